What follows belongs to an exercise in optimizing a design on an open flow for small area; a production flow would make more cautious choices.
RTL that was checked went through simulation tests only; none was proved equivalent to the original.
Order is by start time. A run may have started before the one above it ended, and the first run may already hold edits.
Some runs may be left out. An edit can pass the tests and still lose a function that they never use.
No functional check of the RTL was part of run 12.
No driver is modelled on the clock port, so clocking that relies on it looks cheaper here than on a real chip.
No activity file was given, so power comes from the tool's default toggle rates.

==> flow/design.v <==
`timescale 1ns / 1ps
module debouncer(
    input raw,
    input clk,
    input reset,
    output reg clean
    );
	parameter N = 12;  
	reg [N:0] count;
	always @(posedge clk or posedge reset) 
	begin
		if (reset)
		begin
			count <= 0;
			clean <= 0;
		end
		else
		begin
		count <= (raw != clean)? (count + 1) : 0;
		clean <= (count[N] == 1) ? raw : clean;
		end
	end
endmodule
`timescale 1ns / 1ps
module debounce_buttons( 
	 input b0, b1, b2, b3,
    input clk,
    input reset,
	 output reg [3:0] bp
    );
	wire cleanb0;  
   wire cleanb1;  
	wire cleanb2;
	wire cleanb3;
	debouncer deb0(b0, clk, reset, cleanb0);  
	debouncer deb1(b1, clk, reset, cleanb1);
	debouncer deb2(b2, clk, reset, cleanb2);
	debouncer deb3(b3, clk, reset, cleanb3);
	always@(cleanb0 or cleanb1 or cleanb2 or cleanb3)
		bp = {cleanb0, cleanb1, cleanb2, cleanb3};
endmodule
`timescale 1ns / 1ps
module validate_btns(
	input [3:0] display_bits,
	input [3:0] bp,
	output reg game_over
);
	always@(bp, display_bits)
		begin
			if (bp != 4'b0000)
				begin
					game_over = (bp == display_bits) ? 0 : 1;
				end
			else
				game_over = 0;
		end
endmodule
`timescale 1ns / 1ps
module sound(
input clk_50M, reset, clk_1Hz,
input playing,
output reg pwm_out
);
reg [16:0] count;
reg tone_out;
always @(posedge clk_50M or posedge reset)
	if (reset)
	begin
		count <= 0;
		tone_out <= 0;
		pwm_out <= 0;
	end
	else
	begin 
		count <= count + 1;
		tone_out <= count[16];
		pwm_out <= tone_out && playing;
	end
endmodule
`timescale 1ns / 1ps
module display4digit(
    input win, lose, doneNormal, input [3:0] display_bits,
    input clk_50M, reset,
    output reg an3, an2, an1, an0,
    output reg [6:0] seven_seg
    );
	reg [18:0] counter;
	reg [1:0] toptwo;
	reg [3:0] digitselect;
	wire [27:0] A1 = 28'b1000111_1000000_0010010_0000110;  
	wire [27:0] A2 = 28'b0010000_1000000_1000000_0100001 ;  
	 always @(posedge clk_50M or posedge reset)
		if (reset)
		begin
			counter <= 0;
			toptwo <= 0;
			digitselect <= 0;
		end
		else
		begin
			counter <= counter + 1;	
			toptwo <= counter[18:17];
			digitselect <= ~ (  toptwo == 2'b00 ? 4'b0001   
													: toptwo == 2'b01 ? 4'b0010
													: toptwo == 2'b10 ? 4'b0100
																: 4'b1000 );
		end
	     always@(*)
		  begin
  	         if((win == 1) | (lose == 1))
				   begin
						if(win == 1)
							begin
							an3 = (digitselect == ~4'b1000 ? 0 : 1);
							an2 = (digitselect == ~4'b0100 ? 0 : 1);
							an1 = (digitselect == ~4'b0010 ? 0 : 1);	
							an0 = (digitselect == ~4'b0001 ? 0 : 1);
							seven_seg =   (toptwo == 2'b00 ? A2[6:0]
															: toptwo == 2'b01 ? A2[13:7]
															: toptwo == 2'b10 ? A2[20:14]
																					: A2[27:21] );
							end
						else
							begin								
							an3 = (digitselect == ~4'b1000 ? 0 : 1);
							an2 = (digitselect == ~4'b0100 ? 0 : 1);
							an1 = (digitselect == ~4'b0010 ? 0 : 1);	
							an0 = (digitselect == ~4'b0001 ? 0 : 1);	
							seven_seg   =   (toptwo == 2'b00 ? A1[6:0]
															: toptwo == 2'b01 ? A1[13:7]
															: toptwo == 2'b10 ? A1[20:14]
																					: A1[27:21] );
							end
					end
				else if(doneNormal == 0)
					begin
						an3 = (display_bits == 4'b1000 ? 0 : 1);
						an2 = (display_bits == 4'b0100 ? 0 : 1);
						an1 = (display_bits == 4'b0010 ? 0 : 1);	
						an0 = (display_bits == 4'b0001 ? 0 : 1);
						seven_seg = 7'b100_0000;
					end
				else
					begin	
					an3 = 1;
					an2 = 1;
					an1 = 1;
					an0 = 1;
					seven_seg = 7'b000_0000;
					end	
		end 
endmodule
`timescale 1ns / 1ps
module simon_fsm(
	 input reset,
    input clk_50M,
	 input b0, b1, b2, b3,
    output [6:0] seven_seg,
    output an0,
	 output an1,
	 output an2,
	 output an3,
	 output pwm_out,
	 output reg led, win, lose
);
reg clk_1Hz;  
reg [24:0] counter_50M;
parameter COUNT_50M = 16383;  
always @(posedge clk_50M or posedge reset)
begin
	if (reset)
		begin
			counter_50M <= 0;
			clk_1Hz <= 1'b0;
		end
	else
		if (counter_50M == COUNT_50M)
			begin
				counter_50M <= 0;
				clk_1Hz <= !clk_1Hz;
			end
		else
			counter_50M <= counter_50M + 1;
end
reg doneNormal;
wire [3:0] bp;
reg [3:0] display_bits;  
wire game_over;
debounce_buttons mydebounce_buttons(b0, b1, b2, b3, clk_50M, reset, bp);
validate_btns my_validate_btns(display_bits, bp, game_over);
reg playing;
sound my_sound(clk_50M, reset, clk_1Hz, playing, pwm_out);
display4digit myDisplay(win, lose, doneNormal, display_bits, clk_50M, reset, an3, an2, an1, an0,seven_seg);
reg [4:0] state_reg;
reg [4:0] next_state;
parameter reset_state        = 4'b0000;
parameter win_state          = 4'b0001;
parameter lose_state         = 4'b0010;
parameter show_first_pattern_state1 = 5'b0011;
parameter read_first_pattern_state1 = 5'b0100;
parameter show_first_pattern_state2 = 5'b00101;
parameter show_second_pattern_state1 = 5'b00110;
parameter read_first_pattern_state2 = 5'b00111;
parameter read_second_pattern_state1 = 5'b01000;
parameter show_first_pattern_state3 = 5'b01001;
parameter show_second_pattern_state2 = 5'b01010;
parameter show_third_pattern_state1 = 5'b01011;
parameter read_first_pattern_state3 = 5'b01100;
parameter read_second_pattern_state2 = 5'b01101;
parameter read_third_pattern_state1 = 5'b01110;
wire tick_1Hz = (counter_50M == COUNT_50M) && !clk_1Hz;
always @(posedge clk_50M or posedge reset)
begin
	if (reset)
		state_reg <= reset_state;
	else if (tick_1Hz)
		state_reg <= next_state;
end
always @(*)
begin
	playing = 0;
	case (state_reg)
		reset_state:
			begin
				doneNormal = 1;
				next_state = show_first_pattern_state1;
				led = 0;
				win = 0;
				lose = 0;
				playing = 0;
				display_bits = 4'b0000;
			end
		show_first_pattern_state1:
			begin
				win = 0;
				lose = 0;
				led = 0;
				display_bits = 4'b1000;
				doneNormal = 0;
				next_state = read_first_pattern_state1;
			end
		read_first_pattern_state1:
			begin
				led = 1;
				doneNormal = 1;
				lose = 0;
				win = 0;
				display_bits = 4'b1000;
				if (game_over == 0)
					if (bp == display_bits)  
						begin
							next_state = show_first_pattern_state2;
							playing = 1;
						end
					else  
						if (bp == 4'b0000)  
							next_state = read_first_pattern_state1;
						else  
							next_state = lose_state;
				else
					next_state = lose_state;
			end
		show_first_pattern_state2:
			begin
				win = 0;
				lose = 0;
				led = 0;
				doneNormal = 0;
				display_bits = 4'b1000;
				next_state = show_second_pattern_state1;
			end
		show_second_pattern_state1:
			begin
				win = 0;
				lose = 0;
				led = 0;
				doneNormal = 0;
				display_bits = 4'b0100;
				next_state = read_first_pattern_state2;
			end
		read_first_pattern_state2:
			begin
				led = 1;
				doneNormal = 1;
				lose = 0;
				win = 0;
				display_bits = 4'b1000;
				if (game_over == 0)
					if (bp == display_bits)  
						begin
							next_state = read_second_pattern_state1;
							playing = 1;
						end
					else  
						if (bp == 4'b0000)  
							next_state = read_first_pattern_state2;
						else  
							next_state = lose_state;
				else
					next_state = lose_state;
			end
		read_second_pattern_state1:
			begin
				led = 1;
				doneNormal = 1;
				lose = 0;
				win = 0;
				display_bits = 4'b0100;
				if (game_over == 0)
					if (bp == display_bits)  
						begin
							next_state = show_first_pattern_state3;
							playing = 1;
						end
					else  
						if (bp == 4'b0000)  
							next_state = read_second_pattern_state1;
						else  
							next_state = lose_state;
				else
					next_state = lose_state;
			end
		show_first_pattern_state3:
			begin
				win = 0;
				lose = 0;
				led = 0;
				doneNormal = 0;
				display_bits = 4'b1000;
				next_state = show_second_pattern_state2;
			end
		show_second_pattern_state2:
			begin
				win = 0;
				lose = 0;
				led = 0;
				doneNormal = 0;
				display_bits = 4'b0100;
				next_state = show_third_pattern_state1;
			end
		show_third_pattern_state1:
			begin
				win = 0;
				lose = 0;
				led = 0;
				doneNormal = 0;
				display_bits = 4'b0001;
				next_state = read_first_pattern_state3;
			end
		read_first_pattern_state3:
			begin
				led = 1;
				doneNormal = 1;
				lose = 0;
				win = 0;
				display_bits = 4'b1000;
				if (game_over == 0)
					if (bp == display_bits)  
						begin
							next_state = read_second_pattern_state2;
							playing = 1;
						end
					else  
						if (bp == 4'b0000)  
							next_state = read_first_pattern_state3;
						else  
							next_state = lose_state;
				else
					next_state = lose_state;
			end
		read_second_pattern_state2:
			begin
				led = 1;
				doneNormal = 1;
				lose = 0;
				win = 0;
				display_bits = 4'b0100;
				if (game_over == 0)
					if (bp == display_bits)  
						begin
							next_state = read_third_pattern_state1;
							playing = 1;
						end
					else  
						if (bp == 4'b0000)  
							next_state = read_second_pattern_state2;
						else  
							next_state = lose_state;
				else
					next_state = lose_state;
			end
		read_third_pattern_state1:
			begin
				led = 1;
				doneNormal = 1;
				lose = 0;
				win = 0;
				display_bits = 4'b0001;
				if (game_over == 0)
					if (bp == display_bits)  
						begin
							next_state = win_state;
							playing = 1;
						end
					else  
						if (bp == 4'b0000)  
							next_state = read_third_pattern_state1;
						else  
							next_state = lose_state;
				else
					next_state = lose_state;
			end
		win_state:
			begin		
				win = 1;
				lose = 0;
				led = 0;
				doneNormal = 1;
				display_bits = 4'b0000;
				next_state = win_state;
			end
		lose_state:
			begin
				lose = 1;
				win = 0;
				led = 0;
				doneNormal = 1;
				display_bits = 4'b0000;
				next_state = lose_state;
			end
		default:
			begin
				doneNormal = 1;
				display_bits = 4'b0000;
				next_state = lose_state;
				lose = 0;
				win = 0;
				led = 0;
			end
	endcase
end
endmodule
==> flow/run.sh <==
#!/bin/bash
# synth_recipe.tcl (not shown) runs the flow's synth.tcl, then flattens the netlist and writes it again
# the make line also repeats each setting of config.mk as NAME=value (left out here)
make -C /OpenROAD-flow-scripts/flow DESIGN_CONFIG=/design/flow/config.mk WORK_HOME=/design/flow/orfs CLKGATE_MAP_FILE= SYNTH_SCRIPT=/design/flow/synth_recipe.tcl finish
==> flow/config.mk <==
export PLATFORM = sky130hd
export DESIGN_NAME = simon_fsm
export DESIGN_NICKNAME = simon_fsm
export VERILOG_FILES = /design/flow/design.v
export SDC_FILE = /design/flow/constraint.sdc
export NUM_CORES = 4
export LEC_CHECK = 0
export CAP_MARGIN = 20
export CORE_MARGIN = 2
export CORE_UTILIZATION = 40
export PLACE_DENSITY = 0.6
export SLEW_MARGIN = 20
==> flow/constraint.sdc <==
create_clock -name core_clock -period 10.0 [get_ports {clk_50M}]
set_input_delay 2.0000 -clock core_clock [delete_from_list [all_inputs] [get_ports {clk_50M}]]
set_output_delay 2.0000 -clock core_clock [all_outputs]
set_load 0.01 [all_outputs]
==> run notes, run 1 <==
instance count of the mapped netlist=623; number of buffers inserted during clock tree synthesis=17; quantity of gates resized following cts=0; Final period util=47.9%; register bank with the most flops=counter_50M; Die ar.=16800 um^2; Clock Sinks=130; CTS H-Tree Depth=4; CTS max path bufs=2; RSZ-0062 raised after global routing=no; EDFF count, synth=0; nets=659; minimum clock period=4.79 ns; sequential area share after synthesis=51.4%; Setup TNS Final=0 ns; Synth Cell Area=6320 um^2; max cap viols=0; result of the run=finished clean; Hold Path Depth=0; worst setup path category=flop to output pin; Critical Path, Cell by Cell=inv_1, nor2_1, nand2_1, inv_1, a22o_1, clkdlybuf4s50_1; Reg-to-Reg End=state_reg[3]; max-slew headroom at the worst pin=around a third; clock latency on the worst-skew pair=0.42 ns; pin count of the biggest net entering global routing=81; hold crit path type=flop to flop; Largest regs=counter_50M: 25 flops, myDisplay.counter: 19 flops, my_sound.count: 17 flops; share of async-settable or async-resettable flops after synthesis=100%; floorplan core area=15300 um^2; Worst setup EP type=output pin; average wire per standard cell=13.7 um; initial core utilization=41.3%; clk slew on worst S/H paths=0.05 ns; leading cell type in the layout, fill and taps excluded=sky130_fd_sc_hd__dfrtp_1; fraction of layout instances using a drive strength above 1=between 5 and 6%; YS warnings=6; number of optimization iterations in the first detailed-route pass=4; final-layout fill cell count=1443; Worst Max-Slew Pin Slew=slightly below 1 ns; final std cell area, no fill=7260 um^2; pwr/cell area=170 nW/um^2; Synth cell types=61; Hold Path Origin=my_sound.count[16]; cell type with the highest occurrence count on the critical path=sky130_fd_sc_hd__inv_1; Worst Path Max Fanout=30; number of hold-repair buffers added at the cts stage=0; count of input and output buffers=19; DIE WIDTH=130 um; worst path arrival time=2.79 ns; maximum single-stage delay on the critical path=0.90 ns; R2R cell count=5; number of buffers inserted by post-CTS setup repair=0; required time of the worst setup path=8.00 ns; drt drc=0; die height=130 um; post-route clock skew=0.00965 ns; synthesized net count=642; Placement Cell Area=6690 um^2; most used cells in the layout excluding fill and tap cells=sky130_fd_sc_hd__dfrtp_1, sky130_fd_sc_hd__nor2_1, sky130_fd_sc_hd__xnor2_1, sky130_fd_sc_hd__xor2_1, sky130_fd_sc_hd__nand2_1; antenna diode instance count=0; hold endpoint=my_sound.tone_out; crit start category=flop; number of nets with antenna violations after detailed routing=0; count of pins over their slew limit=0; slack of the worst reg-to-reg path=approximately 7.9 ns; via count=4403; drt total wl=approximately 12 mm; Slowest cell on crit path=sky130_fd_sc_hd__dfrtp_1; Final Setup Violations=0; flip-flop count of the largest register, all copies and words added=25; final global-route overflow total=0; top-level I/O count=21; flip-flop and latch count after synthesis=130; Overall Global Routing Usage=15.7%; RePlAce Congestion=0.863; final hold violations=0; final HPWL from detailed placement=8.06 mm; CTS tree=built; first-pass GRT wire length=20.9 mm; layout-stage area growth over the synthesis result=14.7%; DR iter-0 viols=275; Main synth FF type=sky130_fd_sc_hd__dfrtp_1; Design Power=1230 uW; count of standard-cell rows=45; worst vdd ir=119 uV; initial antenna violation count=0; highest attainable clock frequency=approximately 0.21 GHz; average via count per standard cell=roughly 5.1; Leakage=0.00320 uW; Syn Area/Cell=10.2 um^2; source of the worst register-to-register timing path=state_reg[1]; Root Buffer Master=sky130_fd_sc_hd__clkbuf_16; via count of the first global-routing pass=between 4000 and 5000
[metrics by stage]
stage	util (%)	hold slack, ns	setup slack (ns)	instances
5_1_grt	47.4	0.413	4.93	862
6_report	47.4	0.399	5.21	862
2_1_floorplan	-	0.373	4.53	623
3_3_place_gp	43.7	0.388	5.79	832
3_5_place_dp	43.7	0.387	5.70	832
4_1_cts	47.4	0.400	5.23	862
[cell type report]
| type | instances | area [um^2] | share of cell area, % |
|---|---|---|---|
| Clock inverter | 6 | 80.1 | 1.10 |
| Multi-Input combinational cell | 451 | 2900 | 40.0 |
| Tap cell | 211 | 264 | 3.64 |
| Clock buffer | 24 | 482 | 6.64 |
| Timing Repair Buffer | 20 | 198 | 2.72 |
| Sequential cell | 130 | 3250 | 44.8 |
| Inverter | 20 | 80.1 | 1.10 |
[worst max path at each step]
stage	from	cells after the start	slack (ns)	endpoint
after floorplan	reset	1	4.53	clk_1Hz
after global placement	state_reg[1]	6	5.79	seven_seg[4]
after detailed placement	state_reg[1]	6	5.70	seven_seg[4]
after CTS	state_reg[1]	6	5.23	seven_seg[4]
after global routing	state_reg[1]	6	4.93	seven_seg[4]
final	state_reg[1]	6	5.21	seven_seg[4]
[per-layer routing]
layer	vias to the layer above	track usage, %	part of all wire, %
met5	-	0	0
met4	0	6.39	1.5
met3	16	4.35	4.2
met2	69	25.8	49
met1	2142	19.7	46
li1	2176	-	-
[power by group]
| group | internal (uW) | switching (uW) | leakage [uW] |
|---|---|---|---|
| sequential | 545 | 26.0 | 0.00174 |
| clock | 382 | 212 | 0.000280 |
| combinational | 27.3 | 41.4 | 0.00118 |
[cells in the mapped netlist (all sizes together) (2+ instances only)]
master | number | area (um^2)
xnor2 | 56 | 490
nand2 | 39 | 146
nor2b | 15 | 93.8
and2 | 7 | 43.8
o311a | 2 | 20.0
dfrtp | 130 | 3250
mux2 | 3 | 33.8
o21ai | 24 | 120
nor4 | 7 | 58.8
and3 | 18 | 113
o211ai | 4 | 30.0
or3 | 11 | 68.8
a21oi | 19 | 95.1
xor2 | 42 | 368
a31oi | 4 | 25.0
mux2i | 2 | 20.0
nor3 | 10 | 66.3
ha | 13 | 163
nand4 | 22 | 153
nor2 | 80 | 300
o22ai | 2 | 12.5
buf | 6 | 37.5
inv | 20 | 75.1
clkbuf | 16 | 60.1
nand3 | 39 | 200
and4 | 7 | 65.1
[logic make-up (layout without fill, tap and decap cells)]
group | Yosys count | in the layout | share of synthesized area [%]
other | 1 | 1 | 0.0593
DFF | 130 | 130 | 51.4
buffers and inverters | 42 | 70 | 2.73
and+or+nand+nor | 264 | 264 | 21.9
adders and majority gates | 14 | 14 | 2.73
AOI/OAI and AO/OA | 69 | 69 | 6.75
muxes | 5 | 5 | 0.851
xor gates and xnor gates | 98 | 98 | 13.6
[worst max-delay path, delay by kind of cell, from the launching register on]
kind	cells	cell delay, ns
buffers and inverters	3	0.96
DFF	1	0.90
AOI/OAI and AO/OA	1	0.14
and+or+nand+nor	2	0.37
==> run 2: changes to the inputs <==
==> flow/design.v (replaced) <==
module debouncer(
    input raw,
    input clk,
    input reset,
    output reg clean
    );
	reg [11:0] p;
	reg f;
	wire differ = raw ^ clean;
	wire z = ~|p[10:0];
	wire last = p[11] & z;
	wire fb = p[11] ^ p[0] ^ p[1] ^ p[7] ^ z;
	always @(posedge clk or posedge reset)
		if (reset) begin
			p <= 12'd0;
			f <= 1'b0;
			clean <= 1'b0;
		end else begin
			p <= differ ? {p[10:0], fb} : 12'd0;
			f <= differ & (f ^ last);
			clean <= clean ^ (differ & f);
		end
endmodule
module debounce_buttons(
	input b0, b1, b2, b3,
	input clk,
	input reset,
	output [3:0] bp
	);
	debouncer deb0(b0, clk, reset, bp[3]);
	debouncer deb1(b1, clk, reset, bp[2]);
	debouncer deb2(b2, clk, reset, bp[1]);
	debouncer deb3(b3, clk, reset, bp[0]);
endmodule
module validate_btns(
	input [1:0] d,
	input [3:0] bp,
	output correct,
	output none
);
	assign none = (bp == 4'b0000);
	assign correct = (d == 2'd0) ? (bp == 4'b1000) :
	                 (d == 2'd1) ? (bp == 4'b0100) : (bp == 4'b0001);
endmodule
module sound(
	input clk_50M, reset,
	input tone,      
	input playing,
	output reg pwm_out
);
	always @(posedge clk_50M or posedge reset)
		if (reset)
			pwm_out <= 1'b0;
		else
			pwm_out <= tone & playing;
endmodule
module display4digit(
	input win, lose, show, input [1:0] d, input [1:0] toptwo,
	input clk_50M,
	output an3, an2, an1, an0,
	output [6:0] seven_seg
	);
	reg [1:0] sel;
	always @(posedge clk_50M)
		sel <= toptwo;
	wire [27:0] A1 = 28'b1000111_1000000_0010010_0000110;  
	wire [27:0] A2 = 28'b0010000_1000000_1000000_0100001;  
	wire [27:0] A = win ? A2 : A1;
	wire wl = win | lose;
	assign an3 = wl ? ~(sel == 2'd3) : ~(show & (d == 2'd0));
	assign an2 = wl ? ~(sel == 2'd2) : ~(show & (d == 2'd1));
	assign an1 = wl ? ~(sel == 2'd1) : 1'b1;
	assign an0 = wl ? ~(sel == 2'd0) : ~(show & (d == 2'd2));
	assign seven_seg = wl ? A[toptwo*7 +: 7] : {show, 6'b000000};
endmodule
module simon_fsm(
	input reset,
	input clk_50M,
	input b0, b1, b2, b3,
	output [6:0] seven_seg,
	output an0,
	output an1,
	output an2,
	output an3,
	output pwm_out,
	output reg led, win, lose
);
reg [13:0] p;
reg [4:0] hi;
wire z = ~|p[12:0];
wire wrap = z & ~p[13];           
wire fb = p[13] ^ p[0] ^ p[2] ^ p[4] ^ z;
always @(posedge clk_50M or posedge reset)
	if (reset) begin
		p <= 14'd0;
		hi <= 5'b11111;
	end else begin
		p <= {p[12:0], fb};
		if (wrap)
			hi <= hi + 5'd1;
	end
wire tick_1Hz = z & p[13] & ~hi[0];
wire [3:0] bp;
debounce_buttons mydebounce_buttons(b0, b1, b2, b3, clk_50M, reset, bp);
localparam R0 = 4'd0, S11 = 4'd1, R11 = 4'd2, S21 = 4'd3, S22 = 4'd4,
           R21 = 4'd5, R22 = 4'd6, S31 = 4'd7, S32 = 4'd8, S33 = 4'd9,
           R31 = 4'd10, R32 = 4'd11, R33 = 4'd12, W = 4'd13, L = 4'd15;
reg [3:0] state;
reg show, rd;
reg [1:0] d;      
wire correct, none;
always @(*) begin
	show = 0; rd = 0; d = 2'd0; win = 0; lose = 0;
	case (state)
		S11, S21, S31: show = 1;
		S22, S32: begin show = 1; d = 2'd1; end
		S33: begin show = 1; d = 2'd2; end
		R11, R21, R31: rd = 1;
		R22, R32: begin rd = 1; d = 2'd1; end
		R33: begin rd = 1; d = 2'd2; end
		W: win = 1;
		L: lose = 1;
		default: ;
	endcase
	led = rd;
end
validate_btns my_validate_btns(d, bp, correct, none);
always @(posedge clk_50M or posedge reset)
	if (reset)
		state <= R0;
	else if (tick_1Hz) begin
		if (rd) begin
			if (correct)
				state <= state + 4'd1;
			else if (!none)
				state <= L;
		end else if (!win && !lose)
			state <= state + 4'd1;
	end
sound my_sound(clk_50M, reset, hi[2], rd & correct, pwm_out);
display4digit myDisplay(win, lose, show, d, hi[4:3], clk_50M,
	an3, an2, an1, an0, seven_seg);
endmodule
==> run notes, run 2 <==
result of the run=finished clean (unchanged); drt drc=0 (unchanged); number of hold-repair buffers added at the cts stage=0 (unchanged); number of optimization iterations in the first detailed-route pass=4 (unchanged); count of standard-cell rows=33 (was 45); highest attainable clock frequency=0.224 GHz (was 0.209 GHz); Commonest cells post-synth=sky130_fd_sc_hd__dfrtp_1, sky130_fd_sc_hd__and2_1, sky130_fd_sc_hd__xnor2_1, sky130_fd_sc_hd__nor2_1, sky130_fd_sc_hd__xor2_1 (was sky130_fd_sc_hd__dfrtp_1, sky130_fd_sc_hd__nor2_1, sky130_fd_sc_hd__xnor2_1, sky130_fd_sc_hd__xor2_1, sky130_fd_sc_hd__nand2_1); Final Setup Violations=0 (unchanged); Overall Global Routing Usage=13.0% (was 15.7%); flip-flop and latch count after synthesis=82 (was 130); Critical Path, Cell by Cell=inv_1, ha_1, o21ai_0, o21ai_1, nor3_1, a31oi_1, clkdlybuf4s50_1 (was inv_1, nor2_1, nand2_1, inv_1, a22o_1, clkdlybuf4s50_1); RSZ-0062 raised after global routing=no (unchanged); clk slew on worst S/H paths=0.08 ns (was 0.05 ns); category of cells accounting for the largest share of critical-path delay=buffers and inverters (unchanged); average via count per standard cell=4.85 (was 5.11); buffers plus inverters on the worst setup path=2 (was 3); worst hold-check slack=0.387 ns (was 0.399 ns); Reg-to-Reg End=state[1] (was state_reg[3]); worst path arrival time=2.46 ns (was 2.79 ns); leading area contributor after synthesis=sky130_fd_sc_hd__dfrtp_1 (unchanged); post-layout utilization of the core=48.1% (was 47.4%); antenna diode instance count=0 (unchanged); minimum clock period=4.46 ns (was 4.79 ns); Synth cell types=48 (was 61); EDFF count, synth=0 (unchanged); pwr/cell area=177 nW/um^2 (was 170 nW/um^2); cell types with the largest area share after synthesis=sky130_fd_sc_hd__dfrtp_1, sky130_fd_sc_hd__and2_1, sky130_fd_sc_hd__xnor2_1 (was sky130_fd_sc_hd__dfrtp_1, sky130_fd_sc_hd__xnor2_1, sky130_fd_sc_hd__xor2_1); max-slew headroom at the worst pin=53.5% (was 33.3%); number of buffers inserted by post-CTS setup repair=0 (unchanged); RePlAce Congestion=0.842 (was 0.863); max cap viols=0 (unchanged); DIE WIDTH=97.0 um (was 130 um); sequential area share after synthesis=59.2% (was 51.4%); Synth Cell Area=3460 um^2 (was 6320 um^2); pin count of the biggest net entering global routing=81 (unchanged); count of input and output buffers=19 (unchanged); number of nets with antenna violations after detailed routing=0 (unchanged); clock latency on the worst-skew pair=0.34 ns (was 0.42 ns); floorplan core area=8300 um^2 (was 15300 um^2); final global-route overflow total=0 (unchanged); die height=97.0 um (was 130 um); CTS H-Tree Depth=3 (was 4); YS warnings=4 (was 6); most used cells in the layout excluding fill and tap cells=sky130_fd_sc_hd__dfrtp_1, sky130_fd_sc_hd__and2_1, sky130_fd_sc_hd__xnor2_1, sky130_fd_sc_hd__clkdlybuf4s50_1, sky130_fd_sc_hd__nor2_1 (was sky130_fd_sc_hd__dfrtp_1, sky130_fd_sc_hd__nor2_1, sky130_fd_sc_hd__xnor2_1, sky130_fd_sc_hd__xor2_1, sky130_fd_sc_hd__nand2_1); nets=324 (was 659); hold crit path type=flop to flop (unchanged); slack of the worst reg-to-reg path=7.89 ns (was 7.88 ns); average wire per standard cell=13.0 um (was 13.7 um); instance count of the mapped netlist=289 (was 623); Design Power=709 uW (was 1230 uW); Slowest cell on crit path=sky130_fd_sc_hd__clkdlybuf4s50_1 (was sky130_fd_sc_hd__dfrtp_1); share of async-settable or async-resettable flops after synthesis=97.6% (was 100%); initial core utilization=41.7% (was 41.3%); Leakage=0.00182 uW (was 0.00320 uW); Clock Sinks=82 (was 130); flip-flop count of the largest register, all copies and words added=14 (was 25); first-pass GRT wire length=9.81 mm (was 20.9 mm); worst vdd ir=96.1 uV (was 119 uV); capture point of the worst path=an0 (was seven_seg[4]); maximum single-stage delay on the critical path=0.51 ns (was 0.90 ns); Worst Path Max Fanout=5 (was 30); quantity of gates resized following cts=0 (unchanged); Root Buffer Master=sky130_fd_sc_hd__clkbuf_8 (was sky130_fd_sc_hd__clkbuf_16); Worst setup EP type=output pin (unchanged); DR iter-0 viols=64 (was 275); final hold violations=0 (unchanged); Worst Setup SP=state[0] (was state_reg[1]); CTS max path bufs=2 (unchanged); CTS tree=built (unchanged); top-area cell type share of the netlist area=54.2% (was 51.4%); required time of the worst setup path=8.00 ns (about the same); cell with the most instances after synthesis=sky130_fd_sc_hd__dfrtp_1 (unchanged); number of cells on the critical path=7 (was 6); count of pins over their slew limit=0 (unchanged); Setup TNS Final=0 ns (unchanged); Die ar.=9420 um^2 (was 16800 um^2); via count=2047 (was 4403); R2R cell count=7 (was 5); final HPWL from detailed placement=3.68 mm (was 8.06 mm); leading cell type in the layout, fill and taps excluded=sky130_fd_sc_hd__dfrtp_1 (unchanged); top-level I/O count=21 (unchanged); register bank with the most flops=p (was counter_50M); Hold Path Origin=p[8] (was my_sound.count[16]); worst setup path category=flop to output pin (unchanged); drt total wl=5.47 mm (was 11.8 mm); post-route clock skew=0.00639 ns (was 0.00965 ns); synthesized net count=301 (was 642); Main synth FF type=sky130_fd_sc_hd__dfrtp_1 (unchanged); source of the worst register-to-register timing path=state[0] (was state_reg[1]); number of buffers inserted during clock tree synthesis=9 (was 17); via count of the first global-routing pass=2044 (was 4529); layout-stage area growth over the synthesis result=15.4% (was 14.7%); Syn Area/Cell=12.0 um^2 (was 10.2 um^2); initial antenna violation count=0 (unchanged); Worst Max-Slew Pin Slew=0.697 ns (was 0.994 ns); crit start category=flop (unchanged); Final period util=44.6% (was 47.9%); fraction of layout instances using a drive strength above 1=12.3% (was 5.99%)
[run 2: changes by cell type after synthesis, sizes merged, moves of 17 or more]
cell	change
and2	+47
and3	-17
dfrtp	-55
nand2	-32
nand3	-33
nor2	-64
o21ai	-20
xnor2	-36
xor2	-31
[run 2: power breakdown]
| group | total (uW) | internal [uW] | switching, uW |
|---|---|---|---|
| logic | 73.5 | 39.6 | 33.9 |
| clock network | 279 | 167 | 111 |
| registers | 357 | 345 | 11.3 |
| total | 709 | 552 | 157 |
[run 2: worst min-delay path by stage]
stage	end	slack, ns	depth (start not counted)
floorplan	p[6]	0.35	0
global placement	p[11]	0.36	0
detailed placement	p[11]	0.37	0
CTS	p[9]	0.39	0
global route	p[9]	0.39	0
finish	p[9]	0.39	0
[run 2: per-stage QoR]
step	cell area (um^2)	std cells	setup WS [ns]
after floorplan	3460	289	5.96
after detailed placement	3760	406	5.96
after global placement	3760	406	6.03
after global routing	3990	422	5.36
final	3990	422	5.54
after CTS	3990	422	5.55
[run 2: cells by family after synthesis]
kind of cell | share of synthesized area, %
mux | 2.60
compound gates | 4.45
flops | 59.2
fa+ha+maj | 2.17
buf+inv | 1.66
simple gates | 22.0
xor+xnor | 7.84
other cells | 0.108
[run 2: area by class of cell]
type	count	area, um^2
inverters	6	22.5
clock inverters	4	98.8
flip-flops and latches	82	2050
clock buffers	12	135
fillers	751	4310
repair buffers	20	201
multi-input cells	193	1360
well taps	105	131
[run 2: layer usage]
layer / wire length, um / up-vias / track usage, %
met4: 70 / 0 / 4.88
met3: 252 / 9 / 4.48
met5: 0 / - / 0
met1: 2820 / 979 / 18.7
met2: 2320 / 38 / 18.2
li1: - / 1021 / -
==> run 3: changes to the inputs <==
--- a/flow/config.mk
+++ b/flow/config.mk
@@ -9,4 +9,7 @@
 export CORE_MARGIN = 2
 export CORE_UTILIZATION = 40
+export CTS_BUF_LIST = sky130_fd_sc_hd__clkbuf_16
+export CTS_CLUSTER_DIAMETER = 500
+export CTS_CLUSTER_SIZE = 100
 export PLACE_DENSITY = 0.6
 export SLEW_MARGIN = 20
==> run notes, run 3 <==
xor/xnor share of the synthesized area=7.84% (unchanged); leading area contributor after synthesis=sky130_fd_sc_hd__dfrtp_1 (unchanged); number of nets with antenna violations after detailed routing=0 (unchanged); Leakage=0.00188 uW (was 0.00182 uW); proportion of synthesized area in mux cells=2.60% (unchanged); worst path arrival time=2.43 ns (was 2.46 ns); share of the synthesized area in compound gates (AO/OA/AOI/OAI)=4.45% (unchanged); count of input and output buffers=19 (unchanged); most used cells in the layout excluding fill and tap cells=sky130_fd_sc_hd__dfrtp_1, sky130_fd_sc_hd__and2_1, sky130_fd_sc_hd__xnor2_1, sky130_fd_sc_hd__clkdlybuf4s50_1, sky130_fd_sc_hd__nor2_1 (unchanged); clk slew on worst S/H paths=0.06 ns (was 0.08 ns); buffers plus inverters on the worst setup path=2 (unchanged); Slowest cell on crit path=sky130_fd_sc_hd__clkdlybuf4s50_1 (unchanged); Synth cell types=48 (unchanged); required time of the worst setup path=8.00 ns (about the same); Final period util=44.3% (was 44.6%); maximum single-stage delay on the critical path=0.51 ns (about the same); Overall Global Routing Usage=13.0% (about the same); pin count of the biggest net entering global routing=81 (unchanged); count of pins over their slew limit=0 (unchanged); final HPWL from detailed placement=3.68 mm (unchanged); register bank with the most flops=p (unchanged); max-slew headroom at the worst pin=54.1% (was 53.5%); DR iter-0 viols=55 (was 64); Hold Path Depth=0 (unchanged); final global-route overflow total=0 (unchanged); crit start category=flop (unchanged); initial core utilization=41.7% (unchanged); Clock Sinks=82 (unchanged); result of the run=finished clean (unchanged); Worst Path Max Fanout=5 (unchanged); RePlAce Congestion=0.842 (unchanged); dominant combinational cell family by area after synthesis=simple AND/OR/NAND/NOR gates (unchanged); number of buffers inserted during clock tree synthesis=9 (unchanged); RSZ-0062 raised after global routing=no (unchanged); Root Buffer Master=sky130_fd_sc_hd__clkbuf_16 (was sky130_fd_sc_hd__clkbuf_8); leading cell type in the layout, fill and taps excluded=sky130_fd_sc_hd__dfrtp_1 (unchanged); post-route clock skew=0.00606 ns (was 0.00639 ns); Commonest cells post-synth=sky130_fd_sc_hd__dfrtp_1, sky130_fd_sc_hd__and2_1, sky130_fd_sc_hd__xnor2_1, sky130_fd_sc_hd__nor2_1, sky130_fd_sc_hd__xor2_1 (unchanged); fraction of layout instances using a drive strength above 1=12.3% (unchanged); via count of the first global-routing pass=2053 (was 2044); Main synth FF type=sky130_fd_sc_hd__dfrtp_1 (unchanged); R2R cell count=7 (unchanged); Design Power=795 uW (was 709 uW); Syn Area/Cell=12.0 um^2 (unchanged); EDFF count, synth=0 (unchanged); via count=2079 (was 2047); max cap viols=0 (unchanged); top-area cell type share of the netlist area=54.2% (unchanged); final hold violations=0 (unchanged); CTS max path bufs=2 (unchanged); Critical Path, Cell by Cell=inv_1, ha_1, o21ai_0, o21ai_1, nor3_1, a31oi_1, clkdlybuf4s50_1 (unchanged); share of synthesized cell area in full adder, half adder and majority cells=2.17% (unchanged); drt total wl=5.51 mm (was 5.47 mm); CTS tree=built (unchanged); pwr/cell area=194 nW/um^2 (was 177 nW/um^2); worst setup path category=flop to output pin (unchanged); Synth Cell Area=3460 um^2 (unchanged); flip-flop and latch count after synthesis=82 (unchanged); number of buffers inserted by post-CTS setup repair=0 (unchanged); initial antenna violation count=0 (unchanged); Die ar.=9420 um^2 (unchanged); minimum clock period=4.43 ns (was 4.46 ns); hold crit path type=flop to flop (unchanged); synthesized net count=301 (unchanged); YS warnings=4 (unchanged); drt drc=0 (unchanged); first-pass GRT wire length=9.85 mm (was 9.81 mm); DIE WIDTH=97.0 um (unchanged); flip-flop count of the largest register, all copies and words added=14 (unchanged); highest attainable clock frequency=0.226 GHz (was 0.224 GHz); CTS H-Tree Depth=3 (unchanged); quantity of gates resized following cts=0 (unchanged); Worst Max-Slew Pin Slew=0.689 ns (was 0.697 ns); cell types with the largest area share after synthesis=sky130_fd_sc_hd__dfrtp_1, sky130_fd_sc_hd__and2_1, sky130_fd_sc_hd__xnor2_1 (unchanged); Placed Cells=406 (unchanged); top-level I/O count=21 (unchanged); worst hold-check slack=0.380 ns (was 0.387 ns); category of cells accounting for the largest share of critical-path delay=buffers and inverters (unchanged); post-layout utilization of the core=49.3% (was 48.1%); clock latency on the worst-skew pair=0.33 ns (was 0.34 ns); worst vdd ir=106 uV (was 96.1 uV); average via count per standard cell=4.93 (was 4.85); number of cells on the critical path=7 (unchanged); nets=324 (unchanged); antenna diode instance count=0 (unchanged); die height=97.0 um (unchanged); share of async-settable or async-resettable flops after synthesis=97.6% (unchanged); Final Setup Violations=0 (unchanged); number of hold-repair buffers added at the cts stage=0 (unchanged); number of standard cells in the layout, taps in and fillers out=422 (unchanged); Setup TNS Final=0 ns (unchanged); average wire per standard cell=13.0 um (about the same); sequential area share after synthesis=59.2% (unchanged); layout-stage area growth over the synthesis result=18.3% (was 15.4%); floorplan core area=8300 um^2 (unchanged); instance count of the mapped netlist=289 (unchanged); number of optimization iterations in the first detailed-route pass=4 (unchanged); count of standard-cell rows=33 (unchanged); Worst setup EP type=output pin (unchanged); simple-gate area share of the yosys netlist=22.0% (unchanged); cell with the most instances after synthesis=sky130_fd_sc_hd__dfrtp_1 (unchanged)
[run 3: kinds of logic (layout without fill, tap and decap cells)]
family          count (synthesis)  in the layout
simple gates                  126            126
flops                          82             82
xor+xnor                       31             31
compound gates                 22             22
buf+inv                        14             42
mux                             7              7
fa+ha+maj                       6              6
other cells                     1              1
[run 3: layer usage]
metal / vias up / wire [um] / global-route usage (%)
li1: 1023 / - / -
met1: 1005 / 2820 / 18.8
met2: 40 / 2340 / 18.3
met3: 11 / 243 / 3.61
met4: 0 / 107 / 5.85
met5: - / 0 / 0
[run 3: layout make-up]
class	instances	area (um^2)
clock buffers	9	225
clock inverters	7	110
fillers	742	4200
flip-flops and latches	82	2050
multi-input cells	193	1360
repair buffers	20	201
inverters	6	22.5
well taps	105	131
[run 3: worst paths after layout]
check,from,endpoint,slack (ns)
hold / removal,p[11],p[12],0.38
setup reg to reg,state[0],state[1],7.90
max in group asynchronous,reset,p[4],7.35
min in group asynchronous,reset,mydebounce_buttons.deb2.p[4],2.18
setup / recovery,state[0],an0,5.57
hold reg to reg,p[11],p[12],0.38
[run 3: where the power goes]
group          internal (uW)  switching [uW]
sequential               346            11.3
clock                    242             122
combinational           39.6            33.8
[run 3: through the flow]
| stage | cell area [um^2] | setup WS [ns] |
|---|---|---|
| after floorplan | 3460 | 5.96 |
| after global placement | 3760 | 6.03 |
| after detailed placement | 3760 | 5.96 |
| after CTS | 4090 | 5.58 |
| after global routing | 4100 | 5.40 |
| final | 4100 | 5.57 |
==> run 4: changes to the inputs <==
==> flow/flow/run.sh (new file) <==
#!/bin/bash
# Standard ORFS layout, with minimum-size port buffers and a clock tree
# without dummy loads.
set -euo pipefail
export BUFFER_PORTS_ARGS="-buffer_cell sky130_fd_sc_hd__buf_1"
export CTS_ARGS="-sink_clustering_enable -repair_clock_nets -dont_use_dummy_load -buf_list sky130_fd_sc_hd__clkbuf_8"
bash standard.sh > standard.log 2>&1
==> flow/standard.sh (new file) <==
#!/bin/bash
# synth_recipe.tcl (not shown) runs the flow's synth.tcl, then flattens the netlist and writes it again
# the make line also repeats each setting of config.mk as NAME=value (left out here)
make -C /OpenROAD-flow-scripts/flow DESIGN_CONFIG=/design/flow/config.mk WORK_HOME=/design/flow/orfs CLKGATE_MAP_FILE= SYNTH_SCRIPT=/design/flow/synth_recipe.tcl "${@:-finish}"
--- a/flow/config.mk
+++ b/flow/config.mk
@@ -9,7 +9,4 @@
 export CORE_MARGIN = 2
 export CORE_UTILIZATION = 40
-export CTS_BUF_LIST = sky130_fd_sc_hd__clkbuf_16
-export CTS_CLUSTER_DIAMETER = 500
-export CTS_CLUSTER_SIZE = 100
 export PLACE_DENSITY = 0.6
 export SLEW_MARGIN = 20
removed: flow/run.sh
==> run notes, run 4 <==
Die ar.=9420 um^2 (unchanged); antenna diode instance count=0 (unchanged); nets=324 (unchanged); hold crit path type=flop to flop (unchanged); required time of the worst setup path=8.00 ns (about the same); drt drc=0 (unchanged); final global-route overflow total=0 (unchanged); pwr/cell area=161 nW/um^2 (was 194 nW/um^2); CTS tree=built (unchanged); first-pass GRT wire length=9.67 mm (was 9.85 mm); result of the run=finished clean (unchanged); CTS H-Tree Depth=3 (unchanged); source of the worst register-to-register timing path=state[1] (was state[0]); count of input and output buffers=19 (unchanged); fraction of layout instances using a drive strength above 1=11.3% (was 12.3%); number of buffers inserted during clock tree synthesis=9 (unchanged); slack of the worst reg-to-reg path=7.85 ns (was 7.90 ns); worst vdd ir=88.4 uV (was 106 uV); post-route clock skew=0.0248 ns (was 0.00606 ns); Final Setup Violations=0 (unchanged); initial core utilization=41.7% (unchanged); number of optimization iterations in the first detailed-route pass=4 (unchanged); number of buffers inserted by post-CTS setup repair=0 (unchanged); Hold Path Origin=p[9] (was p[11]); top-level I/O count=21 (unchanged); Synth Cell Area=3460 um^2 (unchanged); floorplan core area=8300 um^2 (unchanged); RSZ-0062 raised after global routing=no (unchanged); Final period util=40.6% (was 44.3%); max-slew headroom at the worst pin=34.9% (was 54.1%); Overall Global Routing Usage=12.7% (was 13.0%); Root Buffer Master=sky130_fd_sc_hd__clkbuf_8 (was sky130_fd_sc_hd__clkbuf_16); top-area cell type share of the netlist area=54.2% (unchanged); Leakage=0.00172 uW (was 0.00188 uW); flip-flop and latch count after synthesis=82 (unchanged); Worst setup EP type=output pin (unchanged); Synth cell types=48 (unchanged); dpl ws=6.33 ns (was 5.96 ns); leading area contributor after synthesis=sky130_fd_sc_hd__dfrtp_1 (unchanged); pin count of the biggest net entering global routing=81 (unchanged); worst setup margin=5.94 ns (was 5.57 ns); instance count of the mapped netlist=289 (unchanged); Clock Sinks=82 (unchanged); die height=97.0 um (unchanged); layout-stage area growth over the synthesis result=8.64% (was 18.3%); clk slew on worst S/H paths=0.08 ns (was 0.06 ns); number of hold-repair buffers added at the cts stage=0 (unchanged); final HPWL from detailed placement=3.77 mm (was 3.68 mm); YS warnings=4 (unchanged); EDFF count, synth=0 (unchanged); average via count per standard cell=4.94 (was 4.93); worst hold-check slack=0.392 ns (was 0.380 ns); worst path arrival time=2.06 ns (was 2.43 ns); sequential area share after synthesis=59.2% (unchanged); R2R cell count=7 (unchanged); max cap viols=0 (unchanged); hold endpoint=p[10] (was p[12]); Reg-to-Reg End=state[3] (was state[1]); Worst Path Max Fanout=5 (unchanged); cell with the most instances after synthesis=sky130_fd_sc_hd__dfrtp_1 (unchanged); via count of the first global-routing pass=2070 (was 2053); final-layout fill cell count=758 (was 742); cell types with the largest area share after synthesis=sky130_fd_sc_hd__dfrtp_1, sky130_fd_sc_hd__and2_1, sky130_fd_sc_hd__xnor2_1 (unchanged); Setup TNS Final=0 ns (unchanged); initial antenna violation count=0 (unchanged); register bank with the most flops=p (unchanged); Hold Path Depth=0 (unchanged); average wire per standard cell=13.2 um (was 13.0 um); RePlAce Congestion=0.830 (was 0.842); most used cells in the layout excluding fill and tap cells=sky130_fd_sc_hd__dfrtp_1, sky130_fd_sc_hd__and2_1, sky130_fd_sc_hd__xnor2_1, sky130_fd_sc_hd__buf_1, sky130_fd_sc_hd__nor2_1 (was sky130_fd_sc_hd__dfrtp_1, sky130_fd_sc_hd__and2_1, sky130_fd_sc_hd__xnor2_1, sky130_fd_sc_hd__clkdlybuf4s50_1, sky130_fd_sc_hd__nor2_1); number of nets with antenna violations after detailed routing=0 (unchanged); via count=2049 (was 2079); count of standard-cell rows=33 (unchanged); Main synth FF type=sky130_fd_sc_hd__dfrtp_1 (unchanged); leading cell type in the layout, fill and taps excluded=sky130_fd_sc_hd__dfrtp_1 (unchanged); quantity of gates resized following cts=0 (unchanged); final hold violations=0 (unchanged); crit start category=flop (unchanged); drt total wl=5.49 mm (was 5.51 mm); DIE WIDTH=97.0 um (unchanged); synthesized net count=301 (unchanged); Commonest cells post-synth=sky130_fd_sc_hd__dfrtp_1, sky130_fd_sc_hd__and2_1, sky130_fd_sc_hd__xnor2_1, sky130_fd_sc_hd__nor2_1, sky130_fd_sc_hd__xor2_1 (unchanged); CTS max path bufs=2 (unchanged); highest attainable clock frequency=0.247 GHz (was 0.226 GHz); flip-flop count of the largest register, all copies and words added=14 (unchanged); DR iter-0 viols=98 (was 55); clock latency on the worst-skew pair=0.34 ns (was 0.33 ns); share of async-settable or async-resettable flops after synthesis=97.6% (unchanged); Worst Max-Slew Pin Slew=0.976 ns (was 0.689 ns); count of pins over their slew limit=0 (unchanged); worst setup path category=flop to output pin (unchanged); minimum clock period=4.06 ns (was 4.43 ns); Syn Area/Cell=12.0 um^2 (unchanged)
==> run 4: changes by cell type in the layout (fill, tap and decap cells not counted), sizes merged <==
cell and delta:
bufinv -3, clkdlybuf4s50 -19, buf +19, inv -4
==> run 4: worst max-delay path, stage by stage (launching register included) <==
cell                      delay [ns]
sky130_fd_sc_hd__dfrtp_1        0.43
sky130_fd_sc_hd__inv_1          0.13
sky130_fd_sc_hd__ha_1           0.37
sky130_fd_sc_hd__o21ai_0        0.16
sky130_fd_sc_hd__o21ai_1        0.12
sky130_fd_sc_hd__nor3_1         0.22
sky130_fd_sc_hd__a31oi_1        0.12
sky130_fd_sc_hd__buf_1          0.16
==> run 4: stage by stage <==
step / total power, uW / instances / utilization [%] / area, um^2
5_1_grt: 641 / 415 / 45.3 / 3760
4_1_cts: 618 / 415 / 45.3 / 3760
6_report: 606 / 415 / 45.3 / 3760
2_1_floorplan: 424 / 289 / - / 3460
3_5_place_dp: 436 / 406 / 43.8 / 3640
3_3_place_gp: 436 / 406 / 43.8 / 3640
==> run 4: power by group <==
part | switching (uW) | internal [uW] | total, uW | leakage, uW
Combinational | 33.7 | 38.2 | 71.9 | 0.000577
Clock | 96.2 | 80.4 | 177 | 0.0000647
Sequential | 11.4 | 346 | 357 | 0.00107
Total | 141 | 464 | 606 | 0.00172
==> run 4: worst max path at each step <==
stage                     startpoint        end  slack [ns]  cells past startpoint
after floorplan                reset  async pin        5.96                      1
after global routing        state[0]        an0        5.69                      7
after detailed placement    state[0]        an0        6.33                      7
after CTS                   state[0]        an0        5.94                      7
after global placement      state[0]        an0        6.38                      7
final                       state[0]        an0        5.94                      7
==> run 4: layout make-up <==
class	instances	area [um^2]	area share (%)
Timing Repair Buffer	20	78.8	2.10
Sequential cell	82	2050	54.5
Inverter	6	22.5	0.599
Multi-Input combinational cell	193	1360	36.1
Clock buffer	9	124	3.29
Tap cell	105	131	3.49
==> run 4: layer usage <==
metal / GRT usage (%) / vias to the layer above / part of all wire (%)
met3: 4.77 / 2 / 4.3
met4: 4.01 / 0 / 0.56
li1: - / 1013 / -
met1: 18.4 / 997 / 52
met5: 0 / - / 0
met2: 17.8 / 37 / 44
==> run 4: cells by family after synthesis <==
family,share of synthesized area (%)
buffers and inverters,1.66
adder cells (fa/ha/maj),2.17
flip-flops,59.2
AND/OR/NAND/NOR,22.0
XOR/XNOR,7.84
multiplexers,2.60
other,0.108
AO/OA/AOI/OAI,4.45
==> run 5: changes to the inputs <==
==> flow/flow/run.sh (replaced) <==
#!/bin/bash
# Standard ORFS layout, with minimum-size port buffers and a clock tree
# without dummy loads.
set -euo pipefail
export BUFFER_PORTS_ARGS="-buffer_cell sky130_fd_sc_hd__buf_1"
export CTS_ARGS="-sink_clustering_enable -repair_clock_nets -dont_use_dummy_load -buf_list {sky130_fd_sc_hd__clkbuf_2 sky130_fd_sc_hd__clkbuf_4 sky130_fd_sc_hd__clkbuf_8}"
bash standard.sh > standard.log 2>&1
==> run notes, run 5 <==
max cap viols=0 (unchanged); YS warnings=4 (unchanged); initial core utilization=41.7% (unchanged); Worst Path Max Fanout=5 (unchanged); most used cells in the layout excluding fill and tap cells=sky130_fd_sc_hd__dfrtp_1, sky130_fd_sc_hd__and2_1, sky130_fd_sc_hd__xnor2_1, sky130_fd_sc_hd__buf_1, sky130_fd_sc_hd__nor2_1 (unchanged); required time of the worst setup path=8.00 ns (about the same); DR iter-0 viols=98 (unchanged); average wire per standard cell=13.2 um (unchanged); number of buffers inserted during clock tree synthesis=9 (unchanged); number of optimization iterations in the first detailed-route pass=4 (unchanged); worst vdd ir=88.4 uV (unchanged); Synth Cell Area=3460 um^2 (unchanged); highest attainable clock frequency=0.247 GHz (unchanged); max-slew headroom at the worst pin=34.9% (unchanged); result of the run=finished clean (unchanged); pin count of the biggest net entering global routing=81 (unchanged); EDFF count, synth=0 (unchanged); count of input and output buffers=19 (unchanged); crit start category=flop (unchanged); buffers plus inverters on the worst setup path=2 (unchanged); cell with the most instances after synthesis=sky130_fd_sc_hd__dfrtp_1 (unchanged); hold crit path type=flop to flop (unchanged); Leakage=0.00172 uW (unchanged); register bank with the most flops=p (unchanged); first-pass GRT wire length=9.67 mm (unchanged); Synth cell types=48 (unchanged); Final Setup Violations=0 (unchanged); clk slew on worst S/H paths=0.08 ns (about the same); nets=324 (unchanged); CTS H-Tree Depth=3 (unchanged); instance count of the mapped netlist=289 (unchanged); drt total wl=5.49 mm (unchanged); minimum clock period=4.06 ns (unchanged); top-area cell type share of the netlist area=54.2% (unchanged); final HPWL from detailed placement=3.77 mm (unchanged); share of the synthesized area in compound gates (AO/OA/AOI/OAI)=4.45% (unchanged); Die ar.=9420 um^2 (unchanged); Main synth FF type=sky130_fd_sc_hd__dfrtp_1 (unchanged); quantity of gates resized following cts=0 (unchanged); Setup TNS Final=0 ns (unchanged); antenna diode instance count=0 (unchanged); Syn Area/Cell=12.0 um^2 (unchanged); post-route clock skew=0.0248 ns (unchanged); category of cells accounting for the largest share of critical-path delay=flip-flops (unchanged); CTS max path bufs=2 (unchanged); via count of the first global-routing pass=2070 (unchanged); CTS tree=built (unchanged); leading cell type in the layout, fill and taps excluded=sky130_fd_sc_hd__dfrtp_1 (unchanged); Commonest cells post-synth=sky130_fd_sc_hd__dfrtp_1, sky130_fd_sc_hd__and2_1, sky130_fd_sc_hd__xnor2_1, sky130_fd_sc_hd__nor2_1, sky130_fd_sc_hd__xor2_1 (unchanged); drt drc=0 (unchanged); share of synthesized cell area in full adder, half adder and majority cells=2.17% (unchanged); pwr/cell area=161 nW/um^2 (unchanged); Slowest cell on crit path=sky130_fd_sc_hd__dfrtp_1 (unchanged); DIE WIDTH=97.0 um (unchanged); dpl ws=6.33 ns (unchanged); number of nets with antenna violations after detailed routing=0 (unchanged); proportion of synthesized area in mux cells=2.60% (unchanged); worst setup margin=5.94 ns (unchanged); simple-gate area share of the yosys netlist=22.0% (unchanged); flip-flop count of the largest register, all copies and words added=14 (unchanged); number of hold-repair buffers added at the cts stage=0 (unchanged); flip-flop and latch count after synthesis=82 (unchanged); clock latency on the worst-skew pair=0.34 ns (about the same); die height=97.0 um (unchanged); worst path arrival time=2.06 ns (about the same); layout-stage area growth over the synthesis result=8.64% (unchanged); via count=2049 (unchanged); worst setup path category=flop to output pin (unchanged); count of pins over their slew limit=0 (unchanged); sequential area share after synthesis=59.2% (unchanged); leading area contributor after synthesis=sky130_fd_sc_hd__dfrtp_1 (unchanged); Worst Max-Slew Pin Slew=0.976 ns (unchanged); Overall Global Routing Usage=12.7% (unchanged); share of async-settable or async-resettable flops after synthesis=97.6% (unchanged); fraction of layout instances using a drive strength above 1=11.3% (unchanged); count of standard-cell rows=33 (unchanged); floorplan core area=8300 um^2 (unchanged); maximum single-stage delay on the critical path=0.43 ns (about the same); RSZ-0062 raised after global routing=no (unchanged); Worst setup EP type=output pin (unchanged); final global-route overflow total=0 (unchanged); RePlAce Congestion=0.830 (unchanged); Final period util=40.6% (unchanged); Clock Sinks=82 (unchanged); Critical Path, Cell by Cell=inv_1, ha_1, o21ai_0, o21ai_1, nor3_1, a31oi_1, buf_1 (unchanged); number of buffers inserted by post-CTS setup repair=0 (unchanged); Root Buffer Master=sky130_fd_sc_hd__clkbuf_8 (unchanged); average via count per standard cell=4.94 (unchanged); xor/xnor share of the synthesized area=7.84% (unchanged); initial antenna violation count=0 (unchanged); synthesized net count=301 (unchanged); cell types with the largest area share after synthesis=sky130_fd_sc_hd__dfrtp_1, sky130_fd_sc_hd__and2_1, sky130_fd_sc_hd__xnor2_1 (unchanged); top-level I/O count=21 (unchanged); final hold violations=0 (unchanged); dominant combinational cell family by area after synthesis=simple AND/OR/NAND/NOR gates (unchanged)
## run 5: cell counts after synthesis
No cell type changed its count.
## run 5: layer usage
layer | part of all wire (%) | global-route usage [%]
met1 | 52 | 18.4
met2 | 44 | 17.8
met3 | 4.3 | 4.77
met4 | 0.56 | 4.01
met5 | 0 | 0
## run 5: layout make-up
cell class,count,area (um^2)
clock buffers,9,124
well taps,105,131
multi-input cells,193,1360
flip-flops and latches,82,2050
inverters,6,22.5
repair buffers,20,78.8
fillers,758,4540
## run 5: kinds of logic (layout without fill, tap and decap cells)
logic type	Yosys count	in the layout
flops	82	82
compound gates	22	22
fa+ha+maj	6	6
mux	7	7
buf+inv	14	35
simple gates	126	126
other cells	1	1
xor+xnor	31	31
## run 5: stage by stage
stage               hold WS [ns]  instances  total power, uW  util [%]  instance area (um^2)
floorplan                  0.354        289              424         -                  3460
global placement           0.361        406              436      43.8                  3640
detailed placement         0.373        406              436      43.8                  3640
CTS                        0.392        415              618      45.3                  3760
global route               0.395        415              641      45.3                  3760
finish                     0.392        415              606      45.3                  3760
## run 5: power by group
group	leakage (uW)	switching [uW]	internal [uW]	total [uW]
clock	0.0000647	96.2	80.4	177
sequential	0.00107	11.4	346	357
combinational	0.000577	33.7	38.2	71.9
## run 5: final timing paths
path | startpoint | endpoint | slack, ns | cells past startpoint
worst min-delay path | p[9] | p[10] | 0.39 | 0
worst max register to register | state[1] | state[3] | 7.85 | 7
max in group asynchronous | reset | mydebounce_buttons.deb1.p[1] | 7.42 | 3
worst min register to register | p[9] | p[10] | 0.39 | 0
worst max-delay path | state[0] | an0 | 5.94 | 7
min in group asynchronous | reset | mydebounce_buttons.deb2.p[1] | 1.92 | 3
## run 5: worst reg2reg max path, stage by stage, from the launching register on
cell and delay [ns]:
sky130_fd_sc_hd__dfrtp_1 0.45, sky130_fd_sc_hd__inv_1 0.10, sky130_fd_sc_hd__ha_1 0.24, sky130_fd_sc_hd__mux2_2 0.32, sky130_fd_sc_hd__a2111oi_0 0.40, sky130_fd_sc_hd__nand3b_1 0.20
sky130_fd_sc_hd__o2bb2ai_2 0.18, sky130_fd_sc_hd__a2bb2oi_1 0.10
==> run 6: changes to the inputs <==
--- a/flow/design.v
+++ b/flow/design.v
@@ -5,19 +5,21 @@
     output reg clean
     );
-	reg [11:0] p;
+	reg [11:0] q;
 	reg f;
+	wire [11:0] p = q ^ 12'haaa;
 	wire differ = raw ^ clean;
 	wire z = ~|p[10:0];
 	wire last = p[11] & z;
-	wire fb = p[11] ^ p[0] ^ p[1] ^ p[7] ^ z;
+	wire y = p[0] ^ p[1] ^ p[7];
+	wire fb = p[11] ^ (y | z);    
 	always @(posedge clk or posedge reset)
 		if (reset) begin
-			p <= 12'd0;
+			q <= 12'haaa;
 			f <= 1'b0;
 			clean <= 1'b0;
 		end else begin
-			p <= differ ? {p[10:0], fb} : 12'd0;
+			q <= (differ ? {p[10:0], fb} : 12'd0) ^ 12'haaa;
 			f <= differ & (f ^ last);
-			clean <= clean ^ (differ & f);
+			clean <= f ? raw : clean;
 		end
 endmodule
==> flow/flow/run.sh (replaced) <==
#!/bin/bash
# Own layout flow: the standard ORFS flow, with three changes:
#  1. after the standard synthesis, the combinational logic between the
#     (unchanged) registers is re-mapped by Yosys/ABC with an area-oriented
#     script (flow/reopt.sh); registers keep their cells and names;
#  2. ports are buffered with minimum-size buffers;
#  3. the clock tree is built without dummy loads.
# Each tool's output goes to a log file of its own in this folder.
set -euo pipefail
export BUFFER_PORTS_ARGS="-buffer_cell sky130_fd_sc_hd__buf_1"
export CTS_ARGS="-sink_clustering_enable -repair_clock_nets -dont_use_dummy_load -buf_list sky130_fd_sc_hd__clkbuf_8"
R=$PWD/orfs/results/$FLOW_PLATFORM/simon_fsm/base
bash standard.sh $R/1_2_yosys.v > synth.log 2>&1
cp $R/1_2_yosys.v std_synth.v
bash flow/reopt.sh std_synth.v reopt.v > reopt.log 2>&1
cp reopt.v $R/1_2_yosys.v
bash standard.sh > standard.log 2>&1
==> flow/flow/reopt.sh (new file) <==
#!/bin/bash
# reopt.sh IN.v OUT.v: re-map the combinational cells of a mapped netlist
# for area.  Flip-flops (and tie cells) are kept as they are, with their
# instance names and the names of the nets on their outputs.
set -euo pipefail
LIB=$FLOW_HOME/platforms/sky130hd/lib/sky130_fd_sc_hd__tt_025C_1v80.lib
DU=""
for c in $(sed -n '/DONT_USE_CELLS +=/,/^#/p' $FLOW_HOME/platforms/sky130hd/config.mk | grep -o "sky130_fd_sc_hd__[a-z0-9_]*"); do
  DU="$DU -dont_use $c"
done
cat > reopt.ys <<EOY
read_liberty -ignore_miss_func $LIB
blackbox sky130_fd_sc_hd__df* sky130_fd_sc_hd__conb_1
read_verilog $1
hierarchy -top $FLOW_TOP
flatten
rename -hide w:_*
opt -purge
abc -script +strash;&get,-n;&deepsyn,-T,30;&put;dch;amap;topo -liberty $LIB $DU
opt_clean -purge
hilomap -singleton -hicell sky130_fd_sc_hd__conb_1 HI -locell sky130_fd_sc_hd__conb_1 LO
splitnets
opt_clean -purge
tee -o reopt_stat.txt stat -liberty $LIB
write_verilog -noattr -nohex -nodec $2
EOY
yosys -c /dev/null >/dev/null 2>&1 || true
yosys reopt.ys
==> run notes, run 6 <==
Die ar.=8380 um^2 (was 9420 um^2); initial antenna violation count=0 (unchanged); Syn Area/Cell=10.7 um^2 (was 12.0 um^2); max cap viols=0 (unchanged); buffers plus inverters on the worst setup path=2 (unchanged); RSZ-0062 raised after global routing=no (unchanged); pin count of the biggest net entering global routing=81 (unchanged); die height=91.5 um (was 97.0 um); maximum single-stage delay on the critical path=0.42 ns (was 0.43 ns); Final Setup Violations=0 (unchanged); count of pins over their slew limit=0 (unchanged); floorplan core area=7330 um^2 (was 8300 um^2); fraction of layout instances using a drive strength above 1=12.9% (was 11.3%); clk slew on worst S/H paths=0.07 ns (was 0.08 ns); CTS H-Tree Depth=3 (unchanged); via count=2007 (was 2049); Synth Cell Area=3070 um^2 (was 3460 um^2); required time of the worst setup path=8.00 ns (about the same); Root Buffer Master=sky130_fd_sc_hd__clkbuf_8 (unchanged); CTS max path bufs=2 (unchanged); leading cell type in the layout, fill and taps excluded=sky130_fd_sc_hd__nor2_1 (was sky130_fd_sc_hd__dfrtp_1); antenna diode instance count=0 (unchanged); number of standard cells in the layout, taps in and fillers out=416 (was 415); dpl ws=6.15 ns (was 6.33 ns); max-slew headroom at the worst pin=46.4% (was 34.9%); Placement Cell Area=3270 um^2 (was 3640 um^2); drt total wl=4.83 mm (was 5.49 mm); Worst setup EP type=output pin (unchanged); Setup TNS Final=0 ns (unchanged); minimum clock period=4.23 ns (was 4.06 ns); first-pass GRT wire length=8.63 mm (was 9.67 mm); DR iter-0 viols=83 (was 98); Worst Max-Slew Pin Slew=0.804 ns (was 0.976 ns); number of buffers inserted during clock tree synthesis=9 (unchanged); initial core utilization=41.8% (was 41.7%); crit start category=flop (unchanged); instance count of the mapped netlist=287 (was 289); Final period util=42.3% (was 40.6%); final std cell area, no fill=3410 um^2 (was 3760 um^2); final global-route overflow total=0 (unchanged); result of the run=finished clean (unchanged); average wire per standard cell=11.6 um (was 13.2 um); average via count per standard cell=4.82 (was 4.94); R2R cell count=12 (was 7); nets=325 (was 324); source of the worst register-to-register timing path=state[2] (was state[1]); number of optimization iterations in the first detailed-route pass=4 (unchanged); Critical Path, Cell by Cell=clkinv_1, nor2b_1, nand2_1, nor2_1, a2111o_1, nor2_1, nor2_1, a21o_1, buf_1 (was inv_1, ha_1, o21ai_0, o21ai_1, nor3_1, a31oi_1, buf_1); most used cells in the layout excluding fill and tap cells=sky130_fd_sc_hd__nor2_1, sky130_fd_sc_hd__dfrtp_1, sky130_fd_sc_hd__nand2_1, sky130_fd_sc_hd__dfstp_2, sky130_fd_sc_hd__clkinv_1 (was sky130_fd_sc_hd__dfrtp_1, sky130_fd_sc_hd__and2_1, sky130_fd_sc_hd__xnor2_1, sky130_fd_sc_hd__buf_1, sky130_fd_sc_hd__nor2_1); number of hold-repair buffers added at the cts stage=0 (unchanged); worst vdd ir=80.7 uV (was 88.4 uV); highest attainable clock frequency=0.237 GHz (was 0.247 GHz); CTS tree=built (unchanged); Overall Global Routing Usage=13.1% (was 12.7%); Clock Sinks=82 (unchanged); Worst Setup SP=state[2] (was state[0]); worst setup path category=flop to output pin (unchanged); Hold Path Depth=0 (unchanged); post-route clock skew=0.0144 ns (was 0.0248 ns); Leakage=0.00142 uW (was 0.00172 uW); cell type with the highest occurrence count on the critical path=sky130_fd_sc_hd__nor2_1; Worst Path Max Fanout=8 (was 5); clock latency on the worst-skew pair=0.34 ns (about the same); synthesized net count=293 (was 301); Design Power=612 uW (was 606 uW); number of cells on the critical path=9 (was 7); Reg-to-Reg End=state[3] (unchanged); number of nets with antenna violations after detailed routing=0 (unchanged); count of input and output buffers=19 (unchanged); RePlAce Congestion=0.780 (was 0.830); Placed Cells=406 (unchanged); capture point of the worst path=seven_seg[0] (was an0); worst path arrival time=2.23 ns (was 2.06 ns); count of standard-cell rows=31 (was 33); hold crit path type=flop to flop (unchanged); Slowest cell on crit path=sky130_fd_sc_hd__dfrtp_1 (unchanged); pwr/cell area=179 nW/um^2 (was 161 nW/um^2); category of cells accounting for the largest share of critical-path delay=simple AND/OR/NAND/NOR gates (was flip-flops); drt drc=0 (unchanged); via count of the first global-routing pass=1896 (was 2070); register bank with the most flops=p (unchanged); slack of the worst reg-to-reg path=7.82 ns (was 7.85 ns); number of buffers inserted by post-CTS setup repair=0 (unchanged); flip-flop count of the largest register, all copies and words added=14 (unchanged); YS warnings=4 (unchanged); final HPWL from detailed placement=3.35 mm (was 3.77 mm); top-level I/O count=21 (unchanged); layout-stage area growth over the synthesis result=11.3% (was 8.64%); worst setup margin=5.77 ns (was 5.94 ns); DIE WIDTH=91.5 um (was 97.0 um); quantity of gates resized following cts=0 (unchanged); final hold violations=0 (unchanged)
## run 6: layer usage
layer,global-route usage [%],part of all wire [%],vias up
met2,18.6,44,37
met4,4.17,1.6,0
met5,0,0,-
li1,-,-,1028
met1,18.4,50,934
met3,5.06,4.7,8
## run 6: final cells by class
cell class | count | area, um^2
inverters | 28 | 105
repair buffers | 21 | 98.8
fillers | 687 | 3920
well taps | 99 | 124
multi-input cells | 177 | 882
clock buffers | 9 | 124
flip-flops and latches | 82 | 2080
## run 6: where the power goes
group | internal, uW | leakage (uW) | switching [uW] | total (uW)
registers | 355 | 0.000980 | 11.4 | 366
clock network | 80.4 | 0.0000647 | 96.2 | 177
logic | 25.4 | 0.000380 | 44.0 | 69.4
total | 460 | 0.00142 | 152 | 612
## run 6: worst min path at each step
stage                                   endpoint                          from  slack, ns
finish                                     p[12]                         p[11]       0.38
global route        mydebounce_buttons.deb1.q[3]  mydebounce_buttons.deb1.q[2]       0.38
CTS                                        p[12]                         p[11]       0.38
detailed placement                          p[6]                          p[5]       0.37
global placement                            p[6]                          p[5]       0.36
floorplan                                   p[8]                          p[7]       0.35
## run 6: metrics by stage
step / util, % / hold WS, ns
2_1_floorplan: - / 0.354
3_3_place_gp: 44.6 / 0.365
3_5_place_dp: 44.6 / 0.367
4_1_cts: 46.3 / 0.382
5_1_grt: 46.5 / 0.384
6_report: 46.5 / 0.380
## run 6: worst reg2reg max path: stages (launching register included)
cell	delay (ns)
sky130_fd_sc_hd__dfrtp_1	0.42
sky130_fd_sc_hd__clkinv_1	0.16
sky130_fd_sc_hd__o21ai_0	0.25
sky130_fd_sc_hd__nor2_1	0.09
sky130_fd_sc_hd__a211oi_1	0.36
sky130_fd_sc_hd__nand2_1	0.14
sky130_fd_sc_hd__nand2_1	0.10
sky130_fd_sc_hd__nor2_1	0.06
sky130_fd_sc_hd__clkinv_1	0.05
sky130_fd_sc_hd__nor2_1	0.04
sky130_fd_sc_hd__clkinv_1	0.06
sky130_fd_sc_hd__nor2_1	0.04
sky130_fd_sc_hd__or3_1	0.30
==> run 7: changes to the inputs <==
--- a/flow/flow/reopt.sh
+++ b/flow/flow/reopt.sh
@@ -25,4 +25,3 @@
 write_verilog -noattr -nohex -nodec $2
 EOY
-yosys -c /dev/null >/dev/null 2>&1 || true
 yosys reopt.ys
==> run notes, run 7 <==
Die ar.=8380 um^2 (unchanged); via count=2007 (unchanged); R2R cell count=12 (unchanged); Synth Cell Area=3070 um^2 (unchanged); RSZ-0062 raised after global routing=no (unchanged); Setup TNS Final=0 ns (unchanged); number of hold-repair buffers added at the cts stage=0 (unchanged); Syn Area/Cell=10.7 um^2 (unchanged); top-level I/O count=21 (unchanged); Slowest cell on crit path=sky130_fd_sc_hd__dfrtp_1 (unchanged); floorplan core area=7330 um^2 (unchanged); capture point of the worst path=seven_seg[0] (unchanged); total area of sequential cells=2080 um^2 (unchanged); final-layout fill cell count=687 (unchanged); Clock Sinks=82 (unchanged); number of cells on the critical path=9 (unchanged); most used cells in the layout excluding fill and tap cells=sky130_fd_sc_hd__nor2_1, sky130_fd_sc_hd__dfrtp_1, sky130_fd_sc_hd__nand2_1, sky130_fd_sc_hd__dfstp_2, sky130_fd_sc_hd__clkinv_1 (unchanged); drt drc=0 (unchanged); number of optimization iterations in the first detailed-route pass=4 (unchanged); wire length on met2=2.11 mm (unchanged); via count of the first global-routing pass=1896 (unchanged); maximum single-stage delay on the critical path=0.42 ns (about the same); max-slew headroom at the worst pin=46.4% (unchanged); cell type with the highest occurrence count on the critical path=sky130_fd_sc_hd__nor2_1 (unchanged); hold crit path type=flop to flop (unchanged); antenna diode instance count=0 (unchanged); DIE WIDTH=91.5 um (unchanged); category of cells accounting for the largest share of critical-path delay=simple AND/OR/NAND/NOR gates (unchanged); Worst setup EP type=output pin (unchanged); Final Setup Violations=0 (unchanged); worst setup path category=flop to output pin (unchanged); CTS H-Tree Depth=3 (unchanged); first-pass GRT wire length=8.63 mm (unchanged); clk slew on worst S/H paths=0.07 ns (about the same); final HPWL from detailed placement=3.35 mm (unchanged); slack of the worst reg-to-reg path=7.82 ns (about the same); pwr/cell area=179 nW/um^2 (unchanged); Reg-to-Reg End=state[3] (unchanged); pin count of the biggest net entering global routing=81 (unchanged); instance count of the mapped netlist=287 (unchanged); drt total wl=4.83 mm (unchanged); met1 wire length=2.41 mm (unchanged); fraction of layout instances using a drive strength above 1=12.9% (unchanged); leading cell type in the layout, fill and taps excluded=sky130_fd_sc_hd__nor2_1 (unchanged); final global-route overflow total=0 (unchanged); DR iter-0 viols=83 (unchanged); number of buffers inserted during clock tree synthesis=9 (unchanged); highest attainable clock frequency=0.237 GHz (unchanged); average wire per standard cell=11.6 um (unchanged); Root Buffer Master=sky130_fd_sc_hd__clkbuf_8 (unchanged); worst path arrival time=2.23 ns (about the same); met3 WL=228 um (unchanged); result of the run=finished clean (unchanged); minimum clock period=4.23 ns (unchanged); required time of the worst setup path=8.00 ns (about the same); Final period util=42.3% (unchanged); count of standard-cell rows=31 (unchanged); RePlAce Congestion=0.780 (unchanged); Worst Path Max Fanout=8 (unchanged); buffers plus inverters on the worst setup path=2 (unchanged); area taken by multi-input logic gates=882 um^2 (unchanged); clock latency on the worst-skew pair=0.34 ns (about the same); count of input and output buffers=19 (unchanged); synthesized net count=293 (unchanged); Worst Max-Slew Pin Slew=0.804 ns (unchanged); die height=91.5 um (unchanged); quantity of gates resized following cts=0 (unchanged); crit start category=flop (unchanged); worst vdd ir=80.7 uV (unchanged); Top Metal Used=met4 (unchanged); max cap viols=0 (unchanged); Leakage=0.00142 uW (unchanged); number of nets with antenna violations after detailed routing=0 (unchanged); Placed Cells=406 (unchanged); count of pins over their slew limit=0 (unchanged); Design Power=612 uW (unchanged); initial core utilization=41.8% (unchanged); register bank with the most flops=p (unchanged); nets=325 (unchanged); source of the worst register-to-register timing path=state[2] (unchanged); YS warnings=4 (unchanged); Worst Setup SP=state[2] (unchanged); number of standard cells in the layout, taps in and fillers out=416 (unchanged); average via count per standard cell=4.82 (unchanged); layout-stage area growth over the synthesis result=11.3% (unchanged); post-route clock skew=0.0144 ns (unchanged); Overall Global Routing Usage=13.1% (unchanged); CTS tree=built (unchanged); number of buffers inserted by post-CTS setup repair=0 (unchanged); flip-flop count of the largest register, all copies and words added=14 (unchanged); final hold violations=0 (unchanged); initial antenna violation count=0 (unchanged); Critical Path, Cell by Cell=clkinv_1, nor2b_1, nand2_1, nor2_1, a2111o_1, nor2_1, nor2_1, a21o_1, buf_1 (unchanged); CTS max path bufs=2 (unchanged)
run 7: worst min path at each step:
stage,cells past startpoint,end,start
after CTS,0,p[12],p[11]
after floorplan,0,p[8],p[7]
after global routing,1,mydebounce_buttons.deb1.q[3],mydebounce_buttons.deb1.q[2]
final,0,p[12],p[11]
after global placement,0,p[6],p[5]
after detailed placement,0,p[6],p[5]
run 7: per-stage QoR:
| stage | setup slack, ns | area, um^2 | hold WS [ns] | utilization, % |
|---|---|---|---|---|
| final | 5.77 | 3410 | 0.380 | 46.5 |
| after global routing | 5.49 | 3410 | 0.384 | 46.5 |
| after CTS | 5.76 | 3390 | 0.382 | 46.3 |
| after detailed placement | 6.15 | 3270 | 0.367 | 44.6 |
| after global placement | 6.24 | 3270 | 0.365 | 44.6 |
| after floorplan | 6.20 | 3070 | 0.354 | - |
run 7: area by class of cell:
type	count	share of cell area (%)
flip-flops and latches	82	60.9
repair buffers	21	2.90
multi-input cells	177	25.9
well taps	99	3.63
inverters	28	3.08
clock buffers	9	3.63
run 7: power by group:
part,leakage (uW),internal [uW],switching [uW]
combinational,0.000380,25.4,44.0
sequential,0.000980,355,11.4
clock,0.0000647,80.4,96.2
run 7: metal layers:
layer  track usage (%)  up-vias
met5                 0        -
met4              4.17        0
met3              5.06        8
met2              18.6       37
met1              18.4      934
li1                  -     1028
==> run 8: changes to the inputs <==
--- a/flow/flow/run.sh
+++ b/flow/flow/run.sh
@@ -9,5 +9,5 @@
 set -euo pipefail
 export BUFFER_PORTS_ARGS="-buffer_cell sky130_fd_sc_hd__buf_1"
-export CTS_ARGS="-sink_clustering_enable -repair_clock_nets -dont_use_dummy_load -buf_list sky130_fd_sc_hd__clkbuf_8"
+export CTS_ARGS="-sink_clustering_enable -repair_clock_nets -dont_use_dummy_load -buf_list sky130_fd_sc_hd__clkbuf_16"
 R=$PWD/orfs/results/$FLOW_PLATFORM/simon_fsm/base
 bash standard.sh $R/1_2_yosys.v > synth.log 2>&1
==> run notes, run 8 <==
YS warnings=4 (unchanged); required time of the worst setup path=8.00 ns (about the same); drt drc=0 (unchanged); floorplan core area=7330 um^2 (unchanged); buffers plus inverters on the worst setup path=2 (unchanged); count of standard-cell rows=31 (unchanged); synthesized net count=293 (unchanged); Root Buffer Master=sky130_fd_sc_hd__clkbuf_16 (was sky130_fd_sc_hd__clkbuf_8); pin count of the biggest net entering global routing=81 (unchanged); crit start category=flop (unchanged); Leakage=0.00147 uW (was 0.00142 uW); minimum clock period=4.23 ns (about the same); fraction of layout instances using a drive strength above 1=12.9% (unchanged); most used cells in the layout excluding fill and tap cells=sky130_fd_sc_hd__nor2_1, sky130_fd_sc_hd__dfrtp_1, sky130_fd_sc_hd__nand2_1, sky130_fd_sc_hd__dfstp_2, sky130_fd_sc_hd__clkinv_1 (unchanged); drt total wl=4.89 mm (was 4.83 mm); initial core utilization=41.8% (unchanged); final HPWL from detailed placement=3.35 mm (unchanged); first-pass GRT wire length=8.71 mm (was 8.63 mm); Critical Path, Cell by Cell=clkinv_1, nor2b_1, nand2_1, nor2_1, a2111o_1, nor2_1, nor2_1, a21o_1, buf_1 (unchanged); dpl ws=6.15 ns (unchanged); initial antenna violation count=0 (unchanged); number of buffers inserted during clock tree synthesis=9 (unchanged); maximum single-stage delay on the critical path=0.42 ns (about the same); clk slew on worst S/H paths=0.06 ns (was 0.07 ns); count of input and output buffers=19 (unchanged); Hold Path Origin=p[8] (was p[11]); number of optimization iterations in the first detailed-route pass=4 (unchanged); clock latency on the worst-skew pair=0.32 ns (was 0.34 ns); Overall Global Routing Usage=13.2% (was 13.1%); DIE WIDTH=91.5 um (unchanged); max cap viols=0 (unchanged); RSZ-0062 raised after global routing=no (unchanged); Placed Cells=406 (unchanged); antenna diode instance count=0 (unchanged); via count of the first global-routing pass=1907 (was 1896); Final Setup Violations=0 (unchanged); final hold violations=0 (unchanged); layout-stage area growth over the synthesis result=14.9% (was 11.3%); Clock Sinks=82 (unchanged); average via count per standard cell=4.86 (was 4.82); Worst Max-Slew Pin Slew=0.804 ns (about the same); Synth Cell Area=3070 um^2 (unchanged); number of hold-repair buffers added at the cts stage=0 (unchanged); final global-route overflow total=0 (unchanged); pwr/cell area=199 nW/um^2 (was 179 nW/um^2); max-slew headroom at the worst pin=46.4% (about the same); average wire per standard cell=11.8 um (was 11.6 um); worst path arrival time=2.23 ns (about the same); nets=325 (unchanged); slack of the worst reg-to-reg path=7.77 ns (was 7.82 ns); DR iter-0 viols=87 (was 83); Final period util=42.3% (about the same); source of the worst register-to-register timing path=state[2] (unchanged); Worst setup EP type=output pin (unchanged); result of the run=finished clean (unchanged); Die ar.=8380 um^2 (unchanged); leading cell type in the layout, fill and taps excluded=sky130_fd_sc_hd__nor2_1 (unchanged); Worst Setup SP=state[2] (unchanged); via count=2023 (was 2007); category of cells accounting for the largest share of critical-path delay=simple AND/OR/NAND/NOR gates (unchanged); hold crit path type=flop to flop (unchanged); cell type with the highest occurrence count on the critical path=sky130_fd_sc_hd__nor2_1 (unchanged); final-layout fill cell count=673 (was 687); worst vdd ir=101 uV (was 80.7 uV); Syn Area/Cell=10.7 um^2 (unchanged); post-route clock skew=0.0101 ns (was 0.0144 ns); register bank with the most flops=p (unchanged); flip-flop count of the largest register, all copies and words added=14 (unchanged); die height=91.5 um (unchanged); instance count of the mapped netlist=287 (unchanged); highest attainable clock frequency=0.236 GHz (was 0.237 GHz); Worst Path Max Fanout=8 (unchanged); post-layout utilization of the core=48.0% (was 46.5%); count of pins over their slew limit=0 (unchanged); Slowest cell on crit path=sky130_fd_sc_hd__dfrtp_1 (unchanged); Setup TNS Final=0 ns (unchanged); RePlAce Congestion=0.780 (unchanged); number of buffers inserted by post-CTS setup repair=0 (unchanged); CTS H-Tree Depth=3 (unchanged); worst setup margin=5.77 ns (about the same); quantity of gates resized following cts=0 (unchanged); top-level I/O count=21 (unchanged); number of standard cells in the layout, taps in and fillers out=416 (unchanged); number of nets with antenna violations after detailed routing=0 (unchanged); worst setup path category=flop to output pin (unchanged); CTS max path bufs=2 (unchanged); CTS tree=built (unchanged)
-- run 8: path summary, 6_finish.rpt --
| check | end | cells past startpoint |
|---|---|---|
| max | seven_seg[0] | 9 |
| min | p[9] | 0 |
| max reg2reg | state[3] | 12 |
| min reg2reg | p[9] | 0 |
| max in group asynchronous | mydebounce_buttons.deb0.q[7] | 4 |
| min in group asynchronous | p[10] | 3 |
-- run 8: power breakdown --
part           leakage (uW)  total (uW)  internal [uW]  switching, uW
sequential         0.000980         367            355           11.4
clock              0.000111         264            158            106
combinational      0.000383        69.7           25.7           44.0
-- run 8: metal layers --
layer | global-route usage, % | wire, um
met1 | 18.7 | 2370
met2 | 19.0 | 2190
met3 | 4.81 | 244
met4 | 4.17 | 78
met5 | 0 | 0
-- run 8: metrics by stage --
| stage | area, um^2 | hold WS, ns | power [uW] |
|---|---|---|---|
| floorplan | 3070 | 0.354 | 426 |
| global placement | 3270 | 0.365 | 441 |
| detailed placement | 3270 | 0.367 | 442 |
| CTS | 3490 | 0.381 | 711 |
| global route | 3520 | 0.389 | 741 |
| finish | 3520 | 0.379 | 700 |
-- run 8: area by class of cell --
class	instances	area, um^2	share of cell area (%)
repair buffers	21	106	3.02
multi-input cells	177	882	25.1
clock buffers	9	225	6.40
inverters	28	105	2.99
flip-flops and latches	82	2080	59.0
well taps	99	124	3.52
==> run 9: changes to the inputs <==
--- a/flow/flow/run.sh
+++ b/flow/flow/run.sh
@@ -9,5 +9,5 @@
 set -euo pipefail
 export BUFFER_PORTS_ARGS="-buffer_cell sky130_fd_sc_hd__buf_1"
-export CTS_ARGS="-sink_clustering_enable -repair_clock_nets -dont_use_dummy_load -buf_list sky130_fd_sc_hd__clkbuf_16"
+export CTS_ARGS="-sink_clustering_enable -repair_clock_nets -dont_use_dummy_load -sink_clustering_size 10 -sink_clustering_max_diameter 40 -buf_list sky130_fd_sc_hd__clkbuf_4"
 R=$PWD/orfs/results/$FLOW_PLATFORM/simon_fsm/base
 bash standard.sh $R/1_2_yosys.v > synth.log 2>&1
==> run notes, run 9 <==
flip-flop count of the largest register, all copies and words added=14 (unchanged); max-slew headroom at the worst pin=45.4% (was 46.4%); number of optimization iterations in the first detailed-route pass=4 (unchanged); clk slew on worst S/H paths=0.10 ns (was 0.06 ns); drt drc=0 (unchanged); Die ar.=8380 um^2 (unchanged); cell type with the highest occurrence count on the critical path=sky130_fd_sc_hd__nor2_1 (unchanged); Clock Sinks=82 (unchanged); pwr/cell area=169 nW/um^2 (was 199 nW/um^2); minimum clock period=4.30 ns (was 4.23 ns); Worst setup EP type=output pin (unchanged); number of buffers inserted by post-CTS setup repair=0 (unchanged); Overall Global Routing Usage=13.1% (was 13.2%); floorplan core area=7330 um^2 (unchanged); instance count of the mapped netlist=287 (unchanged); Synth Cell Area=3070 um^2 (unchanged); switching component of the power=145 uW (was 161 uW); area taken by multi-input logic gates=882 um^2 (unchanged); number of nets with antenna violations after detailed routing=0 (unchanged); maximum single-stage delay on the critical path=0.43 ns (was 0.42 ns); post-route clock skew=0.0246 ns (was 0.0101 ns); fraction of layout instances using a drive strength above 1=12.9% (unchanged); final-layout fill cell count=689 (was 673); category of cells accounting for the largest share of critical-path delay=simple AND/OR/NAND/NOR gates (unchanged); count of input and output buffers=19 (unchanged); CTS H-Tree Depth=3 (unchanged); Clock power frac=23.2% (was 37.7%); Hold Path Depth=0 (unchanged); Critical Path, Cell by Cell=clkinv_1, nor2b_1, nand2_1, nor2_1, a2111o_1, nor2_1, nor2_1, a21o_1, buf_1 (unchanged); drt total wl=4.81 mm (was 4.89 mm); most used cells in the layout excluding fill and tap cells=sky130_fd_sc_hd__nor2_1, sky130_fd_sc_hd__dfrtp_1, sky130_fd_sc_hd__nand2_1, sky130_fd_sc_hd__dfstp_2, sky130_fd_sc_hd__clkinv_1 (unchanged); layout-stage area growth over the synthesis result=9.47% (was 14.9%); worst hold-check slack=0.378 ns (was 0.379 ns); YS warnings=4 (unchanged); Reg-to-Reg End=state[3] (unchanged); RePlAce Congestion=0.780 (unchanged); antenna diode instance count=0 (unchanged); source of the worst register-to-register timing path=state[2] (unchanged); Slowest cell on crit path=sky130_fd_sc_hd__dfrtp_1 (unchanged); Setup TNS Final=0 ns (unchanged); Final Setup Violations=0 (unchanged); number of buffers inserted during clock tree synthesis=9 (unchanged); quantity of gates resized following cts=0 (unchanged); required time of the worst setup path=8.00 ns (about the same); power share of the sequential group=64.5% (was 52.4%); worst vdd ir=75.7 uV (was 101 uV); count of pins over their slew limit=0 (unchanged); average via count per standard cell=4.81 (was 4.86); worst setup path category=flop to output pin (unchanged); final global-route overflow total=0 (unchanged); crit start category=flop (unchanged); Root Buffer Master=sky130_fd_sc_hd__clkbuf_4 (was sky130_fd_sc_hd__clkbuf_16); nets=325 (unchanged); R2R cell count=12 (unchanged); max cap viols=0 (unchanged); CTS max path bufs=2 (unchanged); CTS tree=built (unchanged); Syn Area/Cell=10.7 um^2 (unchanged); Final period util=43.0% (was 42.3%); via count=2003 (was 2023); hold crit path type=flop to flop (unchanged); total area of sequential cells=2080 um^2 (unchanged); average wire per standard cell=11.6 um (was 11.8 um); clock latency on the worst-skew pair=0.40 ns (was 0.32 ns); leading cell type in the layout, fill and taps excluded=sky130_fd_sc_hd__nor2_1 (unchanged); initial core utilization=41.8% (unchanged); final hold violations=0 (unchanged); via count of the first global-routing pass=1897 (was 1907); part of the total power dissipated in combinational logic=12.3% (was 10.0%); result of the run=finished clean (unchanged); Leakage=0.00140 uW (was 0.00147 uW); slack of the worst reg-to-reg path=7.82 ns (was 7.77 ns); initial antenna violation count=0 (unchanged); first-pass GRT wire length=8.63 mm (was 8.71 mm); number of hold-repair buffers added at the cts stage=0 (unchanged); DR iter-0 viols=78 (was 87); synthesized net count=293 (unchanged); count of standard-cell rows=31 (unchanged); final HPWL from detailed placement=3.35 mm (unchanged); highest attainable clock frequency=0.233 GHz (was 0.236 GHz); pin count of the biggest net entering global routing=81 (unchanged); Hold Path Origin=p[11] (was p[8]); register bank with the most flops=p (unchanged); buffers plus inverters on the worst setup path=2 (unchanged); sw frac=25.6% (was 23.0%); hold endpoint=p[12] (was p[9]); die height=91.5 um (unchanged); Worst Max-Slew Pin Slew=0.819 ns (was 0.804 ns); worst path arrival time=2.30 ns (was 2.23 ns); Worst Path Max Fanout=8 (unchanged); internal power of the cells=422 uW (was 539 uW); RSZ-0062 raised after global routing=no (unchanged); top-level I/O count=21 (unchanged); DIE WIDTH=91.5 um (unchanged)
-- run 9: power groups by stage --
stage	Combinational, uW	Sequential [uW]	Clock, uW
floorplan	56.8	369	0
global placement	68.8	372	0
detailed placement	69.9	372	0
CTS	69.9	366	143
global route	80.8	370	156
finish	69.4	366	132
-- run 9: worst max-delay path by stage --
stage,from,end,slack (ns),depth (start not counted)
floorplan,state[2],seven_seg[0],6.20,8
global placement,state[2],seven_seg[0],6.24,9
detailed placement,state[2],seven_seg[0],6.15,9
CTS,state[2],seven_seg[0],5.67,9
global route,state[2],seven_seg[0],5.39,9
finish,state[2],seven_seg[0],5.70,9
-- run 9: final cells by class --
cell class	count	share of cell area (%)
clock buffer	9	2.01
inverter	28	3.13
multi-input combinational	177	26.3
sequential	82	61.9
tap	99	3.69
timing repair buffer	21	2.95
-- run 9: metal layers --
layer	routed length, um	track usage, %	vias to the layer above	share of wire, %
met4	85	5.30	0	1.8
met5	0	0	-	0
met3	205	4.32	8	4.3
met1	2390	18.4	928	50
met2	2120	18.7	33	44
li1	-	-	1034	-
-- run 9: per-stage QoR --
step	instance area (um^2)	instances	util (%)	power, uW	setup slack [ns]
3_5_place_dp	3270	406	44.6	442	6.15
2_1_floorplan	3070	287	-	426	6.20
6_report	3360	416	45.8	567	5.70
4_1_cts	3340	415	45.5	579	5.67
3_3_place_gp	3270	406	44.6	441	6.24
5_1_grt	3360	416	45.8	606	5.39
==> run 10: changes to the inputs <==
--- a/flow/flow/run.sh
+++ b/flow/flow/run.sh
@@ -9,5 +9,5 @@
 set -euo pipefail
 export BUFFER_PORTS_ARGS="-buffer_cell sky130_fd_sc_hd__buf_1"
-export CTS_ARGS="-sink_clustering_enable -repair_clock_nets -dont_use_dummy_load -sink_clustering_size 10 -sink_clustering_max_diameter 40 -buf_list sky130_fd_sc_hd__clkbuf_4"
+export CTS_ARGS="-sink_clustering_enable -repair_clock_nets -dont_use_dummy_load -sink_clustering_size 16 -sink_clustering_max_diameter 60 -buf_list sky130_fd_sc_hd__clkbuf_4"
 R=$PWD/orfs/results/$FLOW_PLATFORM/simon_fsm/base
 bash standard.sh $R/1_2_yosys.v > synth.log 2>&1
==> run notes, run 10 <==
floorplan core area=7330 um^2 (unchanged); leading cell type in the layout, fill and taps excluded=sky130_fd_sc_hd__nor2_1 (unchanged); switching component of the power=145 uW (unchanged); pin count of the biggest net entering global routing=81 (unchanged); sw frac=25.6% (unchanged); Synth Cell Area=3070 um^2 (unchanged); busiest grt layer=met2 (unchanged); Leakage=0.00140 uW (unchanged); fraction of layout instances using a drive strength above 1=12.9% (unchanged); Placed Cells=406 (unchanged); met2 track utilization from global routing=18.7% (unchanged); drt drc=0 (unchanged); number of hold-repair buffers added at the cts stage=0 (unchanged); global routing usage on met1=18.4% (unchanged); number of buffers inserted during clock tree synthesis=9 (unchanged); Syn Area/Cell=10.7 um^2 (unchanged); register bank with the most flops=p (unchanged); initial antenna violation count=0 (unchanged); CTS tree=built (unchanged); instance count of the mapped netlist=287 (unchanged); count of standard-cell rows=31 (unchanged); Worst Max-Slew Pin Slew=0.819 ns (unchanged); final global-route overflow total=0 (unchanged); final hold violations=0 (unchanged); result of the run=finished clean (unchanged); initial core utilization=41.8% (unchanged); clk slew on worst S/H paths=0.10 ns (about the same); minimum clock period=4.30 ns (unchanged); synthesized net count=293 (unchanged); part of the total power dissipated in combinational logic=12.3% (about the same); Root Buffer Master=sky130_fd_sc_hd__clkbuf_4 (unchanged); required time of the worst setup path=8.00 ns (about the same); clock latency on the worst-skew pair=0.40 ns (about the same); crit start category=flop (unchanged); pwr/cell area=169 nW/um^2 (unchanged); first-pass GRT wire length=8.63 mm (unchanged); number of buffers inserted by post-CTS setup repair=0 (unchanged); Final period util=43.0% (unchanged); drt total wl=4.81 mm (unchanged); Worst setup EP type=output pin (unchanged); Worst Path Max Fanout=8 (unchanged); global routing usage on met3=4.32% (unchanged); RSZ-0062 raised after global routing=no (unchanged); DIE WIDTH=91.5 um (unchanged); CTS H-Tree Depth=3 (unchanged); worst setup path category=flop to output pin (unchanged); Final Setup Violations=0 (unchanged); count of pins over their slew limit=0 (unchanged); quantity of gates resized following cts=0 (unchanged); final HPWL from detailed placement=3.35 mm (unchanged); Overall Global Routing Usage=13.1% (unchanged); antenna diode instance count=0 (unchanged); max cap viols=0 (unchanged); power share of the sequential group=64.5% (about the same); highest attainable clock frequency=0.233 GHz (unchanged); top-level I/O count=21 (unchanged); layout-stage area growth over the synthesis result=9.47% (unchanged); Placement Cell Area=3270 um^2 (unchanged); flip-flop count of the largest register, all copies and words added=14 (unchanged); max-slew headroom at the worst pin=45.4% (unchanged); via count of the first global-routing pass=1897 (unchanged); Clock power frac=23.2% (about the same); RePlAce Congestion=0.780 (unchanged); YS warnings=4 (unchanged); count of input and output buffers=19 (unchanged); Die ar.=8380 um^2 (unchanged); post-route clock skew=0.0246 ns (unchanged); DR iter-0 viols=78 (unchanged); die height=91.5 um (unchanged); Clock Sinks=82 (unchanged); nets=325 (unchanged); average via count per standard cell=4.81 (unchanged); worst vdd ir=75.7 uV (unchanged); average wire per standard cell=11.6 um (unchanged); Setup TNS Final=0 ns (unchanged); CTS max path bufs=2 (unchanged); worst path arrival time=2.30 ns (about the same); hold crit path type=flop to flop (unchanged); most used cells in the layout excluding fill and tap cells=sky130_fd_sc_hd__nor2_1, sky130_fd_sc_hd__dfrtp_1, sky130_fd_sc_hd__nand2_1, sky130_fd_sc_hd__dfstp_2, sky130_fd_sc_hd__clkinv_1 (unchanged); via count=2003 (unchanged); number of standard cells in the layout, taps in and fillers out=416 (unchanged); final std cell area, no fill=3360 um^2 (unchanged); number of optimization iterations in the first detailed-route pass=4 (unchanged); internal power of the cells=422 uW (unchanged); number of nets with antenna violations after detailed routing=0 (unchanged)
## run 10: cell type report
class	instances	area, um^2
well taps	99	124
multi-input cells	177	882
repair buffers	21	98.8
fillers	689	3980
flip-flops and latches	82	2080
inverters	28	105
clock buffers	9	67.6
## run 10: worst paths after layout
check	from	to	slack, ns	cells past startpoint
min in group asynchronous	reset	p[10]	1.65	3
max	state[2]	seven_seg[0]	5.70	9
min reg2reg	p[11]	p[12]	0.38	0
min	p[11]	p[12]	0.38	0
max in group asynchronous	reset	mydebounce_buttons.deb0.q[7]	7.69	4
max reg2reg	state[2]	state[3]	7.82	12
## run 10: power groups by stage
stage,registers [uW],clock network [uW],logic [uW]
2_1_floorplan,369,0,56.8
3_3_place_gp,372,0,68.8
3_5_place_dp,372,0,69.9
4_1_cts,366,143,69.9
5_1_grt,370,156,80.8
6_report,366,132,69.4
## run 10: metrics by stage
step,util (%),setup WS [ns],hold slack (ns),power (uW)
floorplan,-,6.20,0.354,426
global placement,44.6,6.24,0.365,441
detailed placement,44.6,6.15,0.367,442
CTS,45.5,5.67,0.381,579
global route,45.8,5.39,0.377,606
finish,45.8,5.70,0.378,567
## run 10: critical path, stage by stage, from the launching register on
cell,delay [ns]
sky130_fd_sc_hd__dfrtp_1,0.43
sky130_fd_sc_hd__clkinv_1,0.16
sky130_fd_sc_hd__nor2b_1,0.22
sky130_fd_sc_hd__nand2_1,0.22
sky130_fd_sc_hd__nor2_1,0.23
sky130_fd_sc_hd__a2111o_1,0.22
sky130_fd_sc_hd__nor2_1,0.05
sky130_fd_sc_hd__nor2_1,0.11
sky130_fd_sc_hd__a21o_1,0.13
sky130_fd_sc_hd__buf_1,0.14
## run 10: layer usage
metal  wire length [um]  part of all wire, %
met5                  0                    0
met4                 85                  1.8
met2               2120                   44
met1               2390                   50
met3                205                  4.3
==> run 11: changes to the inputs <==
--- a/flow/flow/run.sh
+++ b/flow/flow/run.sh
@@ -9,5 +9,5 @@
 set -euo pipefail
 export BUFFER_PORTS_ARGS="-buffer_cell sky130_fd_sc_hd__buf_1"
-export CTS_ARGS="-sink_clustering_enable -repair_clock_nets -dont_use_dummy_load -sink_clustering_size 16 -sink_clustering_max_diameter 60 -buf_list sky130_fd_sc_hd__clkbuf_4"
+export CTS_ARGS="-sink_clustering_enable -repair_clock_nets -dont_use_dummy_load -sink_clustering_size 8 -sink_clustering_max_diameter 30 -buf_list sky130_fd_sc_hd__clkbuf_4"
 R=$PWD/orfs/results/$FLOW_PLATFORM/simon_fsm/base
 bash standard.sh $R/1_2_yosys.v > synth.log 2>&1
--- a/flow/config.mk
+++ b/flow/config.mk
@@ -6,7 +6,7 @@
 export NUM_CORES = 4
 export LEC_CHECK = 0
-export CAP_MARGIN = 20
+export CAP_MARGIN = 0
 export CORE_MARGIN = 2
 export CORE_UTILIZATION = 40
 export PLACE_DENSITY = 0.6
-export SLEW_MARGIN = 20
+export SLEW_MARGIN = 0
==> run notes, run 11 <==
quantity of gates resized following cts=0 (unchanged); clock latency on the worst-skew pair=0.40 ns (about the same); max-slew headroom at the worst pin=36.6% (was 45.4%); Synth Cell Area=3070 um^2 (unchanged); worst setup margin=5.71 ns (was 5.70 ns); R2R cell count=12 (unchanged); CTS tree=built (unchanged); average via count per standard cell=4.82 (was 4.81); Syn Area/Cell=10.7 um^2 (unchanged); minimum clock period=4.29 ns (was 4.30 ns); leading cell type in the layout, fill and taps excluded=sky130_fd_sc_hd__nor2_1 (unchanged); pin count of the biggest net entering global routing=81 (unchanged); worst path arrival time=2.29 ns (was 2.30 ns); CTS H-Tree Depth=3 (unchanged); initial core utilization=41.8% (unchanged); initial antenna violation count=0 (unchanged); Worst setup EP type=output pin (unchanged); Worst Max-Slew Pin Slew=0.951 ns (was 0.819 ns); final global-route overflow total=0 (unchanged); CTS max path bufs=2 (unchanged); first-pass GRT wire length=8.63 mm (unchanged); final-layout fill cell count=691 (was 689); clk slew on worst S/H paths=0.10 ns (about the same); max cap viols=0 (unchanged); number of nets with antenna violations after detailed routing=0 (unchanged); crit start category=flop (unchanged); worst vdd ir=75.2 uV (was 75.7 uV); nets=324 (was 325); Final period util=42.9% (was 43.0%); count of standard-cell rows=31 (unchanged); source of the worst register-to-register timing path=state[2] (unchanged); Placed Cells=406 (unchanged); Die ar.=8380 um^2 (unchanged); slack of the worst reg-to-reg path=7.82 ns (about the same); Hold Path Depth=0 (unchanged); instance count of the mapped netlist=287 (unchanged); RePlAce Congestion=0.780 (unchanged); count of pins over their slew limit=0 (unchanged); Final Setup Violations=0 (unchanged); highest attainable clock frequency=0.233 GHz (about the same); drt drc=0 (unchanged); Hold Path Origin=p[11] (unchanged); post-route clock skew=0.0247 ns (was 0.0246 ns); register bank with the most flops=p (unchanged); number of standard cells in the layout, taps in and fillers out=415 (was 416); total area of sequential cells=2080 um^2 (unchanged); die height=91.5 um (unchanged); fraction of layout instances using a drive strength above 1=12.7% (was 12.9%); worst setup path category=flop to output pin (unchanged); layout-stage area growth over the synthesis result=8.82% (was 9.47%); count of input and output buffers=19 (unchanged); via count=2000 (was 2003); YS warnings=4 (unchanged); pwr/cell area=170 nW/um^2 (was 169 nW/um^2); via count of the first global-routing pass=1897 (unchanged); number of buffers inserted by post-CTS setup repair=0 (unchanged); synthesized net count=293 (unchanged); Worst Path Max Fanout=8 (unchanged); number of buffers inserted during clock tree synthesis=9 (unchanged); result of the run=finished clean (unchanged); hold crit path type=flop to flop (unchanged); dpl ws=6.15 ns (unchanged); floorplan core area=7330 um^2 (unchanged); number of optimization iterations in the first detailed-route pass=4 (unchanged); Reg-to-Reg End=state[3] (unchanged); RSZ-0062 raised after global routing=no (unchanged); Leakage=0.00139 uW (was 0.00140 uW); most used cells in the layout excluding fill and tap cells=sky130_fd_sc_hd__nor2_1, sky130_fd_sc_hd__dfrtp_1, sky130_fd_sc_hd__nand2_1, sky130_fd_sc_hd__dfstp_2, sky130_fd_sc_hd__clkinv_1 (unchanged); DR iter-0 viols=86 (was 78); Overall Global Routing Usage=13.1% (unchanged); final HPWL from detailed placement=3.35 mm (unchanged); antenna diode instance count=0 (unchanged); Root Buffer Master=sky130_fd_sc_hd__clkbuf_4 (unchanged); Setup TNS Final=0 ns (unchanged); area taken by multi-input logic gates=882 um^2 (unchanged); DIE WIDTH=91.5 um (unchanged); hold endpoint=p[12] (unchanged); drt total wl=4.80 mm (was 4.81 mm); required time of the worst setup path=8.00 ns (about the same); number of hold-repair buffers added at the cts stage=0 (unchanged); top-level I/O count=21 (unchanged); Clock Sinks=82 (unchanged); flip-flop count of the largest register, all copies and words added=14 (unchanged); final hold violations=0 (unchanged); average wire per standard cell=11.6 um (about the same)
run 11: cell types whose count changed in the layout (fill, tap and decap cells not counted):
cell	delta
sky130_fd_sc_hd__buf_12	-1
run 11: critical path, cell delays in order, from the launching register on:
cell and delay, ns:
sky130_fd_sc_hd__dfrtp_1 0.44, sky130_fd_sc_hd__clkinv_1 0.16, sky130_fd_sc_hd__nor2b_1 0.22, sky130_fd_sc_hd__nand2_1 0.21, sky130_fd_sc_hd__nor2_1 0.23, sky130_fd_sc_hd__a2111o_1 0.22, sky130_fd_sc_hd__nor2_1 0.05, sky130_fd_sc_hd__nor2_1 0.11
sky130_fd_sc_hd__a21o_1 0.13, sky130_fd_sc_hd__buf_1 0.14
run 11: through the flow:
stage,hold WS (ns),util (%),instance area (um^2),power (uW)
after floorplan,0.354,-,3070,426
after global placement,0.365,44.6,3270,441
after detailed placement,0.367,44.6,3270,442
after CTS,0.381,45.5,3340,579
after global routing,0.377,45.5,3340,605
final,0.378,45.5,3340,566
run 11: layout make-up:
| type | instances | share of cell area, % |
|---|---|---|
| well taps | 99 | 3.71 |
| multi-input cells | 177 | 26.4 |
| flip-flops and latches | 82 | 62.3 |
| repair buffers | 20 | 2.36 |
| clock buffers | 9 | 2.03 |
| inverters | 28 | 3.15 |
run 11: how the worst max path moves through the flow:
stage | from | end | slack, ns | depth (start not counted)
3_5_place_dp | state[2] | seven_seg[0] | 6.15 | 9
5_1_grt | state[2] | seven_seg[0] | 5.39 | 9
3_3_place_gp | state[2] | seven_seg[0] | 6.24 | 9
4_1_cts | state[2] | seven_seg[0] | 5.67 | 9
2_1_floorplan | state[2] | seven_seg[0] | 6.20 | 8
6_report | state[2] | seven_seg[0] | 5.71 | 9
run 11: routing by layer:
metal	vias up	track usage, %	wire (um)
met5	-	0	0
met4	0	5.30	85
met3	8	4.32	200
met2	31	18.7	2130
met1	929	18.4	2390
li1	1032	-	-
run 11: report_power, final:
part | internal [uW] | total (uW) | leakage, uW | switching (uW)
registers | 354 | 366 | 0.000980 | 11.4
clock network | 42.0 | 131 | 0.0000414 | 89.5
logic | 24.6 | 68.4 | 0.000370 | 43.8
==> run 12: changes to the inputs <==
--- a/flow/design.v
+++ b/flow/design.v
@@ -92,5 +92,7 @@
 wire z = ~|p[12:0];
 wire wrap = z & ~p[13];           
-wire fb = p[13] ^ p[0] ^ p[2] ^ p[4] ^ z;
+wire y = p[0] ^ p[2] ^ p[4];
+wire fb = p[13] ^ (y | z);        
+wire [4:0] carry = {carry[3:0] & hi[3:0], wrap};
 always @(posedge clk_50M or posedge reset)
 	if (reset) begin
@@ -99,29 +101,33 @@
 	end else begin
 		p <= {p[12:0], fb};
-		if (wrap)
-			hi <= hi + 5'd1;
+		hi <= hi ^ carry;
 	end
 wire tick_1Hz = z & p[13] & ~hi[0];
 wire [3:0] bp;
 debounce_buttons mydebounce_buttons(b0, b1, b2, b3, clk_50M, reset, bp);
-localparam R0 = 4'd0, S11 = 4'd1, R11 = 4'd2, S21 = 4'd3, S22 = 4'd4,
-           R21 = 4'd5, R22 = 4'd6, S31 = 4'd7, S32 = 4'd8, S33 = 4'd9,
-           R31 = 4'd10, R32 = 4'd11, R33 = 4'd12, W = 4'd13, L = 4'd15;
 reg [3:0] state;
+reg [3:0] adv;
 reg show, rd;
 reg [1:0] d;      
 wire correct, none;
 always @(*) begin
-	show = 0; rd = 0; d = 2'd0; win = 0; lose = 0;
+	show = 0; rd = 0; d = 2'd0; win = 0; lose = 0; adv = 4'd0;
 	case (state)
-		S11, S21, S31: show = 1;
-		S22, S32: begin show = 1; d = 2'd1; end
-		S33: begin show = 1; d = 2'd2; end
-		R11, R21, R31: rd = 1;
-		R22, R32: begin rd = 1; d = 2'd1; end
-		R33: begin rd = 1; d = 2'd2; end
-		W: win = 1;
-		L: lose = 1;
-		default: ;
+		4'd8: begin adv = 4'd11; end
+		4'd11: begin show = 1; adv = 4'd2; end
+		4'd2: begin rd = 1; adv = 4'd12; end
+		4'd12: begin show = 1; adv = 4'd14; end
+		4'd14: begin show = 1; d = 2'd1; adv = 4'd6; end
+		4'd6: begin rd = 1; adv = 4'd7; end
+		4'd7: begin rd = 1; d = 2'd1; adv = 4'd4; end
+		4'd4: begin show = 1; adv = 4'd10; end
+		4'd10: begin show = 1; d = 2'd1; adv = 4'd9; end
+		4'd9: begin show = 1; d = 2'd2; adv = 4'd1; end
+		4'd1: begin rd = 1; adv = 4'd3; end
+		4'd3: begin rd = 1; d = 2'd1; adv = 4'd0; end
+		4'd0: begin rd = 1; d = 2'd2; adv = 4'd15; end
+		4'd15: begin win = 1; adv = 4'd15; end
+		4'd13: begin lose = 1; adv = 4'd13; end
+		default: begin lose = 1; adv = 4'd13; end
 	endcase
 	led = rd;
@@ -130,13 +136,10 @@
 always @(posedge clk_50M or posedge reset)
 	if (reset)
-		state <= R0;
+		state <= 4'd8;
 	else if (tick_1Hz) begin
-		if (rd) begin
-			if (correct)
-				state <= state + 4'd1;
-			else if (!none)
-				state <= L;
-		end else if (!win && !lose)
-			state <= state + 4'd1;
+		if (!rd || correct)
+			state <= adv;
+		else if (!none)
+			state <= 4'd13;
 	end
 sound my_sound(clk_50M, reset, hi[2], rd & correct, pwm_out);
==> run notes, run 12 <==
worst vdd ir=51.9 uV (was 75.2 uV); number of nets with antenna violations after detailed routing=0 (unchanged); Placement Cell Area=3380 um^2 (was 3270 um^2); Hold Path Depth=0 (unchanged); synthesized net count=316 (was 293); Worst Max-Slew Pin Slew=0.951 ns (about the same); worst setup margin=5.86 ns (was 5.71 ns); drt drc=0 (unchanged); crit start category=flop (unchanged); Final period util=41.4% (was 42.9%); most used cells in the layout excluding fill and tap cells=sky130_fd_sc_hd__nor2_1, sky130_fd_sc_hd__dfrtp_1, sky130_fd_sc_hd__clkinv_1, sky130_fd_sc_hd__dfstp_2 (was sky130_fd_sc_hd__nor2_1, sky130_fd_sc_hd__dfrtp_1, sky130_fd_sc_hd__nand2_1, sky130_fd_sc_hd__dfstp_2, sky130_fd_sc_hd__clkinv_1); Critical Path, Cell by Cell=clkinv_1, nor2_1, clkinv_1, nor3_1, clkinv_1, nor3_1, or2_0, buf_1 (was clkinv_1, nor2b_1, nand2_1, nor2_1, a2111o_1, nor2_1, nor2_1, a21o_1, buf_1); number of standard cells in the layout, taps in and fillers out=441 (was 415); final std cell area, no fill=3450 um^2 (was 3340 um^2); Clock Sinks=82 (unchanged); Worst setup EP type=output pin (unchanged); CTS max path bufs=2 (unchanged); max-slew headroom at the worst pin=36.6% (about the same); slack of the worst reg-to-reg path=7.98 ns (was 7.82 ns); antenna diode instance count=0 (unchanged); top-level I/O count=21 (unchanged); count of pins over their slew limit=0 (unchanged); final HPWL from detailed placement=3.51 mm (was 3.35 mm); quantity of gates resized following cts=0 (unchanged); via count of the first global-routing pass=2062 (was 1897); initial antenna violation count=0 (unchanged); Overall Global Routing Usage=13.2% (was 13.1%); first-pass GRT wire length=9.06 mm (was 8.63 mm); DIE WIDTH=93.1 um (was 91.5 um); average via count per standard cell=4.83 (was 4.82); final-layout fill cell count=754 (was 691); result of the run=finished clean (unchanged); Slowest cell on crit path=sky130_fd_sc_hd__dfrtp_1 (unchanged); pin count of the biggest net entering global routing=81 (unchanged); instance count of the mapped netlist=310 (was 287); Final Setup Violations=0 (unchanged); average wire per standard cell=11.4 um (was 11.6 um); pwr/cell area=178 nW/um^2 (was 170 nW/um^2); Syn Area/Cell=10.3 um^2 (was 10.7 um^2); count of standard-cell rows=32 (was 31); register bank with the most flops=p (unchanged); floorplan core area=7730 um^2 (was 7330 um^2); YS warnings=4 (unchanged); RSZ-0062 raised after global routing=no (unchanged); final hold violations=0 (unchanged); maximum single-stage delay on the critical path=0.44 ns (about the same); worst setup path category=flop to output pin (unchanged); die height=93.1 um (was 91.5 um); via count=2128 (was 2000); minimum clock period=4.14 ns (was 4.29 ns); number of hold-repair buffers added at the cts stage=0 (unchanged); flip-flop count of the largest register, all copies and words added=14 (unchanged); worst path arrival time=2.14 ns (was 2.29 ns); fraction of layout instances using a drive strength above 1=12.1% (was 12.7%); highest attainable clock frequency=0.242 GHz (was 0.233 GHz); count of input and output buffers=19 (unchanged); clk slew on worst S/H paths=0.10 ns (about the same); Leakage=0.00142 uW (was 0.00139 uW); CTS tree=built (unchanged); DR iter-0 viols=66 (was 86); nets=347 (was 324); R2R cell count=8 (was 12); required time of the worst setup path=8.00 ns (about the same); CTS H-Tree Depth=3 (unchanged); number of optimization iterations in the first detailed-route pass=4 (unchanged); cell type with the highest occurrence count on the critical path=sky130_fd_sc_hd__clkinv_1 (was sky130_fd_sc_hd__nor2_1); Placed Cells=432 (was 406); dpl ws=6.28 ns (was 6.15 ns); layout-stage area growth over the synthesis result=8.62% (was 8.82%); initial core utilization=41.1% (was 41.8%); Worst Path Max Fanout=6 (was 8); final global-route overflow total=0 (unchanged); number of buffers inserted during clock tree synthesis=9 (unchanged); post-route clock skew=0.0357 ns (was 0.0247 ns); number of buffers inserted by post-CTS setup repair=0 (unchanged); clock latency on the worst-skew pair=0.40 ns (about the same); hold crit path type=flop to flop (unchanged); worst hold-check slack=0.384 ns (was 0.378 ns); leading cell type in the layout, fill and taps excluded=sky130_fd_sc_hd__nor2_1 (unchanged); Setup TNS Final=0 ns (unchanged); Synth Cell Area=3180 um^2 (was 3070 um^2); Die ar.=8670 um^2 (was 8380 um^2); drt total wl=5.04 mm (was 4.80 mm); Root Buffer Master=sky130_fd_sc_hd__clkbuf_4 (unchanged); max cap viols=0 (unchanged); RePlAce Congestion=0.902 (was 0.780)
## run 12: layout make-up
| class | instances | area (um^2) | area share, % |
|---|---|---|---|
| clock buffer | 9 | 67.6 | 1.96 |
| inverter | 46 | 173 | 5.00 |
| multi-input combinational | 182 | 926 | 26.8 |
| sequential | 82 | 2080 | 60.2 |
| tap | 102 | 128 | 3.70 |
| timing repair buffer | 20 | 78.8 | 2.28 |
## run 12: per-layer routing
layer	up-vias	global-route usage, %	share of wire, %
met5	-	0	0
met4	0	6.74	1.8
met3	9	3.30	3.4
met2	31	20.2	44
met1	1005	17.5	50
li1	1083	-	-
## run 12: worst paths after layout
check	startpoint	end
max in group asynchronous	reset	p[5]
worst min register to register	p[5]	p[6]
min in group asynchronous	reset	mydebounce_buttons.deb3.q[8]
worst min-delay path	p[5]	p[6]
worst max register to register	state[1]	state[0]
worst max-delay path	state[0]	seven_seg[0]
## run 12: metrics by stage
stage / util [%] / total power [uW]
CTS: 44.7 / 625
detailed placement: 43.8 / 490
global route: 44.7 / 656
global placement: 43.8 / 489
floorplan: - / 465
finish: 44.7 / 614
## run 12: power by group
part | switching (uW) | internal [uW] | total (uW)
Combinational | 59.8 | 36.3 | 96.1
Sequential | 20.0 | 366 | 386
Clock | 89.8 | 42.0 | 132
## run 12: critical path, delay by kind of cell, from the launching register on
kind | cells | cell delay [ns]
AND/OR/NAND/NOR | 4 | 0.75
buffers and inverters | 4 | 0.56
flip-flops | 1 | 0.44
==> run 13: changes to the inputs <==
--- a/flow/design.v
+++ b/flow/design.v
@@ -59,11 +59,8 @@
 module display4digit(
 	input win, lose, show, input [1:0] d, input [1:0] toptwo,
-	input clk_50M,
+	input [1:0] sel,
 	output an3, an2, an1, an0,
 	output [6:0] seven_seg
 	);
-	reg [1:0] sel;
-	always @(posedge clk_50M)
-		sel <= toptwo;
 	wire [27:0] A1 = 28'b1000111_1000000_0010010_0000110;  
 	wire [27:0] A2 = 28'b0010000_1000000_1000000_0100001;  
@@ -90,9 +87,9 @@
 reg [13:0] p;
 reg [4:0] hi;
-wire z = ~|p[12:0];
+wire w = ~|p[12:1];
+wire z = w & ~p[0];               
 wire wrap = z & ~p[13];           
-wire y = p[0] ^ p[2] ^ p[4];
-wire fb = p[13] ^ (y | z);        
-wire [4:0] carry = {carry[3:0] & hi[3:0], wrap};
+wire idx1 = w & p[0] & ~p[13];    
+wire fb = p[13] ^ p[0] ^ p[2] ^ p[4] ^ z;
 always @(posedge clk_50M or posedge reset)
 	if (reset) begin
@@ -101,33 +98,29 @@
 	end else begin
 		p <= {p[12:0], fb};
-		hi <= hi ^ carry;
+		if (wrap)
+			hi <= hi + 5'd1;
 	end
 wire tick_1Hz = z & p[13] & ~hi[0];
 wire [3:0] bp;
 debounce_buttons mydebounce_buttons(b0, b1, b2, b3, clk_50M, reset, bp);
+localparam R0 = 4'd0, S11 = 4'd1, R11 = 4'd2, S21 = 4'd3, S22 = 4'd4,
+           R21 = 4'd5, R22 = 4'd6, S31 = 4'd7, S32 = 4'd8, S33 = 4'd9,
+           R31 = 4'd10, R32 = 4'd11, R33 = 4'd12, W = 4'd13, L = 4'd15;
 reg [3:0] state;
-reg [3:0] adv;
 reg show, rd;
 reg [1:0] d;      
 wire correct, none;
 always @(*) begin
-	show = 0; rd = 0; d = 2'd0; win = 0; lose = 0; adv = 4'd0;
+	show = 0; rd = 0; d = 2'd0; win = 0; lose = 0;
 	case (state)
-		4'd8: begin adv = 4'd11; end
-		4'd11: begin show = 1; adv = 4'd2; end
-		4'd2: begin rd = 1; adv = 4'd12; end
-		4'd12: begin show = 1; adv = 4'd14; end
-		4'd14: begin show = 1; d = 2'd1; adv = 4'd6; end
-		4'd6: begin rd = 1; adv = 4'd7; end
-		4'd7: begin rd = 1; d = 2'd1; adv = 4'd4; end
-		4'd4: begin show = 1; adv = 4'd10; end
-		4'd10: begin show = 1; d = 2'd1; adv = 4'd9; end
-		4'd9: begin show = 1; d = 2'd2; adv = 4'd1; end
-		4'd1: begin rd = 1; adv = 4'd3; end
-		4'd3: begin rd = 1; d = 2'd1; adv = 4'd0; end
-		4'd0: begin rd = 1; d = 2'd2; adv = 4'd15; end
-		4'd15: begin win = 1; adv = 4'd15; end
-		4'd13: begin lose = 1; adv = 4'd13; end
-		default: begin lose = 1; adv = 4'd13; end
+		S11, S21, S31: show = 1;
+		S22, S32: begin show = 1; d = 2'd1; end
+		S33: begin show = 1; d = 2'd2; end
+		R11, R21, R31: rd = 1;
+		R22, R32: begin rd = 1; d = 2'd1; end
+		R33: begin rd = 1; d = 2'd2; end
+		W: win = 1;
+		L: lose = 1;
+		default: ;
 	endcase
 	led = rd;
@@ -136,13 +129,18 @@
 always @(posedge clk_50M or posedge reset)
 	if (reset)
-		state <= 4'd8;
+		state <= R0;
 	else if (tick_1Hz) begin
-		if (!rd || correct)
-			state <= adv;
-		else if (!none)
-			state <= 4'd13;
+		if (rd) begin
+			if (correct)
+				state <= state + 4'd1;
+			else if (!none)
+				state <= L;
+		end else if (!win && !lose)
+			state <= state + 4'd1;
 	end
 sound my_sound(clk_50M, reset, hi[2], rd & correct, pwm_out);
-display4digit myDisplay(win, lose, show, d, hi[4:3], clk_50M,
+wire sel_b = idx1 & ~|hi[2:0];
+wire [1:0] sel = hi[4:3] - {1'b0, sel_b};
+display4digit myDisplay(win, lose, show, d, hi[4:3], sel,
 	an3, an2, an1, an0, seven_seg);
 endmodule
==> run notes, run 13 <==
number of nets with antenna violations after detailed routing=0 (unchanged); Setup TNS Final=0 ns (unchanged); number of optimization iterations in the first detailed-route pass=4 (unchanged); number of buffers inserted by post-CTS setup repair=0 (unchanged); Hold Path Origin=p[6] (was p[5]); YS warnings=3 (was 4); Worst Max-Slew Pin Slew=0.962 ns (was 0.951 ns); Worst Setup SP=p[11] (was state[0]); final hold violations=0 (unchanged); via count=2060 (was 2128); Root Buffer Master=sky130_fd_sc_hd__clkbuf_4 (unchanged); fraction of layout instances using a drive strength above 1=12.3% (was 12.1%); pin count of the biggest net entering global routing=81 (unchanged); final global-route overflow total=0 (unchanged); post-layout utilization of the core=44.1% (was 44.7%); worst path arrival time=2.37 ns (was 2.14 ns); Worst setup EP type=output pin (unchanged); Final Setup Violations=0 (unchanged); Clock Sinks=80 (was 82); initial antenna violation count=0 (unchanged); worst vdd ir=43.1 uV (was 51.9 uV); RePlAce Congestion=0.741 (was 0.902); Placed Cells=419 (was 432); hold crit path type=flop to flop (unchanged); antenna diode instance count=0 (unchanged); via count of the first global-routing pass=1997 (was 2062); initial core utilization=40.5% (was 41.1%); Critical Path, Cell by Cell=nor4_1, nand4_1, nor4_1, nor2_1, a21oi_1, nor2_1, a22oi_1, o21ai_0, buf_1 (was clkinv_1, nor2_1, clkinv_1, nor3_1, clkinv_1, nor3_1, or2_0, buf_1); number of standard cells in the layout, taps in and fillers out=428 (was 441); CTS H-Tree Depth=3 (unchanged); Die ar.=8420 um^2 (was 8670 um^2); maximum single-stage delay on the critical path=0.40 ns (was 0.44 ns); layout-stage area growth over the synthesis result=8.89% (was 8.62%); DR iter-0 viols=67 (was 66); leading cell type in the layout, fill and taps excluded=sky130_fd_sc_hd__nor2_1 (unchanged); count of input and output buffers=19 (unchanged); post-route clock skew=0.0316 ns (was 0.0357 ns); pwr/cell area=179 nW/um^2 (was 178 nW/um^2); quantity of gates resized following cts=0 (unchanged); count of pins over their slew limit=0 (unchanged); die height=91.8 um (was 93.1 um); synthesized net count=303 (was 316); final-layout fill cell count=746 (was 754); highest attainable clock frequency=0.229 GHz (was 0.242 GHz); CTS max path bufs=2 (unchanged); average via count per standard cell=4.81 (was 4.83); clk slew on worst S/H paths=0.12 ns (was 0.10 ns); DIE WIDTH=91.8 um (was 93.1 um); Synth Cell Area=3080 um^2 (was 3180 um^2); minimum clock period=4.37 ns (was 4.14 ns); average wire per standard cell=11.7 um (was 11.4 um); first-pass GRT wire length=8.95 mm (was 9.06 mm); nets=334 (was 347); CTS tree=built (unchanged); flip-flop count of the largest register, all copies and words added=14 (unchanged); most used cells in the layout excluding fill and tap cells=sky130_fd_sc_hd__nor2_1, sky130_fd_sc_hd__dfrtp_1, sky130_fd_sc_hd__clkinv_1, sky130_fd_sc_hd__dfstp_2, sky130_fd_sc_hd__buf_1 (was sky130_fd_sc_hd__nor2_1, sky130_fd_sc_hd__dfrtp_1, sky130_fd_sc_hd__clkinv_1, sky130_fd_sc_hd__dfstp_2); Final period util=43.7% (was 41.4%); RSZ-0062 raised after global routing=no (unchanged); number of buffers inserted during clock tree synthesis=9 (unchanged); drt drc=0 (unchanged); count of standard-cell rows=32 (unchanged); Syn Area/Cell=10.4 um^2 (was 10.3 um^2); crit start category=flop (unchanged); Leakage=0.00137 uW (was 0.00142 uW); final HPWL from detailed placement=3.42 mm (was 3.51 mm); required time of the worst setup path=8.00 ns (about the same); Slowest cell on crit path=sky130_fd_sc_hd__dfrtp_1 (unchanged); max cap viols=0 (unchanged); floorplan core area=7610 um^2 (was 7730 um^2); source of the worst register-to-register timing path=state[1] (unchanged); top-level I/O count=21 (unchanged); register bank with the most flops=p (unchanged); max-slew headroom at the worst pin=35.9% (was 36.6%); instance count of the mapped netlist=297 (was 310); clock latency on the worst-skew pair=0.41 ns (was 0.40 ns); number of hold-repair buffers added at the cts stage=0 (unchanged); Overall Global Routing Usage=13.3% (was 13.2%); worst setup path category=flop to output pin (unchanged); drt total wl=5.00 mm (was 5.04 mm); result of the run=finished clean (unchanged); Worst Path Max Fanout=3 (was 6)
==> run 13: cell type report <==
type,count,area (um^2),share of cell area [%]
Sequential cell,80,2040,60.7
Multi-Input combinational cell,183,916,27.3
Inverter,34,128,3.80
Tap cell,102,128,3.80
Timing Repair Buffer,20,78.8,2.35
Clock buffer,9,67.6,2.01
==> run 13: power by group <==
part / switching (uW) / internal (uW)
Clock: 91.1 / 42.0
Combinational: 56.1 / 35.1
Sequential: 18.2 / 357
==> run 13: per-stage QoR <==
stage	hold slack, ns	worst slack [ns]	total power, uW	instance area [um^2]
after floorplan	0.354	6.23	450	3080
after global placement	0.356	6.14	471	3290
after detailed placement	0.364	6.10	474	3290
after CTS	0.368	5.62	609	3360
after global routing	0.386	5.28	640	3360
final	0.362	5.63	599	3360
==> run 13: routing by layer <==
metal  track usage [%]  up-vias  part of all wire (%)
met1              18.9      967                    52
met4              7.09        0                   2.4
li1                  -     1047                     -
met2              19.7       37                    43
met3              2.30        9                   3.0
met5                 0        -                     0
==> run 13: worst max-delay path, delay by kind of cell (launching register included) <==
kind / cells / cell delay, ns
AOI/OAI and AO/OA: 3 / 0.50
buffers and inverters: 1 / 0.14
DFF: 1 / 0.40
and+or+nand+nor: 5 / 0.92
==> run 13: path summary, 6_finish.rpt <==
kind,endpoint,slack [ns],depth (start not counted)
setup / recovery,an0,5.63,9
hold / removal,p[7],0.36,0
setup reg to reg,state[1],7.53,13
hold reg to reg,p[7],0.36,0
max in group asynchronous,mydebounce_buttons.deb0.q[2],7.50,3
min in group asynchronous,p[4],1.84,3
==> run 14: changes to the inputs <==
--- a/flow/flow/run.sh
+++ b/flow/flow/run.sh
@@ -10,4 +10,5 @@
 export BUFFER_PORTS_ARGS="-buffer_cell sky130_fd_sc_hd__buf_1"
 export CTS_ARGS="-sink_clustering_enable -repair_clock_nets -dont_use_dummy_load -sink_clustering_size 8 -sink_clustering_max_diameter 30 -buf_list sky130_fd_sc_hd__clkbuf_4"
+export POST_CTS_TCL=$PWD/flow/post_cts.tcl
 R=$PWD/orfs/results/$FLOW_PLATFORM/simon_fsm/base
 bash standard.sh $R/1_2_yosys.v > synth.log 2>&1
==> flow/flow/post_cts.tcl (new file) <==
# Clock leaf buffers driving many flip-flops get a stronger cell, so that the
# flip-flop clock pins keep their slew well under the limit after routing.
set changed 0
foreach inst [[ord::get_db_block] getInsts] {
  if { [[$inst getMaster] getName] != "sky130_fd_sc_hd__clkbuf_4" } { continue }
  set out [$inst findITerm X]
  set net [$out getNet]
  if { $net == "NULL" } { continue }
  set n [expr { [llength [$net getITerms]] - 1 }]
  if { $n >= 12 } {
    replace_cell [$inst getName] sky130_fd_sc_hd__clkbuf_8
    incr changed
  }
}
puts "post_cts: $changed clock buffers upsized"
if { $changed > 0 } {
  detailed_placement
  check_placement -verbose
  estimate_parasitics -placement
}
==> flow/flow/reopt.sh (replaced) <==
#!/bin/bash
# reopt.sh IN.v OUT.v: re-map the combinational cells of a mapped netlist
# for area.  Flip-flops (and tie cells) are kept as they are, with their
# instance names and the names of the nets on their outputs.  ABC's deepsyn
# is run with a few random seeds; the smallest result is kept.
set -euo pipefail
LIB=$FLOW_HOME/platforms/sky130hd/lib/sky130_fd_sc_hd__tt_025C_1v80.lib
DU=""
for c in $(sed -n '/DONT_USE_CELLS +=/,/^#/p' $FLOW_HOME/platforms/sky130hd/config.mk | grep -o "sky130_fd_sc_hd__[a-z0-9_]*"); do
  DU="$DU -dont_use $c"
done
for S in 0 1 2 3; do
cat > reopt_$S.ys <<EOY
read_liberty -ignore_miss_func $LIB
blackbox sky130_fd_sc_hd__df* sky130_fd_sc_hd__conb_1
read_verilog $1
hierarchy -top $FLOW_TOP
flatten
rename -hide w:_*
opt -purge
abc -script +strash;&get,-n;&deepsyn,-T,30,-S,$S;&put;dch;amap;topo -liberty $LIB $DU
opt_clean -purge
hilomap -singleton -hicell sky130_fd_sc_hd__conb_1 HI -locell sky130_fd_sc_hd__conb_1 LO
splitnets
opt_clean -purge
tee -o reopt_stat_$S.txt stat -liberty $LIB
write_verilog -noattr -nohex -nodec reopt_$S.v
EOY
yosys reopt_$S.ys > reopt_$S.log 2>&1 &
done
wait
best=$(for S in 0 1 2 3; do echo "$(grep 'Chip area' reopt_stat_$S.txt | awk '{print $NF}') $S"; done | sort -n | head -n 1 | awk '{print $2}')
echo "areas:"; grep 'Chip area' reopt_stat_*.txt; echo "kept seed $best"
cp reopt_$best.v $2
==> run notes, run 14 <==
die height=91.4 um (was 91.8 um); internal power of the cells=414 uW (was 434 uW); Worst Setup SP=p[12] (was p[11]); synthesized net count=306 (was 303); final hold violations=0 (unchanged); nets=337 (was 334); pwr/cell area=168 nW/um^2 (was 179 nW/um^2); Clock power frac=25.5% (was 22.2%); most used cells in the layout excluding fill and tap cells=sky130_fd_sc_hd__nor2_1, sky130_fd_sc_hd__dfrtp_1, sky130_fd_sc_hd__nand2_1, sky130_fd_sc_hd__dfstp_2, sky130_fd_sc_hd__clkinv_1 (was sky130_fd_sc_hd__nor2_1, sky130_fd_sc_hd__dfrtp_1, sky130_fd_sc_hd__clkinv_1, sky130_fd_sc_hd__dfstp_2, sky130_fd_sc_hd__buf_1); clock latency on the worst-skew pair=0.41 ns (about the same); antenna diode instance count=0 (unchanged); source of the worst register-to-register timing path=state[1] (unchanged); average wire per standard cell=11.7 um (about the same); floorplan core area=7330 um^2 (was 7610 um^2); via count of the first global-routing pass=2007 (was 1997); maximum single-stage delay on the critical path=0.40 ns (about the same); category of cells accounting for the largest share of critical-path delay=simple AND/OR/NAND/NOR gates (unchanged); result of the run=finished clean (unchanged); final HPWL from detailed placement=3.55 mm (was 3.42 mm); register bank with the most flops=p (unchanged); hold crit path type=flop to flop (unchanged); number of nets with antenna violations after detailed routing=0 (unchanged); count of standard-cell rows=31 (was 32); layout-stage area growth over the synthesis result=9.25% (was 8.89%); global routing usage on met3=2.82% (was 2.30%); DR iter-0 viols=72 (was 67); global routing usage on met1=17.6% (was 18.9%); via count=2078 (was 2060); top-level I/O count=21 (unchanged); buffers plus inverters on the worst setup path=1 (unchanged); number of optimization iterations in the first detailed-route pass=4 (unchanged); initial antenna violation count=0 (unchanged); required time of the worst setup path=8.00 ns (about the same); CTS tree=built (unchanged); max-slew headroom at the worst pin=36.8% (was 35.9%); Synth Cell Area=3060 um^2 (was 3080 um^2); cell type with the highest occurrence count on the critical path=sky130_fd_sc_hd__nor4_1; count of pins over their slew limit=0 (unchanged); sw frac=26.2% (was 27.6%); clk slew on worst S/H paths=0.10 ns (was 0.12 ns); switching component of the power=147 uW (was 165 uW); Final period util=43.4% (was 43.7%); RSZ-0062 raised after global routing=no (unchanged); post-route clock skew=0.0267 ns (was 0.0316 ns); leading cell type in the layout, fill and taps excluded=sky130_fd_sc_hd__nor2_1 (unchanged); Clock Sinks=80 (unchanged); Placed Cells=419 (unchanged); busiest grt layer=met2 (unchanged); DIE WIDTH=91.4 um (was 91.8 um); initial core utilization=41.7% (was 40.5%); Worst Max-Slew Pin Slew=0.947 ns (was 0.962 ns); met2 track utilization from global routing=20.2% (was 19.7%); Worst Path Max Fanout=4 (was 3); part of the total power dissipated in combinational logic=11.6% (was 15.2%); Hold Path Origin=p[2] (was p[6]); Syn Area/Cell=10.2 um^2 (was 10.4 um^2); worst path arrival time=2.34 ns (was 2.37 ns); drt drc=0 (unchanged); max cap viols=0 (unchanged); flip-flop count of the largest register, all copies and words added=14 (unchanged); Leakage=0.00139 uW (was 0.00137 uW); instance count of the mapped netlist=300 (was 297); drt total wl=4.99 mm (was 5.00 mm); highest attainable clock frequency=0.230 GHz (was 0.229 GHz); fraction of layout instances using a drive strength above 1=12.2% (was 12.3%); Overall Global Routing Usage=13.2% (was 13.3%); Final Setup Violations=0 (unchanged); Worst setup EP type=output pin (unchanged); first-pass GRT wire length=8.80 mm (was 8.95 mm); RePlAce Congestion=0.825 (was 0.741); minimum clock period=4.34 ns (was 4.37 ns); worst vdd ir=50.5 uV (was 43.1 uV); count of input and output buffers=19 (unchanged); number of standard cells in the layout, taps in and fillers out=428 (unchanged); crit start category=flop (unchanged); final global-route overflow total=0 (unchanged); power share of the sequential group=63.0% (was 62.6%); Die ar.=8350 um^2 (was 8420 um^2); YS warnings=3 (unchanged); average via count per standard cell=4.86 (was 4.81); Critical Path, Cell by Cell=nor4_1, nand4_1, nor4_1, nor2_1, a21oi_1, or2_0, o22a_1, buf_1 (was nor4_1, nand4_1, nor4_1, nor2_1, a21oi_1, nor2_1, a22oi_1, o21ai_0, buf_1); Setup TNS Final=0 ns (unchanged); Slowest cell on crit path=sky130_fd_sc_hd__dfrtp_1 (unchanged); pin count of the biggest net entering global routing=81 (unchanged); worst setup path category=flop to output pin (unchanged)
==> run 14: cell type report <==
cell class / count / area, um^2
Fill cell: 692 / 3990
Sequential cell: 80 / 2040
Multi-Input combinational cell: 194 / 920
Tap cell: 99 / 124
Inverter: 26 / 97.6
Clock buffer: 9 / 80.1
Timing Repair Buffer: 20 / 78.8
==> run 14: metal layers <==
| layer | wire, um | vias to the layer above |
|---|---|---|
| met5 | 0 | - |
| met4 | 112 | 0 |
| met3 | 164 | 10 |
| met2 | 2130 | 31 |
| met1 | 2590 | 972 |
| li1 | - | 1065 |
==> run 14: path summary, 6_finish.rpt <==
check                                           endpoint  slack (ns)  cells after the start
hold reg to reg                                     p[3]        0.37                      0
setup / recovery                                     an2        5.66                      8
min in group asynchronous                           p[1]        1.86                      3
hold / removal                                      p[3]        0.37                      0
max in group asynchronous  mydebounce_buttons.deb3.q[10]        7.52                      3
setup reg to reg                                state[2]        7.80                     11
==> run 14: power groups by stage <==
stage / Sequential (uW) / Combinational, uW / Clock, uW
after floorplan: 356 / 52.3 / 0
after detailed placement: 358 / 66.4 / 0
final: 353 / 64.8 / 143
after global routing: 356 / 76.4 / 158
after global placement: 359 / 64.5 / 0
==> run 14: per-stage QoR <==
step	util (%)	total power [uW]	cell area (um^2)	hold WS (ns)	setup WS [ns]
after floorplan	-	408	3060	0.354	6.39
after global placement	44.4	423	3260	0.362	6.14
after detailed placement	44.4	425	3260	0.366	6.09
after global routing	45.5	590	3340	0.399	5.43
final	45.5	561	3340	0.367	5.66
==> run 15: changes to the inputs <==
--- a/flow/flow/run.sh
+++ b/flow/flow/run.sh
@@ -5,5 +5,7 @@
 #     script (flow/reopt.sh); registers keep their cells and names;
 #  2. ports are buffered with minimum-size buffers;
-#  3. the clock tree is built without dummy loads.
+#  3. the clock tree is built from clkbuf_4 cells without dummy loads, and
+#     leaf buffers with 12 or more flip-flops are then upsized
+#     (flow/post_cts.tcl).
 # Each tool's output goes to a log file of its own in this folder.
 set -euo pipefail
==> flow/flow/reopt.sh (replaced) <==
#!/bin/bash
# reopt.sh IN.v OUT.v: re-map the combinational cells of a mapped netlist
# for area.  Flip-flops (and tie cells) are kept as they are, with their
# instance names and the names of the nets on their outputs.  ABC's deepsyn
# is run with eight random seeds (four at a time); the smallest result is
# kept.
set -euo pipefail
LIB=$FLOW_HOME/platforms/sky130hd/lib/sky130_fd_sc_hd__tt_025C_1v80.lib
DU=""
for c in $(sed -n '/DONT_USE_CELLS +=/,/^#/p' $FLOW_HOME/platforms/sky130hd/config.mk | grep -o "sky130_fd_sc_hd__[a-z0-9_]*"); do
  DU="$DU -dont_use $c"
done
for S in 0 1 2 3 4 5 6 7; do
cat > reopt_$S.ys <<EOY
read_liberty -ignore_miss_func $LIB
blackbox sky130_fd_sc_hd__df* sky130_fd_sc_hd__conb_1
read_verilog $1
hierarchy -top $FLOW_TOP
flatten
rename -hide w:_*
opt -purge
abc -script +strash;&get,-n;&deepsyn,-T,30,-S,$S;&put;dch;amap,-m,-F,4,-A,10;topo -liberty $LIB $DU
opt_clean -purge
hilomap -singleton -hicell sky130_fd_sc_hd__conb_1 HI -locell sky130_fd_sc_hd__conb_1 LO
splitnets
opt_clean -purge
tee -o reopt_stat_$S.txt stat -liberty $LIB
write_verilog -noattr -nohex -nodec reopt_$S.v
EOY
yosys reopt_$S.ys > reopt_$S.log 2>&1 &
if [ $S = 3 ]; then wait; fi
done
wait
best=$(for S in 0 1 2 3 4 5 6 7; do echo "$(grep 'Chip area' reopt_stat_$S.txt | awk '{print $NF}') $S"; done | sort -n | head -n 1 | awk '{print $2}')
echo "areas:"; grep 'Chip area' reopt_stat_*.txt; echo "kept seed $best"
cp reopt_$best.v $2
==> run notes, run 15 <==
result of the run=finished clean (unchanged); pin count of the biggest net entering global routing=81 (unchanged); initial antenna violation count=0 (unchanged); antenna diode instance count=0 (unchanged); max-slew headroom at the worst pin=36.5% (was 36.8%); maximum single-stage delay on the critical path=0.41 ns (was 0.40 ns); drt total wl=5.29 mm (was 4.99 mm); clk slew on worst S/H paths=0.11 ns (was 0.10 ns); post-layout utilization of the core=45.6% (was 45.5%); YS warnings=3 (unchanged); Worst Path Max Fanout=4 (unchanged); most used cells in the layout excluding fill and tap cells=sky130_fd_sc_hd__nor2_1, sky130_fd_sc_hd__dfrtp_1, sky130_fd_sc_hd__nand2_1, sky130_fd_sc_hd__dfstp_2, sky130_fd_sc_hd__clkinv_1 (unchanged); required time of the worst setup path=8.00 ns (about the same); final HPWL from detailed placement=3.67 mm (was 3.55 mm); Overall Global Routing Usage=14.3% (was 13.2%); Slowest cell on crit path=sky130_fd_sc_hd__dfrtp_1 (unchanged); cell type with the highest occurrence count on the critical path=sky130_fd_sc_hd__nor4_1 (unchanged); average via count per standard cell=4.93 (was 4.86); final-layout fill cell count=734 (was 692); average wire per standard cell=12.5 um (was 11.7 um); layout-stage area growth over the synthesis result=9.29% (was 9.25%); instance count of the mapped netlist=294 (was 300); hold crit path type=flop to flop (unchanged); worst path arrival time=2.29 ns (was 2.34 ns); number of standard cells in the layout, taps in and fillers out=422 (was 428); floorplan core area=7290 um^2 (was 7330 um^2); Clock Sinks=80 (unchanged); Setup TNS Final=0 ns (unchanged); Worst Setup SP=p[2] (was p[12]); Design Power=534 uW (was 561 uW); Worst setup EP type=output pin (unchanged); count of pins over their slew limit=0 (unchanged); register bank with the most flops=p (unchanged); DR iter-0 viols=131 (was 72); via count=2081 (was 2078); Worst Max-Slew Pin Slew=0.952 ns (was 0.947 ns); via count of the first global-routing pass=2032 (was 2007); leading cell type in the layout, fill and taps excluded=sky130_fd_sc_hd__nor2_1 (unchanged); die height=91.2 um (was 91.4 um); hold endpoint=mydebounce_buttons.deb0.q[7] (was p[3]); count of standard-cell rows=31 (unchanged); clock latency on the worst-skew pair=0.42 ns (was 0.41 ns); Reg-to-Reg End=state[2] (unchanged); Final Setup Violations=0 (unchanged); drt drc=0 (unchanged); RSZ-0062 raised after global routing=no (unchanged); slack of the worst reg-to-reg path=7.37 ns (was 7.80 ns); CTS tree=built (unchanged); fraction of layout instances using a drive strength above 1=12.4% (was 12.2%); Hold Path Depth=1 (was 0); final global-route overflow total=0 (unchanged); post-route clock skew=0.0301 ns (was 0.0267 ns); final hold violations=0 (unchanged); Syn Area/Cell=10.4 um^2 (was 10.2 um^2); source of the worst register-to-register timing path=state[1] (unchanged); number of optimization iterations in the first detailed-route pass=4 (unchanged); Critical Path, Cell by Cell=nor4_1, nand4_1, nor4_1, nor2_1, a21oi_1, or2_0, o22a_1, buf_1 (unchanged); synthesized net count=300 (was 306); minimum clock period=4.29 ns (was 4.34 ns); nets=331 (was 337); pwr/cell area=161 nW/um^2 (was 168 nW/um^2); Die ar.=8320 um^2 (was 8350 um^2); max cap viols=0 (unchanged); Leakage=0.00138 uW (was 0.00139 uW); worst setup path category=flop to output pin (unchanged); first-pass GRT wire length=9.36 mm (was 8.80 mm); R2R cell count=13 (was 11); initial core utilization=41.7% (about the same); number of nets with antenna violations after detailed routing=0 (unchanged); flip-flop count of the largest register, all copies and words added=14 (unchanged); Hold Path Origin=mydebounce_buttons.deb0.q[6] (was p[2]); worst vdd ir=58.6 uV (was 50.5 uV); top-level I/O count=21 (unchanged); Final period util=42.9% (was 43.4%); crit start category=flop (unchanged); RePlAce Congestion=0.839 (was 0.825); worst hold-check slack=0.366 ns (was 0.367 ns); highest attainable clock frequency=0.233 GHz (was 0.230 GHz); Placed Cells=413 (was 419); DIE WIDTH=91.2 um (was 91.4 um); count of input and output buffers=19 (unchanged); Synth Cell Area=3040 um^2 (was 3060 um^2)
## run 15: routing by layer
metal | track usage (%) | vias to the layer above | wire length, um
met3 | 3.98 | 7 | 150
met2 | 20.1 | 25 | 2310
met5 | 0 | - | 0
li1 | - | 1054 | -
met1 | 20.2 | 995 | 2750
met4 | 7.20 | 0 | 77
## run 15: critical path: cells and delay by family (launching register included)
kind            cells  cell delay [ns]
compound gates      2             0.34
buf+inv             1             0.15
flops               1             0.41
simple gates        5             0.99
## run 15: worst max path at each step
stage	endpoint	slack, ns
2_1_floorplan	seven_seg[0]	6.32
3_3_place_gp	an2	6.13
3_5_place_dp	seven_seg[1]	6.15
5_1_grt	seven_seg[1]	5.42
6_report	an0	5.71
## run 15: power by group
group / internal (uW) / switching, uW / total, uW
Clock: 50.4 / 94.3 / 145
Combinational: 13.9 / 31.2 / 45.1
Sequential: 337 / 6.95 / 344
Total: 402 / 132 / 534
## run 15: layout make-up
cell class,count,area [um^2],share of cell area [%]
inverter,25,93.8,2.82
multi-input combinational,189,911,27.4
timing repair buffer,20,78.8,2.37
tap,99,124,3.72
clock buffer,9,80.1,2.41
sequential,80,2040,61.3
## run 15: per-stage QoR
step | cell area [um^2] | worst slack (ns)
floorplan | 3040 | 6.32
global placement | 3250 | 6.13
detailed placement | 3250 | 6.15
global route | 3330 | 5.42
finish | 3330 | 5.71
==> run 16: changes to the inputs <==
--- a/flow/flow/run.sh
+++ b/flow/flow/run.sh
@@ -11,5 +11,5 @@
 set -euo pipefail
 export BUFFER_PORTS_ARGS="-buffer_cell sky130_fd_sc_hd__buf_1"
-export CTS_ARGS="-sink_clustering_enable -repair_clock_nets -dont_use_dummy_load -sink_clustering_size 8 -sink_clustering_max_diameter 30 -buf_list sky130_fd_sc_hd__clkbuf_4"
+export CTS_ARGS="-sink_clustering_enable -repair_clock_nets -dont_use_dummy_load -sink_clustering_levels 1 -sink_clustering_size 25 -sink_clustering_max_diameter 200 -buf_list sky130_fd_sc_hd__clkbuf_8"
 export POST_CTS_TCL=$PWD/flow/post_cts.tcl
 R=$PWD/orfs/results/$FLOW_PLATFORM/simon_fsm/base
==> run notes, run 16 <==
Die ar.=8320 um^2 (unchanged); required time of the worst setup path=8.00 ns (about the same); final global-route overflow total=0 (unchanged); nets=331 (unchanged); instance count of the mapped netlist=294 (unchanged); die height=91.2 um (unchanged); hold crit path type=flop to flop (unchanged); layout-stage area growth over the synthesis result=10.7% (was 9.29%); YS warnings=3 (unchanged); initial core utilization=41.7% (unchanged); number of optimization iterations in the first detailed-route pass=4 (unchanged); top-level I/O count=21 (unchanged); synthesized net count=300 (unchanged); final HPWL from detailed placement=3.67 mm (unchanged); sw frac=23.7% (was 24.8%); met2 track utilization from global routing=20.7% (was 20.1%); Slowest cell on crit path=sky130_fd_sc_hd__dfrtp_1 (unchanged); number of nets with antenna violations after detailed routing=0 (unchanged); RePlAce Congestion=0.839 (unchanged); source of the worst register-to-register timing path=state[1] (unchanged); Worst Path Max Fanout=4 (unchanged); R2R cell count=13 (unchanged); DR iter-0 viols=119 (was 131); global routing usage on met3=4.23% (was 3.98%); DIE WIDTH=91.2 um (unchanged); cell type with the highest occurrence count on the critical path=sky130_fd_sc_hd__nor4_1 (unchanged); Reg-to-Reg End=state[2] (unchanged); final std cell area, no fill=3370 um^2 (was 3330 um^2); maximum single-stage delay on the critical path=0.41 ns (about the same); Worst setup EP type=output pin (unchanged); via count of the first global-routing pass=2054 (was 2032); floorplan core area=7290 um^2 (unchanged); Overall Global Routing Usage=14.3% (unchanged); crit start category=flop (unchanged); Final period util=42.5% (was 42.9%); average wire per standard cell=12.6 um (was 12.5 um); Leakage=0.00140 uW (was 0.00138 uW); final hold violations=0 (unchanged); busiest grt layer=met2 (was met1); global routing usage on met1=20.0% (was 20.2%); worst path arrival time=2.25 ns (was 2.29 ns); post-route clock skew=0.0221 ns (was 0.0301 ns); Critical Path, Cell by Cell=nor4_1, nand4_1, nor4_1, nor2_1, a21oi_1, or2_0, o22a_1, buf_1 (unchanged); pin count of the biggest net entering global routing=81 (unchanged); fraction of layout instances using a drive strength above 1=12.4% (unchanged); hold endpoint=p[12] (was mydebounce_buttons.deb0.q[7]); switching component of the power=134 uW (was 132 uW); register bank with the most flops=p (unchanged); drt drc=0 (unchanged); Hold Path Origin=p[11] (was mydebounce_buttons.deb0.q[6]); first-pass GRT wire length=9.43 mm (was 9.36 mm); drt total wl=5.30 mm (was 5.29 mm); flip-flop count of the largest register, all copies and words added=14 (unchanged); clock latency on the worst-skew pair=0.35 ns (was 0.42 ns); max cap viols=0 (unchanged); clk slew on worst S/H paths=0.09 ns (was 0.11 ns); Clock power frac=31.1% (was 27.1%); result of the run=finished clean (unchanged); antenna diode instance count=0 (unchanged); CTS tree=built (unchanged); internal power of the cells=432 uW (was 402 uW); part of the total power dissipated in combinational logic=8.0% (was 8.4%); Worst Max-Slew Pin Slew=0.951 ns (was 0.952 ns); worst setup path category=flop to output pin (unchanged); leading cell type in the layout, fill and taps excluded=sky130_fd_sc_hd__nor2_1 (unchanged); pwr/cell area=168 nW/um^2 (was 161 nW/um^2); Final Setup Violations=0 (unchanged); slack of the worst reg-to-reg path=7.37 ns (about the same); final-layout fill cell count=721 (was 734); most used cells in the layout excluding fill and tap cells=sky130_fd_sc_hd__nor2_1, sky130_fd_sc_hd__dfrtp_1, sky130_fd_sc_hd__nand2_1, sky130_fd_sc_hd__dfstp_2, sky130_fd_sc_hd__clkinv_1 (unchanged); average via count per standard cell=4.96 (was 4.93); worst vdd ir=60.6 uV (was 58.6 uV); power share of the sequential group=60.9% (was 64.5%); Placement Cell Area=3250 um^2 (unchanged); RSZ-0062 raised after global routing=no (unchanged); count of pins over their slew limit=0 (unchanged); Hold Path Depth=0 (was 1); Clock Sinks=80 (unchanged); via count=2093 (was 2081); count of input and output buffers=19 (unchanged); highest attainable clock frequency=0.235 GHz (was 0.233 GHz); Synth Cell Area=3040 um^2 (unchanged); Setup TNS Final=0 ns (unchanged); initial antenna violation count=0 (unchanged); minimum clock period=4.25 ns (was 4.29 ns); max-slew headroom at the worst pin=36.6% (was 36.5%); count of standard-cell rows=31 (unchanged); Syn Area/Cell=10.4 um^2 (unchanged)
## run 16: critical path: cells and delay by family, from the launching register on
| kind | cells | cell delay (ns) |
|---|---|---|
| buffers and inverters | 1 | 0.15 |
| AO/OA/AOI/OAI | 2 | 0.34 |
| flip-flops | 1 | 0.41 |
| AND/OR/NAND/NOR | 5 | 1.00 |
## run 16: layout make-up
cell class	instances	area (um^2)	area share, %
clock buffer	9	124	3.68
inverter	25	93.8	2.78
multi-input combinational	189	911	27.0
sequential	80	2040	60.5
tap	99	124	3.68
timing repair buffer	20	78.8	2.34
## run 16: worst max path at each step
| stage | slack, ns | startpoint | end | cells past startpoint |
|---|---|---|---|---|
| floorplan | 6.32 | state[2] | seven_seg[0] | 5 |
| global placement | 6.13 | p[2] | an2 | 7 |
| detailed placement | 6.15 | state[2] | seven_seg[1] | 7 |
| global route | 5.52 | state[2] | seven_seg[1] | 7 |
| finish | 5.75 | p[2] | an0 | 8 |
## run 16: power by group through the flow
stage / combinational [uW] / clock (uW) / sequential [uW]
floorplan: 35.7 / 0 / 348
global placement: 45.4 / 0 / 350
detailed placement: 46.1 / 0 / 350
global route: 53.3 / 198 / 346
finish: 45.2 / 176 / 345
## run 16: metrics by stage
step / hold WS [ns] / cells / power [uW] / worst slack [ns] / utilization, %
6_report: 0.371 / 422 / 566 / 5.75 / 46.2
5_1_grt: 0.375 / 422 / 598 / 5.52 / 46.2
3_5_place_dp: 0.362 / 413 / 396 / 6.15 / 44.5
3_3_place_gp: 0.362 / 413 / 396 / 6.13 / 44.5
2_1_floorplan: 0.354 / 294 / 384 / 6.32 / -
## run 16: routing by layer
layer	part of all wire (%)	vias to the layer above	wire, um
li1	-	1049	-
met1	51	1002	2680
met2	45	35	2380
met3	2.9	7	155
met4	1.6	0	83
met5	0	-	0
==> run 17: changes to the inputs <==
--- a/flow/flow/run.sh
+++ b/flow/flow/run.sh
@@ -11,5 +11,5 @@
 set -euo pipefail
 export BUFFER_PORTS_ARGS="-buffer_cell sky130_fd_sc_hd__buf_1"
-export CTS_ARGS="-sink_clustering_enable -repair_clock_nets -dont_use_dummy_load -sink_clustering_levels 1 -sink_clustering_size 25 -sink_clustering_max_diameter 200 -buf_list sky130_fd_sc_hd__clkbuf_8"
+export CTS_ARGS="-repair_clock_nets -dont_use_dummy_load -buf_list sky130_fd_sc_hd__clkbuf_8"
 export POST_CTS_TCL=$PWD/flow/post_cts.tcl
 R=$PWD/orfs/results/$FLOW_PLATFORM/simon_fsm/base
==> run notes, run 17 <==
instance count of the mapped netlist=294 (unchanged); highest attainable clock frequency=0.235 GHz (unchanged); number of nets with antenna violations after detailed routing=0 (unchanged); fraction of layout instances using a drive strength above 1=12.4% (unchanged); via count of the first global-routing pass=2054 (unchanged); Worst Setup SP=p[2] (unchanged); worst path arrival time=2.25 ns (about the same); area taken by multi-input logic gates=911 um^2 (unchanged); number of cells on the critical path=8 (unchanged); Reg-to-Reg End=state[2] (unchanged); CTS tree=built (unchanged); slack of the worst reg-to-reg path=7.37 ns (about the same); source of the worst register-to-register timing path=state[1] (unchanged); YS warnings=3 (unchanged); antenna diode instance count=0 (unchanged); switching component of the power=134 uW (unchanged); hold crit path type=flop to flop (unchanged); max-slew headroom at the worst pin=36.6% (unchanged); flip-flop count of the largest register, all copies and words added=14 (unchanged); cell type with the highest occurrence count on the critical path=sky130_fd_sc_hd__nor4_1 (unchanged); R2R cell count=13 (unchanged); result of the run=finished clean (unchanged); most used cells in the layout excluding fill and tap cells=sky130_fd_sc_hd__nor2_1, sky130_fd_sc_hd__dfrtp_1, sky130_fd_sc_hd__nand2_1, sky130_fd_sc_hd__dfstp_2, sky130_fd_sc_hd__clkinv_1 (unchanged); power share of the sequential group=60.9% (about the same); Die ar.=8320 um^2 (unchanged); count of standard-cell rows=31 (unchanged); via count=2093 (unchanged); floorplan core area=7290 um^2 (unchanged); Top Metal Used=met4 (unchanged); initial antenna violation count=0 (unchanged); worst setup path category=flop to output pin (unchanged); RSZ-0062 raised after global routing=no (unchanged); required time of the worst setup path=8.00 ns (about the same); average via count per standard cell=4.96 (unchanged); top-level I/O count=21 (unchanged); Placed Cells=413 (unchanged); Worst setup EP type=output pin (unchanged); part of the total power dissipated in combinational logic=8.0% (about the same); number of optimization iterations in the first detailed-route pass=4 (unchanged); layout-stage area growth over the synthesis result=10.7% (unchanged); minimum clock period=4.25 ns (unchanged); met3 WL=155 um (unchanged); number of standard cells in the layout, taps in and fillers out=422 (unchanged); final hold violations=0 (unchanged); pwr/cell area=168 nW/um^2 (unchanged); Leakage=0.00140 uW (unchanged); drt drc=0 (unchanged); maximum single-stage delay on the critical path=0.41 ns (about the same); internal power of the cells=432 uW (unchanged); die height=91.2 um (unchanged); Clock power frac=31.1% (about the same); drt total wl=5.30 mm (unchanged); final HPWL from detailed placement=3.67 mm (unchanged); Slowest cell on crit path=sky130_fd_sc_hd__dfrtp_1 (unchanged); capture point of the worst path=an0 (unchanged); register bank with the most flops=p (unchanged); Worst Path Max Fanout=4 (unchanged); Setup TNS Final=0 ns (unchanged); count of pins over their slew limit=0 (unchanged); first-pass GRT wire length=9.43 mm (unchanged); Overall Global Routing Usage=14.3% (unchanged); Clock Sinks=80 (unchanged); sw frac=23.7% (unchanged); wire length on met2=2.38 mm (unchanged); met1 wire length=2.68 mm (unchanged); worst hold-check slack=0.371 ns (unchanged); final global-route overflow total=0 (unchanged); leading cell type in the layout, fill and taps excluded=sky130_fd_sc_hd__nor2_1 (unchanged); initial core utilization=41.7% (unchanged); clock latency on the worst-skew pair=0.35 ns (about the same); Final period util=42.5% (unchanged); RePlAce Congestion=0.839 (unchanged); buffers plus inverters on the worst setup path=1 (unchanged); Design Power=566 uW (unchanged); category of cells accounting for the largest share of critical-path delay=simple AND/OR/NAND/NOR gates (unchanged); clk slew on worst S/H paths=0.09 ns (about the same); average wire per standard cell=12.6 um (unchanged); nets=331 (unchanged); worst vdd ir=60.6 uV (unchanged); final-layout fill cell count=721 (unchanged); synthesized net count=300 (unchanged); count of input and output buffers=19 (unchanged); DIE WIDTH=91.2 um (unchanged); Syn Area/Cell=10.4 um^2 (unchanged); Worst Max-Slew Pin Slew=0.951 ns (unchanged); total area of sequential cells=2040 um^2 (unchanged); post-route clock skew=0.0221 ns (unchanged); pin count of the biggest net entering global routing=81 (unchanged); crit start category=flop (unchanged); Critical Path, Cell by Cell=nor4_1, nand4_1, nor4_1, nor2_1, a21oi_1, or2_0, o22a_1, buf_1 (unchanged); Final Setup Violations=0 (unchanged); Synth Cell Area=3040 um^2 (unchanged); DR iter-0 viols=119 (unchanged); max cap viols=0 (unchanged)
## run 17: layout make-up
type	count	share of cell area, %
Inverter	25	2.78
Clock buffer	9	3.68
Timing Repair Buffer	20	2.34
Sequential cell	80	60.5
Multi-Input combinational cell	189	27.0
Tap cell	99	3.68
## run 17: per-stage QoR
stage / util, % / cell area (um^2) / setup slack [ns]
finish: 46.2 / 3370 / 5.75
global route: 46.2 / 3370 / 5.52
detailed placement: 44.5 / 3250 / 6.15
global placement: 44.5 / 3250 / 6.13
floorplan: - / 3040 / 6.32
## run 17: power by group through the flow
stage / combinational [uW] / clock, uW / sequential (uW)
final: 45.2 / 176 / 345
after detailed placement: 46.1 / 0 / 350
after global placement: 45.4 / 0 / 350
after floorplan: 35.7 / 0 / 348
after global routing: 53.3 / 198 / 346
## run 17: how the worst min path moves through the flow
stage / start / endpoint / slack [ns] / depth (start not counted)
floorplan: p[12] / p[13] / 0.35 / 0
global placement: p[9] / p[10] / 0.36 / 0
detailed placement: p[12] / p[13] / 0.36 / 0
global route: p[11] / p[12] / 0.37 / 0
finish: p[11] / p[12] / 0.37 / 0
## run 17: worst reg2reg max path, delay by kind of cell (launching register included)
family / cells / cell delay (ns)
buffers and inverters: 3 / 0.54
AND/OR/NAND/NOR: 5 / 0.99
flip-flops: 1 / 0.47
AO/OA/AOI/OAI: 5 / 0.52
## run 17: per-layer routing
metal / global-route usage (%) / vias up
met4: 6.06 / 0
met5: 0 / -
met2: 20.7 / 35
met3: 4.23 / 7
met1: 20.0 / 1002
li1: - / 1049
==> run 18: changes to the inputs <==
--- a/flow/design.v
+++ b/flow/design.v
@@ -11,5 +11,5 @@
 	wire z = ~|p[10:0];
 	wire last = p[11] & z;
-	wire y = p[0] ^ p[1] ^ p[7];
+	wire y = p[1] ^ p[2] ^ p[8];
 	wire fb = p[11] ^ (y | z);    
 	always @(posedge clk or posedge reset)
@@ -91,5 +91,5 @@
 wire wrap = z & ~p[13];           
 wire idx1 = w & p[0] & ~p[13];    
-wire fb = p[13] ^ p[0] ^ p[2] ^ p[4] ^ z;
+wire fb = p[13] ^ p[1] ^ p[2] ^ p[7] ^ z;
 always @(posedge clk_50M or posedge reset)
 	if (reset) begin
--- a/flow/flow/run.sh
+++ b/flow/flow/run.sh
@@ -11,5 +11,5 @@
 set -euo pipefail
 export BUFFER_PORTS_ARGS="-buffer_cell sky130_fd_sc_hd__buf_1"
-export CTS_ARGS="-repair_clock_nets -dont_use_dummy_load -buf_list sky130_fd_sc_hd__clkbuf_8"
+export CTS_ARGS="-sink_clustering_enable -repair_clock_nets -dont_use_dummy_load -sink_clustering_size 8 -sink_clustering_max_diameter 30 -buf_list sky130_fd_sc_hd__clkbuf_4"
 export POST_CTS_TCL=$PWD/flow/post_cts.tcl
 R=$PWD/orfs/results/$FLOW_PLATFORM/simon_fsm/base
==> run notes, run 18 <==
count of standard-cell rows=31 (unchanged); layout-stage area growth over the synthesis result=9.30% (was 10.7%); Syn Area/Cell=10.4 um^2 (about the same); clk slew on worst S/H paths=0.09 ns (about the same); cell type with the highest occurrence count on the critical path=sky130_fd_sc_hd__nor4_1 (unchanged); final global-route overflow total=0 (unchanged); maximum single-stage delay on the critical path=0.42 ns (was 0.41 ns); register bank with the most flops=p (unchanged); Setup TNS Final=0 ns (unchanged); Overall Global Routing Usage=14.6% (was 14.3%); fraction of layout instances using a drive strength above 1=12.5% (was 12.4%); buffers plus inverters on the worst setup path=2 (was 1); Clock Sinks=80 (unchanged); drt drc=0 (unchanged); hold crit path type=flop to flop (unchanged); slack of the worst reg-to-reg path=7.69 ns (was 7.37 ns); most used cells in the layout excluding fill and tap cells=sky130_fd_sc_hd__nor2_1, sky130_fd_sc_hd__dfrtp_1, sky130_fd_sc_hd__nand2_1, sky130_fd_sc_hd__dfstp_2, sky130_fd_sc_hd__clkinv_1 (unchanged); RePlAce Congestion=0.819 (was 0.839); worst path arrival time=2.53 ns (was 2.25 ns); source of the worst register-to-register timing path=state[2] (was state[1]); crit start category=flop (unchanged); Design Power=583 uW (was 566 uW); Hold Path Depth=0 (unchanged); YS warnings=3 (unchanged); number of optimization iterations in the first detailed-route pass=4 (unchanged); instance count of the mapped netlist=291 (was 294); highest attainable clock frequency=0.221 GHz (was 0.235 GHz); via count=2037 (was 2093); via count of the first global-routing pass=2006 (was 2054); hold endpoint=p[5] (was p[12]); max-slew headroom at the worst pin=36.3% (was 36.6%); DR iter-0 viols=107 (was 119); worst vdd ir=45.6 uV (was 60.6 uV); worst setup margin=5.47 ns (was 5.75 ns); worst hold-check slack=0.384 ns (was 0.371 ns); initial core utilization=41.7% (about the same); number of nets with antenna violations after detailed routing=0 (unchanged); Reg-to-Reg End=state[2] (unchanged); minimum clock period=4.53 ns (was 4.25 ns); first-pass GRT wire length=9.48 mm (was 9.43 mm); Worst setup EP type=output pin (unchanged); drt total wl=5.24 mm (was 5.30 mm); Critical Path, Cell by Cell=nor4_1, nand4_1, nor4_1, o21ai_0, nand3_1, clkinv_1, or4_1, buf_1 (was nor4_1, nand4_1, nor4_1, nor2_1, a21oi_1, or2_0, o22a_1, buf_1); Slowest cell on crit path=sky130_fd_sc_hd__dfrtp_1 (unchanged); floorplan core area=7290 um^2 (unchanged); max cap viols=0 (unchanged); count of pins over their slew limit=0 (unchanged); dpl ws=5.91 ns (was 6.15 ns); worst setup path category=flop to output pin (unchanged); leading cell type in the layout, fill and taps excluded=sky130_fd_sc_hd__nor2_1 (unchanged); clock latency on the worst-skew pair=0.41 ns (was 0.35 ns); Final period util=45.3% (was 42.5%); R2R cell count=12 (was 13); Die ar.=8310 um^2 (was 8320 um^2); result of the run=finished clean (unchanged); nets=328 (was 331); synthesized net count=297 (was 300); final HPWL from detailed placement=3.64 mm (was 3.67 mm); Hold Path Origin=p[4] (was p[11]); RSZ-0062 raised after global routing=no (unchanged); Worst Max-Slew Pin Slew=0.955 ns (was 0.951 ns); required time of the worst setup path=8.00 ns (about the same); category of cells accounting for the largest share of critical-path delay=simple AND/OR/NAND/NOR gates (unchanged); average via count per standard cell=4.86 (was 4.96); die height=91.2 um (about the same); Leakage=0.00139 uW (was 0.00140 uW); average wire per standard cell=12.5 um (was 12.6 um); Synth Cell Area=3040 um^2 (about the same); top-level I/O count=21 (unchanged); flip-flop count of the largest register, all copies and words added=14 (unchanged); Worst Path Max Fanout=4 (unchanged); Final Setup Violations=0 (unchanged); DIE WIDTH=91.2 um (about the same); antenna diode instance count=0 (unchanged); final hold violations=0 (unchanged); count of input and output buffers=19 (unchanged); post-route clock skew=0.0223 ns (was 0.0221 ns); initial antenna violation count=0 (unchanged); pin count of the biggest net entering global routing=81 (unchanged); CTS tree=built (unchanged); pwr/cell area=176 nW/um^2 (was 168 nW/um^2); post-layout utilization of the core=45.6% (was 46.2%)
-- run 18: cell types whose count changed in the layout (fill, tap and decap cells not counted), sizes merged, moves of 3 or more --
cell | before | now
o21ai | 15 | 5
nor4 | 7 | 4
clkinv | 24 | 27
nand2 | 44 | 48
-- run 18: layout make-up --
class / instances / area [um^2]
Clock buffer: 9 / 80.1
Fill cell: 715 / 3970
Inverter: 28 / 105
Multi-Input combinational cell: 183 / 896
Sequential cell: 80 / 2040
Tap cell: 99 / 124
Timing Repair Buffer: 20 / 78.8
-- run 18: worst max-delay path by stage --
| stage | start | end | cells after the start |
|---|---|---|---|
| after floorplan | p[1] | an0 | 7 |
| after global placement | p[2] | an0 | 8 |
| after detailed placement | p[2] | an0 | 8 |
| after global routing | p[1] | an0 | 8 |
| final | p[1] | an0 | 8 |
-- run 18: metal layers --
layer / wire length, um / part of all wire (%) / vias to the layer above / GRT usage [%]
li1: - / - / 1036 / -
met1: 2700 / 52 / 963 / 20.8
met2: 2260 / 43 / 29 / 20.4
met3: 167 / 3.2 / 9 / 4.73
met4: 108 / 2.1 / 0 / 6.44
met5: 0 / 0 / - / 0
-- run 18: power breakdown --
| group | internal, uW | total [uW] | switching (uW) |
|---|---|---|---|
| clock | 50.4 | 144 | 94.0 |
| sequential | 351 | 367 | 15.7 |
| combinational | 26.2 | 72.1 | 45.9 |
-- run 18: through the flow --
stage,area [um^2],std cells
2_1_floorplan,3040,291
3_3_place_gp,3240,410
3_5_place_dp,3240,410
5_1_grt,3320,419
6_report,3320,419

what the ideal ports hide:
Ports are ideal in the flow. The routed layouts listed here were re-timed in OpenROAD. Step 1 sets driving cells, clkbuf_16 on the clock port and buf_2 on the other inputs (assumed; they add their load-dependent delay and slew). Step 2 also shifts input and output timing later by t, the mid clock arrival at the registers, as if the neighbouring blocks saw the same clock. Slacks: no drivers / after step 1 / after step 2; pairs: no drivers / after step 1.
run	t, ns	setup slack, ns	pins driven straight from the clock port
run 1	0.457	5.208 / 5.166 / 5.623	1
run 2	0.369	5.544 / 5.514 / 5.883	1
run 3	0.358	5.569 / 5.535 / 5.893	1
run 4	0.359	5.945 / 5.916 / 6.275	1
run 5	0.359	5.945 / 5.916 / 6.275	1
run 6	0.356	5.772 / 5.745 / 6.101	1
run 7	0.356	5.772 / 5.745 / 6.101	1
run 8	0.347	5.766 / 5.736 / 6.082	1
run 9	0.413	5.700 / 5.675 / 6.088	1
run 10	0.413	5.700 / 5.675 / 6.088	1
run 11	0.412	5.705 / 5.680 / 6.092	1
run 12	0.410	5.862 / 5.834 / 6.244	1
run 13	0.416	5.634 / 5.611 / 6.027	1
run 14	0.424	5.657 / 5.629 / 6.053	1
run 15	0.430	5.714 / 5.687 / 6.118	1
run 16	0.365	5.747 / 5.718 / 6.083	1
run 17	0.365	5.747 / 5.718 / 6.083	1
run 18	0.428	5.471 / 5.444 / 5.872	1
After both steps setup and hold are still met in every run listed.
